From an optimization exercise on the open Yosys and OpenROAD flow, aimed at small area and a short achievable clock period; shortcuts taken in it are not production practice. At most, simulation tests tie the RTL to the original design; equivalence was not proved. The runs stand in the order in which they began. Some may have run side by side, so a run need not build on the results above it, and the first need not be the original design. The series may have gaps, and a smaller design here may also do less where the tests do not look. The RTL of runs 1 to 4 and 16 was laid out without a check of its function.

### flow/constraint.sdc
create_clock -name core_clock -period 42.0 [get_ports {clk}]
set_input_delay 8.4000 -clock core_clock [delete_from_list [all_inputs] [get_ports {clk}]]
set_output_delay 8.4000 -clock core_clock [all_outputs]
set_load 0.01 [all_outputs]
### flow/run.sh
#!/bin/bash
# synth_recipe.tcl (not shown) runs the flow's synth.tcl, then flattens the netlist and writes it again
# the make line also repeats each setting of config.mk as NAME=value (left out here)
make -C /OpenROAD-flow-scripts/flow DESIGN_CONFIG=/design/flow/config.mk WORK_HOME=/design/flow/orfs CLKGATE_MAP_FILE= SYNTH_SCRIPT=/design/flow/synth_recipe.tcl finish
### flow/config.mk
export PLATFORM = sky130hd
export DESIGN_NAME = mac_top
export DESIGN_NICKNAME = mac_top
export VERILOG_FILES = /design/flow/design.v
export SDC_FILE = /design/flow/constraint.sdc
export NUM_CORES = 4
export LEC_CHECK = 0
export CAP_MARGIN = 20
export CORE_MARGIN = 2
export CORE_UTILIZATION = 40
export PLACE_DENSITY = 0.6
export SLEW_MARGIN = 20
### flow/design.v
module cla_nbit #(
    parameter n = 4
) (
  input   [n-1:0] a,
  input   [n-1:0] b,
  input           ci,
  output  [n-1:0] s,
  output          co
  );
  wire [n-1:0] g;
  wire [n-1:0] p;
  wire [  n:0] c;
  assign c[0] = ci;
  assign co   = c[n];
  genvar i;   
  generate
    for (i = 0; i < n; i = i + 1) begin : addbit
      assign s[i] = a[i] ^ b[i] ^ c[i];
      assign g[i] = a[i] & b[i];
      assign p[i] = a[i] | b[i];
      assign c[i + 1] = g[i] | (p[i] & c[i]);
    end
  endgenerate
endmodule
module mul2x2(
	input  [1:0] a,
	input  [1:0] b,
	output [3:0] c
	);
	wire [3:0] tmp;
	assign tmp[0] = a[0] & b[0];
	assign tmp[1] = (a[1]&b[0]) ^ (a[0]&b[1]);
	assign tmp[2] = (a[0]&b[1]) & (a[1]&b[0]) ^ (a[1]&b[1]);
	assign tmp[3] = (a[0]&b[1]) & (a[1]&b[0]) & (a[1]&b[1]);
	assign c 	  = {tmp[3],tmp[2],tmp[1],tmp[0]};
endmodule
module mul4x4(
	input  [3:0] a,
	input  [3:0] b,
	output [7:0] c
	);
	wire [15:0] tmp1;
	wire [ 5:0] result1;
	wire [ 5:0] result2;
	wire 		co1,co2,co3;
	mul2x2 u1(a[3:2],b[3:2],tmp1[15:12]);
	mul2x2 u2(a[1:0],b[3:2],tmp1[11:8]);
	mul2x2 u3(a[3:2],b[1:0],tmp1[7:4]);
	mul2x2 u4(a[1:0],b[1:0],tmp1[3:0]);
	cla_nbit #(.n(6)) u5({tmp1[15:12],2'b0},{2'b0,tmp1[11:8]},1'b0	,result1	,co1);
	cla_nbit #(.n(6)) u6({2'b0,tmp1[7:4]}  ,{4'b0,tmp1[3:2]} ,co1 	,result2	,co2);
	cla_nbit #(.n(6)) u7(result1		   ,result2			 ,co2 	,c[7:2] 	,co3);
	assign c[1:0] = tmp1[1:0];
endmodule
module mul8x8(
	input  [ 7:0] a,
	input  [ 7:0] b,
	output [15:0] c
);
	wire [31:0] tmp1;
	wire [11:0] result1;
	wire [11:0] result2;
	wire co1,co2,co3;
	mul4x4 u1(a[7:4],b[7:4],tmp1[31:24]);
	mul4x4 u2(a[3:0],b[7:4],tmp1[23:16]);
	mul4x4 u3(a[7:4],b[3:0],tmp1[15:8]);
	mul4x4 u4(a[3:0],b[3:0],tmp1[7:0]);
	cla_nbit #(.n(12)) u5({tmp1[31:24],4'b0} ,{4'b0,tmp1[23:16]} ,1'b0 ,result1 ,co1);
	cla_nbit #(.n(12)) u6({4'b0,tmp1[15:8]}  ,{8'b0,tmp1[7:4]}   ,co1  ,result2 ,co2);
	cla_nbit #(.n(12)) u7(result1			 ,result2			 ,co2  ,c[15:4] ,co3);
	assign c[3:0] = tmp1[3:0];
endmodule
module mul16x16(
    input  [15:0] a,
    input  [15:0] b,
    output [31:0] c);
    wire [63:0] tmp1,tmp2;
    wire [23:0] result1;
    wire [23:0] result2;
    wire co1,co2,co3;
	assign tmp2 = tmp1;
    mul8x8 u1(a[15:8],b[15:8],tmp1[63:48]);
    mul8x8 u2(a[7:0] ,b[15:8],tmp1[47:32]);
    mul8x8 u3(a[15:8],b[ 7:0],tmp1[31:16]);
    mul8x8 u4(a[7:0] ,b[ 7:0],tmp1[15:0]);
    cla_nbit #(.n(24)) u5({tmp2[63:48],8'b0} ,{8'b0,tmp2[47:32]} ,1'b0 ,result1 ,co1);
    cla_nbit #(.n(24)) u6({8'b0,tmp2[31:16]} ,{16'b0,tmp2[15:8]} ,co1  ,result2 ,co2);
    cla_nbit #(.n(24)) u7(result1            ,result2            ,co2  ,c[31:8] ,co3);
    assign c[7:0] = tmp2[7:0];
endmodule
module mul_normalizer (
	input  [ 4:0] exponent,
	input  [21:0] mantissa_prod,
	output [14:0] result
);
	wire [4:0] result_exponent;
	wire [9:0] result_mantissa;
	assign result_exponent = (mantissa_prod[21]) ? (exponent + 1'b1): exponent;
	assign result_mantissa = (mantissa_prod[21]) ? mantissa_prod[20:11]:mantissa_prod[19:10];
	assign result 		   = {result_exponent,result_mantissa};
endmodule
module int_fp_mul (
    input         mode,
    input  [15:0] a,
    input  [15:0] b,
    output [15:0] c,
    output        error  
    );
    wire [15:0] c_tmp;
    wire        c_sign,a_zero,b_zero;
    wire [4:0] sum_exponent, biased_sum_exponent;
    wire [15:0] multiplier_input1,multiplier_input2;
    wire [31:0] multiplier_output;
    wire [14:0] normalized_out;
    wire [21:0] mantissa_prod;
    wire c1,c2,underflow,overflow;
    assign overflow = (c1 && c2 && ~biased_sum_exponent[4]) ? 1'b1 :1'b0;
    assign underflow = (~c1 && ~c2 && biased_sum_exponent[4]) ? 1'b1:1'b0;
    assign a_zero = ~(|a);
    assign b_zero = ~(|b);
    assign c_sign = a[15] ^ b[15];
    assign multiplier_input1 = mode ? {5'b0,1'b1,a[9:0]} : ((a[7]==1'b0) ? {9'b0,a[6:0]} : {9'b0,~a[6:0]+1'b1});
    assign multiplier_input2 = mode ? {5'b0,1'b1,b[9:0]} : ((b[7]==1'b0) ? {9'b0,b[6:0]} : {9'b0,~b[6:0]+1'b1});
    assign c = mode ? ((a_zero | b_zero) ? 16'b0 : c_tmp) : ((a[7]^b[7] == 1'b0) ? multiplier_output[15:0] : {1'b1,~multiplier_output[14:0]+1'b1});
    assign c_tmp = (~error) ? {c_sign,normalized_out} : (underflow ? {c_sign,15'b0000_0000_0000_000} : {c_sign,5'b1111_1,10'b0000_0000_00});
    assign error = overflow | underflow; 
    assign mantissa_prod = multiplier_output[21:0];
    mul16x16 u1(multiplier_input1,multiplier_input2,multiplier_output);
    cla_nbit #(.n(5)) u2(a[14:10],b[14:10],1'b0,sum_exponent,c1);  
    cla_nbit #(.n(5)) u3(sum_exponent, 5'b10001,1'b0,biased_sum_exponent,c2);  
    mul_normalizer u4(biased_sum_exponent,mantissa_prod,normalized_out);
endmodule
module alignment (
	input  [14:0] bigger, 
	input  [14:0] smaller,
	output [13:0] aligned_small
	);
	wire c1;
	wire G;
	wire R;
	wire S;
	wire [4:0] bigger_exponent, smaller_exponent,shift_bits;
	wire [21:0] aligned_full;
	assign bigger_exponent  = bigger  [14:10];
	assign smaller_exponent = smaller [14:10];
	assign aligned_full = ({1'b1,smaller[9:0],11'd0} >> shift_bits);
	assign G = aligned_full[10];
	assign S = aligned_full[9];
	assign R = |aligned_full[8:0];
	assign aligned_small = {aligned_full[21:11],G,R,S};
	cla_nbit #(.n(5)) u1(bigger_exponent,~smaller_exponent+1'b1,1'b0,shift_bits,c1);
endmodule
module add_normalizer (
    input             sign,
    input      [ 4:0] exponent,
    input      [13:0] mantissa_add_in,
    output reg [15:0] result,
    input             if_carray,
    input             if_sub
    );
    wire [14:0] mantissa_add;
    reg [4:0] number_of_zero_lead;
    reg [3:0] left_shift_val;
    reg [14:0] norm_mantissa_add;
    reg [9:0] mantissa_tmp;
    wire [4:0] shift_left_exp;
    wire c1;
    wire borrow;
    reg round;
    assign mantissa_add = {if_carray,mantissa_add_in};
    always @ (*) begin
        if (mantissa_add[14:3] == 12'b0000_0000_0001) begin
            number_of_zero_lead = 5'd11;
        end else if (mantissa_add[14:4] == 11'b0000_0000_001) begin
            number_of_zero_lead = 5'd10;
        end else if (mantissa_add[14:5] == 10'b0000_0000_01) begin
            number_of_zero_lead = 5'd9;
        end else if (mantissa_add[14:6] == 9'b0000_0000_1) begin
            number_of_zero_lead = 5'd8;
        end else if (mantissa_add[14:7] == 8'b0000_0001) begin
            number_of_zero_lead = 5'd7;
        end else if (mantissa_add[14:8] == 7'b0000_001) begin
            number_of_zero_lead = 5'd6;
        end else if (mantissa_add[14:9] == 6'b0000_01) begin 
            number_of_zero_lead = 5'd5;
        end else if (mantissa_add[14:10] == 5'b0000_1) begin
            number_of_zero_lead = 5'd4;
        end else if (mantissa_add[14:11] == 4'b0001) begin
            number_of_zero_lead = 5'd3;
        end else if (mantissa_add[14:12] == 3'b001) begin
            number_of_zero_lead = 5'd2;
        end else if (mantissa_add[14:13] == 2'b01) begin
            number_of_zero_lead = 5'd1;
        end else begin 
            number_of_zero_lead = 5'd0;
        end 
    end
    always @(*) begin
        result[15]          = sign;
        left_shift_val      = number_of_zero_lead > shift_left_exp ? shift_left_exp : number_of_zero_lead;
        norm_mantissa_add   = (mantissa_add << left_shift_val[3:0]);
        if (!if_sub) begin 
            result[14:10] = if_carray ? exponent + 1'b1 : exponent;
        end else begin 
            result[14:10] = borrow ? 5'd0 : shift_left_exp ;
        end 
        round = (|norm_mantissa_add[2:0] || norm_mantissa_add[4])&&norm_mantissa_add[3];
        result[9:0]   = norm_mantissa_add[13:4] + {8'd0,round};
    end
    assign {borrow, shift_left_exp} = exponent-number_of_zero_lead + 1;
endmodule
module int_fp_add (
    input         mode,
    input  [15:0] a,
    input  [15:0] b,
    output [15:0] c
    );
    wire [13:0] adder_input_1,adder_input_2,aligned_small,adder_output;
    wire if_sub,a_sign, b_sign, c_sign,c1;
    wire [15:0] normalized_out;
    wire [4:0] higher_add,higher_a,higher_b;
    wire carry_valid;
    wire [15:0] result;
    reg [14:0] bigger, smaller;
    reg a_larger_b;
    assign a_sign        = a[15];
    assign b_sign        = b[15];
    assign if_sub        = (a_sign == b_sign) ? 1'b0 : 1'b1;
    assign c_sign        = a_larger_b ? a_sign : b_sign;
    assign higher_a      = (mode == 1'b0) ? a[15:11] : 5'b0;
    assign higher_b      = (mode == 1'b0) ? b[15:11] : 5'b0;
    assign adder_input_1 = (mode==1'b0) ? a[10:0] :{1'b1,bigger[9:0],3'd0};
    assign adder_input_2 = (mode==1'b0) ? b[10:0] : (if_sub ? ~aligned_small + 1'b1 : aligned_small);
    assign c             = (mode == 1'b0) ? {higher_add,adder_output} : result;
    always @(*) begin
        if (a[14:0] > b[14:0]) begin
            bigger = a[14:0];
            smaller = b[14:0];
            a_larger_b = 1'b1;
        end else begin 
            bigger = b[14:0];
            smaller = a[14:0];
            a_larger_b = 1'b0;
        end 
    end
    alignment u1(bigger,smaller,aligned_small);
    cla_nbit #(.n(14)) u2(adder_input_1,adder_input_2,1'b0,adder_output,c1);
    cla_nbit #(.n(5)) u3(higher_a,higher_b,c1,higher_add,c2);
    assign carry_valid = if_sub ? 0 : c1;
    add_normalizer u4(c_sign,bigger[14:10],adder_output,result,carry_valid,if_sub);
endmodule
module mac_unit
(
	input     [15:0] in_a,  
	input     [15:0] in_b,  
	input     [15:0] in_c,  
	input 	     	 mode,
	output    [15:0] mac_out,
	output 		     error
);
	wire [15:0] mul_out;
	int_fp_add add(
		.mode  ( mode  ) ,
		.a     (mul_out) ,
		.b     ( in_c  ) ,
		.c     (mac_out)
	);
	int_fp_mul mul(
		.mode  ( mode  ) ,
		.a     ( in_a  ) ,
		.b     ( in_b  ) ,
		.c     (mul_out),
		.error (error  )
	);
endmodule	
module mac_top
(
	input                    clk, 
	input                    rst_n,         
	input					 enable,
	input 					 valid,
	input 					 read,    
	input                    mode,    
	input					 cfg,
	input             [15:0] in_a, 
	input             [15:0] in_b, 
	output            [15:0] mac_out,
	output					 error
);
	reg [15:0] a_reg, b_reg, c_reg;
	reg mode_reg;
	wire [15:0] a,b,c,mac_out_tmp;
	wire float_int;
	assign a         = a_reg;
	assign b         = b_reg;
	assign c         = c_reg;
	assign float_int = mode_reg;
	assign mac_out   = (read && enable && ~valid) ? mac_out_tmp : 16'b0 ;  
	always @ ( posedge clk or negedge rst_n ) begin
		if ( ! rst_n ) begin
			a_reg    <= 16'b0 ;
			b_reg    <= 16'b0 ;
			c_reg    <= 16'b0;
			mode_reg <= 1'b0;
		end else if(enable) begin
			if (valid) begin 
				a_reg   <= in_a ;
				b_reg   <= in_b ;
				c_reg   <= mac_out_tmp;
			end
			else if (read) begin  
				c_reg <= 16'b0;
				a_reg <= 16'b0;
				b_reg <= 16'b0;
			end
		end else if (cfg) begin
			mode_reg <= mode;
		end 
	end 
	mac_unit u_mac (
		 .in_a    (a          ),
		 .in_b    (b          ),
		 .in_c    (c          ),
		 .mode    (float_int  ),
		 .mac_out (mac_out_tmp),
		 .error	  (error      )
	);
endmodule	
==> results of run 1 <==
[per-layer routing]
| metal | GRT usage [%] | up-vias | routed length [µm] |
|---|---|---|---|
| li1 | - | 5316 | - |
| met1 | 29.9 | 5432 | 16400 |
| met2 | 42.3 | 325 | 19300 |
| met3 | 1.85 | 75 | 1550 |
| met4 | 8.23 | 0 | 1290 |
| met5 | 0 | - | 0 |
[worst paths after layout]
kind                       cells after the start  startpoint         end
max                                          128    b_reg[0]  mac_out[4]
min                                            2   c_reg[13]   c_reg[13]
max reg2reg                                  127    b_reg[0]    c_reg[4]
min reg2reg                                    2   c_reg[13]   c_reg[13]
max in group asynchronous                      2       rst_n    mode_reg
min in group asynchronous                      2       rst_n    b_reg[4]
[area by class of cell]
type / instances / area [µm²]
Sequential cell: 49 / 1230
Timing Repair Buffer: 98 / 901
Tap cell: 396 / 495
Inverter: 234 / 878
Clock buffer: 5 / 125
Clock inverter: 3 / 28.8
Multi-Input combinational cell: 1189 / 10500
Fill cell: 3083 / 16700
[cell usage in the layout, fill, tap and decap left out, types with 7 or more instances in the layout]
cell type        count
inv_1              228
a21oi_2              8
a22o_1              37
nor4_1               9
nand2b_1             7
buf_4               39
and2_1              17
mux4_2              11
nand2_1            109
nor2_1             198
a211oi_1            12
dfrtp_1             47
nand3_1             24
ha_1               166
clkdlybuf4s50_1     54
a22oi_1              8
a21o_1              14
a21oi_1             73
o21ai_0             51
o211ai_1            14
a31oi_1              8
xor2_1              25
xnor2_1             43
nor3_1              11
fa_1               114
mux2i_1             33
o31ai_1              8
and3_1              22
[logic make-up (layout without fill, tap and decap cells)]
| family | count (synthesis) | after routing | share of synthesized area (%) |
|---|---|---|---|
| AND/OR/NAND/NOR | 452 | 452 | 16.7 |
| AO/OA/AOI/OAI | 319 | 319 | 17.7 |
| buffers and inverters | 296 | 340 | 9.20 |
| adder cells (fa/ha/maj) | 286 | 286 | 35.2 |
| XOR/XNOR | 73 | 73 | 5.22 |
| multiplexers | 59 | 59 | 6.17 |
| flip-flops | 49 | 49 | 9.73 |
[per-stage QoR]
stage / TNS [ps] / hold slack, ps / worst slack (ps)
2_1_floorplan: 0 / 471 / 2600
5_1_grt: -181 / 551 / -124
6_report: 0 / 522 / 1480
4_1_cts: 0 / 533 / 5.05
3_5_place_dp: 0 / 516 / 356
3_3_place_gp: 0 / 512 / 890
[tightest hold or removal path: stages (launching register included)]
cell	delay, ps
dfrtp_1	370
nand2_1	50
o21ai_0	60
[what timing repair did]
item / 4_1_cts / 5_1_grt
setup buffers: 0 / 12
gates resized for setup: 0 / 51
hold buffers: 0 / 0
hold endpoints to repair: 0 / 0
endpoints found under the setup margin: 0 / 10
==> results.sh, run 1 <==
export IMPL_ys_types=93
export IMPL_cts_buffers_inserted=5
export IMPL_ys_ff_latch=49
export IMPL_core_um2=30800
export IMPL_placed_area_um2=13600
export IMPL_startpoint_type="flop"
export IMPL_cp_top_family="adder cells"
export IMPL_worst_pin_slew_ps=906
export IMPL_finalMaxSlewViolations=0
export IMPL_max_stage_delay_ps=700
export IMPL_ys_flop_type="dfrtp_1"
export IMPL_drive_above_1_share_pct=9.63
export IMPL_finalSetupViolCount=0
export IMPL_numClockSinks=49
export IMPL_skew_ps=19.3
export IMPL_area_delta_synth_final_pct=12.1
export IMPL_synth_top_cells_by_count="inv_1, nor2_1, ha_1"
export IMPL_cts_tree="built"
export IMPL_drt_iter0_drc=804
export IMPL_num_vias=11148
export IMPL_drc=0
export IMPL_hold_viol_final=0
export IMPL_track_usage_pct=23.6
export IMPL_row_count=64
export IMPL_syn_inst=1534
export IMPL_initial_core_util_pct=40.9
export IMPL_clock_path_buffers=2
export IMPL_diodes=0
export IMPL_worst_setup_path_end_kind="output pin"
export IMPL_finalInstanceArea_um2=14100
export IMPL_grt_ovfl_total=0
export IMPL_stdcell_count=1974
export IMPL_yosysTopAreaCellShare_pct=18.4
export IMPL_drtPass1Iterations=5
export IMPL_grt_pass1_vias=11318
export IMPL_layout_nets=1898
export IMPL_io_pins=56
export IMPL_slew_headroom_pct=38.0
export IMPL_yosysTopAreaCell="fa_1"
export IMPL_yosys_top_cells_area="fa_1, ha_1, dfrtp_1"
export IMPL_synth_seq_area_share_pct=9.73
export IMPL_fin_crit_sh_pct=96.5
export IMPL_setup_worst_path_class="reg2out"
export IMPL_die_width_um=181
export IMPL_die_h_um=181
export IMPL_yosysWarnings=4
export IMPL_drv_cap=0
export IMPL_grt_pass1_wl_um=61600
export IMPL_critPathArrivalTime_ps=32120
export IMPL_htree_num_levels=2
export IMPL_clk_pin_slew_worst_paths_ps=90
export IMPL_clk_latency_ps=330
export IMPL_run_status="no timing/DRC/antenna violations"
export IMPL_port_buffers=55
export IMPL_grt_max_degree=78
export IMPL_slowest_stage="fa_1"
export IMPL_max_freq_mhz=24.7
export IMPL_dieArea_um2=32900
export IMPL_required_ps=33600
export IMPL_path_max_fanout=14
export IMPL_wl_um=38500
export IMPL_fin_util_pct=45.8
export IMPL_place_inst=1954
export IMPL_antenna_found_initial=0
export IMPL_timing_final_crit_period_ps=40520
export IMPL_routed_via_density=5.65
export IMPL_synth_edff_count=0
export IMPL_min_path_type="reg2reg"
export IMPL_dpl_hpwl_um=31400
export IMPL_yosysMostFrequentCell="inv_1"
export IMPL_cp_num_buf_inv=26
export IMPL_r2r_setup_slack_ps=10590
export IMPL_wl_per_cell_um=19.5
export IMPL_netlist_area_um2=12600
export IMPL_ant_nets=0
export IMPL_syn_area_per_cell_um2=8.21
export IMPL_place_congestion=0.965
export IMPL_synth_fp_nets=1855
export IMPL_cp_common_cell="fa_1"
export IMPL_cts_root_buf="clkbuf_16"
export IMPL_async_flop_share_pct=100
Power of run 1 is not shown: default switching activity piles up to over one toggle a cycle in this logic, so the estimate is an artifact.
==> run 2: changes to the inputs <==
--- a/flow/design.v
+++ b/flow/design.v
@@ -250,79 +250,70 @@
     add_normalizer u4(c_sign,bigger[14:10],adder_output,result,carry_valid,if_sub);
 endmodule
-module mac_unit
-(
-	input     [15:0] in_a,  
-	input     [15:0] in_b,  
-	input     [15:0] in_c,  
-	input 	     	 mode,
-	output    [15:0] mac_out,
-	output 		     error
-);
-	wire [15:0] mul_out;
-	int_fp_add add(
-		.mode  ( mode  ) ,
-		.a     (mul_out) ,
-		.b     ( in_c  ) ,
-		.c     (mac_out)
-	);
-	int_fp_mul mul(
-		.mode  ( mode  ) ,
-		.a     ( in_a  ) ,
-		.b     ( in_b  ) ,
-		.c     (mul_out),
-		.error (error  )
-	);
-endmodule	
 module mac_top
 (
-	input                    clk, 
+	input                    clk,
 	input                    rst_n,         
-	input					 enable,
-	input 					 valid,
-	input 					 read,    
+	input                    enable,
+	input                    valid,
+	input                    read,    
 	input                    mode,    
-	input					 cfg,
-	input             [15:0] in_a, 
-	input             [15:0] in_b, 
+	input                    cfg,
+	input             [15:0] in_a,
+	input             [15:0] in_b,
 	output            [15:0] mac_out,
-	output					 error
+	output                   error
 );
-	reg [15:0] a_reg, b_reg, c_reg;
-	reg mode_reg;
-	wire [15:0] a,b,c,mac_out_tmp;
-	wire float_int;
-	assign a         = a_reg;
-	assign b         = b_reg;
-	assign c         = c_reg;
-	assign float_int = mode_reg;
-	assign mac_out   = (read && enable && ~valid) ? mac_out_tmp : 16'b0 ;  
+	reg [15:0] pf_reg;    
+	reg [15:0] pi_reg;    
+	reg        err_reg;   
+	reg [15:0] c_reg;
+	reg        mode_reg;
+	wire [15:0] pf_next, pi_next, mac_out_tmp;
+	wire        err_next, err_unused;
+	int_fp_mul mul_fp (
+		.mode  (1'b1    ),
+		.a     (in_a    ),
+		.b     (in_b    ),
+		.c     (pf_next ),
+		.error (err_next)
+	);
+	int_fp_mul mul_int (
+		.mode  (1'b0      ),
+		.a     (in_a      ),
+		.b     (in_b      ),
+		.c     (pi_next   ),
+		.error (err_unused)
+	);
 	always @ ( posedge clk or negedge rst_n ) begin
 		if ( ! rst_n ) begin
-			a_reg    <= 16'b0 ;
-			b_reg    <= 16'b0 ;
+			pf_reg   <= 16'b0;   
+			pi_reg   <= 16'b0;
+			err_reg  <= 1'b1;    
 			c_reg    <= 16'b0;
 			mode_reg <= 1'b0;
-		end else if(enable) begin
-			if (valid) begin 
-				a_reg   <= in_a ;
-				b_reg   <= in_b ;
+		end else if (enable) begin
+			if (valid) begin
+				pf_reg  <= pf_next;
+				pi_reg  <= pi_next;
+				err_reg <= err_next;
 				c_reg   <= mac_out_tmp;
 			end
 			else if (read) begin  
-				c_reg <= 16'b0;
-				a_reg <= 16'b0;
-				b_reg <= 16'b0;
+				pf_reg  <= 16'b0;
+				pi_reg  <= 16'b0;
+				err_reg <= 1'b1;
+				c_reg   <= 16'b0;
 			end
 		end else if (cfg) begin
 			mode_reg <= mode;
-		end 
-	end 
-	mac_unit u_mac (
-		 .in_a    (a          ),
-		 .in_b    (b          ),
-		 .in_c    (c          ),
-		 .mode    (float_int  ),
-		 .mac_out (mac_out_tmp),
-		 .error	  (error      )
+		end
+	end
+	int_fp_add add (
+		.mode  (mode_reg                     ),
+		.a     (mode_reg ? pf_reg : pi_reg   ),
+		.b     (c_reg                        ),
+		.c     (mac_out_tmp                  )
 	);
-endmodule	
+	assign error   = err_reg;
+	assign mac_out = (read && enable && ~valid) ? mac_out_tmp : 16'b0;
+endmodule
==> run 2 against run 1 <==
Critical path depth fell by 58. Wire length up 5.7%. Final cell count grew 12%. Fmax rose by 43%. Final area is 9.7% higher. Die area rose by 14%. First-iteration DRC count grew 0.25%. Synthesized area is 14% higher. Clock-buffer cell count unchanged. Largest cell class unchanged. Highest routed layer is now met5.
==> results.sh, run 2 <==
export IMPL_ys_types=93
export IMPL_dpl_hpwl_um=33600
export IMPL_finalMaxSlewViolations=0
export IMPL_timing_final_crit_period_ps=28350
export IMPL_drv_cap=0
export IMPL_rsz0062_at_grt="no"
export IMPL_yosys_top_cells_area="fa_1, ha_1, dfrtp_1"
export IMPL_tns_ps=0
export IMPL_die_h_um=194
export IMPL_area_delta_synth_final_pct=7.77
export IMPL_htree_num_levels=2
export IMPL_yosysWarnings=4
export IMPL_yosysTopAreaCell="fa_1"
export IMPL_dieArea_um2=37500
export IMPL_slew_headroom_pct=25.5
export IMPL_fill_cells=3606
export IMPL_wl_um=40700
export IMPL_run_status="no timing/DRC/antenna violations"
export IMPL_drtPass1Iterations=5
export IMPL_ys_ff_latch=50
export IMPL_num_vias=12281
export IMPL_grt_max_degree=51
export IMPL_cts_buffers_inserted=5
export IMPL_routed_via_density=5.57
export IMPL_clk_latency_ps=290
export IMPL_yosysMostFrequentCell="inv_1"
export IMPL_port_buffers=55
export IMPL_cp_common_cell="fa_1"
export IMPL_min_path_type="reg2reg"
export IMPL_synth_top_cells_by_count="inv_1, ha_1, fa_1"
export IMPL_yosysTopAreaCellShare_pct=20.7
export IMPL_track_usage_pct=21.9
export IMPL_drive_above_1_share_pct=4.64
export IMPL_numClockSinks=50
export IMPL_setup_worst_path_class="reg2out"
export IMPL_place_congestion=0.948
export IMPL_startpoint_type="flop"
export IMPL_ant_nets=0
export IMPL_mostFrequentLayoutCell="inv_1"
export IMPL_grt_ovfl_total=0
export IMPL_initial_core_util_pct=40.5
export IMPL_die_width_um=194
export IMPL_syn_area_per_cell_um2=8.29
export IMPL_grt_pass1_vias=12596
export IMPL_netlist_area_um2=14400
export IMPL_wl_per_cell_um=18.5
export IMPL_row_count=69
export IMPL_postCtsSetupRepairBufs=0
export IMPL_ys_flop_type="dfrtp_1"
export IMPL_clk_pin_slew_worst_paths_ps=70
export IMPL_fin_crit_sh_pct=67.5
export IMPL_path_max_fanout=45
export IMPL_final_cell_mix="inv_1, ha_1, fa_1, nand2_1, nor2_1"
export IMPL_cts_root_buf="clkbuf_16"
export IMPL_worst_pin_slew_ps=1110
export IMPL_max_stage_delay_ps=800
export IMPL_hold_viol_final=0
export IMPL_grt_pass1_wl_um=66900
export IMPL_finalSetupViolCount=0
export IMPL_hold_buffers=0
export IMPL_worst_setup_path_end_kind="output pin"
export IMPL_syn_inst=1735
export IMPL_io_pins=56
export IMPL_synth_edff_count=0
export IMPL_required_ps=33600
export IMPL_clock_path_buffers=2
export IMPL_drc=0
export IMPL_synth_seq_area_share_pct=8.71
export IMPL_layout_nets=2138
export IMPL_max_freq_mhz=35.3
export IMPL_synth_fp_nets=2130
export IMPL_post_cts_resized=0
export IMPL_critPathArrivalTime_ps=19950
export IMPL_async_flop_share_pct=100
export IMPL_cts_tree="built"
export IMPL_core_um2=35500
export IMPL_drt_iter0_drc=806
export IMPL_slowest_stage="dfrtp_2"
export IMPL_antenna_found_initial=1
export IMPL_diodes=0
export IMPL_skew_ps=5.57
-- run 2: cell types whose count changed after synthesis, sizes merged, moves of 8 or more --
cell / delta
nand2: +32
fa: +33
a21oi: -27
xor2: +8
o32ai: +10
a22o: -13
o21ai: +33
ha: +41
and2: +70
and3: -17
or2: +9
nor2: -62
inv: +55
a211o: +10
-- run 2: stage by stage --
stage | setup WS, ps | util [%] | area, µm² | hold slack (ps) | cells
finish | 13650 | 43.7 | 15500 | 488 | 2205
detailed placement | 14320 | 43.2 | 15300 | 481 | 2197
CTS | 13940 | 43.7 | 15500 | 496 | 2205
floorplan | 17570 | - | 14400 | 442 | 1735
global placement | 14790 | 43.2 | 15300 | 477 | 2197
global route | 12200 | 43.7 | 15500 | 535 | 2205
-- run 2: critical path, delay by kind of cell, from the launching register on --
family	cells	cell delay (ps)
buffers and inverters	15	3020
xor gates and xnor gates	1	190
adders and majority gates	21	6580
AOI/OAI and AO/OA	21	6310
DFF	1	800
muxes	1	770
and+or+nand+nor	11	1920
-- run 2: path summary, 6_finish.rpt --
check / startpoint / to / slack (ps) / depth (start not counted)
worst min-delay path: pi_reg[0] / pi_reg[0] / 490 / 2
worst min register to register: pi_reg[0] / pi_reg[0] / 490 / 2
worst max register to register: mode_reg / c_reg[8] / 22830 / 69
min in group asynchronous: rst_n / c_reg[9] / 8200 / 2
worst max-delay path: mode_reg / mac_out[8] / 13650 / 70
max in group asynchronous: rst_n / mode_reg / 33340 / 2
-- run 2: area by class of cell --
type	instances	area (µm²)	share of cell area (%)
clock inverter	3	43.8	0.283
timing repair buffer	69	651	4.20
sequential	50	1250	8.09
inverter	288	1080	6.98
clock buffer	5	125	0.807
multi-input combinational	1329	11800	75.9
tap	461	577	3.72
-- run 2: logic make-up (layout without fill, tap and decap cells) --
family | count (synthesis) | after routing | share of synthesized area [%]
flip-flops | 50 | 50 | 8.71
AND/OR/NAND/NOR | 493 | 493 | 16.6
multiplexers | 54 | 54 | 4.35
AO/OA/AOI/OAI | 342 | 342 | 16.7
XOR/XNOR | 76 | 76 | 4.63
adder cells (fa/ha/maj) | 364 | 364 | 39.3
buffers and inverters | 356 | 365 | 9.69
-- run 2: layer usage --
layer  part of all wire [%]  track usage (%)
met4                    3.1             6.79
met3                    5.0             1.74
met2                     47             37.4
met1                     44             29.5
met5                  0.032                0
Power of run 2 is left out for the same reason.
==> run 3: changes to the inputs <==
==> flow/design.v (replaced) <==
module mac_top
(
	input                    clk,
	input                    rst_n,         
	input                    enable,
	input                    valid,
	input                    read,    
	input                    mode,    
	input                    cfg,
	input             [15:0] in_a,
	input             [15:0] in_b,
	output            [15:0] mac_out,
	output                   error
);
	reg [15:0] pf_reg;    
	reg [12:0] pi_reg;    
	reg        err_reg;   
	reg [15:0] c_reg;
	reg        mode_reg;
	wire [15:0] pf_next, sum;
	wire [12:0] pi_next;
	wire        err_next;
	fp_mul   u_fmul (.a(in_a), .b(in_b), .p(pf_next), .error(err_next));
	int_mul  u_imul (.a(in_a[7:0]), .b(in_b[7:0]), .p(pi_next));
	mac_add  u_add  (.mode(mode_reg), .pf(pf_reg), .pi(pi_reg), .c(c_reg), .s(sum));
	always @ ( posedge clk or negedge rst_n ) begin
		if ( ! rst_n ) begin
			pf_reg   <= 16'b0;   
			pi_reg   <= 13'b0;
			err_reg  <= 1'b1;    
			c_reg    <= 16'b0;
			mode_reg <= 1'b0;
		end else if (enable) begin
			if (valid) begin
				pf_reg  <= pf_next;
				pi_reg  <= pi_next;
				err_reg <= err_next;
				c_reg   <= sum;
			end
			else if (read) begin  
				pf_reg  <= 16'b0;
				pi_reg  <= 13'b0;
				err_reg <= 1'b1;
				c_reg   <= 16'b0;
			end
		end else if (cfg) begin
			mode_reg <= mode;
		end
	end
	assign error   = err_reg;
	assign mac_out = (read && enable && ~valid) ? sum : 16'b0;
endmodule
module fp_mul (
	input  [15:0] a,
	input  [15:0] b,
	output [15:0] p,
	output        error
);
	wire [5:0]  s  = a[14:10] + b[14:10];
	wire        uf = (s < 6'd15);
	wire        of = (s > 6'd46);
	wire [21:0] m  = {1'b1, a[9:0]} * {1'b1, b[9:0]};
	wire [4:0]  e  = s[4:0] + 5'd17 + {4'd0, m[21]};
	wire [9:0]  f  = m[21] ? m[20:11] : m[19:10];
	wire        sg = a[15] ^ b[15];
	wire        z  = ~(|a) | ~(|b);
	assign error = uf | of;
	assign p = z  ? 16'b0 :
	           uf ? {sg, 15'b0} :
	           of ? {sg, 5'h1f, 10'b0} :
	                {sg, e, f};
endmodule
module int_mul (
	input  [7:0]  a,
	input  [7:0]  b,
	output [12:0] p
);
	wire [6:0]  ma = a[7] ? -a[6:0] : a[6:0];
	wire [6:0]  mb = b[7] ? -b[6:0] : b[6:0];
	wire [13:0] m  = ma * mb;
	assign p = (a[7] ^ b[7]) ? -m[12:0] : m[12:0];
endmodule
module mac_add (
	input         mode,
	input  [15:0] pf,
	input  [12:0] pi,
	input  [15:0] c,
	output [15:0] s
);
	wire [11:0] lo = pi[10:0] + c[10:0];
	wire [1:0]  hi = pi[12:11] + c[12:11];
	wire [15:0] s_int = {hi, 2'b00, lo};
	wire        a_gt = pf[14:0] > c[14:0];
	wire [14:0] big  = a_gt ? pf[14:0] : c[14:0];
	wire [14:0] sml  = a_gt ? c[14:0]  : pf[14:0];
	wire        sign = a_gt ? pf[15]   : c[15];
	wire        sub  = pf[15] ^ c[15];
	wire [4:0]  sh   = big[14:10] - sml[14:10];
	wire [21:0] af   = {1'b1, sml[9:0], 11'd0} >> sh;
	wire [13:0] al   = {af[21:11], af[10], |af[8:0], af[9]};
	wire [14:0] add  = {1'b1, big[9:0], 3'd0} + (sub ? -al : al);
	wire [14:0] ma   = {add[14] & ~sub, add[13:0]};
	reg  [4:0]  nzl;
	always @(*) begin
		casez (ma[14:3])
			12'b1???????????: nzl = 5'd0;
			12'b01??????????: nzl = 5'd1;
			12'b001?????????: nzl = 5'd2;
			12'b0001????????: nzl = 5'd3;
			12'b00001???????: nzl = 5'd4;
			12'b000001??????: nzl = 5'd5;
			12'b0000001?????: nzl = 5'd6;
			12'b00000001????: nzl = 5'd7;
			12'b000000001???: nzl = 5'd8;
			12'b0000000001??: nzl = 5'd9;
			12'b00000000001?: nzl = 5'd10;
			12'b000000000001: nzl = 5'd11;
			default:          nzl = 5'd0;
		endcase
	end
	wire [5:0]  sle  = {1'b0, big[14:10]} - {1'b0, nzl} + 6'd1;
	wire [3:0]  lsv  = (nzl > sle[4:0]) ? sle[3:0] : nzl[3:0];
	wire [14:0] nm   = ma << lsv;
	wire        rnd  = (|nm[2:0] | nm[4]) & nm[3];
	wire [4:0]  ex   = sub ? (sle[5] ? 5'd0 : sle[4:0]) : (big[14:10] + {4'd0, ma[14]});
	wire [9:0]  fr   = nm[13:4] + {9'd0, rnd};
	wire [15:0] s_fp = {sign, ex, fr};
	assign s = mode ? s_fp : s_int;
endmodule
==> run 3 against run 2 <==
Still clean on timing, DRC and antenna. Wire length decreased by 12%. Sequential share of layout area increased by 0.55 points. Fmax increased by 19%. Synthesized area decreased by 12%. Critical endpoint is now mac_out[9]. Highest routed layer is now met4.
==> results.sh, run 3 <==
export IMPL_row_count=64
export IMPL_drv_cap=0
export IMPL_synth_edff_count=0
export IMPL_worst_pin_slew_ps=1080
export IMPL_track_usage_pct=22.1
export IMPL_ys_types=99
export IMPL_core_um2=30800
export IMPL_synth_fp_nets=1852
export IMPL_htree_num_levels=2
export IMPL_run_status="no timing/DRC/antenna violations"
export IMPL_place_congestion=0.926
export IMPL_clk_pin_slew_worst_paths_ps=70
export IMPL_critPathArrivalTime_ps=15340
export IMPL_startpoint_type="flop"
export IMPL_clk_latency_ps=290
export IMPL_yosysMostFrequentCell="nand2_1"
export IMPL_syn_area_per_cell_um2=8.11
export IMPL_clock_path_buffers=2
export IMPL_timing_final_crit_period_ps=23740
export IMPL_skew_ps=9.32
export IMPL_wl_um=35800
export IMPL_grt_pass1_vias=11159
export IMPL_dieArea_um2=32900
export IMPL_drc=0
export IMPL_hold_buffers=0
export IMPL_rsz0062_at_grt="no"
export IMPL_routed_via_density=5.66
export IMPL_async_flop_share_pct=100
export IMPL_finalSetupViolCount=0
export IMPL_yosys_top_cells_area="fa_1, ha_1, dfrtp_1"
export IMPL_io_pins=56
export IMPL_max_stage_delay_ps=850
export IMPL_synth_seq_area_share_pct=9.34
export IMPL_drtPass1Iterations=5
export IMPL_yosysTopAreaCellShare_pct=16.8
export IMPL_cts_root_buf="clkbuf_16"
export IMPL_post_cts_resized=0
export IMPL_cts_buffers_inserted=5
export IMPL_fin_crit_sh_pct=56.5
export IMPL_syn_inst=1555
export IMPL_ant_nets=0
export IMPL_worst_setup_path_end_kind="output pin"
export IMPL_yosysWarnings=2
export IMPL_grt_max_degree=48
export IMPL_cts_tree="built"
export IMPL_postCtsSetupRepairBufs=0
export IMPL_ys_flop_type="dfrtp_1"
export IMPL_num_vias=11114
export IMPL_r2r_setup_slack_ps=27470
export IMPL_cp_common_cell="ha_1"
export IMPL_max_freq_mhz=42.1
export IMPL_final_cell_mix="nand2_1, inv_1, ha_1, fa_1, nor2_1"
export IMPL_die_width_um=182
export IMPL_yosysTopAreaCell="fa_1"
export IMPL_diodes=0
export IMPL_fill_cells=3121
export IMPL_numClockSinks=47
export IMPL_die_h_um=182
export IMPL_dpl_hpwl_um=29700
export IMPL_setup_worst_path_class="reg2out"
export IMPL_path_max_fanout=30
export IMPL_hold_viol_final=0
export IMPL_wl_per_cell_um=18.2
export IMPL_required_ps=33600
export IMPL_initial_core_util_pct=40.9
export IMPL_finalMaxSlewViolations=0
export IMPL_synth_top_cells_by_count="nand2_1, inv_1, ha_1"
export IMPL_antenna_found_initial=0
export IMPL_netlist_area_um2=12600
export IMPL_drt_iter0_drc=767
export IMPL_slowest_stage="ha_1"
export IMPL_grt_ovfl_total=0
export IMPL_slew_headroom_pct=27.3
export IMPL_tns_ps=0
export IMPL_min_path_type="reg2reg"
export IMPL_area_delta_synth_final_pct=8.17
export IMPL_layout_nets=1863
export IMPL_drive_above_1_share_pct=5.42
export IMPL_port_buffers=55
export IMPL_mostFrequentLayoutCell="nand2_1"
export IMPL_ys_ff_latch=47
export IMPL_grt_pass1_wl_um=59300
run 3: metrics by stage:
| step | utilization (%) | hold WS [ps] | instances | instance area, µm² | setup WS, ps |
|---|---|---|---|---|---|
| final | 44.2 | 494 | 1963 | 13600 | 18260 |
| after CTS | 44.2 | 500 | 1963 | 13600 | 18430 |
| after global routing | 44.2 | 523 | 1963 | 13600 | 16990 |
| after detailed placement | 43.7 | 482 | 1955 | 13500 | 18780 |
| after floorplan | - | 456 | 1555 | 12600 | 21320 |
| after global placement | 43.6 | 477 | 1954 | 13400 | 19260 |
run 3: worst paths after layout:
kind / from / to / depth (start not counted)
hold reg to reg: pi_reg[4] / pi_reg[4] / 2
setup / recovery: c_reg[10] / mac_out[9] / 58
max in group asynchronous: rst_n / pf_reg[0] / 2
min in group asynchronous: rst_n / c_reg[7] / 2
setup reg to reg: c_reg[10] / c_reg[3] / 56
hold / removal: pi_reg[4] / pi_reg[4] / 2
run 3: cell families (layout without fill, tap and decap cells):
kind of cell    Yosys count  in the layout  share of synthesized area, %
compound gates          360            360                          19.8
xor+xnor                 98             98                          6.81
fa+ha+maj               258            258                          31.9
buf+inv                 228            240                          7.08
flops                    47             47                          9.34
mux                      60             60                          5.35
simple gates            504            504                          19.7
run 3: routing by layer:
metal | share of wire [%] | vias up | global-route usage (%)
met4 | 3.5 | 0 | 7.54
met1 | 46 | 5410 | 29.9
met3 | 4.6 | 59 | 1.99
met2 | 46 | 290 | 37.1
li1 | - | 5355 | -
met5 | 0 | - | 0
run 3: area by class of cell:
class                           instances  area [µm²]  area share (%)
Clock buffer                            7         143            1.05
Clock inverter                          1        8.76          0.0642
Inverter                              170         638            4.68
Multi-Input combinational cell       1280       10600            77.4
Sequential cell                        47        1180            8.64
Tap cell                              396         495            3.63
Timing Repair Buffer                   62         618            4.53
run 3: critical path, delay by kind of cell, from the launching register on:
family          cells  cell delay, ps
flops               1             430
buf+inv             8            1900
fa+ha+maj           9            3160
mux                 1             600
xor+xnor            4             790
compound gates     21            4980
simple gates       15            3180
Power of run 3 is left out for the same reason.
==> run 4: changes to the inputs <==
--- a/flow/design.v
+++ b/flow/design.v
@@ -91,14 +91,20 @@
 	wire [1:0]  hi = pi[12:11] + c[12:11];
 	wire [15:0] s_int = {hi, 2'b00, lo};
+	wire [4:0]  ep   = pf[14:10];
+	wire [4:0]  ec   = c[14:10];
+	wire [5:0]  d1   = {1'b0, ep} - {1'b0, ec};
+	wire [4:0]  d2   = ec - ep;
+	wire        p_ge = ~d1[5];
+	wire [4:0]  sh   = p_ge ? d1[4:0] : d2;
+	wire [4:0]  eb   = p_ge ? ep : ec;
 	wire        a_gt = pf[14:0] > c[14:0];
-	wire [14:0] big  = a_gt ? pf[14:0] : c[14:0];
-	wire [14:0] sml  = a_gt ? c[14:0]  : pf[14:0];
-	wire        sign = a_gt ? pf[15]   : c[15];
+	wire [9:0]  mb   = a_gt ? pf[9:0] : c[9:0];
+	wire [9:0]  ms   = a_gt ? c[9:0]  : pf[9:0];
+	wire        sign = a_gt ? pf[15]  : c[15];
 	wire        sub  = pf[15] ^ c[15];
-	wire [4:0]  sh   = big[14:10] - sml[14:10];
-	wire [21:0] af   = {1'b1, sml[9:0], 11'd0} >> sh;
+	wire [21:0] af   = {1'b1, ms, 11'd0} >> sh;
 	wire [13:0] al   = {af[21:11], af[10], |af[8:0], af[9]};
-	wire [14:0] add  = {1'b1, big[9:0], 3'd0} + (sub ? -al : al);
-	wire [14:0] ma   = {add[14] & ~sub, add[13:0]};
+	wire [14:0] sum  = {2'b01, mb, 3'd0} + {1'b0, al ^ {14{sub}}} + {14'd0, sub};
+	wire [14:0] ma   = {sum[14] & ~sub, sum[13:0]};
 	reg  [4:0]  nzl;
 	always @(*) begin
@@ -119,9 +125,9 @@
 		endcase
 	end
-	wire [5:0]  sle  = {1'b0, big[14:10]} - {1'b0, nzl} + 6'd1;
+	wire [5:0]  sle  = {1'b0, eb} - {1'b0, nzl} + 6'd1;
 	wire [3:0]  lsv  = (nzl > sle[4:0]) ? sle[3:0] : nzl[3:0];
 	wire [14:0] nm   = ma << lsv;
 	wire        rnd  = (|nm[2:0] | nm[4]) & nm[3];
-	wire [4:0]  ex   = sub ? (sle[5] ? 5'd0 : sle[4:0]) : (big[14:10] + {4'd0, ma[14]});
+	wire [4:0]  ex   = sub ? (sle[5] ? 5'd0 : sle[4:0]) : (eb + {4'd0, ma[14]});
 	wire [9:0]  fr   = nm[13:4] + {9'd0, rnd};
 	wire [15:0] s_fp = {sign, ex, fr};
==> run 4 against run 3 <==
Utilization shrank 0.20 points. Critical path depth decreased by 14. Global-route usage rose by 0.34 points. Synthesized area up 2.8%. Fmax grew 11%. Final cell count increased by 1.6%. Via count grew 2.1%. Synthesized cell count is 1.7% higher. Final area increased by 2.4%.
==> results.sh, run 4 <==
export IMPL_run_status="no timing/DRC/antenna violations"
export IMPL_clock_path_buffers=2
export IMPL_cp_num_buf_inv=3
export IMPL_ys_flop_type="dfrtp_1"
export IMPL_syn_area_per_cell_um2=8.19
export IMPL_clk_pin_slew_worst_paths_ps=70
export IMPL_worst_pin_slew_ps=1080
export IMPL_regArea_um2=1180
export IMPL_drv_cap=0
export IMPL_finalMaxSlewViolations=0
export IMPL_finalSetupViolCount=0
export IMPL_wl_per_cell_um=18.5
export IMPL_r2r_end="c_reg[4]"
export IMPL_min_path_type="reg2reg"
export IMPL_place_congestion=0.907
export IMPL_yosys_top_cells_area="fa_1, ha_1, dfrtp_1"
export IMPL_die_width_um=184
export IMPL_fin_crit_sh_pct=51.1
export IMPL_drc=0
export IMPL_dieArea_um2=33800
export IMPL_initial_core_util_pct=40.8
export IMPL_critPathArrivalTime_ps=13050
export IMPL_required_ps=33600
export IMPL_drive_above_1_share_pct=5.46
export IMPL_drt_iter0_drc=826
export IMPL_place_inst=1986
export IMPL_yosysTopAreaCell="fa_1"
export IMPL_setup_worst_path_class="reg2out"
export IMPL_fill_cells=3185
export IMPL_max_freq_mhz=46.6
export IMPL_async_flop_share_pct=100
export IMPL_grt_max_degree=48
export IMPL_stdcell_count=1994
export IMPL_hold_buffers=0
export IMPL_die_h_um=184
export IMPL_cts_tree="built"
export IMPL_diodes=0
export IMPL_num_vias=11344
export IMPL_synth_fp_nets=1885
export IMPL_startpoint_type="flop"
export IMPL_rsz0062_at_grt="no"
export IMPL_reg2reg_from="pf_reg[10]"
export IMPL_path_max_fanout=28
export IMPL_layout_nets=1894
export IMPL_slew_headroom_pct=27.4
export IMPL_timing_final_crit_period_ps=21460
export IMPL_numClockSinks=47
export IMPL_postCtsSetupRepairBufs=0
export IMPL_cp_common_cell="ha_1"
export IMPL_skew_ps=10.9
export IMPL_row_count=65
export IMPL_antenna_found_initial=0
export IMPL_cp_top_family="simple AND/OR/NAND/NOR gates"
export IMPL_min_path_cells=2
export IMPL_synth_top_cells_by_count="nand2_1, inv_1, ha_1"
export IMPL_core_um2=31700
export IMPL_r2r_cells=43
export IMPL_grt_pass1_wl_um=60700
export IMPL_hold_viol_final=0
export IMPL_track_usage_pct=22.5
export IMPL_drtPass1Iterations=6
export IMPL_syn_inst=1582
export IMPL_synth_seq_area_share_pct=9.09
export IMPL_mostFrequentLayoutCell="nand2_1"
export IMPL_port_buffers=55
export IMPL_ys_ff_latch=47
export IMPL_grt_ovfl_total=0
export IMPL_max_stage_delay_ps=930
export IMPL_wl_um=36800
export IMPL_io_pins=56
export IMPL_routed_via_density=5.69
export IMPL_r2r_setup_slack_ps=29660
export IMPL_slowest_stage="ha_1"
export IMPL_cts_buffers_inserted=5
export IMPL_hold_start="pi_reg[3]"
export IMPL_dpl_hpwl_um=30200
export IMPL_yosysMostFrequentCell="nand2_1"
export IMPL_yosysWarnings=2
export IMPL_yosysTopAreaCellShare_pct=16.5
export IMPL_clk_latency_ps=300
export IMPL_grt_pass1_vias=11321
export IMPL_cts_root_buf="clkbuf_16"
export IMPL_tns_ps=0
export IMPL_multi_input_area_um2=10800
export IMPL_ys_types=101
export IMPL_area_delta_synth_final_pct=7.78
export IMPL_ant_nets=0
export IMPL_whs_endpoint="pi_reg[3]"
export IMPL_htree_num_levels=2
export IMPL_worst_setup_path_end_kind="output pin"
export IMPL_post_cts_resized=0
export IMPL_final_cell_mix="nand2_1, inv_1, ha_1, fa_1, nor2_1"
export IMPL_synth_edff_count=0
export IMPL_netlist_area_um2=13000
[run 4: changes by cell type after synthesis, moves of 7 or more]
cell      delta
nand3b_1     +9
a21oi_1      -7
a21o_1      +16
buf_2        +7
xnor2_1     +10
o21ai_0      -8
nor2_1      -17
clkbuf_1     -7
and3_1      +12
[run 4: worst max-delay path by stage]
stage | from | end | cells after the start
6_report | pf_reg[10] | mac_out[8] | 44
5_1_grt | pf_reg[10] | mac_out[8] | 48
4_1_cts | pf_reg[10] | mac_out[8] | 45
3_5_place_dp | pf_reg[10] | mac_out[8] | 45
3_3_place_gp | pf_reg[10] | mac_out[8] | 44
2_1_floorplan | c_reg[12] | mac_out[8] | 47
[run 4: logic make-up after synthesis]
family	after synthesis	synth area share, %
and+or+nand+nor	507	19.7
AOI/OAI and AO/OA	366	20.1
adders and majority gates	264	31.7
buffers and inverters	233	7.36
xor gates and xnor gates	108	7.30
muxes	57	4.75
DFF	47	9.09
[run 4: worst min-delay path: stages (launching register included)]
cell and delay [ps]:
dfrtp_1 350, nand2_1 50, o21ai_0 60
[run 4: area by class of cell]
class / instances / area share (%)
multi-input cells: 1302 / 77.7
flip-flops and latches: 47 / 8.43
inverters: 170 / 4.57
repair buffers: 65 / 4.44
well taps: 402 / 3.60
clock buffers: 6 / 0.995
clock inverters: 2 / 0.278
[run 4: layer usage]
metal,routed length (µm),GRT usage (%)
met5,0,0
met3,1450,1.70
met1,16700,29.8
met2,17900,39.7
met4,842,5.28
[run 4: metrics by stage]
step,setup slack [ps],hold slack [ps],area (µm²),utilization [%]
3_3_place_gp,21230,480,13800,43.5
4_1_cts,20630,498,14000,44.0
5_1_grt,19460,534,14000,44.0
2_1_floorplan,23250,456,13000,-
6_report,20550,497,14000,44.0
3_5_place_dp,21000,480,13800,43.5
Power of run 4 is left out for the same reason.
==> run 5: changes to the inputs <==
--- a/flow/design.v
+++ b/flow/design.v
@@ -1,2 +1,260 @@
+module mul_unit (
+	input  [15:0] a,
+	input  [15:0] b,
+	output [15:0] pf,
+	output [12:0] pi,
+	output        error
+);
+wire m1, m2, m3, m4, m5, m6, m7, m8, m9, m10, m11, m12;
+wire m13, m14, m15, m16, m17, m18, m19, m20, m21, m22, m23, m24;
+wire m25, m26, m27, m28, m29, m30, m31, m32, m33, m34, m35, m36;
+wire m37, m38, m39, m40, m41, m42, m43, m44, m45, m46, m47, m48;
+wire m49, m50, m51, m52, m53, m54, m55, m56, m57, m58, m59, m60;
+wire m61, m62, m63, m64, m65, m66, m67, m68, m69, m70, m71, m72;
+wire m73, m74, m75, m76, m77, m78, m79, m80, m81, m82, m83, m84;
+wire m85, m86, m87, m88, m89, m90, m91, m92, m93, m94, m95, m96;
+wire m97, m98, m99, m100, m101, m102, m103, m104, m105, m106, m107, m108;
+wire m109, m110, m111, m112, m113, m114, m115, m116, m117, m118, m119, m120;
+wire m121, m122, m123, m124, m125, m126, m127, m128, m129, m130, m131, m132;
+wire m133, m134, m135, m136, m137, m138, m139, m140, m141, m142, m143, m144;
+wire m145, m146, m147, m148, m149, m150, m151, m152, m153, m154, m155, m156;
+wire m157, m158, m159, m160, m161, m162, m163, m164, m165, m166, m167, m168;
+wire m169, m170, m171, m172, m173, m174, m175, m176, m177, m178, m179, m180;
+wire m181, m182, m183, m184, m185, m186, m187, m188, m189, m190, m191, m192;
+wire m193, m194, m195, m196, m197, m198, m199, m200, m201, m202, m203, m204;
+wire m205, m206, m207, m208, m209, m210, m211, m212;
+assign m1 = (a[0] & b[6]) ^ (a[1] & b[5]);
+assign m2 = (a[0] & b[6]) & (a[1] & b[5]);
+assign m3 = (a[0] & b[7]) ^ (a[1] & b[6]) ^ (a[2] & b[5]);
+assign m4 = ((a[0] & b[7]) & (a[1] & b[6])) | ((a[0] & b[7]) & (a[2] & b[5])) | ((a[1] & b[6]) & (a[2] & b[5]));
+assign m5 = (a[3] & b[4]) ^ (a[4] & b[3]);
+assign m6 = (a[3] & b[4]) & (a[4] & b[3]);
+assign m7 = (a[1] & b[7]) ^ (a[2] & b[6]) ^ (a[3] & b[5]);
+assign m8 = ((a[1] & b[7]) & (a[2] & b[6])) | ((a[1] & b[7]) & (a[3] & b[5])) | ((a[2] & b[6]) & (a[3] & b[5]));
+assign m9 = (a[4] & b[4]) ^ (a[5] & b[3]);
+assign m10 = (a[4] & b[4]) & (a[5] & b[3]);
+assign m11 = (a[2] & b[7]) ^ (a[3] & b[6]) ^ (a[4] & b[5]);
+assign m12 = ((a[2] & b[7]) & (a[3] & b[6])) | ((a[2] & b[7]) & (a[4] & b[5])) | ((a[3] & b[6]) & (a[4] & b[5]));
+assign m13 = (a[0] & b[4]) ^ (a[1] & b[3]);
+assign m14 = (a[0] & b[4]) & (a[1] & b[3]);
+assign m15 = (a[0] & b[5]) ^ (a[1] & b[4]) ^ (a[2] & b[3]);
+assign m16 = ((a[0] & b[5]) & (a[1] & b[4])) | ((a[0] & b[5]) & (a[2] & b[3])) | ((a[1] & b[4]) & (a[2] & b[3]));
+assign m17 = (a[3] & b[2]) ^ (a[4] & b[1]);
+assign m18 = (a[3] & b[2]) & (a[4] & b[1]);
+assign m19 = m1 ^ (a[2] & b[4]) ^ (a[3] & b[3]);
+assign m20 = (m1 & (a[2] & b[4])) | (m1 & (a[3] & b[3])) | ((a[2] & b[4]) & (a[3] & b[3]));
+assign m21 = (a[4] & b[2]) ^ (a[5] & b[1]) ^ (a[6] & b[0]);
+assign m22 = ((a[4] & b[2]) & (a[5] & b[1])) | ((a[4] & b[2]) & (a[6] & b[0])) | ((a[5] & b[1]) & (a[6] & b[0]));
+assign m23 = m2 ^ m3 ^ m5;
+assign m24 = (m2 & m3) | (m2 & m5) | (m3 & m5);
+assign m25 = (a[5] & b[2]) ^ (a[6] & b[1]) ^ (a[7] & b[0]);
+assign m26 = ((a[5] & b[2]) & (a[6] & b[1])) | ((a[5] & b[2]) & (a[7] & b[0])) | ((a[6] & b[1]) & (a[7] & b[0]));
+assign m27 = m4 ^ m6 ^ m7;
+assign m28 = (m4 & m6) | (m4 & m7) | (m6 & m7);
+assign m29 = m9 ^ (a[6] & b[2]) ^ (a[7] & b[1]);
+assign m30 = (m9 & (a[6] & b[2])) | (m9 & (a[7] & b[1])) | ((a[6] & b[2]) & (a[7] & b[1]));
+assign m31 = m8 ^ m10 ^ m11;
+assign m32 = (m8 & m10) | (m8 & m11) | (m10 & m11);
+assign m33 = (a[5] & b[4]) ^ (a[6] & b[3]) ^ (a[7] & b[2]);
+assign m34 = ((a[5] & b[4]) & (a[6] & b[3])) | ((a[5] & b[4]) & (a[7] & b[2])) | ((a[6] & b[3]) & (a[7] & b[2]));
+assign m35 = m12 ^ (a[3] & b[7]) ^ (a[4] & b[6]);
+assign m36 = (m12 & (a[3] & b[7])) | (m12 & (a[4] & b[6])) | ((a[3] & b[7]) & (a[4] & b[6]));
+assign m37 = (a[5] & b[5]) ^ (a[6] & b[4]) ^ (a[7] & b[3]);
+assign m38 = ((a[5] & b[5]) & (a[6] & b[4])) | ((a[5] & b[5]) & (a[7] & b[3])) | ((a[6] & b[4]) & (a[7] & b[3]));
+assign m39 = (a[4] & b[7]) ^ (a[5] & b[6]) ^ (a[6] & b[5]);
+assign m40 = ((a[4] & b[7]) & (a[5] & b[6])) | ((a[4] & b[7]) & (a[6] & b[5])) | ((a[5] & b[6]) & (a[6] & b[5]));
+assign m41 = (a[0] & b[3]) ^ (a[1] & b[2]);
+assign m42 = (a[0] & b[3]) & (a[1] & b[2]);
+assign m43 = m13 ^ (a[2] & b[2]) ^ (a[3] & b[1]);
+assign m44 = (m13 & (a[2] & b[2])) | (m13 & (a[3] & b[1])) | ((a[2] & b[2]) & (a[3] & b[1]));
+assign m45 = m14 ^ m15 ^ m17;
+assign m46 = (m14 & m15) | (m14 & m17) | (m15 & m17);
+assign m47 = m16 ^ m18 ^ m19;
+assign m48 = (m16 & m18) | (m16 & m19) | (m18 & m19);
+assign m49 = m20 ^ m22 ^ m23;
+assign m50 = (m20 & m22) | (m20 & m23) | (m22 & m23);
+assign m51 = m24 ^ m26 ^ m27;
+assign m52 = (m24 & m26) | (m24 & m27) | (m26 & m27);
+assign m53 = m28 ^ m30 ^ m31;
+assign m54 = (m28 & m30) | (m28 & m31) | (m30 & m31);
+assign m55 = m32 ^ m34 ^ m35;
+assign m56 = (m32 & m34) | (m32 & m35) | (m34 & m35);
+assign m57 = m36 ^ m38 ^ m39;
+assign m58 = (m36 & m38) | (m36 & m39) | (m38 & m39);
+assign m59 = m40 ^ (a[5] & b[7]) ^ (a[6] & b[6]);
+assign m60 = (m40 & (a[5] & b[7])) | (m40 & (a[6] & b[6])) | ((a[5] & b[7]) & (a[6] & b[6]));
+assign m61 = (a[0] & b[2]) ^ (a[1] & b[1]);
+assign m62 = (a[0] & b[2]) & (a[1] & b[1]);
+assign m63 = m41 ^ (a[2] & b[1]) ^ (a[3] & b[0]);
+assign m64 = (m41 & (a[2] & b[1])) | (m41 & (a[3] & b[0])) | ((a[2] & b[1]) & (a[3] & b[0]));
+assign m65 = m42 ^ m43 ^ (a[4] & b[0]);
+assign m66 = (m42 & m43) | (m42 & (a[4] & b[0])) | (m43 & (a[4] & b[0]));
+assign m67 = m44 ^ m45 ^ (a[5] & b[0]);
+assign m68 = (m44 & m45) | (m44 & (a[5] & b[0])) | (m45 & (a[5] & b[0]));
+assign m69 = m46 ^ m47 ^ m21;
+assign m70 = (m46 & m47) | (m46 & m21) | (m47 & m21);
+assign m71 = m48 ^ m49 ^ m25;
+assign m72 = (m48 & m49) | (m48 & m25) | (m49 & m25);
+assign m73 = m50 ^ m51 ^ m29;
+assign m74 = (m50 & m51) | (m50 & m29) | (m51 & m29);
+assign m75 = m52 ^ m53 ^ m33;
+assign m76 = (m52 & m53) | (m52 & m33) | (m53 & m33);
+assign m77 = m54 ^ m55 ^ m37;
+assign m78 = (m54 & m55) | (m54 & m37) | (m55 & m37);
+assign m79 = m56 ^ m57 ^ (a[7] & b[4]);
+assign m80 = (m56 & m57) | (m56 & (a[7] & b[4])) | (m57 & (a[7] & b[4]));
+assign m81 = m58 ^ m59 ^ (a[7] & b[5]);
+assign m82 = (m58 & m59) | (m58 & (a[7] & b[5])) | (m59 & (a[7] & b[5]));
+assign m83 = m60 ^ (a[6] & b[7]) ^ (a[7] & b[6]);
+assign m84 = (m60 & (a[6] & b[7])) | (m60 & (a[7] & b[6])) | ((a[6] & b[7]) & (a[7] & b[6]));
+assign m85 = m74 ^ m75;
+assign m86 = m74 & m75;
+assign m87 = m76 ^ m77;
+assign m88 = m76 & m77;
+assign m89 = m78 ^ m79;
+assign m90 = m78 & m79;
+assign m91 = m80 ^ m81;
+assign m92 = m80 & m81;
+assign m93 = m72 ^ m73;
+assign m94 = m72 & m73;
+assign m95 = m85 ^ ~(a[7] & b[1]) ^ ~(b[7] & a[1]);
+assign m96 = (m85 & ~(a[7] & b[1])) | (m85 & ~(b[7] & a[1])) | (~(a[7] & b[1]) & ~(b[7] & a[1]));
+assign m97 = m86 ^ m87 ^ ~(a[7] & b[2]);
+assign m98 = (m86 & m87) | (m86 & ~(a[7] & b[2])) | (m87 & ~(a[7] & b[2]));
+assign m99 = m88 ^ m89 ^ ~(a[7] & b[3]);
+assign m100 = (m88 & m89) | (m88 & ~(a[7] & b[3])) | (m89 & ~(a[7] & b[3]));
+assign m101 = m90 ^ m91 ^ ~(a[7] & b[4]);
+assign m102 = (m90 & m91) | (m90 & ~(a[7] & b[4])) | (m91 & ~(a[7] & b[4]));
+assign m103 = m93 ^ ~(a[7] & b[0]);
+assign m104 = m93 & ~(a[7] & b[0]);
+assign m105 = m94 ^ m95 ^ 1'b1;
+assign m106 = (m94 & m95) | (m94 & 1'b1) | (m95 & 1'b1);
+assign m107 = m96 ^ m97 ^ ~(b[7] & a[2]);
+assign m108 = (m96 & m97) | (m96 & ~(b[7] & a[2])) | (m97 & ~(b[7] & a[2]));
+assign m109 = m98 ^ m99 ^ ~(b[7] & a[3]);
+assign m110 = (m98 & m99) | (m98 & ~(b[7] & a[3])) | (m99 & ~(b[7] & a[3]));
+assign m111 = m100 ^ m101 ^ ~(b[7] & a[4]);
+assign m112 = (m100 & m101) | (m100 & ~(b[7] & a[4])) | (m101 & ~(b[7] & a[4]));
+assign m113 = m102 ^ m92;
+assign m114 = m102 & m92;
+assign m115 = m76 ^ m77 ^ a[0];
+assign m116 = (m76 & m77) | (m76 & a[0]) | (m77 & a[0]);
+assign m117 = m78 ^ m79 ^ a[1];
+assign m118 = (m78 & m79) | (m78 & a[1]) | (m79 & a[1]);
+assign m119 = (a[2] & b[9]) ^ (a[3] & b[8]);
+assign m120 = (a[2] & b[9]) & (a[3] & b[8]);
+assign m121 = m80 ^ m81 ^ a[2];
+assign m122 = (m80 & m81) | (m80 & a[2]) | (m81 & a[2]);
+assign m123 = (a[3] & b[9]) ^ (a[4] & b[8]) ^ (a[8] & b[4]);
+assign m124 = ((a[3] & b[9]) & (a[4] & b[8])) | ((a[3] & b[9]) & (a[8] & b[4])) | ((a[4] & b[8]) & (a[8] & b[4]));
+assign m125 = m82 ^ m83 ^ a[3];
+assign m126 = (m82 & m83) | (m82 & a[3]) | (m83 & a[3]);
+assign m127 = (a[4] & b[9]) ^ (a[5] & b[8]) ^ (a[8] & b[5]);
+assign m128 = ((a[4] & b[9]) & (a[5] & b[8])) | ((a[4] & b[9]) & (a[8] & b[5])) | ((a[5] & b[8]) & (a[8] & b[5]));
+assign m129 = m84 ^ (a[7] & b[7]) ^ a[4];
+assign m130 = (m84 & (a[7] & b[7])) | (m84 & a[4]) | ((a[7] & b[7]) & a[4]);
+assign m131 = (a[5] & b[9]) ^ (a[6] & b[8]) ^ (a[8] & b[6]);
+assign m132 = ((a[5] & b[9]) & (a[6] & b[8])) | ((a[5] & b[9]) & (a[8] & b[6])) | ((a[6] & b[8]) & (a[8] & b[6]));
+assign m133 = a[5] ^ (a[6] & b[9]) ^ (a[7] & b[8]);
+assign m134 = (a[5] & (a[6] & b[9])) | (a[5] & (a[7] & b[8])) | ((a[6] & b[9]) & (a[7] & b[8]));
+assign m135 = m74 ^ m75 ^ (a[0] & b[9]);
+assign m136 = (m74 & m75) | (m74 & (a[0] & b[9])) | (m75 & (a[0] & b[9]));
+assign m137 = m115 ^ (a[1] & b[9]) ^ (a[2] & b[8]);
+assign m138 = (m115 & (a[1] & b[9])) | (m115 & (a[2] & b[8])) | ((a[1] & b[9]) & (a[2] & b[8]));
+assign m139 = (a[8] & b[2]) ^ (a[9] & b[1]);
+assign m140 = (a[8] & b[2]) & (a[9] & b[1]);
+assign m141 = m116 ^ m117 ^ m119;
+assign m142 = (m116 & m117) | (m116 & m119) | (m117 & m119);
+assign m143 = (a[8] & b[3]) ^ (a[9] & b[2]) ^ b[1];
+assign m144 = ((a[8] & b[3]) & (a[9] & b[2])) | ((a[8] & b[3]) & b[1]) | ((a[9] & b[2]) & b[1]);
+assign m145 = m118 ^ m120 ^ m121;
+assign m146 = (m118 & m120) | (m118 & m121) | (m120 & m121);
+assign m147 = m123 ^ (a[9] & b[3]) ^ b[2];
+assign m148 = (m123 & (a[9] & b[3])) | (m123 & b[2]) | ((a[9] & b[3]) & b[2]);
+assign m149 = m122 ^ m124 ^ m125;
+assign m150 = (m122 & m124) | (m122 & m125) | (m124 & m125);
+assign m151 = m127 ^ (a[9] & b[4]) ^ b[3];
+assign m152 = (m127 & (a[9] & b[4])) | (m127 & b[3]) | ((a[9] & b[4]) & b[3]);
+assign m153 = m126 ^ m128 ^ m129;
+assign m154 = (m126 & m128) | (m126 & m129) | (m128 & m129);
+assign m155 = m131 ^ (a[9] & b[5]) ^ b[4];
+assign m156 = (m131 & (a[9] & b[5])) | (m131 & b[4]) | ((a[9] & b[5]) & b[4]);
+assign m157 = m130 ^ m132 ^ m133;
+assign m158 = (m130 & m132) | (m130 & m133) | (m132 & m133);
+assign m159 = (a[8] & b[7]) ^ (a[9] & b[6]) ^ b[5];
+assign m160 = ((a[8] & b[7]) & (a[9] & b[6])) | ((a[8] & b[7]) & b[5]) | ((a[9] & b[6]) & b[5]);
+assign m161 = m134 ^ a[6] ^ (a[7] & b[9]);
+assign m162 = (m134 & a[6]) | (m134 & (a[7] & b[9])) | (a[6] & (a[7] & b[9]));
+assign m163 = (a[8] & b[8]) ^ (a[9] & b[7]) ^ b[6];
+assign m164 = ((a[8] & b[8]) & (a[9] & b[7])) | ((a[8] & b[8]) & b[6]) | ((a[9] & b[7]) & b[6]);
+assign m165 = a[7] ^ (a[8] & b[9]) ^ (a[9] & b[8]);
+assign m166 = (a[7] & (a[8] & b[9])) | (a[7] & (a[9] & b[8])) | ((a[8] & b[9]) & (a[9] & b[8]));
+assign m167 = m72 ^ m73;
+assign m168 = m72 & m73;
+assign m169 = m135 ^ (a[1] & b[8]) ^ (a[8] & b[1]);
+assign m170 = (m135 & (a[1] & b[8])) | (m135 & (a[8] & b[1])) | ((a[1] & b[8]) & (a[8] & b[1]));
+assign m171 = m136 ^ m137 ^ m139;
+assign m172 = (m136 & m137) | (m136 & m139) | (m137 & m139);
+assign m173 = m138 ^ m140 ^ m141;
+assign m174 = (m138 & m140) | (m138 & m141) | (m140 & m141);
+assign m175 = m142 ^ m144 ^ m145;
+assign m176 = (m142 & m144) | (m142 & m145) | (m144 & m145);
+assign m177 = m146 ^ m148 ^ m149;
+assign m178 = (m146 & m148) | (m146 & m149) | (m148 & m149);
+assign m179 = m150 ^ m152 ^ m153;
+assign m180 = (m150 & m152) | (m150 & m153) | (m152 & m153);
+assign m181 = m154 ^ m156 ^ m157;
+assign m182 = (m154 & m156) | (m154 & m157) | (m156 & m157);
+assign m183 = m158 ^ m160 ^ m161;
+assign m184 = (m158 & m160) | (m158 & m161) | (m160 & m161);
+assign m185 = m162 ^ m164 ^ m165;
+assign m186 = (m162 & m164) | (m162 & m165) | (m164 & m165);
+assign m187 = m166 ^ a[8] ^ (a[9] & b[9]);
+assign m188 = (m166 & a[8]) | (m166 & (a[9] & b[9])) | (a[8] & (a[9] & b[9]));
+assign m189 = m167 ^ (a[0] & b[8]);
+assign m190 = m167 & (a[0] & b[8]);
+assign m191 = m168 ^ m169 ^ (a[9] & b[0]);
+assign m192 = (m168 & m169) | (m168 & (a[9] & b[0])) | (m169 & (a[9] & b[0]));
+assign m193 = m170 ^ m171 ^ b[0];
+assign m194 = (m170 & m171) | (m170 & b[0]) | (m171 & b[0]);
+assign m195 = m172 ^ m173 ^ m143;
+assign m196 = (m172 & m173) | (m172 & m143) | (m173 & m143);
+assign m197 = m174 ^ m175 ^ m147;
+assign m198 = (m174 & m175) | (m174 & m147) | (m175 & m147);
+assign m199 = m176 ^ m177 ^ m151;
+assign m200 = (m176 & m177) | (m176 & m151) | (m177 & m151);
+assign m201 = m178 ^ m179 ^ m155;
+assign m202 = (m178 & m179) | (m178 & m155) | (m179 & m155);
+assign m203 = m180 ^ m181 ^ m159;
+assign m204 = (m180 & m181) | (m180 & m159) | (m181 & m159);
+assign m205 = m182 ^ m183 ^ m163;
+assign m206 = (m182 & m183) | (m182 & m163) | (m183 & m163);
+assign m207 = m184 ^ m185 ^ b[7];
+assign m208 = (m184 & m185) | (m184 & b[7]) | (m185 & b[7]);
+assign m209 = m186 ^ m187 ^ b[8];
+assign m210 = (m186 & m187) | (m186 & b[8]) | (m187 & b[8]);
+assign m211 = m188 ^ a[9] ^ b[9];
+assign m212 = (m188 & a[9]) | (m188 & b[9]) | (a[9] & b[9]);
+wire [12:0] ix0 = {m110, m108, m106, m104, m103, m70, m68, m66, m64, m62, m61, (a[0] & b[1]), (a[0] & b[0])};
+wire [12:0] ix1 = {m111, m109, m107, m105, ~(b[7] & a[0]), m71, m69, m67, m65, m63, (a[2] & b[0]), (a[1] & b[0]), 1'b0};
+wire [21:0] fx0 = {1'b0, m212, m210, m208, m206, m204, m202, m200, m198, m196, m194, m192, m190, m189, m70, m68, m66, m64, m62, m61, (a[0] & b[1]), (a[0] & b[0])};
+wire [21:0] fx1 = {1'b0, 1'b1, m211, m209, m207, m205, m203, m201, m199, m197, m195, m193, m191, (a[8] & b[0]), m71, m69, m67, m65, m63, (a[2] & b[0]), (a[1] & b[0]), 1'b0};
+	wire [12:0] isum = ix0 + ix1;
+	wire        iz   = (a[7:0] == 8'h80) | (b[7:0] == 8'h80);
+	assign pi = iz ? 13'd0 : isum;
+	wire [21:0] m  = fx0 + fx1;
+	wire [5:0]  s  = a[14:10] + b[14:10];
+	wire        uf = (s < 6'd15);
+	wire        of = (s > 6'd46);
+	wire [4:0]  e  = s[4:0] + 5'd17 + {4'd0, m[21]};
+	wire [9:0]  f  = m[21] ? m[20:11] : m[19:10];
+	wire        sg = a[15] ^ b[15];
+	wire        z  = ~(|a) | ~(|b);
+	assign error = uf | of;
+	assign pf = z  ? 16'b0 :
+	            uf ? {sg, 15'b0} :
+	            of ? {sg, 5'h1f, 10'b0} :
+	                 {sg, e, f};
+endmodule
 module mac_top
 (
@@ -21,6 +279,5 @@
 	wire [12:0] pi_next;
 	wire        err_next;
-	fp_mul   u_fmul (.a(in_a), .b(in_b), .p(pf_next), .error(err_next));
-	int_mul  u_imul (.a(in_a[7:0]), .b(in_b[7:0]), .p(pi_next));
+	mul_unit u_mul  (.a(in_a), .b(in_b), .pf(pf_next), .pi(pi_next), .error(err_next));
 	mac_add  u_add  (.mode(mode_reg), .pf(pf_reg), .pi(pi_reg), .c(c_reg), .s(sum));
 	always @ ( posedge clk or negedge rst_n ) begin
@@ -50,34 +307,4 @@
 	assign error   = err_reg;
 	assign mac_out = (read && enable && ~valid) ? sum : 16'b0;
-endmodule
-module fp_mul (
-	input  [15:0] a,
-	input  [15:0] b,
-	output [15:0] p,
-	output        error
-);
-	wire [5:0]  s  = a[14:10] + b[14:10];
-	wire        uf = (s < 6'd15);
-	wire        of = (s > 6'd46);
-	wire [21:0] m  = {1'b1, a[9:0]} * {1'b1, b[9:0]};
-	wire [4:0]  e  = s[4:0] + 5'd17 + {4'd0, m[21]};
-	wire [9:0]  f  = m[21] ? m[20:11] : m[19:10];
-	wire        sg = a[15] ^ b[15];
-	wire        z  = ~(|a) | ~(|b);
-	assign error = uf | of;
-	assign p = z  ? 16'b0 :
-	           uf ? {sg, 15'b0} :
-	           of ? {sg, 5'h1f, 10'b0} :
-	                {sg, e, f};
-endmodule
-module int_mul (
-	input  [7:0]  a,
-	input  [7:0]  b,
-	output [12:0] p
-);
-	wire [6:0]  ma = a[7] ? -a[6:0] : a[6:0];
-	wire [6:0]  mb = b[7] ? -b[6:0] : b[6:0];
-	wire [13:0] m  = ma * mb;
-	assign p = (a[7] ^ b[7]) ? -m[12:0] : m[12:0];
 endmodule
 module mac_add (
==> flow/flow/run.sh (new file) <==
#!/bin/bash
set -euo pipefail
bash standard.sh SETUP_SLACK_MARGIN=24 finish > standard_flow.log 2>&1
==> flow/standard.sh (new file) <==
#!/bin/bash
# synth_recipe.tcl (not shown) runs the flow's synth.tcl, then flattens the netlist and writes it again
# the make line also repeats each setting of config.mk as NAME=value (left out here)
make -C /OpenROAD-flow-scripts/flow DESIGN_CONFIG=/design/flow/config.mk WORK_HOME=/design/flow/orfs CLKGATE_MAP_FILE= SYNTH_SCRIPT=/design/flow/synth_recipe.tcl "${@:-finish}"
--- a/flow/config.mk
+++ b/flow/config.mk
@@ -6,4 +6,5 @@
 export NUM_CORES = 4
 export LEC_CHECK = 0
+export ABC_AREA = 1
 export CAP_MARGIN = 20
 export CORE_MARGIN = 2
removed: flow/run.sh
==> run 5 against run 4 <==
Clock-buffer cell count down 1. Largest cell class unchanged. Die area down 15%. Non-clock buffer count up 26. Wire length down 16%. Still clean on timing, DRC and antenna. Critical path depth down 37.
==> results.sh, run 5 <==
export IMPL_ant_nets=0
export IMPL_area_delta_synth_final_pct=12.5
export IMPL_slowest_stage="dlygate4sd2_1"
export IMPL_max_stage_delay_ps=230
export IMPL_ys_flop_type="dfrtp_1"
export IMPL_synth_fp_nets=1921
export IMPL_min_path_type="reg2reg"
export IMPL_num_vias=10590
export IMPL_initial_core_util_pct=40.7
export IMPL_cts_buffers_inserted=5
export IMPL_grt_pass1_wl_um=50600
export IMPL_grt_max_degree=48
export IMPL_clock_path_buffers=2
export IMPL_yosysWarnings=2
export IMPL_worst_setup_path_end_kind="output pin"
export IMPL_ys_types=54
export IMPL_yosysTopAreaCellShare_pct=16.7
export IMPL_worstPathCellList="dlygate4sd2_1 -> nand2_1 -> nor2_4 -> clkinvlp_4 -> buf_4 -> a21oi_2 -> clkbuf_2"
export IMPL_final_cell_mix="nand2_1, inv_1, nand3_1, ha_1, nor2_1"
export IMPL_grt_ovfl_total=0
export IMPL_finalSetupViolCount=0
export IMPL_syn_inst=1684
export IMPL_layout_nets=1965
export IMPL_core_um2=26900
export IMPL_skew_ps=6.16
export IMPL_netlist_area_um2=10900
export IMPL_cts_root_buf="clkbuf_16"
export IMPL_critPathArrivalTime_ps=9470
export IMPL_async_flop_share_pct=100
export IMPL_yosysTopAreaCell="fa_1"
export IMPL_tns_ps=0
export IMPL_stdcell_count=2070
export IMPL_htree_num_levels=2
export IMPL_worst_pin_slew_ps=1080
export IMPL_numClockSinks=47
export IMPL_startpoint_type="primary input"
export IMPL_drc=0
export IMPL_setup_worst_path_class="in2out"
export IMPL_ys_ff_latch=47
export IMPL_row_count=60
export IMPL_mostFrequentLayoutCell="nand2_1"
export IMPL_finalMaxSlewViolations=0
export IMPL_syn_area_per_cell_um2=6.50
export IMPL_dpl_hpwl_um=25100
export IMPL_drt_iter0_drc=753
export IMPL_wl_per_cell_um=14.9
export IMPL_wl_um=30800
export IMPL_io_pins=56
export IMPL_hold_viol_final=0
export IMPL_clk_pin_slew_worst_paths_ps=70
export IMPL_drv_cap=0
export IMPL_die_h_um=169
export IMPL_dieArea_um2=28700
export IMPL_diodes=0
export IMPL_required_ps=33600
export IMPL_grt_pass1_vias=10180
export IMPL_drtPass1Iterations=7
export IMPL_finalWorstSetupSlack_ps=24130
export IMPL_track_usage_pct=21.6
export IMPL_cts_tree="built"
export IMPL_run_status="no timing/DRC/antenna violations"
export IMPL_max_freq_mhz=56.0
export IMPL_yosysMostFrequentCell="nand2_1"
export IMPL_place_inst=2026
export IMPL_die_width_um=169
export IMPL_path_max_fanout=6
export IMPL_rsz0062_at_grt="yes"
export IMPL_slew_headroom_pct=28.1
export IMPL_yosys_top_cells_area="fa_1, nand2_1, ha_1"
export IMPL_drive_above_1_share_pct=9.66
export IMPL_antenna_found_initial=0
export IMPL_routed_via_density=5.12
export IMPL_place_congestion=0.908
export IMPL_place_ws_ps=23300
export IMPL_port_buffers=55
export IMPL_synth_top_cells_by_count="nand2_1, inv_1, nand3_1"
export IMPL_fill_cells=2848
export IMPL_fin_crit_sh_pct=42.5
export IMPL_synth_seq_area_share_pct=10.8
export IMPL_timing_final_crit_period_ps=17870
export IMPL_clk_latency_ps=300
export IMPL_synth_edff_count=0
## run 5: worst paths after layout
check | from | to | cells after the start | slack [ps]
worst min register to register | pi_reg[9] | pi_reg[9] | 2 | 510
max in group asynchronous | rst_n | c_reg[5] | 1 | 33440
worst max register to register | pf_reg[13] | c_reg[6] | 63 | 33240
worst max-delay path | enable | mac_out[8] | 7 | 24130
worst min-delay path | pi_reg[9] | pi_reg[9] | 2 | 510
min in group asynchronous | rst_n | pf_reg[12] | 1 | 8100
## run 5: metal layers
layer  wire length (µm)  track usage [%]
met1              13800             27.9
met2              15300             38.8
met3                794            0.863
met4                887             7.02
met5                  0                0
## run 5: cells by family after synthesis
logic type | count (synthesis) | synth area share, %
buffers and inverters | 391 | 14.1
xor gates and xnor gates | 49 | 3.99
adders and majority gates | 198 | 28.9
DFF | 47 | 10.8
and+or+nand+nor | 790 | 31.5
AOI/OAI and AO/OA | 207 | 10.6
muxes | 2 | 0.183
## run 5: layout make-up
type / instances / area, µm² / share of cell area (%)
flip-flops and latches: 47 / 1180 / 9.60
repair buffers: 91 / 769 / 6.25
well taps: 341 / 427 / 3.47
clock inverters: 3 / 27.5 / 0.224
inverters: 335 / 1270 / 10.4
multi-input cells: 1248 / 8500 / 69.1
clock buffers: 5 / 125 / 1.02
## run 5: through the flow
step	instance area (µm²)	hold slack [ps]	utilization (%)
after floorplan	10900	458	-
after global placement	11600	488	43.3
after detailed placement	11600	486	43.3
after CTS	11800	507	44.0
after global routing	12300	512	45.8
final	12300	506	45.8
## run 5: critical path: cells and delay by family
family                 cells  cell delay (ps)
and+or+nand+nor            2              240
AOI/OAI and AO/OA          1              100
buffers and inverters      4              720
## run 5: repair_timing
action | in CTS | in global routing
buffers inserted | 6 | 28
resized for setup | 76 | 62
pin swaps | 3 | 10
setup endpoints to repair | 16 | 16
hold buffers | 0 | 0
cloned | 0 | 2
Power of run 5 is left out for the same reason.
==> run 6: changes to the inputs <==
==> flow/run.sh (new file) <==
#!/bin/bash
# synth_recipe.tcl (not shown) runs the flow's synth.tcl, then flattens the netlist and writes it again
# the make line also repeats each setting of config.mk as NAME=value (left out here)
make -C /OpenROAD-flow-scripts/flow DESIGN_CONFIG=/design/flow/config.mk WORK_HOME=/design/flow/orfs CLKGATE_MAP_FILE= SYNTH_SCRIPT=/design/flow/synth_recipe.tcl finish
removed: flow/flow/run.sh
removed: flow/standard.sh
==> run 6 against run 5 <==
Utilization down 1.9 points. Hold slack worse by 0.56 ps. Die area did not move. Sequential cell count stayed put. Non-clock buffer count down 34. Via count fell by 2.2%. Synthesized area unchanged. Critical endpoint unchanged. Clock-buffer cell count unchanged. Still clean. Register-to-register slack got worse by 1100 ps.
==> results.sh, run 6 <==
export IMPL_ys_types=54
export IMPL_die_h_um=169
export IMPL_grt_max_degree=48
export IMPL_rsz0062_at_grt="no"
export IMPL_slowest_stage="clkdlybuf4s50_1"
export IMPL_syn_inst=1684
export IMPL_worst_setup_path_end_kind="output pin"
export IMPL_postCtsSetupRepairBufs=0
export IMPL_critPathArrivalTime_ps=10650
export IMPL_yosysWarnings=2
export IMPL_cp_common_cell="nand2_1"
export IMPL_max_freq_mhz=52.5
export IMPL_hold_buffers=0
export IMPL_synth_fp_nets=1921
export IMPL_mostFrequentLayoutCell="nand2_1"
export IMPL_multi_input_area_um2=8220
export IMPL_met3_usage_pct=0.840
export IMPL_synth_edff_count=0
export IMPL_final_cell_mix="nand2_1, inv_1, nand3_1, ha_1, nor2_1"
export IMPL_post_cts_resized=0
export IMPL_grtUsageMet1_pct=27.8
export IMPL_finalWorstSetupSlack_ps=22950
export IMPL_timing_final_crit_period_ps=19050
export IMPL_syn_area_per_cell_um2=6.50
export IMPL_slew_headroom_pct=26.4
export IMPL_tns_ps=0
export IMPL_dieArea_um2=28700
export IMPL_path_max_fanout=16
export IMPL_track_usage_pct=21.4
export IMPL_clk_pin_slew_worst_paths_ps=70
export IMPL_diodes=0
export IMPL_port_buffers=55
export IMPL_wl_per_cell_um=14.7
export IMPL_cts_buffers_inserted=5
export IMPL_yosys_top_cells_area="fa_1, nand2_1, ha_1"
export IMPL_max_stage_delay_ps=600
export IMPL_skew_ps=6.28
export IMPL_dpl_hpwl_um=25100
export IMPL_fill_cells=2872
export IMPL_drive_above_1_share_pct=4.25
export IMPL_finalSetupViolCount=0
export IMPL_cp_num_buf_inv=10
export IMPL_drc=0
export IMPL_place_ws_ps=23300
export IMPL_die_width_um=169
export IMPL_layout_nets=1929
export IMPL_cts_tree="built"
export IMPL_place_congestion=0.908
export IMPL_grt_pass1_wl_um=50300
export IMPL_routed_via_density=5.09
export IMPL_finalInstanceArea_um2=11800
export IMPL_ys_ff_latch=47
export IMPL_initial_core_util_pct=40.7
export IMPL_netlist_area_um2=10900
export IMPL_wl_um=29900
export IMPL_fin_crit_sh_pct=45.4
export IMPL_finalMaxSlewViolations=0
export IMPL_area_delta_synth_final_pct=7.87
export IMPL_antenna_found_initial=0
export IMPL_cts_root_buf="clkbuf_16"
export IMPL_grt_use_met2_pct=38.9
export IMPL_row_count=60
export IMPL_num_vias=10357
export IMPL_setup_worst_path_class="reg2out"
export IMPL_htree_num_levels=2
export IMPL_drv_cap=0
export IMPL_synth_seq_area_share_pct=10.8
export IMPL_required_ps=33600
export IMPL_io_pins=56
export IMPL_ant_nets=0
export IMPL_synth_top_cells_by_count="nand2_1, inv_1, nand3_1"
export IMPL_run_status="no timing/DRC/antenna violations"
export IMPL_busiest_layer="met2"
export IMPL_r2r_setup_slack_ps=32090
export IMPL_min_path_type="reg2reg"
export IMPL_placed_area_um2=11600
export IMPL_drt_iter0_drc=688
export IMPL_hold_viol_final=0
export IMPL_grt_pass1_vias=10114
export IMPL_cp_top_family="simple AND/OR/NAND/NOR gates"
export IMPL_core_um2=26900
export IMPL_numClockSinks=47
export IMPL_worst_pin_slew_ps=1100
export IMPL_yosysMostFrequentCell="nand2_1"
export IMPL_clk_latency_ps=300
export IMPL_yosysTopAreaCell="fa_1"
export IMPL_clock_path_buffers=2
export IMPL_async_flop_share_pct=100
export IMPL_grt_ovfl_total=0
export IMPL_ys_flop_type="dfrtp_1"
export IMPL_yosysTopAreaCellShare_pct=16.7
export IMPL_regArea_um2=1180
export IMPL_startpoint_type="flop"
export IMPL_whs_ps=505
export IMPL_drtPass1Iterations=6
==> run 6: kinds of logic (layout without fill, tap and decap cells) <==
logic type               Yosys count  in the layout  synth area share (%)
multiplexers                       2              2                 0.183
AND/OR/NAND/NOR                  790            790                  31.5
adder cells (fa/ha/maj)          198            198                  28.9
flip-flops                        47             47                  10.8
XOR/XNOR                          49             49                  3.99
AO/OA/AOI/OAI                    207            207                  10.6
buffers and inverters            391            400                  14.1
==> run 6: final timing paths <==
path	start	to	depth (start not counted)
setup / recovery	pf_reg[12]	mac_out[8]	57
hold / removal	pi_reg[9]	pi_reg[9]	2
setup reg to reg	pf_reg[12]	c_reg[6]	57
hold reg to reg	pi_reg[9]	pi_reg[9]	2
max in group asynchronous	rst_n	c_reg[3]	1
min in group asynchronous	rst_n	pf_reg[12]	1
==> run 6: layout make-up <==
class                   instances  area share [%]
multi-input cells            1246            69.7
clock inverters                 3           0.233
well taps                     341            3.62
flip-flops and latches         47            9.98
inverters                     335            10.7
clock buffers                   5            1.06
repair buffers                 57            4.77
==> run 6: per-stage QoR <==
step	util (%)	std cells
finish	43.9	2034
global route	43.9	2034
CTS	43.9	2034
detailed placement	43.3	2026
global placement	43.3	2026
floorplan	-	1684
==> run 6: worst register-to-register path, delay by kind of cell, from the launching register on <==
kind	cells	cell delay [ps]
flops	1	370
simple gates	29	3530
compound gates	10	2210
xor+xnor	1	80
buf+inv	9	980
fa+ha+maj	8	2580
==> run 6: metal layers <==
metal | wire [µm] | up-vias
li1 | - | 5304
met1 | 13800 | 4817
met2 | 14800 | 196
met3 | 707 | 40
met4 | 680 | 0
met5 | 0 | -
Power of run 6 is left out for the same reason.
==> run 7: changes to the inputs <==
==> flow/flow/run.sh (new file) <==
#!/bin/bash
set -euo pipefail
bash standard.sh SETUP_SLACK_MARGIN=24 finish > standard_flow.log 2>&1
==> flow/standard.sh (new file) <==
#!/bin/bash
# synth_recipe.tcl (not shown) runs the flow's synth.tcl, then flattens the netlist and writes it again
# the make line also repeats each setting of config.mk as NAME=value (left out here)
make -C /OpenROAD-flow-scripts/flow DESIGN_CONFIG=/design/flow/config.mk WORK_HOME=/design/flow/orfs CLKGATE_MAP_FILE= SYNTH_SCRIPT=/design/flow/synth_recipe.tcl "${@:-finish}"
--- a/flow/config.mk
+++ b/flow/config.mk
@@ -9,5 +9,5 @@
 export CAP_MARGIN = 20
 export CORE_MARGIN = 2
-export CORE_UTILIZATION = 40
-export PLACE_DENSITY = 0.6
+export CORE_UTILIZATION = 60
+export PLACE_DENSITY = 0.8
 export SLEW_MARGIN = 20
removed: flow/run.sh
==> run 7 against run 6 <==
Hold slack gained 3.0 ps. Fmax increased by 6.4%. Clock-buffer cell count did not move. Sequential cell count unchanged. Utilization grew 26 points. Final area rose by 5.6%. Critical path depth down 50. Register-to-register slack gained 1000 ps. Wire length grew 1.5%. Via count rose by 6.8%. Clock skew down 4.1 ps. Critical endpoint is now mac_out[2].
==> results.sh, run 7 <==
export IMPL_run_status="no timing/DRC/antenna violations"
export IMPL_yosysTopAreaCell="fa_1"
export IMPL_hold_start="err_reg"
export IMPL_worst_pin_slew_ps=1020
export IMPL_drc=0
export IMPL_r2r_cells=60
export IMPL_yosysTopAreaCellShare_pct=16.7
export IMPL_worst_setup_path_end_kind="output pin"
export IMPL_hold_viol_final=0
export IMPL_diodes=0
export IMPL_yosys_top_cells_area="fa_1, nand2_1, ha_1"
export IMPL_dieArea_um2=19300
export IMPL_finalSetupViolCount=0
export IMPL_timing_final_crit_period_ps=17910
export IMPL_finalMaxSlewViolations=0
export IMPL_critPathArrivalTime_ps=9510
export IMPL_track_usage_pct=29.6
export IMPL_cts_tree="built"
export IMPL_place_congestion=1.01
export IMPL_ys_ff_latch=47
export IMPL_grt_ovfl_total=0
export IMPL_clk_latency_ps=300
export IMPL_reg2reg_from="c_reg[10]"
export IMPL_routed_via_density=5.61
export IMPL_grt_pass1_vias=10333
export IMPL_drtPass1Iterations=6
export IMPL_max_freq_mhz=55.8
export IMPL_ant_nets=0
export IMPL_ys_flop_type="dfrtp_1"
export IMPL_grt_pass1_wl_um=47900
export IMPL_numClockSinks=47
export IMPL_yosysWarnings=2
export IMPL_synth_fp_nets=1921
export IMPL_async_flop_share_pct=100
export IMPL_final_cell_mix="nand2_1, inv_1, nand3_1, ha_1, nor2_1"
export IMPL_core_um2=17900
export IMPL_layout_nets=1978
export IMPL_cts_root_buf="clkbuf_16"
export IMPL_tns_ps=0
export IMPL_dpl_hpwl_um=23600
export IMPL_synth_top_cells_by_count="nand2_1, inv_1, nand3_1"
export IMPL_drive_above_1_share_pct=12.1
export IMPL_fin_crit_sh_pct=42.6
export IMPL_slew_headroom_pct=32.2
export IMPL_mostFrequentLayoutCell="nand2_1"
export IMPL_synth_edff_count=0
export IMPL_required_ps=33600
export IMPL_grt_max_degree=48
export IMPL_row_count=49
export IMPL_wl_um=30300
export IMPL_cts_buffers_inserted=5
export IMPL_die_width_um=139
export IMPL_rsz0062_at_grt="no"
export IMPL_drv_cap=0
export IMPL_drt_iter0_drc=706
export IMPL_ys_types=54
export IMPL_startpoint_type="primary input"
export IMPL_hold_buffers=0
export IMPL_skew_ps=2.20
export IMPL_io_pins=56
export IMPL_clk_pin_slew_worst_paths_ps=70
export IMPL_htree_num_levels=2
export IMPL_area_delta_synth_final_pct=13.9
export IMPL_crit_start="enable"
export IMPL_antenna_found_initial=0
export IMPL_setup_worst_path_class="in2out"
export IMPL_syn_area_per_cell_um2=6.50
export IMPL_yosysMostFrequentCell="nand2_1"
export IMPL_port_buffers=55
export IMPL_path_max_fanout=5
export IMPL_initial_core_util_pct=61.1
export IMPL_min_path_type="reg2reg"
export IMPL_clock_path_buffers=2
export IMPL_min_path_cells=2
export IMPL_die_h_um=139
export IMPL_syn_inst=1684
export IMPL_wl_per_cell_um=15.4
export IMPL_synth_seq_area_share_pct=10.8
export IMPL_num_vias=11059
export IMPL_netlist_area_um2=10900
run 7: changes by cell type in the layout (fill, tap and decap cells not counted), moves of 11 or more:
cell	change
buf_2	+11
nand2_1	-21
clkdlybuf4s50_1	-19
nand2_2	+14
buf_4	+40
nand3_2	+12
nand3_1	-13
run 7: path summary, 6_finish.rpt:
kind,end,slack (ps)
min,err_reg,510
max in group asynchronous,c_reg[1],33440
min in group asynchronous,pf_reg[14],8100
max,mac_out[2],24090
min reg2reg,err_reg,510
max reg2reg,c_reg[7],33110
run 7: timing repair:
| action | 4_1_cts | 5_1_grt |
|---|---|---|
| pin swaps | 4 | 31 |
| buffers inserted | 7 | 38 |
| setup endpoints to repair | 16 | 16 |
| resized for setup | 76 | 103 |
| gates cloned | 2 | 3 |
run 7: worst max-delay path, cell delays in order:
cell	delay, ps
dlygate4sd2_1	250
nand2_2	100
nor2_4	120
clkinvlp_4	150
buf_6	150
nor2_1	100
clkdlybuf4s15_1	240
run 7: metrics by stage:
stage	instance area (µm²)	cells	hold slack [ps]	setup WS, ps	utilization [%]
after floorplan	10900	1684	458	24570	-
after global placement	11500	1912	477	23430	64.2
after detailed placement	11500	1912	484	23410	64.2
after CTS	11800	1929	504	23910	65.8
after global routing	12500	1971	544	23780	69.6
final	12500	1971	508	24090	69.6
run 7: final cells by class:
cell class / count / area [µm²]
timing repair buffer: 102 / 857
clock inverter: 3 / 71.3
fill: 1545 / 5440
clock buffer: 5 / 125
tap: 229 / 287
timing repair inverter: 1 / 7.51
inverter: 335 / 1280
multi-input combinational: 1249 / 8650
sequential: 47 / 1190
run 7: kinds of logic after synthesis:
family	count (synthesis)	synth area share (%)
AND/OR/NAND/NOR	790	31.5
buffers and inverters	391	14.1
AO/OA/AOI/OAI	207	10.6
adder cells (fa/ha/maj)	198	28.9
XOR/XNOR	49	3.99
flip-flops	47	10.8
multiplexers	2	0.183
run 7: metal layers:
layer	vias up	track usage (%)	share of wire, %
li1	5421	-	-
met1	5161	35.6	40
met2	373	54.2	50
met3	104	1.73	4.7
met4	0	14.2	5.1
met5	-	0	0
Power of run 7 is left out for the same reason.
==> run 8: changes to the inputs <==
==> flow/flow/run.sh (replaced) <==
#!/bin/bash
set -euo pipefail
bash standard.sh SETUP_SLACK_MARGIN=23 finish > standard_flow.log 2>&1
--- a/flow/config.mk
+++ b/flow/config.mk
@@ -9,5 +9,5 @@
 export CAP_MARGIN = 20
 export CORE_MARGIN = 2
-export CORE_UTILIZATION = 60
-export PLACE_DENSITY = 0.8
+export CORE_UTILIZATION = 40
+export PLACE_DENSITY = 0.6
 export SLEW_MARGIN = 20
==> run 8 against run 7 <==
Fmax decreased by 3.8%. Setup slack got worse by 700 ps. Register-to-register slack got worse by 200 ps. First-iteration DRC count decreased by 6.1%. Synthesized area unchanged. Non-clock buffer count decreased by 24. Still clean on timing, DRC and antenna. Hold slack got worse by 2.7 ps. Sequential share of layout area increased by 0.21 points. Via count decreased by 5.5%. Sequential cell count unchanged.
==> results.sh, run 8 <==
export IMPL_run_status="no timing/DRC/antenna violations"
export IMPL_port_buffers=55
export IMPL_core_um2=26900
export IMPL_rsz0062_at_grt="no"
export IMPL_clk_latency_ps=300
export IMPL_drtPass1Iterations=5
export IMPL_async_flop_share_pct=100
export IMPL_timing_final_crit_period_ps=18610
export IMPL_crit_cells=6
export IMPL_worst_pin_slew_ps=1100
export IMPL_htree_num_levels=2
export IMPL_drc=0
export IMPL_initial_core_util_pct=40.7
export IMPL_mostFrequentLayoutCell="nand2_1"
export IMPL_num_vias=10455
export IMPL_drive_above_1_share_pct=6.35
export IMPL_wl_per_cell_um=14.7
export IMPL_place_congestion=0.908
export IMPL_grt_ovfl_total=0
export IMPL_numClockSinks=47
export IMPL_min_path_cells=2
export IMPL_worst_setup_path_end_kind="output pin"
export IMPL_ys_flop_type="dfrtp_1"
export IMPL_slowest_stage="clkdlybuf4s50_1"
export IMPL_synth_top_family_by_area="simple AND/OR/NAND/NOR gates"
export IMPL_finalMaxSlewViolations=0
export IMPL_multi_input_area_um2=8350
export IMPL_synthMuxAreaShare_pct=0.183
export IMPL_finalSetupViolCount=0
export IMPL_row_count=60
export IMPL_drv_cap=0
export IMPL_drt_iter0_drc=663
export IMPL_r2r_setup_slack_ps=32910
export IMPL_area_delta_synth_final_pct=10.7
export IMPL_routed_via_density=5.08
export IMPL_wl_um=30300
export IMPL_clock_path_buffers=2
export IMPL_clk_pin_slew_worst_paths_ps=70
export IMPL_grt_pass1_vias=10114
export IMPL_regArea_um2=1180
export IMPL_dpl_hpwl_um=25100
export IMPL_synth_fp_nets=1921
export IMPL_synth_seq_area_share_pct=10.8
export IMPL_slew_headroom_pct=26.4
export IMPL_ys_ff_latch=47
export IMPL_diodes=0
export IMPL_die_width_um=169
export IMPL_yosysWarnings=2
export IMPL_cts_tree="built"
export IMPL_layout_nets=1952
export IMPL_yosysTopAreaCell="fa_1"
export IMPL_cts_root_buf="clkbuf_16"
export IMPL_synthAdderAreaFrac_pct=28.9
export IMPL_critPathArrivalTime_ps=10210
export IMPL_min_path_type="reg2reg"
export IMPL_synth_edff_count=0
export IMPL_cp_num_buf_inv=3
export IMPL_yosysTopAreaCellShare_pct=16.7
export IMPL_dieArea_um2=28700
export IMPL_startpoint_type="primary input"
export IMPL_grt_pass1_wl_um=50300
export IMPL_syn_area_per_cell_um2=6.50
export IMPL_max_stage_delay_ps=560
export IMPL_final_cell_mix="nand2_1, inv_1, nand3_1, ha_1, nor2_1"
export IMPL_ys_types=54
export IMPL_required_ps=33600
export IMPL_cp_top_family="buffers and inverters"
export IMPL_die_h_um=169
export IMPL_track_usage_pct=21.4
export IMPL_hold_viol_final=0
export IMPL_cts_buffers_inserted=5
export IMPL_io_pins=56
export IMPL_synth_top_cells_by_count="nand2_1, inv_1, nand3_1"
export IMPL_fin_crit_sh_pct=44.3
export IMPL_tns_ps=0
export IMPL_r2r_cells=59
export IMPL_ant_nets=0
export IMPL_max_freq_mhz=53.7
export IMPL_synth_compound_area_share_pct=10.6
export IMPL_netlist_area_um2=10900
export IMPL_cp_common_cell="clkdlybuf4s50_1"
export IMPL_grt_max_degree=48
export IMPL_synthXorXnorAreaFrac_pct=3.99
export IMPL_skew_ps=5.66
export IMPL_yosys_top_cells_area="fa_1, nand2_1, ha_1"
export IMPL_setup_worst_path_class="in2out"
export IMPL_yosysMostFrequentCell="nand2_1"
export IMPL_worstPathCellList="clkdlybuf4s50_1 -> nand2_1 -> nor2_1 -> inv_1 -> a21oi_1 -> clkdlybuf4s50_1"
export IMPL_path_max_fanout=15
export IMPL_yosys_area_share_simple_pct=31.5
export IMPL_antenna_found_initial=0
export IMPL_syn_inst=1684
export IMPL_fill_cells=2861
==> run 8: metal layers <==
layer  GRT usage, %  routed length, µm  up-vias
li1               -                  -     5353
met1           27.8              13800     4811
met2           38.9              15000      245
met3          0.840                789       46
met4           6.13                766        0
met5              0                  0        -
==> run 8: layout make-up <==
class | instances | area share (%)
multi-input combinational | 1248 | 69.0
inverter | 335 | 10.5
sequential | 47 | 9.73
timing repair buffer | 78 | 6.06
tap | 341 | 3.52
clock buffer | 5 | 1.03
clock inverter | 3 | 0.227
==> run 8: cell families (layout without fill, tap and decap cells) <==
| logic type | count (synthesis) | count (layout) |
|---|---|---|
| AOI/OAI and AO/OA | 207 | 207 |
| DFF | 47 | 47 |
| muxes | 2 | 2 |
| buffers and inverters | 391 | 421 |
| adders and majority gates | 198 | 198 |
| xor gates and xnor gates | 49 | 49 |
| and+or+nand+nor | 790 | 792 |
==> run 8: through the flow <==
step	worst slack [ps]	instance area (µm²)	util, %	hold WS (ps)	instances
after floorplan	24570	10900	-	458	1684
after global placement	23430	11600	43.3	488	2026
after detailed placement	23300	11600	43.3	486	2026
after CTS	23090	11800	43.9	507	2034
after global routing	23070	12100	45.0	512	2057
final	23390	12100	45.0	506	2057
==> run 8: repair_timing <==
| action | in CTS | in global routing |
|---|---|---|
| resized for setup | 0 | 31 |
| buffers inserted | 0 | 21 |
| hold buffers | 0 | 0 |
| endpoints found under the setup margin | 0 | 10 |
==> run 8: worst paths after layout <==
| kind | startpoint | end |
|---|---|---|
| min in group asynchronous | rst_n | pf_reg[12] |
| min | pi_reg[9] | pi_reg[9] |
| max in group asynchronous | rst_n | c_reg[7] |
| max | enable | mac_out[9] |
| max reg2reg | c_reg[6] | c_reg[6] |
| min reg2reg | pi_reg[9] | pi_reg[9] |
==> run 8: worst min-delay path, cell delays in order, from the launching register on <==
cell     delay (ps)
dfrtp_1         360
nand2_1          60
o31ai_1          50
Power of run 8 is left out for the same reason.
==> run 9: changes to the inputs <==
==> flow/flow/run.sh (replaced) <==
#!/bin/bash
# Standard layout with three changes to how it is made (the clock, constraints
# and checks are the design's own):
#  - synthesis maps logic with the area-oriented ABC script in flow/abc_area.script
#  - synthesis maps adders' carry logic with Yosys's default Brent-Kung tree
#    (any SYNTH_OPERATIONS_ARGS drops ORFS's Kogge-Stone extra map; -nordff
#    only concerns memories, which this design has none of)
#  - timing repair aims for more setup slack than the design's period needs
set -euo pipefail
W=$(pwd)
rm -rf "$W/scripts_local"
cp -r "$FLOW_HOME/scripts" "$W/scripts_local"
cp "$W/flow/abc_area.script" "$W/scripts_local/abc_area.script"
bash standard.sh SCRIPTS_DIR="$W/scripts_local" SYNTH_OPERATIONS_ARGS=-nordff \
	SETUP_SLACK_MARGIN=24 finish > standard_flow.log 2>&1
==> flow/flow/abc_area.script (new file) <==
strash
dch -f
map -a
topo
stime -c
dnsize -c
==> run 9 against run 8 <==
Still clean on timing, DRC and antenna. Hold slack got worse by 8.9 ps. Fmax down 2.4%. Via count shrank 14%. Final cell count is 17% lower. Critical path depth rose by 60. Die area fell by 14%. Clock skew about the same. Synthesized area decreased by 14%. Setup slack got worse by 460 ps. Sequential share of layout area grew 0.10 points. Global-route usage increased by 3.4 points. Largest cell class unchanged.
==> results.sh, run 9 <==
export IMPL_die_width_um=157
export IMPL_clk_latency_ps=300
export IMPL_synth_top_cells_by_count="clkinv_1, nand2_1, nor2_1"
export IMPL_synth_fp_nets=1501
export IMPL_fin_crit_sh_pct=45.4
export IMPL_max_stage_delay_ps=580
export IMPL_hold_buffers=0
export IMPL_cts_tree="built"
export IMPL_htree_num_levels=2
export IMPL_clk_pin_slew_worst_paths_ps=70
export IMPL_yosysWarnings=2
export IMPL_setup_worst_path_class="reg2out"
export IMPL_initial_core_util_pct=41.1
export IMPL_numClockSinks=47
export IMPL_grt_ovfl_total=0
export IMPL_row_count=55
export IMPL_ys_flop_type="dfrtp_1"
export IMPL_worst_pin_slew_ps=1010
export IMPL_slowest_stage="fa_1"
export IMPL_cts_root_buf="clkbuf_16"
export IMPL_port_buffers=55
export IMPL_cts_buffers_inserted=5
export IMPL_layout_nets=1651
export IMPL_drv_cap=0
export IMPL_required_ps=33600
export IMPL_track_usage_pct=24.8
export IMPL_mostFrequentLayoutCell="clkinv_1"
export IMPL_drtPass1Iterations=5
export IMPL_cp_common_cell="nor2_4"
export IMPL_synth_edff_count=0
export IMPL_num_vias=8958
export IMPL_die_h_um=157
export IMPL_dpl_hpwl_um=23000
export IMPL_final_cell_mix="clkinv_1, nand2_1, nor2_1, fa_1, ha_1"
export IMPL_max_freq_mhz=52.4
export IMPL_yosysTopAreaCell="fa_1"
export IMPL_finalSetupViolCount=0
export IMPL_drc=0
export IMPL_synth_seq_area_share_pct=12.6
export IMPL_finalMaxSlewViolations=0
export IMPL_wl_um=29600
export IMPL_yosysMostFrequentCell="clkinv_1"
export IMPL_timing_final_crit_period_ps=19070
export IMPL_min_path_type="reg2reg"
export IMPL_tns_ps=0
export IMPL_io_pins=56
export IMPL_hold_viol_final=0
export IMPL_ys_types=37
export IMPL_startpoint_type="flop"
export IMPL_skew_ps=5.79
export IMPL_drive_above_1_share_pct=19.1
export IMPL_area_delta_synth_final_pct=28.1
export IMPL_core_um2=22800
export IMPL_drt_iter0_drc=582
export IMPL_grt_pass1_wl_um=48000
export IMPL_syn_area_per_cell_um2=7.56
export IMPL_run_status="no timing/DRC/antenna violations"
export IMPL_critPathArrivalTime_ps=10670
export IMPL_grt_pass1_vias=9215
export IMPL_fill_cells=2154
export IMPL_yosys_top_cells_area="fa_1, ha_1, dfrtp_1"
export IMPL_ant_nets=0
export IMPL_syn_inst=1239
export IMPL_path_max_fanout=5
export IMPL_routed_via_density=5.26
export IMPL_place_congestion=0.912
export IMPL_grt_max_degree=48
export IMPL_rsz0062_at_grt="yes"
export IMPL_worst_setup_path_end_kind="output pin"
export IMPL_clock_path_buffers=2
export IMPL_dieArea_um2=24600
export IMPL_async_flop_share_pct=100
export IMPL_wl_per_cell_um=17.4
export IMPL_ys_ff_latch=47
export IMPL_antenna_found_initial=0
export IMPL_slew_headroom_pct=32.7
export IMPL_yosysTopAreaCellShare_pct=25.0
export IMPL_diodes=0
export IMPL_netlist_area_um2=9360
-- run 9: cell types whose count changed in the layout (fill, tap and decap cells not counted), moves of 27 or more --
cell / before / now
nor2_1: 99 / 148
buf_4: 22 / 67
inv_1: 320 / 0
o22ai_1: 13 / 40
nand3_1: 167 / 28
nand2_1: 431 / 160
clkinv_1: 3 / 236
-- run 9: cell type report --
cell class,count,area (µm²),area share [%]
multi-input combinational,938,8030,67.0
inverter,259,1010,8.46
tap,313,392,3.27
timing repair inverter,1,5.00,0.0417
clock buffer,6,129,1.07
timing repair buffer,137,1210,10.1
sequential,47,1180,9.83
clock inverter,1,30.0,0.250
-- run 9: worst paths after layout --
kind / startpoint / end / slack (ps) / cells after the start
setup / recovery: c_reg[3] / mac_out[9] / 22930 / 66
hold / removal: pi_reg[5] / pi_reg[5] / 500 / 2
setup reg to reg: c_reg[3] / c_reg[7] / 31540 / 68
hold reg to reg: pi_reg[5] / pi_reg[5] / 500 / 2
max in group asynchronous: rst_n / c_reg[9] / 33350 / 2
min in group asynchronous: rst_n / pf_reg[15] / 8200 / 2
-- run 9: layer usage --
layer / routed length [µm] / share of wire, % / up-vias / GRT usage, %
li1: - / - / 4326 / -
met1: 12200 / 41 / 4284 / 30.0
met5: 0 / 0 / - / 0
met2: 15000 / 51 / 263 / 45.3
met3: 1120 / 3.8 / 85 / 1.95
met4: 1290 / 4.3 / 0 / 10.7
-- run 9: per-stage QoR --
step | instance area [µm²] | hold slack [ps] | setup slack (ps) | std cells | util (%)
final | 12000 | 497 | 22930 | 1702 | 52.7
after global routing | 12000 | 538 | 22290 | 1702 | 52.7
after CTS | 11700 | 500 | 23110 | 1684 | 51.3
after detailed placement | 10600 | 484 | 21620 | 1611 | 46.4
after global placement | 10600 | 478 | 21770 | 1611 | 46.4
after floorplan | 9610 | 458 | 23740 | 1239 | -
-- run 9: logic make-up after synthesis --
group | share of synthesized area [%]
AND/OR/NAND/NOR | 17.9
buffers and inverters | 10.4
AO/OA/AOI/OAI | 14.5
adder cells (fa/ha/maj) | 39.2
XOR/XNOR | 4.96
flip-flops | 12.6
multiplexers | 0.535
-- run 9: worst max-delay path, delay by kind of cell, from the launching register on --
family                   cells  cell delay [ps]
AO/OA/AOI/OAI               23             3070
buffers and inverters        8              880
adder cells (fa/ha/maj)     10             2720
XOR/XNOR                     3              460
flip-flops                   1              350
AND/OR/NAND/NOR             22             2870
-- run 9: what timing repair did --
| action | in CTS | in global routing |
|---|---|---|
| setup buffers | 59 | 17 |
| pin swaps | 59 | 40 |
| setup endpoints to repair | 16 | 16 |
| resized for setup | 156 | 68 |
| gates cloned | 7 | 1 |
Power of run 9 is left out for the same reason.
==> run 10: changes to the inputs <==
==> flow/flow/run.sh (replaced) <==
#!/bin/bash
# Standard layout with two changes to how it is made (the clock, constraints
# and checks are the design's own):
#  - synthesis maps adders' carry logic with Yosys's default Brent-Kung tree
#    (any SYNTH_OPERATIONS_ARGS drops ORFS's Kogge-Stone extra map; -nordff
#    only concerns memories, which this design has none of)
#  - timing repair aims for more setup slack than the design's period needs
set -euo pipefail
bash standard.sh SYNTH_OPERATIONS_ARGS=-nordff SETUP_SLACK_MARGIN=24 finish > standard_flow.log 2>&1
removed: flow/flow/abc_area.script
==> run 10 against run 9 <==
Still clean on timing, DRC and antenna. Sequential cell count is the same. First-iteration DRC count shrank 5.5%. Setup slack gained 1100 ps. Wire length grew 6.3%. Synthesized area grew 11%. Critical path type is now in2out. Largest cell class unchanged.
==> results.sh, run 10 <==
export IMPL_run_status="no timing/DRC/antenna violations"
export IMPL_ys_types=53
export IMPL_drive_above_1_share_pct=22.3
export IMPL_yosysWarnings=2
export IMPL_tns_ps=0
export IMPL_dpl_hpwl_um=24100
export IMPL_fill_cells=2528
export IMPL_cp_num_buf_inv=3
export IMPL_initial_core_util_pct=40.3
export IMPL_cts_buffers_inserted=5
export IMPL_fin_crit_sh_pct=42.8
export IMPL_finalSetupViolCount=0
export IMPL_wl_per_cell_um=16.4
export IMPL_startpoint_type="primary input"
export IMPL_synth_seq_area_share_pct=11.3
export IMPL_worst_setup_path_end_kind="output pin"
export IMPL_cp_top_family="buffers and inverters"
export IMPL_setup_worst_path_class="in2out"
export IMPL_routed_via_density=5.12
export IMPL_drv_cap=0
export IMPL_min_path_type="reg2reg"
export IMPL_grt_pass1_vias=10157
export IMPL_num_vias=9862
export IMPL_drt_iter0_drc=550
export IMPL_rsz0062_at_grt="yes"
export IMPL_synth_edff_count=0
export IMPL_critPathArrivalTime_ps=9570
export IMPL_place_congestion=0.967
export IMPL_syn_inst=1467
export IMPL_synth_fp_nets=1729
export IMPL_async_flop_share_pct=100
export IMPL_drtPass1Iterations=5
export IMPL_hold_buffers=0
export IMPL_hold_viol_final=0
export IMPL_core_um2=25800
export IMPL_dieArea_um2=27300
export IMPL_path_max_fanout=6
export IMPL_drc=0
export IMPL_cp_common_cell="buf_6"
export IMPL_clk_latency_ps=290
export IMPL_finalMaxSlewViolations=0
export IMPL_cts_tree="built"
export IMPL_max_stage_delay_ps=420
export IMPL_die_width_um=165
export IMPL_worst_pin_slew_ps=979
export IMPL_row_count=59
export IMPL_grt_max_degree=48
export IMPL_io_pins=56
export IMPL_timing_final_crit_period_ps=17970
export IMPL_syn_area_per_cell_um2=7.10
export IMPL_port_buffers=55
export IMPL_ys_ff_latch=47
export IMPL_final_cell_mix="nand2_1, inv_1, fa_1, buf_4, nand3_1"
export IMPL_yosys_top_cells_area="fa_1, ha_1, inv_1"
export IMPL_grt_ovfl_total=0
export IMPL_ys_flop_type="dfrtp_1"
export IMPL_max_freq_mhz=55.7
export IMPL_mostFrequentLayoutCell="nand2_1"
export IMPL_slowest_stage="clkdlybuf4s50_1"
export IMPL_clock_path_buffers=2
export IMPL_htree_num_levels=2
export IMPL_yosysTopAreaCellShare_pct=22.5
export IMPL_track_usage_pct=23.6
export IMPL_worstPathCellList="clkdlybuf4s50_1 -> or2_4 -> buf_6 -> nor2_4 -> buf_6"
export IMPL_area_delta_synth_final_pct=26.4
export IMPL_netlist_area_um2=10400
export IMPL_layout_nets=1853
export IMPL_wl_um=31500
export IMPL_antenna_found_initial=0
export IMPL_cts_root_buf="clkbuf_16"
export IMPL_yosysTopAreaCell="fa_1"
export IMPL_required_ps=33600
export IMPL_numClockSinks=47
export IMPL_grt_pass1_wl_um=51100
export IMPL_diodes=0
export IMPL_clk_pin_slew_worst_paths_ps=60
export IMPL_ant_nets=0
export IMPL_die_h_um=165
export IMPL_slew_headroom_pct=34.0
export IMPL_skew_ps=8.29
export IMPL_synth_top_cells_by_count="inv_1, nand2_1, fa_1"
-- run 10: worst paths after layout --
| check | from | cells past startpoint | slack [ps] | endpoint |
|---|---|---|---|---|
| worst max-delay path | valid | 5 | 24030 | mac_out[1] |
| min in group asynchronous | rst_n | 1 | 8130 | pi_reg[6] |
| worst min register to register | pi_reg[3] | 2 | 500 | pi_reg[3] |
| max in group asynchronous | rst_n | 1 | 33400 | c_reg[12] |
| worst min-delay path | pi_reg[3] | 2 | 500 | pi_reg[3] |
| worst max register to register | c_reg[5] | 74 | 32450 | c_reg[8] |
-- run 10: kinds of logic after synthesis --
family,count (synthesis),synth area share (%)
buffers and inverters,389,14.3
xor gates and xnor gates,48,4.04
DFF,47,11.3
muxes,3,0.288
adders and majority gates,223,35.2
and+or+nand+nor,569,24.3
AOI/OAI and AO/OA,188,10.6
-- run 10: routing by layer --
layer	vias to the layer above	track usage (%)	routed length, µm
li1	4806	-	-
met3	64	1.62	1030
met1	4752	29.6	13500
met4	0	7.72	1080
met5	-	0	0
met2	240	43.1	15900
-- run 10: through the flow --
step | cells | setup WS [ps] | hold slack (ps) | instance area (µm²) | util [%]
3_3_place_gp | 1809 | 21740 | 482 | 11200 | 43.3
5_1_grt | 1925 | 23500 | 524 | 13200 | 50.9
6_report | 1925 | 24030 | 496 | 13200 | 50.9
4_1_cts | 1895 | 23960 | 504 | 12600 | 48.6
3_5_place_dp | 1809 | 21540 | 490 | 11200 | 43.3
2_1_floorplan | 1467 | 24080 | 459 | 10400 | -
-- run 10: cell type report --
cell class | count | area, µm² | share of cell area [%]
inverter | 338 | 1290 | 9.84
timing repair inverter | 1 | 7.51 | 0.0570
tap | 335 | 419 | 3.18
timing repair buffer | 164 | 1360 | 10.3
multi-input combinational | 1034 | 8760 | 66.5
clock buffer | 5 | 125 | 0.951
clock inverter | 1 | 7.51 | 0.0570
sequential | 47 | 1190 | 9.07
-- run 10: tightest hold or removal path: stages, from the launching register on --
cell and delay (ps):
dfrtp_1 350, nand2_1 50, o21ai_0 60
-- run 10: timing repair --
| action | 4_1_cts | 5_1_grt |
|---|---|---|
| cloned | 5 | 0 |
| resized for setup | 248 | 87 |
| endpoints found under the setup margin | 16 | 16 |
| buffers inserted | 75 | 30 |
| pin swaps | 69 | 70 |
Power of run 10 is left out for the same reason.
==> run 11: changes to the inputs <==
==> flow/flow/run.sh (replaced) <==
#!/bin/bash
# Standard layout with four changes to how it is made (the clock, constraints
# and checks are the design's own):
#  - synthesis maps logic with the delay-bounded area mapping in flow/abc_area.script
#  - synthesis leaves full and half adders to that mapping (no ADDER_MAP_FILE)
#  - synthesis maps adders' carry logic with Yosys's default Brent-Kung tree
#    (any SYNTH_OPERATIONS_ARGS drops ORFS's Kogge-Stone extra map; -nordff
#    only concerns memories, which this design has none of)
#  - timing repair aims for more setup slack than the design's period needs
set -euo pipefail
W=$(pwd)
rm -rf "$W/scripts_local"
cp -r "$FLOW_HOME/scripts" "$W/scripts_local"
cp "$W/flow/abc_area.script" "$W/scripts_local/abc_area.script"
bash standard.sh SCRIPTS_DIR="$W/scripts_local" SYNTH_OPERATIONS_ARGS=-nordff ADDER_MAP_FILE= \
	SETUP_SLACK_MARGIN=24 finish > standard_flow.log 2>&1
==> flow/flow/abc_area.script (new file) <==
strash
dch -f
map -D 5000
topo
stime -c
dnsize -c -D 5000
==> run 11 against run 10 <==
Via count rose by 29%. Still clean. Sequential cell count did not move. Die area fell by 2.9%. Clock skew barely moved. Critical endpoint is now mac_out[11]. Global-route usage rose by 3.6 points. Fmax rose by 0.97%. Largest cell class unchanged. Register-to-register slack improved by 890 ps. Setup slack improved by 170 ps. Synthesized cell count rose by 31%.
==> results.sh, run 11 <==
export IMPL_run_status="no timing/DRC/antenna violations"
export IMPL_yosysWarnings=2
export IMPL_initial_core_util_pct=40.5
export IMPL_tns_ps=0
export IMPL_numClockSinks=47
export IMPL_clk_latency_ps=290
export IMPL_finalSetupViolCount=0
export IMPL_synth_fp_nets=1957
export IMPL_io_pins=56
export IMPL_fin_util_pct=47.0
export IMPL_busiest_layer="met2"
export IMPL_dieArea_um2=26600
export IMPL_grt_pass1_wl_um=58400
export IMPL_ys_types=43
export IMPL_min_path_cells=2
export IMPL_yosysTopAreaCellShare_pct=18.1
export IMPL_ant_nets=0
export IMPL_hold_buffers=0
export IMPL_max_freq_mhz=56.2
export IMPL_dpl_hpwl_um=29800
export IMPL_place_congestion=0.951
export IMPL_syn_area_per_cell_um2=5.27
export IMPL_grt_pass1_vias=11828
export IMPL_synth_seq_area_share_pct=11.7
export IMPL_ys_flop_type="dfrtp_1"
export IMPL_mostFrequentLayoutCell="nand2_1"
export IMPL_grt_ovfl_total=0
export IMPL_placed_area_um2=11100
export IMPL_drc=0
export IMPL_htree_num_levels=2
export IMPL_critPathArrivalTime_ps=9400
export IMPL_grtUsageMet1_pct=32.3
export IMPL_synth_edff_count=0
export IMPL_final_cell_mix="nand2_1, nor2_1, clkinv_1, nand3_1, o21ai_0"
export IMPL_cts_buffers_inserted=5
export IMPL_clock_path_buffers=2
export IMPL_antenna_found_initial=0
export IMPL_cts_tree="built"
export IMPL_core_um2=25000
export IMPL_yosysTopAreaCell="nand2_1"
export IMPL_met3_usage_pct=1.40
export IMPL_drt_iter0_drc=921
export IMPL_wl_um=36500
export IMPL_startpoint_type="primary input"
export IMPL_routed_via_density=5.46
export IMPL_r2r_cells=43
export IMPL_required_ps=33600
export IMPL_grt_use_met2_pct=50.3
export IMPL_cts_root_buf="clkbuf_16"
export IMPL_row_count=58
export IMPL_finalMaxSlewViolations=0
export IMPL_yosysMostFrequentCell="nand2_1"
export IMPL_yosys_top_cells_area="nand2_1, nor2_1, dfrtp_1"
export IMPL_die_h_um=163
export IMPL_timing_final_crit_period_ps=17800
export IMPL_ys_ff_latch=47
export IMPL_worst_pin_slew_ps=781
export IMPL_track_usage_pct=27.2
export IMPL_num_vias=12768
export IMPL_path_max_fanout=6
export IMPL_setup_worst_path_class="in2out"
export IMPL_hold_viol_final=0
export IMPL_diodes=0
export IMPL_drive_above_1_share_pct=6.98
export IMPL_wl_per_cell_um=15.6
export IMPL_layout_nets=2045
export IMPL_drtPass1Iterations=6
export IMPL_finalInstanceArea_um2=11700
export IMPL_die_width_um=163
export IMPL_clk_pin_slew_worst_paths_ps=60
export IMPL_netlist_area_um2=10100
export IMPL_port_buffers=55
export IMPL_async_flop_share_pct=100
export IMPL_drv_cap=0
export IMPL_min_path_type="reg2reg"
export IMPL_slew_headroom_pct=47.6
export IMPL_fin_crit_sh_pct=42.4
export IMPL_syn_inst=1918
export IMPL_worst_setup_path_end_kind="output pin"
export IMPL_grt_max_degree=48
export IMPL_skew_ps=8.66
export IMPL_area_delta_synth_final_pct=16.0
export IMPL_synth_top_cells_by_count="nand2_1, nor2_1, clkinv_1"
export IMPL_rsz0062_at_grt="no"
-- run 11: cell types whose count changed after synthesis, moves of 50 or more --
| cell | before | now |
|---|---|---|
| o21ai_0 | 75 | 125 |
| ha_1 | 106 | 0 |
| inv_1 | 334 | 0 |
| a21oi_1 | 31 | 95 |
| nor2_1 | 62 | 340 |
| clkinv_1 | 1 | 273 |
| fa_1 | 117 | 0 |
| xor2_1 | 26 | 92 |
| nand2_1 | 334 | 486 |
| nand3_1 | 105 | 165 |
-- run 11: path summary, 6_finish.rpt --
kind / slack [ps] / start / endpoint
max: 24200 / enable / mac_out[11]
max reg2reg: 33340 / c_reg[12] / c_reg[9]
min in group asynchronous: 8190 / rst_n / mode_reg
max in group asynchronous: 33370 / rst_n / c_reg[4]
min: 540 / pi_reg[12] / pi_reg[12]
min reg2reg: 540 / pi_reg[12] / pi_reg[12]
-- run 11: logic make-up after synthesis --
logic type | synth area share [%]
buffers and inverters | 10.1
adders and majority gates | 0.198
DFF | 11.7
xor gates and xnor gates | 10.8
AOI/OAI and AO/OA | 20.7
and+or+nand+nor | 46.5
-- run 11: through the flow --
step	worst slack (ps)	hold slack, ps	instances
6_report	24200	538	2337
5_1_grt	23960	567	2337
4_1_cts	23900	538	2327
3_5_place_dp	22490	524	2312
3_3_place_gp	22820	520	2312
2_1_floorplan	24350	473	1918
-- run 11: area by class of cell --
cell class	instances	area, µm²
Fill cell	2778	13200
Inverter	273	1040
Timing Repair Buffer	80	699
Multi-Input combinational cell	1599	8220
Clock buffer	6	139
Clock inverter	2	35.0
Tap cell	330	413
Sequential cell	47	1180
-- run 11: critical path, cell delays in order --
cell	delay [ps]
dlygate4sd2_1	250
nand3b_1	170
buf_6	180
nor2_2	150
clkdlybuf4s15_2	240
-- run 11: what timing repair did --
action | in CTS | in global routing
endpoints found under the setup margin | 16 | 16
setup buffers | 7 | 8
resized for setup | 56 | 87
pin swaps | 2 | 9
gates cloned | 0 | 2
-- run 11: per-layer routing --
layer / part of all wire (%) / up-vias
li1: - / 6558
met1: 41 / 5708
met2: 50 / 388
met3: 4.1 / 114
met4: 5.0 / 0
met5: 0 / -
Power of run 11 is left out for the same reason.
==> run 12: changes to the inputs <==
==> flow/flow/run.sh (replaced) <==
#!/bin/bash
# Standard layout with five changes to how it is made (the clock, constraints
# and checks are the design's own):
#  - synthesis maps logic with the delay-bounded area mapping in flow/abc_area.script
#  - synthesis leaves full and half adders to that mapping (no ADDER_MAP_FILE)
#  - synthesis maps adders' carry logic with Yosys's default Brent-Kung tree
#    (any SYNTH_OPERATIONS_ARGS drops ORFS's Kogge-Stone extra map; -nordff
#    only concerns memories, which this design has none of)
#  - ports get the smallest buffer (buf_1); timing repair resizes the ones that matter
#  - timing repair aims for more setup slack than the design's period needs
set -euo pipefail
W=$(pwd)
rm -rf "$W/scripts_local"
cp -r "$FLOW_HOME/scripts" "$W/scripts_local"
cp "$W/flow/abc_area.script" "$W/scripts_local/abc_area.script"
bash standard.sh SCRIPTS_DIR="$W/scripts_local" SYNTH_OPERATIONS_ARGS=-nordff ADDER_MAP_FILE= \
	"BUFFER_PORTS_ARGS=-buffer_cell sky130_fd_sc_hd__buf_1" SETUP_SLACK_MARGIN=23.5 finish > standard_flow.log 2>&1
==> run 12 against run 11 <==
Final area is 4.2% lower. Synthesized area unchanged. Via count down 0.56%. Sequential cell count unchanged. Synthesized cell count unchanged. Largest cell class unchanged. Setup slack got worse by 270 ps.
==> results.sh, run 12 <==
export IMPL_run_status="no timing/DRC/antenna violations"
export IMPL_ant_nets=0
export IMPL_yosysTopAreaCellShare_pct=18.1
export IMPL_worstPathCellList="buf_1 -> nand3b_1 -> nor2_1 -> buf_1"
export IMPL_slew_headroom_pct=37.0
export IMPL_initial_core_util_pct=40.5
export IMPL_hold_viol_final=0
export IMPL_grt_pass1_vias=11491
export IMPL_dieArea_um2=26600
export IMPL_startpoint_type="primary input"
export IMPL_path_max_fanout=16
export IMPL_final_cell_mix="nand2_1, nor2_1, clkinv_1, nand3_1, o21ai_0"
export IMPL_diodes=0
export IMPL_ys_types=43
export IMPL_min_path_type="reg2reg"
export IMPL_reg2reg_from="pf_reg[10]"
export IMPL_syn_inst=1918
export IMPL_r2r_cells=45
export IMPL_place_ws_ps=22900
export IMPL_drt_iter0_drc=1045
export IMPL_drv_cap=0
export IMPL_hold_buffers=0
export IMPL_timing_final_crit_period_ps=18070
export IMPL_wl_per_cell_um=15.3
export IMPL_skew_ps=8.68
export IMPL_grt_max_degree=48
export IMPL_whs_ps=530
export IMPL_async_flop_share_pct=100
export IMPL_yosysMostFrequentCell="nand2_1"
export IMPL_cts_root_buf="clkbuf_16"
export IMPL_finalInstanceArea_um2=11200
export IMPL_r2r_setup_slack_ps=33000
export IMPL_max_stage_delay_ps=550
export IMPL_synth_seq_area_share_pct=11.7
export IMPL_grt_pass1_wl_um=57200
export IMPL_die_width_um=163
export IMPL_endpoint="mac_out[1]"
export IMPL_slowest_stage="nand3b_1"
export IMPL_finalSetupViolCount=0
export IMPL_die_h_um=163
export IMPL_clk_latency_ps=300
export IMPL_fin_crit_sh_pct=43.0
export IMPL_max_freq_mhz=55.3
export IMPL_critPathArrivalTime_ps=9670
export IMPL_track_usage_pct=26.6
export IMPL_io_pins=56
export IMPL_min_path_cells=2
export IMPL_ys_ff_latch=47
export IMPL_numClockSinks=47
export IMPL_row_count=58
export IMPL_placed_area_um2=10800
export IMPL_required_ps=33600
export IMPL_place_congestion=0.930
export IMPL_worst_pin_slew_ps=941
export IMPL_clock_path_buffers=2
export IMPL_crit_start="valid"
export IMPL_htree_num_levels=2
export IMPL_layout_nets=2040
export IMPL_core_um2=25000
export IMPL_rsz0062_at_grt="no"
export IMPL_cts_buffers_inserted=5
export IMPL_drive_above_1_share_pct=4.75
export IMPL_yosysWarnings=2
export IMPL_r2r_end="c_reg[9]"
export IMPL_yosys_top_cells_area="nand2_1, nor2_1, dfrtp_1"
export IMPL_syn_area_per_cell_um2=5.27
export IMPL_finalMaxSlewViolations=0
export IMPL_ys_flop_type="dfrtp_1"
export IMPL_port_buffers=55
export IMPL_netlist_area_um2=10100
export IMPL_synth_fp_nets=1957
export IMPL_num_vias=12696
export IMPL_synth_top_cells_by_count="nand2_1, nor2_1, clkinv_1"
export IMPL_synth_edff_count=0
export IMPL_drtPass1Iterations=7
export IMPL_cp_common_cell="buf_1"
export IMPL_area_delta_synth_final_pct=11.1
export IMPL_grt_ovfl_total=0
export IMPL_cts_tree="built"
export IMPL_wl_um=35800
export IMPL_drc=0
export IMPL_setup_worst_path_class="in2out"
export IMPL_tns_ps=0
export IMPL_dpl_hpwl_um=29200
export IMPL_finalWorstSetupSlack_ps=23930
export IMPL_clk_pin_slew_worst_paths_ps=70
export IMPL_mostFrequentLayoutCell="nand2_1"
export IMPL_routed_via_density=5.44
export IMPL_yosysTopAreaCell="nand2_1"
export IMPL_antenna_found_initial=0
export IMPL_worst_setup_path_end_kind="output pin"
-- run 12: changes by cell type in the layout (fill, tap and decap cells not counted), sizes merged --
cell,change
buf,+46
clkbuf,-9
clkdlybuf4s15,-4
clkdlybuf4s50,-35
clkinv,+3
clkinvlp,-2
dlygate4sd2,-1
dlymetal6s2s,-2
nor3,-1
-- run 12: worst min path at each step --
stage	startpoint	to
floorplan	pi_reg[12]	pi_reg[12]
detailed placement	pi_reg[12]	pi_reg[12]
global placement	pi_reg[12]	pi_reg[12]
finish	pi_reg[12]	pi_reg[12]
CTS	pi_reg[12]	pi_reg[12]
global route	pi_reg[12]	pi_reg[12]
-- run 12: kinds of logic after synthesis --
family                   Yosys count  synth area share [%]
adder cells (fa/ha/maj)            2                 0.198
AND/OR/NAND/NOR                 1118                  46.5
AO/OA/AOI/OAI                    353                  20.7
flip-flops                        47                  11.7
XOR/XNOR                         125                  10.8
buffers and inverters            273                  10.1
-- run 12: layer usage --
layer	vias to the layer above	global-route usage, %	share of wire (%)
li1	6545	-	-
met2	382	48.5	49
met3	97	1.15	3.9
met4	0	11.4	4.3
met1	5672	32.5	43
met5	-	0	0
-- run 12: per-stage QoR --
stage	std cells	util [%]
after detailed placement	2315	43.3
final	2332	45.0
after global placement	2315	43.3
after floorplan	1918	-
after CTS	2325	44.2
after global routing	2332	45.0
-- run 12: layout make-up --
class                           count  area, µm²
Clock buffer                        5        125
Clock inverter                      3       47.5
Fill cell                        2795      13700
Inverter                          273       1030
Multi-Input combinational cell   1598       8070
Sequential cell                    47       1180
Tap cell                          330        413
Timing Repair Buffer               76        369
-- run 12: worst max-delay path: cells and delay by family --
family | cells | cell delay (ps)
and+or+nand+nor | 2 | 980
buffers and inverters | 2 | 280
-- run 12: timing repair --
item | in CTS | in global routing
pin swaps | 1 | 5
gates resized for setup | 7 | 33
endpoints found under the hold margin | 0 | 0
gates cloned | 0 | 0
endpoints found under the setup margin | 10 | 11
setup buffers | 2 | 7
Power of run 12 is left out for the same reason.
==> run 13: changes to the inputs <==
--- a/flow/flow/run.sh
+++ b/flow/flow/run.sh
@@ -2,5 +2,5 @@
 # Standard layout with five changes to how it is made (the clock, constraints
 # and checks are the design's own):
-#  - synthesis maps logic with the delay-bounded area mapping in flow/abc_area.script
+#  - synthesis maps logic with the area mapping under a delay bound in flow/abc_area.script (after the resyn2 rewriting)
 #  - synthesis leaves full and half adders to that mapping (no ADDER_MAP_FILE)
 #  - synthesis maps adders' carry logic with Yosys's default Brent-Kung tree
@@ -15,3 +15,3 @@
 cp "$W/flow/abc_area.script" "$W/scripts_local/abc_area.script"
 bash standard.sh SCRIPTS_DIR="$W/scripts_local" SYNTH_OPERATIONS_ARGS=-nordff ADDER_MAP_FILE= \
-	"BUFFER_PORTS_ARGS=-buffer_cell sky130_fd_sc_hd__buf_1" SETUP_SLACK_MARGIN=23.5 finish > standard_flow.log 2>&1
+	"BUFFER_PORTS_ARGS=-buffer_cell sky130_fd_sc_hd__buf_1" SETUP_SLACK_MARGIN=24 finish > standard_flow.log 2>&1
==> flow/flow/abc_area.script (replaced) <==
strash
balance
rewrite
refactor
balance
rewrite
rewrite -z
balance
refactor -z
rewrite -z
balance
dch -f
map -D 6000
topo
stime -c
dnsize -c -D 6000
==> run 13 against run 12 <==
Via count fell by 6.4%. Fmax increased by 1.8%. Hold slack gained 5.3 ps. Critical path depth increased by 55. Critical endpoint is now mac_out[9]. Sequential cell count stayed put.
==> results.sh, run 13 <==
export IMPL_drt_iter0_drc=946
export IMPL_area_delta_synth_final_pct=21.7
export IMPL_drive_above_1_share_pct=13.9
export IMPL_hold_viol_final=0
export IMPL_mostFrequentLayoutCell="nand2_1"
export IMPL_antenna_found_initial=0
export IMPL_hold_buffers=0
export IMPL_routed_via_density=5.45
export IMPL_yosysMostFrequentCell="nand2_1"
export IMPL_setup_worst_path_class="reg2out"
export IMPL_worst_pin_slew_ps=884
export IMPL_synth_edff_count=0
export IMPL_numClockSinks=47
export IMPL_clock_path_buffers=2
export IMPL_fill_cells=2463
export IMPL_grt_max_degree=48
export IMPL_ys_types=46
export IMPL_path_max_fanout=21
export IMPL_ant_nets=0
export IMPL_slowest_stage="dfrtp_1"
export IMPL_die_h_um=157
export IMPL_clk_latency_ps=310
export IMPL_final_cell_mix="nand2_1, nor2_1, clkinv_1, o21ai_0, xor2_1"
export IMPL_yosysTopAreaCell="nand2_1"
export IMPL_drc=0
export IMPL_cts_root_buf="clkbuf_16"
export IMPL_cts_tree="built"
export IMPL_grt_pass1_wl_um=52700
export IMPL_yosys_top_cells_area="nand2_1, dfrtp_1, nor2_1"
export IMPL_synth_top_cells_by_count="nand2_1, nor2_1, clkinv_1"
export IMPL_wl_per_cell_um=16.0
export IMPL_timing_final_crit_period_ps=17740
export IMPL_rsz0062_at_grt="no"
export IMPL_drtPass1Iterations=5
export IMPL_clk_pin_slew_worst_paths_ps=70
export IMPL_synth_seq_area_share_pct=12.6
export IMPL_layout_nets=1906
export IMPL_htree_num_levels=2
export IMPL_drv_cap=0
export IMPL_max_freq_mhz=56.4
export IMPL_run_status="no timing/DRC/antenna violations"
export IMPL_finalSetupViolCount=0
export IMPL_tns_ps=0
export IMPL_dieArea_um2=24600
export IMPL_ys_flop_type="dfrtp_1"
export IMPL_port_buffers=55
export IMPL_max_stage_delay_ps=420
export IMPL_yosysTopAreaCellShare_pct=18.6
export IMPL_skew_ps=13.9
export IMPL_cts_buffers_inserted=5
export IMPL_yosysWarnings=2
export IMPL_place_congestion=0.929
export IMPL_critPathArrivalTime_ps=9340
export IMPL_netlist_area_um2=9340
export IMPL_cp_common_cell="nand2_1"
export IMPL_initial_core_util_pct=41.0
export IMPL_syn_inst=1728
export IMPL_num_vias=11881
export IMPL_row_count=55
export IMPL_diodes=0
export IMPL_startpoint_type="flop"
export IMPL_wl_um=34900
export IMPL_ys_ff_latch=47
export IMPL_grt_ovfl_total=0
export IMPL_fin_crit_sh_pct=42.2
export IMPL_dpl_hpwl_um=26600
export IMPL_min_path_type="reg2reg"
export IMPL_track_usage_pct=26.7
export IMPL_finalMaxSlewViolations=0
export IMPL_die_width_um=157
export IMPL_core_um2=22800
export IMPL_required_ps=33600
export IMPL_async_flop_share_pct=100
export IMPL_io_pins=56
export IMPL_synth_fp_nets=1767
export IMPL_worst_setup_path_end_kind="output pin"
export IMPL_syn_area_per_cell_um2=5.40
export IMPL_grt_pass1_vias=10801
export IMPL_slew_headroom_pct=40.9
## run 13: changes by cell type after synthesis, sizes merged, moves of 15 or more
| cell | previous run | this run |
|---|---|---|
| nand2 | 486 | 463 |
| or2 | 33 | 48 |
| nand4 | 44 | 16 |
| clkinv | 273 | 223 |
| nand3 | 165 | 87 |
| nor2 | 340 | 293 |
## run 13: worst paths after layout
check | slack [ps] | startpoint | cells after the start | endpoint
setup / recovery | 24260 | c_reg[10] | 59 | mac_out[9]
max in group asynchronous | 33340 | rst_n | 2 | c_reg[0]
hold reg to reg | 540 | err_reg | 1 | err_reg
setup reg to reg | 32860 | c_reg[10] | 58 | c_reg[9]
hold / removal | 540 | err_reg | 1 | err_reg
min in group asynchronous | 8200 | rst_n | 2 | c_reg[5]
## run 13: kinds of logic (layout without fill, tap and decap cells)
kind of cell,Yosys count,in the layout,share of synthesized area (%)
xor gates and xnor gates,140,140,13.1
AOI/OAI and AO/OA,359,359,22.6
buffers and inverters,223,363,8.96
DFF,47,47,12.6
adders and majority gates,5,5,0.536
and+or+nand+nor,954,954,42.1
## run 13: cell type report
type	count	area, µm²	share of cell area, %
Clock inverter	3	46.3	0.407
Timing Repair Buffer	132	855	7.52
Multi-Input combinational cell	1458	7920	69.7
Clock buffer	5	125	1.10
Tap cell	313	392	3.45
Sequential cell	47	1180	10.4
Inverter	223	848	7.46
## run 13: critical path: cells and delay by family (launching register included)
kind                     cells  cell delay [ps]
AND/OR/NAND/NOR             32             4190
XOR/XNOR                     1              200
flip-flops                   1              420
buffers and inverters        9             1270
AO/OA/AOI/OAI               16             2610
adder cells (fa/ha/maj)      1              320
## run 13: repair_timing
action / 4_1_cts / 5_1_grt
resized for setup: 37 / 155
setup buffers: 16 / 44
cloned: 0 / 3
pin swaps: 10 / 46
endpoints found under the setup margin: 11 / 10
## run 13: per-stage QoR
step / instances / hold slack (ps) / area, µm² / utilization (%) / worst slack [ps]
5_1_grt: 2181 / 550 / 11400 / 49.9 / 23730
2_1_floorplan: 1728 / 473 / 9340 / - / 24420
3_5_place_dp: 2110 / 529 / 10000 / 44.1 / 22540
4_1_cts: 2134 / 539 / 10500 / 45.9 / 24010
3_3_place_gp: 2110 / 523 / 10000 / 44.1 / 22840
6_report: 2181 / 536 / 11400 / 49.9 / 24260
## run 13: per-layer routing
metal | global-route usage, % | part of all wire [%] | vias to the layer above
met5 | 0 | 0 | -
met3 | 2.30 | 5.4 | 99
met2 | 49.4 | 49 | 418
met4 | 10.0 | 4.2 | 0
li1 | - | - | 6015
met1 | 31.9 | 41 | 5349
Power of run 13 is left out for the same reason.
==> run 14: changes to the inputs <==
--- a/flow/flow/run.sh
+++ b/flow/flow/run.sh
@@ -15,3 +15,3 @@
 cp "$W/flow/abc_area.script" "$W/scripts_local/abc_area.script"
 bash standard.sh SCRIPTS_DIR="$W/scripts_local" SYNTH_OPERATIONS_ARGS=-nordff ADDER_MAP_FILE= \
-	"BUFFER_PORTS_ARGS=-buffer_cell sky130_fd_sc_hd__buf_1" SETUP_SLACK_MARGIN=24 finish > standard_flow.log 2>&1
+	"BUFFER_PORTS_ARGS=-buffer_cell sky130_fd_sc_hd__buf_1" SETUP_SLACK_MARGIN=24.4 finish > standard_flow.log 2>&1
==> run 14 against run 13 <==
Still clean on timing, DRC and antenna. Final area up 5.1%. Fmax increased by 0.86%. Sequential share of layout area down 0.44 points. Die area unchanged. Wire length increased by 3.8%. Global-route usage increased by 0.35 points. Final cell count is 0.78% higher. First-iteration DRC count is 5.5% higher. Non-clock buffer count grew 14. Hold slack better by 1.1 ps. Clock-buffer cell count unchanged.
==> results.sh, run 14 <==
export IMPL_tns_ps=0
export IMPL_whs_endpoint="err_reg"
export IMPL_setup_worst_path_class="reg2out"
export IMPL_clock_path_buffers=2
export IMPL_cts_buffers_inserted=5
export IMPL_crit_start="c_reg[7]"
export IMPL_max_stage_delay_ps=410
export IMPL_dieArea_um2=24600
export IMPL_cp_num_buf_inv=8
export IMPL_r2r_setup_slack_ps=33010
export IMPL_numClockSinks=47
export IMPL_critPathArrivalTime_ps=9190
export IMPL_clk_pin_slew_worst_paths_ps=80
export IMPL_slowest_stage="a311o_1"
export IMPL_drt_iter0_drc=998
export IMPL_clk_latency_ps=310
export IMPL_yosys_top_cells_area="nand2_1, dfrtp_1, nor2_1"
export IMPL_dpl_hpwl_um=26600
export IMPL_r2r_cells=51
export IMPL_synth_edff_count=0
export IMPL_yosysTopAreaCellShare_pct=18.6
export IMPL_startpoint_type="flop"
export IMPL_hold_viol_final=0
export IMPL_placed_area_um2=10000
export IMPL_worst_pin_slew_ps=895
export IMPL_finalMaxSlewViolations=0
export IMPL_cts_root_buf="clkbuf_16"
export IMPL_grt_pass1_wl_um=53500
export IMPL_routed_via_density=5.50
export IMPL_cts_tree="built"
export IMPL_row_count=55
export IMPL_drive_above_1_share_pct=18.3
export IMPL_diodes=0
export IMPL_reg2reg_from="c_reg[7]"
export IMPL_yosysWarnings=2
export IMPL_worst_setup_path_end_kind="output pin"
export IMPL_async_flop_share_pct=100
export IMPL_grt_ovfl_total=0
export IMPL_final_cell_mix="nand2_1, nor2_1, clkinv_1, o21ai_0, xor2_1"
export IMPL_synth_fp_nets=1767
export IMPL_cp_top_family="simple AND/OR/NAND/NOR gates"
export IMPL_min_path_type="reg2reg"
export IMPL_required_ps=33600
export IMPL_min_path_cells=1
export IMPL_ys_types=46
export IMPL_r2r_end="c_reg[9]"
export IMPL_synth_top_cells_by_count="nand2_1, nor2_1, clkinv_1"
export IMPL_run_status="no timing/DRC/antenna violations"
export IMPL_grt_max_degree=48
export IMPL_fin_util_pct=52.4
export IMPL_htree_num_levels=2
export IMPL_finalInstanceArea_um2=11900
export IMPL_io_pins=56
export IMPL_die_h_um=157
export IMPL_core_um2=22800
export IMPL_ys_flop_type="dfrtp_1"
export IMPL_fin_crit_sh_pct=41.9
export IMPL_wl_per_cell_um=16.5
export IMPL_ys_ff_latch=47
export IMPL_yosysMostFrequentCell="nand2_1"
export IMPL_drv_cap=0
export IMPL_synth_seq_area_share_pct=12.6
export IMPL_ant_nets=0
export IMPL_timing_final_crit_period_ps=17590
export IMPL_num_vias=12085
export IMPL_drtPass1Iterations=7
export IMPL_die_width_um=157
export IMPL_skew_ps=14.8
export IMPL_place_congestion=0.929
export IMPL_area_delta_synth_final_pct=27.9
export IMPL_antenna_found_initial=0
export IMPL_netlist_area_um2=9340
export IMPL_crit_cells=51
export IMPL_syn_area_per_cell_um2=5.40
export IMPL_syn_inst=1728
export IMPL_hold_start="err_reg"
export IMPL_layout_nets=1923
export IMPL_initial_core_util_pct=41.0
export IMPL_track_usage_pct=27.1
export IMPL_yosysTopAreaCell="nand2_1"
export IMPL_mostFrequentLayoutCell="nand2_1"
export IMPL_drc=0
export IMPL_slew_headroom_pct=40.2
export IMPL_grt_pass1_vias=10946
export IMPL_rsz0062_at_grt="yes"
export IMPL_finalSetupViolCount=0
export IMPL_max_freq_mhz=56.8
export IMPL_path_max_fanout=8
export IMPL_wl_um=36200
export IMPL_port_buffers=55
[run 14: cell counts after synthesis]
No cell type changed its count.
[run 14: cells by family (layout without fill, tap and decap cells)]
| kind of cell | Yosys count | in the layout | share of synthesized area, % |
|---|---|---|---|
| buffers and inverters | 223 | 378 | 8.96 |
| AOI/OAI and AO/OA | 359 | 359 | 22.6 |
| DFF | 47 | 47 | 12.6 |
| xor gates and xnor gates | 140 | 140 | 13.1 |
| and+or+nand+nor | 954 | 956 | 42.1 |
| adders and majority gates | 5 | 5 | 0.536 |
[run 14: worst max-delay path by stage]
stage / end / slack (ps)
global placement: mac_out[9] / 22840
floorplan: mac_out[9] / 24420
detailed placement: mac_out[9] / 22540
global route: mac_out[7] / 23970
finish: mac_out[9] / 24410
CTS: mac_out[9] / 24410
[run 14: layout make-up]
type	count	area, µm²
inverters	223	861
clock buffers	5	125
flip-flops and latches	47	1190
well taps	313	392
multi-input cells	1460	8300
repair buffers	146	1020
repair inverters	1	5.00
fillers	2377	10800
clock inverters	3	46.3
[run 14: worst register-to-register path, delay by kind of cell, from the launching register on]
| family | cells | cell delay (ps) |
|---|---|---|
| buf+inv | 8 | 1200 |
| compound gates | 16 | 3250 |
| xor+xnor | 1 | 210 |
| simple gates | 26 | 3710 |
| flops | 1 | 400 |
[run 14: through the flow]
stage	hold WS, ps	std cells	worst slack, ps
finish	537	2198	24410
global route	550	2198	23970
CTS	539	2142	24410
detailed placement	529	2110	22540
global placement	523	2110	22840
floorplan	473	1728	24420
[run 14: metal layers]
metal  GRT usage (%)  up-vias  wire length [µm]  share of wire [%]
met5               0        -                 0                  0
met3            2.22      119              1910                5.3
met2            50.4      475             18000                 50
met4            9.92        0              1490                4.1
li1                -     6044                 -                  -
met1            32.3     5447             14800                 41
[run 14: repair_timing]
item,CTS,global route
pin swaps,25,72
endpoints found under the hold margin,0,0
buffers inserted,24,46
hold buffers,0,0
setup endpoints to repair,16,15
cloned,0,10
resized for setup,83,229
Power of run 14 is left out for the same reason.
==> run 15: changes to the inputs <==
--- a/flow/flow/run.sh
+++ b/flow/flow/run.sh
@@ -2,5 +2,5 @@
 # Standard layout with five changes to how it is made (the clock, constraints
 # and checks are the design's own):
-#  - synthesis maps logic with the area mapping under a delay bound in flow/abc_area.script (after the resyn2 rewriting)
+#  - synthesis maps logic with the delay-bounded area mapping in flow/abc_area.script
 #  - synthesis leaves full and half adders to that mapping (no ADDER_MAP_FILE)
 #  - synthesis maps adders' carry logic with Yosys's default Brent-Kung tree
@@ -15,3 +15,3 @@
 cp "$W/flow/abc_area.script" "$W/scripts_local/abc_area.script"
 bash standard.sh SCRIPTS_DIR="$W/scripts_local" SYNTH_OPERATIONS_ARGS=-nordff ADDER_MAP_FILE= \
-	"BUFFER_PORTS_ARGS=-buffer_cell sky130_fd_sc_hd__buf_1" SETUP_SLACK_MARGIN=24.4 finish > standard_flow.log 2>&1
+	"BUFFER_PORTS_ARGS=-buffer_cell sky130_fd_sc_hd__buf_1" SETUP_SLACK_MARGIN=24 finish > standard_flow.log 2>&1
==> flow/flow/abc_area.script (replaced) <==
strash
dch -f
map -D 5000
topo
stime -c
dnsize -c -D 5000
==> run 15 against run 14 <==
Still clean on timing, DRC and antenna. Die area grew 8.0%. Final area shrank 5.2%. Wire length shrank 2.8%. Hold slack lost 1.1 ps. Non-clock buffer count shrank 66. Highest routed layer unchanged.
==> results.sh, run 15 <==
export IMPL_worstPathCellList="buf_1 -> nand3b_1 -> buf_4 -> nor2_1 -> buf_1"
export IMPL_routed_via_density=5.37
export IMPL_synthXorXnorAreaFrac_pct=10.8
export IMPL_synth_top_cells_by_count="nand2_1, nor2_1, clkinv_1"
export IMPL_timing_final_crit_period_ps=17650
export IMPL_numClockSinks=47
export IMPL_ys_flop_type="dfrtp_1"
export IMPL_drive_above_1_share_pct=5.28
export IMPL_netlist_area_um2=10100
export IMPL_clock_path_buffers=2
export IMPL_grt_max_degree=48
export IMPL_cp_num_buf_inv=3
export IMPL_diodes=0
export IMPL_finalSetupViolCount=0
export IMPL_drc=0
export IMPL_grt_ovfl_total=0
export IMPL_path_max_fanout=10
export IMPL_slew_headroom_pct=37.9
export IMPL_dpl_hpwl_um=29000
export IMPL_port_buffers=55
export IMPL_row_count=58
export IMPL_drtPass1Iterations=7
export IMPL_hold_viol_final=0
export IMPL_grt_pass1_wl_um=56500
export IMPL_startpoint_type="primary input"
export IMPL_synth_top_family_by_area="simple AND/OR/NAND/NOR gates"
export IMPL_run_status="no timing/DRC/antenna violations"
export IMPL_mostFrequentLayoutCell="nand2_1"
export IMPL_clk_pin_slew_worst_paths_ps=60
export IMPL_yosysTopAreaCellShare_pct=18.1
export IMPL_finalWorstSetupSlack_ps=24350
export IMPL_core_um2=25000
export IMPL_wl_um=35200
export IMPL_rsz0062_at_grt="no"
export IMPL_fin_crit_sh_pct=42.0
export IMPL_ys_types=43
export IMPL_cp_top_family="buffers and inverters"
export IMPL_yosysMostFrequentCell="nand2_1"
export IMPL_critPathArrivalTime_ps=9250
export IMPL_drv_cap=0
export IMPL_die_width_um=163
export IMPL_tns_ps=0
export IMPL_cts_buffers_inserted=5
export IMPL_slowest_stage="nor2_1"
export IMPL_finalMaxSlewViolations=0
export IMPL_cts_root_buf="clkbuf_16"
export IMPL_initial_core_util_pct=40.5
export IMPL_dieArea_um2=26600
export IMPL_synth_seq_area_share_pct=11.7
export IMPL_htree_num_levels=2
export IMPL_die_h_um=163
export IMPL_yosysWarnings=2
export IMPL_worst_setup_path_end_kind="output pin"
export IMPL_track_usage_pct=26.3
export IMPL_setup_worst_path_class="in2out"
export IMPL_synth_fp_nets=1957
export IMPL_cp_common_cell="buf_1"
export IMPL_syn_inst=1918
export IMPL_clk_latency_ps=290
export IMPL_final_cell_mix="nand2_1, nor2_1, clkinv_1, nand3_1, o21ai_0"
export IMPL_place_congestion=0.954
export IMPL_required_ps=33600
export IMPL_worst_pin_slew_ps=928
export IMPL_cts_tree="built"
export IMPL_area_delta_synth_final_pct=12.1
export IMPL_min_path_type="reg2reg"
export IMPL_yosys_top_cells_area="nand2_1, nor2_1, dfrtp_1"
export IMPL_num_vias=12545
export IMPL_antenna_found_initial=0
export IMPL_synthAdderAreaFrac_pct=0.198
export IMPL_io_pins=56
export IMPL_yosys_area_share_simple_pct=46.5
export IMPL_max_freq_mhz=56.6
export IMPL_drt_iter0_drc=892
export IMPL_skew_ps=5.59
export IMPL_ant_nets=0
export IMPL_async_flop_share_pct=100
export IMPL_synthMuxAreaShare_pct=0
export IMPL_synth_edff_count=0
export IMPL_grt_pass1_vias=11327
export IMPL_max_stage_delay_ps=240
export IMPL_synth_compound_area_share_pct=20.7
export IMPL_syn_area_per_cell_um2=5.27
export IMPL_place_ws_ps=22350
export IMPL_whs_ps=536
export IMPL_yosysTopAreaCell="nand2_1"
export IMPL_layout_nets=2045
export IMPL_ys_ff_latch=47
export IMPL_wl_per_cell_um=15.1
export IMPL_stdcell_count=2337
export IMPL_place_inst=2314
run 15: repair_timing:
action / 4_1_cts / 5_1_grt
setup buffers: 2 / 12
endpoints found under the setup margin: 15 / 10
pin swaps: 2 / 6
resized for setup: 12 / 39
cloned: 1 / 0
hold buffers: 0 / 0
run 15: per-layer routing:
layer | vias to the layer above | wire [µm] | global-route usage (%)
li1 | 6561 | - | -
met1 | 5574 | 15000 | 32.0
met2 | 332 | 17400 | 48.7
met3 | 78 | 1440 | 1.07
met4 | 0 | 1430 | 10.3
met5 | - | 0 | 0
run 15: final timing paths:
check	startpoint	endpoint	slack, ps	cells after the start
setup reg to reg	pf_reg[10]	c_reg[6]	33370	46
min in group asynchronous	rst_n	mode_reg	8190	2
setup / recovery	valid	mac_out[2]	24350	5
hold / removal	pi_reg[12]	pi_reg[12]	540	2
hold reg to reg	pi_reg[12]	pi_reg[12]	540	2
max in group asynchronous	rst_n	pf_reg[8]	33380	2
run 15: cells by family after synthesis:
group,Yosys count
fa+ha+maj,2
flops,47
simple gates,1118
buf+inv,273
compound gates,353
xor+xnor,125
run 15: final cells by class:
class,instances,area (µm²)
inverter,273,1030
clock buffer,5,125
timing repair buffer,80,420
tap,330,413
clock inverter,3,67.6
fill,2779,13600
multi-input combinational,1599,8100
sequential,47,1180
run 15: tightest hold or removal path: stages (launching register included):
cell and delay [ps]:
dfrtp_1 380, nand2_1 60, o21ai_0 60
run 15: through the flow:
stage               area (µm²)  util, %
finish                   11300     45.4
global route             11300     45.4
CTS                      11100     44.4
detailed placement       10800     43.3
global placement         10800     43.3
floorplan                10100        -
Power of run 15 is left out for the same reason.
==> run 16: changes to the inputs <==
==> flow/design.v (replaced) <==
module mul_unit (input [15:0] a, input [15:0] b, output [15:0] pf, output [12:0] pi, output error);
	wire [15:0] x  = a[7:0] * b[7:0];
	wire [4:0]  corr = (a[7] ? b[4:0] : 5'd0) + (b[7] ? a[4:0] : 5'd0);
	wire        iz = (a[7:0] == 8'h80) | (b[7:0] == 8'h80);
	assign pi = iz ? 13'd0 : {x[12:8] - corr, x[7:0]};
	wire [2:0]  ah = {1'b1, a[9:8]}, bh = {1'b1, b[9:8]};
	wire [10:0] t1 = ah * b[7:0];
	wire [10:0] t2 = bh * a[7:0];
	wire [5:0]  t3 = ah * bh;
	wire [21:0] m  = {6'd0, x} + {3'd0, t1, 8'd0} + {3'd0, t2, 8'd0} + {t3, 16'd0};
	wire [5:0]  s  = a[14:10] + b[14:10];
	wire        uf = (s < 6'd15);
	wire        of = (s > 6'd46);
	wire [4:0]  e  = s[4:0] + 5'd17 + {4'd0, m[21]};
	wire [9:0]  f  = m[21] ? m[20:11] : m[19:10];
	wire        sg = a[15] ^ b[15];
	wire        z  = ~(|a) | ~(|b);
	assign error = uf | of;
	assign pf = z  ? 16'b0 : uf ? {sg, 15'b0} : of ? {sg, 5'h1f, 10'b0} : {sg, e, f};
endmodule
module mac_top
(
	input                    clk,
	input                    rst_n,         
	input                    enable,
	input                    valid,
	input                    read,    
	input                    mode,    
	input                    cfg,
	input             [15:0] in_a,
	input             [15:0] in_b,
	output            [15:0] mac_out,
	output                   error
);
	reg [15:0] pf_reg;    
	reg [12:0] pi_reg;    
	reg        err_reg;   
	reg [15:0] c_reg;
	reg        mode_reg;
	wire [15:0] pf_next, sum;
	wire [12:0] pi_next;
	wire        err_next;
	mul_unit u_mul  (.a(in_a), .b(in_b), .pf(pf_next), .pi(pi_next), .error(err_next));
	mac_add  u_add  (.mode(mode_reg), .pf(pf_reg), .pi(pi_reg), .c(c_reg), .s(sum));
	always @ ( posedge clk or negedge rst_n ) begin
		if ( ! rst_n ) begin
			pf_reg   <= 16'b0;   
			pi_reg   <= 13'b0;
			err_reg  <= 1'b1;    
			c_reg    <= 16'b0;
			mode_reg <= 1'b0;
		end else if (enable) begin
			if (valid) begin
				pf_reg  <= pf_next;
				pi_reg  <= pi_next;
				err_reg <= err_next;
				c_reg   <= sum;
			end
			else if (read) begin  
				pf_reg  <= 16'b0;
				pi_reg  <= 13'b0;
				err_reg <= 1'b1;
				c_reg   <= 16'b0;
			end
		end else if (cfg) begin
			mode_reg <= mode;
		end
	end
	assign error   = err_reg;
	assign mac_out = (read && enable && ~valid) ? sum : 16'b0;
endmodule
module mac_add (
	input         mode,
	input  [15:0] pf,
	input  [12:0] pi,
	input  [15:0] c,
	output [15:0] s
);
	wire [11:0] lo = pi[10:0] + c[10:0];
	wire [1:0]  hi = pi[12:11] + c[12:11];
	wire [15:0] s_int = {hi, 2'b00, lo};
	wire [4:0]  ep   = pf[14:10];
	wire [4:0]  ec   = c[14:10];
	wire [5:0]  d1   = {1'b0, ep} - {1'b0, ec};
	wire [4:0]  d2   = ec - ep;
	wire        p_ge = ~d1[5];
	wire [4:0]  sh   = p_ge ? d1[4:0] : d2;
	wire [4:0]  eb   = p_ge ? ep : ec;
	wire        a_gt = pf[14:0] > c[14:0];
	wire [9:0]  mb   = a_gt ? pf[9:0] : c[9:0];
	wire [9:0]  ms   = a_gt ? c[9:0]  : pf[9:0];
	wire        sign = a_gt ? pf[15]  : c[15];
	wire        sub  = pf[15] ^ c[15];
	wire [21:0] af   = {1'b1, ms, 11'd0} >> sh;
	wire [13:0] al   = {af[21:11], af[10], |af[8:0], af[9]};
	wire [14:0] sum  = {2'b01, mb, 3'd0} + {1'b0, al ^ {14{sub}}} + {14'd0, sub};
	wire [14:0] ma   = {sum[14] & ~sub, sum[13:0]};
	reg  [4:0]  nzl;
	always @(*) begin
		casez (ma[14:3])
			12'b1???????????: nzl = 5'd0;
			12'b01??????????: nzl = 5'd1;
			12'b001?????????: nzl = 5'd2;
			12'b0001????????: nzl = 5'd3;
			12'b00001???????: nzl = 5'd4;
			12'b000001??????: nzl = 5'd5;
			12'b0000001?????: nzl = 5'd6;
			12'b00000001????: nzl = 5'd7;
			12'b000000001???: nzl = 5'd8;
			12'b0000000001??: nzl = 5'd9;
			12'b00000000001?: nzl = 5'd10;
			12'b000000000001: nzl = 5'd11;
			default:          nzl = 5'd0;
		endcase
	end
	wire [5:0]  sle  = {1'b0, eb} - {1'b0, nzl} + 6'd1;
	wire [3:0]  lsv  = (nzl > sle[4:0]) ? sle[3:0] : nzl[3:0];
	wire [14:0] nm   = ma << lsv;
	wire        rnd  = (|nm[2:0] | nm[4]) & nm[3];
	wire [4:0]  ex   = sub ? (sle[5] ? 5'd0 : sle[4:0]) : (eb + {4'd0, ma[14]});
	wire [9:0]  fr   = nm[13:4] + {9'd0, rnd};
	wire [15:0] s_fp = {sign, ex, fr};
	assign s = mode ? s_fp : s_int;
endmodule
==> run 16 against run 15 <==
Largest cell class unchanged. Clock-buffer cell count is 1 higher. Fmax is 0.57% lower. Synthesized area is 2.4% higher. Setup slack worse by 100 ps. Hold slack worse by 28 ps. First-iteration DRC count is 48% higher. Final area is 4.1% higher.
==> results.sh, run 16 <==
export IMPL_startpoint_type="primary input"
export IMPL_reg2reg_from="pf_reg[13]"
export IMPL_min_path_type="reg2reg"
export IMPL_yosys_top_cells_area="nand2_1, dfrtp_1, nor2_1"
export IMPL_ys_types=53
export IMPL_cts_root_buf="clkbuf_16"
export IMPL_htree_num_levels=2
export IMPL_slowest_stage="buf_1"
export IMPL_worst_pin_slew_ps=851
export IMPL_tns_ps=0
export IMPL_place_congestion=0.966
export IMPL_grt_ovfl_total=0
export IMPL_worstPathCellList="buf_1 -> nand3b_1 -> buf_4 -> buf_12 -> nor2_1 -> buf_1"
export IMPL_finalInstanceArea_um2=11800
export IMPL_min_path_cells=2
export IMPL_synth_fp_nets=1922
export IMPL_area_delta_synth_final_pct=14.0
export IMPL_cts_tree="built"
export IMPL_wl_um=37800
export IMPL_yosysWarnings=2
export IMPL_clk_pin_slew_worst_paths_ps=60
export IMPL_place_ws_ps=23340
export IMPL_slew_headroom_pct=42.8
export IMPL_hold_viol_final=0
export IMPL_whs_ps=507
export IMPL_io_pins=56
export IMPL_port_buffers=55
export IMPL_grt_pass1_wl_um=60100
export IMPL_placed_area_um2=11100
export IMPL_netlist_area_um2=10300
export IMPL_layout_nets=2026
export IMPL_drtPass1Iterations=7
export IMPL_ant_nets=0
export IMPL_async_flop_share_pct=100
export IMPL_drt_iter0_drc=1318
export IMPL_cp_top_family="buffers and inverters"
export IMPL_clock_path_buffers=2
export IMPL_num_vias=13309
export IMPL_yosysMostFrequentCell="nand2_1"
export IMPL_required_ps=33600
export IMPL_r2r_setup_slack_ps=33510
export IMPL_r2r_cells=47
export IMPL_drv_cap=0
export IMPL_die_width_um=165
export IMPL_routed_via_density=5.74
export IMPL_drive_above_1_share_pct=6.64
export IMPL_finalSetupViolCount=0
export IMPL_run_status="no timing/DRC/antenna violations"
export IMPL_finalMaxSlewViolations=0
export IMPL_max_freq_mhz=56.3
export IMPL_r2r_end="c_reg[9]"
export IMPL_core_um2=25300
export IMPL_mostFrequentLayoutCell="nand2_1"
export IMPL_ys_ff_latch=47
export IMPL_hold_buffers=0
export IMPL_syn_area_per_cell_um2=5.50
export IMPL_die_h_um=165
export IMPL_finalWorstSetupSlack_ps=24250
export IMPL_row_count=58
export IMPL_track_usage_pct=27.7
export IMPL_rsz0062_at_grt="yes"
export IMPL_cts_buffers_inserted=5
export IMPL_fin_crit_sh_pct=42.3
export IMPL_cp_common_cell="buf_1"
export IMPL_fill_cells=2800
export IMPL_max_stage_delay_ps=220
export IMPL_numClockSinks=47
export IMPL_antenna_found_initial=0
export IMPL_yosysTopAreaCell="nand2_1"
export IMPL_diodes=0
export IMPL_final_cell_mix="nand2_1, nor2_1, clkinv_1, nand3_1, o21ai_0"
export IMPL_ys_flop_type="dfrtp_1"
export IMPL_grt_pass1_vias=11643
export IMPL_initial_core_util_pct=41.0
export IMPL_critPathArrivalTime_ps=9350
export IMPL_timing_final_crit_period_ps=17750
export IMPL_cp_num_buf_inv=4
export IMPL_synth_top_cells_by_count="nand2_1, nor2_1, clkinv_1"
export IMPL_yosysTopAreaCellShare_pct=16.3
export IMPL_dieArea_um2=27200
export IMPL_grt_max_degree=48
export IMPL_worst_setup_path_end_kind="output pin"
export IMPL_setup_worst_path_class="in2out"
export IMPL_syn_inst=1883
export IMPL_synth_seq_area_share_pct=11.4
export IMPL_wl_per_cell_um=16.3
export IMPL_skew_ps=9.54
export IMPL_clk_latency_ps=310
export IMPL_dpl_hpwl_um=29900
export IMPL_hold_start="err_reg"
export IMPL_drc=0
export IMPL_synth_edff_count=0
export IMPL_whs_endpoint="err_reg"
export IMPL_path_max_fanout=9
-- run 16: changes by cell type after synthesis, sizes merged, moves of 12 or more --
cell,previous run,this run
nor2,340,289
a21oi,95,107
maj3,2,15
clkinv,273,230
nand3,165,185
nand2,486,449
-- run 16: timing repair --
item	CTS	global route
resized for setup	18	60
setup endpoints to repair	16	10
gates cloned	0	1
setup buffers	7	17
pin swaps	3	6
-- run 16: tightest hold or removal path, cell delays in order (launching register included) --
cell	delay [ps]
dfstp_2	370
nor2_1	90
nor2_1	50
-- run 16: kinds of logic after synthesis --
logic type	Yosys count	share of synthesized area [%]
and+or+nand+nor	1077	44.9
adders and majority gates	15	1.45
AOI/OAI and AO/OA	381	21.6
xor gates and xnor gates	133	12.3
DFF	47	11.4
buffers and inverters	230	8.34
-- run 16: worst max-delay path by stage --
| stage | end | slack, ps | start | cells after the start |
|---|---|---|---|---|
| finish | mac_out[3] | 24250 | enable | 6 |
| global route | mac_out[9] | 23900 | pf_reg[10] | 53 |
| CTS | mac_out[9] | 24050 | pf_reg[10] | 53 |
| detailed placement | mac_out[9] | 23340 | c_reg[12] | 43 |
| global placement | mac_out[9] | 23380 | c_reg[11] | 44 |
| floorplan | mac_out[9] | 24130 | pf_reg[10] | 46 |
-- run 16: per-layer routing --
| metal | wire length (µm) | global-route usage (%) | vias up | part of all wire (%) |
|---|---|---|---|---|
| li1 | - | - | 6655 | - |
| met1 | 17800 | 41.3 | 6047 | 47 |
| met2 | 16200 | 42.4 | 549 | 43 |
| met3 | 3040 | 2.61 | 58 | 8.0 |
| met4 | 852 | 7.08 | 0 | 2.3 |
| met5 | 0 | 0 | - | 0 |
-- run 16: layout make-up --
cell class	instances	area [µm²]	area share, %
Multi-Input combinational cell	1607	8630	73.2
Clock inverter	2	12.5	0.106
Sequential cell	47	1180	9.99
Inverter	230	868	7.36
Clock buffer	6	129	1.09
Tap cell	330	413	3.50
Timing Repair Buffer	96	557	4.72
-- run 16: stage by stage --
stage,utilization [%],instances
final,46.7,2318
after CTS,45.1,2300
after global routing,46.7,2318
after floorplan,-,1883
after global placement,43.9,2285
after detailed placement,43.9,2285
Power of run 16 is left out for the same reason.
==> run 17: changes to the inputs <==
==> flow/design.v: back to that of run 5 <==
--- a/flow/flow/run.sh
+++ b/flow/flow/run.sh
@@ -15,3 +15,3 @@
 cp "$W/flow/abc_area.script" "$W/scripts_local/abc_area.script"
 bash standard.sh SCRIPTS_DIR="$W/scripts_local" SYNTH_OPERATIONS_ARGS=-nordff ADDER_MAP_FILE= \
-	"BUFFER_PORTS_ARGS=-buffer_cell sky130_fd_sc_hd__buf_1" SETUP_SLACK_MARGIN=24 finish > standard_flow.log 2>&1
+	"BUFFER_PORTS_ARGS=-buffer_cell sky130_fd_sc_hd__buf_1" SETUP_SLACK_MARGIN=24.5 finish > standard_flow.log 2>&1
--- a/flow/config.mk
+++ b/flow/config.mk
@@ -7,7 +7,8 @@
 export LEC_CHECK = 0
 export ABC_AREA = 1
-export CAP_MARGIN = 20
+export CAP_MARGIN = 10
 export CORE_MARGIN = 2
 export CORE_UTILIZATION = 40
+export CTS_BUF_LIST = sky130_fd_sc_hd__clkbuf_4 sky130_fd_sc_hd__clkbuf_8
 export PLACE_DENSITY = 0.6
-export SLEW_MARGIN = 20
+export SLEW_MARGIN = 10
==> run 17 against run 16 <==
Still clean. Wire length down 4.5%. Sequential cell count stayed put. Die area shrank 2.3%. Hold slack better by 42 ps. Fmax up 0.88%. Clock skew up 11 ps. Final cell count grew 1.6%. Global-route usage shrank 1.6 points. Synthesized area decreased by 2.3%. Largest cell class unchanged.
==> results.sh, run 17 <==
export IMPL_run_status="no timing/DRC/antenna violations"
export IMPL_dpl_hpwl_um=28400
export IMPL_grt_ovfl_total=0
export IMPL_hold_viol_final=0
export IMPL_place_congestion=0.986
export IMPL_synth_top_cells_by_count="nand2_1, nor2_1, clkinv_1"
export IMPL_max_freq_mhz=56.8
export IMPL_skew_ps=20.3
export IMPL_area_delta_synth_final_pct=16.9
export IMPL_fin_crit_sh_pct=41.9
export IMPL_setup_worst_path_class="in2out"
export IMPL_ys_flop_type="dfrtp_1"
export IMPL_mostFrequentLayoutCell="nand2_1"
export IMPL_dieArea_um2=26600
export IMPL_min_path_type="reg2reg"
export IMPL_worst_setup_path_end_kind="output pin"
export IMPL_syn_inst=1918
export IMPL_synth_seq_area_share_pct=11.7
export IMPL_ys_types=43
export IMPL_grt_pass1_vias=11509
export IMPL_initial_core_util_pct=40.5
export IMPL_finalSetupViolCount=0
export IMPL_yosysTopAreaCell="nand2_1"
export IMPL_endpoint="mac_out[10]"
export IMPL_synth_fp_nets=1957
export IMPL_clk_latency_ps=320
export IMPL_tns_ps=0
export IMPL_worst_pin_slew_ps=851
export IMPL_rsz0062_at_grt="yes"
export IMPL_crit_start="valid"
export IMPL_yosysTopAreaCellShare_pct=18.1
export IMPL_grt_pass1_wl_um=56500
export IMPL_ant_nets=0
export IMPL_timing_final_crit_period_ps=17600
export IMPL_die_h_um=163
export IMPL_routed_via_density=5.54
export IMPL_drt_iter0_drc=1246
export IMPL_clk_pin_slew_worst_paths_ps=90
export IMPL_diodes=0
export IMPL_cts_tree="built"
export IMPL_critPathArrivalTime_ps=9200
export IMPL_hold_buffers=0
export IMPL_netlist_area_um2=10100
export IMPL_yosys_top_cells_area="nand2_1, nor2_1, dfrtp_1"
export IMPL_path_max_fanout=7
export IMPL_fill_cells=2740
export IMPL_row_count=58
export IMPL_ys_ff_latch=47
export IMPL_slew_headroom_pct=43.1
export IMPL_r2r_setup_slack_ps=33560
export IMPL_track_usage_pct=26.1
export IMPL_drive_above_1_share_pct=9.43
export IMPL_startpoint_type="primary input"
export IMPL_htree_num_levels=2
export IMPL_clock_path_buffers=2
export IMPL_grt_max_degree=48
export IMPL_syn_area_per_cell_um2=5.27
export IMPL_cts_root_buf="clkbuf_8"
export IMPL_core_um2=25000
export IMPL_r2r_end="c_reg[8]"
export IMPL_num_vias=13046
export IMPL_async_flop_share_pct=100
export IMPL_synth_edff_count=0
export IMPL_min_path_cells=2
export IMPL_drc=0
export IMPL_whs_ps=549
export IMPL_yosysMostFrequentCell="nand2_1"
export IMPL_layout_nets=2063
export IMPL_r2r_cells=44
export IMPL_cts_buffers_inserted=5
export IMPL_yosysWarnings=2
export IMPL_finalMaxSlewViolations=0
export IMPL_wl_um=36100
export IMPL_final_cell_mix="nand2_1, nor2_1, clkinv_1, nand3_1, o21ai_0"
export IMPL_io_pins=56
export IMPL_required_ps=33600
export IMPL_drtPass1Iterations=6
export IMPL_drv_cap=0
export IMPL_wl_per_cell_um=15.3
export IMPL_die_width_um=163
export IMPL_antenna_found_initial=0
export IMPL_port_buffers=55
export IMPL_reg2reg_from="c_reg[7]"
export IMPL_numClockSinks=47
[run 17: final cells by class]
type	instances	area, µm²	share of cell area [%]
multi-input cells	1601	8450	71.5
flip-flops and latches	47	1180	9.96
inverters	273	1040	8.78
repair buffers	96	624	5.28
well taps	330	413	3.49
clock buffers	6	76.3	0.646
clock inverters	2	37.5	0.318
[run 17: timing repair]
action	4_1_cts	5_1_grt
gates cloned	1	4
gates resized for setup	49	112
pin swaps	6	31
setup endpoints to repair	16	16
setup buffers	12	21
[run 17: critical path, stage by stage]
cell and delay (ps):
buf_6 90, nand3b_1 190, buf_6 170, buf_12 150, nor2_4 90, buf_6 110
[run 17: how the worst min path moves through the flow]
stage / start / endpoint / slack (ps)
2_1_floorplan: pi_reg[12] / pi_reg[12] / 470
3_3_place_gp: pi_reg[12] / pi_reg[12] / 520
3_5_place_dp: pi_reg[12] / pi_reg[12] / 530
4_1_cts: pi_reg[12] / pi_reg[12] / 550
5_1_grt: err_reg / err_reg / 580
6_report: pi_reg[12] / pi_reg[12] / 550
[run 17: per-stage QoR]
stage               worst slack, ps  std cells  area (µm²)  utilization, %
finish                        24400       2355       11800            47.3
global route                  24240       2355       11800            47.3
CTS                           24400       2330       11200            44.8
detailed placement            22790       2309       10800            43.2
global placement              23180       2309       10800            43.2
floorplan                     24540       1918       10100               -
[run 17: kinds of logic after synthesis]
| logic type | share of synthesized area, % |
|---|---|
| AO/OA/AOI/OAI | 20.7 |
| XOR/XNOR | 10.8 |
| adder cells (fa/ha/maj) | 0.198 |
| buffers and inverters | 10.1 |
| flip-flops | 11.7 |
| AND/OR/NAND/NOR | 46.5 |
[run 17: layer usage]
metal / global-route usage [%] / vias up / wire (µm)
li1: - / 6623 / -
met1: 32.6 / 5810 / 15200
met2: 46.6 / 500 / 17500
met3: 1.20 / 113 / 1780
met4: 11.2 / 0 / 1670
met5: 0 / - / 0
Power of run 17 is left out for the same reason.
==> run 18: changes to the inputs <==
--- a/flow/flow/run.sh
+++ b/flow/flow/run.sh
@@ -15,3 +15,3 @@
 cp "$W/flow/abc_area.script" "$W/scripts_local/abc_area.script"
 bash standard.sh SCRIPTS_DIR="$W/scripts_local" SYNTH_OPERATIONS_ARGS=-nordff ADDER_MAP_FILE= \
-	"BUFFER_PORTS_ARGS=-buffer_cell sky130_fd_sc_hd__buf_1" SETUP_SLACK_MARGIN=24.5 finish > standard_flow.log 2>&1
+	"BUFFER_PORTS_ARGS=-buffer_cell sky130_fd_sc_hd__buf_1" SETUP_SLACK_MARGIN=24.25 finish > standard_flow.log 2>&1
==> run 18 against run 17 <==
Final area shrank 3.1%. Non-clock buffer count decreased by 10. First-iteration DRC count is 28% lower. Wire length fell by 1.3%. Synthesized cell count did not move.
==> results.sh, run 18 <==
export IMPL_max_freq_mhz=56.6
export IMPL_io_pins=56
export IMPL_grt_pass1_wl_um=56700
export IMPL_finalWorstSetupSlack_ps=24350
export IMPL_run_status="no timing/DRC/antenna violations"
export IMPL_skew_ps=6.95
export IMPL_setup_worst_path_class="in2out"
export IMPL_routed_via_density=5.45
export IMPL_yosysWarnings=2
export IMPL_synth_top_cells_by_count="nand2_1, nor2_1, clkinv_1"
export IMPL_slowest_stage="buf_4"
export IMPL_finalSetupViolCount=0
export IMPL_timing_final_crit_period_ps=17650
export IMPL_ys_ff_latch=47
export IMPL_clock_path_buffers=2
export IMPL_drt_iter0_drc=896
export IMPL_yosysTopAreaCellShare_pct=18.1
export IMPL_ant_nets=0
export IMPL_initial_core_util_pct=40.5
export IMPL_min_path_type="reg2reg"
export IMPL_area_delta_synth_final_pct=13.3
export IMPL_cts_tree="built"
export IMPL_clk_latency_ps=310
export IMPL_netlist_area_um2=10100
export IMPL_tns_ps=0
export IMPL_wl_per_cell_um=15.2
export IMPL_rsz0062_at_grt="no"
export IMPL_worst_setup_path_end_kind="output pin"
export IMPL_drive_above_1_share_pct=6.56
export IMPL_htree_num_levels=2
export IMPL_synth_edff_count=0
export IMPL_syn_area_per_cell_um2=5.27
export IMPL_drc=0
export IMPL_cts_buffers_inserted=5
export IMPL_finalMaxSlewViolations=0
export IMPL_cp_num_buf_inv=4
export IMPL_wl_um=35700
export IMPL_port_buffers=55
export IMPL_required_ps=33600
export IMPL_hold_viol_final=0
export IMPL_syn_inst=1918
export IMPL_row_count=58
export IMPL_worstPathCellList="buf_1 -> nand3b_1 -> buf_4 -> buf_4 -> nor2_1 -> buf_1"
export IMPL_ys_types=43
export IMPL_startpoint_type="primary input"
export IMPL_dieArea_um2=26600
export IMPL_finalInstanceArea_um2=11400
export IMPL_mostFrequentLayoutCell="nand2_1"
export IMPL_antenna_found_initial=0
export IMPL_dpl_hpwl_um=29000
export IMPL_drtPass1Iterations=7
export IMPL_final_cell_mix="nand2_1, nor2_1, clkinv_1, nand3_1, o21ai_0"
export IMPL_num_vias=12770
export IMPL_track_usage_pct=26.4
export IMPL_yosysMostFrequentCell="nand2_1"
export IMPL_grt_ovfl_total=0
export IMPL_yosys_top_cells_area="nand2_1, nor2_1, dfrtp_1"
export IMPL_cp_top_family="buffers and inverters"
export IMPL_clk_pin_slew_worst_paths_ps=90
export IMPL_numClockSinks=47
export IMPL_place_ws_ps=22350
export IMPL_grt_max_degree=48
export IMPL_path_max_fanout=10
export IMPL_place_congestion=0.954
export IMPL_diodes=0
export IMPL_die_width_um=163
export IMPL_synth_seq_area_share_pct=11.7
export IMPL_worst_pin_slew_ps=786
export IMPL_ys_flop_type="dfrtp_1"
export IMPL_cts_root_buf="clkbuf_8"
export IMPL_die_h_um=163
export IMPL_fin_crit_sh_pct=42.0
export IMPL_grt_pass1_vias=11394
export IMPL_layout_nets=2051
export IMPL_critPathArrivalTime_ps=9250
export IMPL_synth_fp_nets=1957
export IMPL_max_stage_delay_ps=180
export IMPL_drv_cap=0
export IMPL_async_flop_share_pct=100
export IMPL_core_um2=25000
export IMPL_placed_area_um2=10800
export IMPL_slew_headroom_pct=47.5
export IMPL_yosysTopAreaCell="nand2_1"
[run 18: logic make-up after synthesis]
group / synth area share [%]
compound gates: 20.7
xor+xnor: 10.8
fa+ha+maj: 0.198
buf+inv: 10.1
flops: 11.7
simple gates: 46.5
[run 18: through the flow]
stage | std cells | utilization [%] | hold WS, ps
global route | 2343 | 45.9 | 560
floorplan | 1918 | - | 473
finish | 2343 | 45.9 | 541
detailed placement | 2314 | 43.3 | 519
CTS | 2330 | 44.5 | 540
global placement | 2314 | 43.3 | 516
[run 18: worst paths after layout]
kind	start	to	slack, ps	cells after the start
max	valid	mac_out[8]	24350	6
min	pi_reg[12]	pi_reg[12]	540	2
max reg2reg	c_reg[7]	c_reg[3]	33540	47
min reg2reg	pi_reg[12]	pi_reg[12]	540	2
max in group asynchronous	rst_n	pf_reg[8]	33400	2
min in group asynchronous	rst_n	mode_reg	8170	2
[run 18: worst reg2reg max path: cells and delay by family, from the launching register on]
family,cells,cell delay [ps]
compound gates,17,3600
buf+inv,6,1030
flops,1,450
simple gates,24,3260
[run 18: area by class of cell]
| class | count | area [µm²] |
|---|---|---|
| Fill cell | 2756 | 13500 |
| Multi-Input combinational cell | 1599 | 8240 |
| Sequential cell | 47 | 1180 |
| Inverter | 273 | 1030 |
| Timing Repair Buffer | 86 | 453 |
| Tap cell | 330 | 413 |
| Clock buffer | 5 | 68.8 |
| Clock inverter | 3 | 67.6 |
[run 18: metal layers]
layer  wire (µm)  GRT usage (%)  vias to the layer above  part of all wire, %
met1       15100           32.3                     5702                   42
met2       17700           48.5                      410                   50
met4        1450           10.4                        0                  4.1
met5           0              0                        -                    0
met3        1460           1.04                       90                  4.1
li1            -              -                     6568                    -
[run 18: repair_timing]
item                                    in CTS  in global routing
setup buffers                                7                 13
pin swaps                                    2                 14
endpoints found under the setup margin      16                 10
hold buffers                                 0                  0
gates resized for setup                     19                 68
gates cloned                                 1                  0
Power of run 18 is left out for the same reason.
==> run 19: changes to the inputs <==
--- a/flow/flow/run.sh
+++ b/flow/flow/run.sh
@@ -15,3 +15,3 @@
 cp "$W/flow/abc_area.script" "$W/scripts_local/abc_area.script"
 bash standard.sh SCRIPTS_DIR="$W/scripts_local" SYNTH_OPERATIONS_ARGS=-nordff ADDER_MAP_FILE= \
-	"BUFFER_PORTS_ARGS=-buffer_cell sky130_fd_sc_hd__buf_1" SETUP_SLACK_MARGIN=24.25 finish > standard_flow.log 2>&1
+	"BUFFER_PORTS_ARGS=-buffer_cell sky130_fd_sc_hd__buf_1" SETUP_SLACK_MARGIN=24 finish > standard_flow.log 2>&1
--- a/flow/config.mk
+++ b/flow/config.mk
@@ -11,4 +11,4 @@
 export CORE_UTILIZATION = 40
 export CTS_BUF_LIST = sky130_fd_sc_hd__clkbuf_4 sky130_fd_sc_hd__clkbuf_8
-export PLACE_DENSITY = 0.6
+export PLACE_DENSITY = 0.5
 export SLEW_MARGIN = 10
==> run 19 against run 18 <==
Still clean on timing, DRC and antenna. Die area unchanged. Critical path depth unchanged. Global-route usage up 1.6 points. Sequential share of layout area up 0.090 points. Clock-buffer cell count unchanged. First-iteration DRC count down 6.4%. Register-to-register slack worse by 110 ps. Via count down 1.4%. Critical path type unchanged. Highest routed layer unchanged.
==> results.sh, run 19 <==
export IMPL_drv_cap=0
export IMPL_place_congestion=0.921
export IMPL_async_flop_share_pct=100
export IMPL_cts_root_buf="clkbuf_8"
export IMPL_startpoint_type="primary input"
export IMPL_numClockSinks=47
export IMPL_regArea_um2=1180
export IMPL_multi_input_area_um2=8190
export IMPL_antenna_found_initial=0
export IMPL_layout_nets=2049
export IMPL_yosys_top_cells_area="nand2_1, nor2_1, dfrtp_1"
export IMPL_slew_headroom_pct=54.6
export IMPL_grt_pass1_wl_um=59200
export IMPL_finalSetupViolCount=0
export IMPL_wl_um=37300
export IMPL_min_path_cells=2
export IMPL_clk_latency_ps=310
export IMPL_yosysWarnings=2
export IMPL_worst_setup_path_end_kind="output pin"
export IMPL_fin_crit_sh_pct=42.0
export IMPL_netlist_area_um2=10100
export IMPL_clock_path_buffers=2
export IMPL_synth_fp_nets=1957
export IMPL_drc=0
export IMPL_initial_core_util_pct=40.5
export IMPL_setup_worst_path_class="in2out"
export IMPL_finalMaxSlewViolations=0
export IMPL_worst_pin_slew_ps=673
export IMPL_diodes=0
export IMPL_final_cell_mix="nand2_1, nor2_1, clkinv_1, nand3_1, o21ai_0"
export IMPL_min_path_type="reg2reg"
export IMPL_io_pins=56
export IMPL_synth_edff_count=0
export IMPL_max_freq_mhz=56.7
export IMPL_clk_pin_slew_worst_paths_ps=90
export IMPL_die_h_um=163
export IMPL_ant_nets=0
export IMPL_synth_top_cells_by_count="nand2_1, nor2_1, clkinv_1"
export IMPL_port_buffers=55
export IMPL_ys_flop_type="dfrtp_1"
export IMPL_tns_ps=0
export IMPL_synth_seq_area_share_pct=11.7
export IMPL_ys_types=43
export IMPL_die_width_um=163
export IMPL_wl_per_cell_um=15.9
export IMPL_htree_num_levels=2
export IMPL_core_um2=25000
export IMPL_reg2reg_from="c_reg[12]"
export IMPL_drive_above_1_share_pct=6.22
export IMPL_hold_viol_final=0
export IMPL_mostFrequentLayoutCell="nand2_1"
export IMPL_fill_cells=2853
export IMPL_hold_buffers=0
export IMPL_critPathArrivalTime_ps=9240
export IMPL_syn_area_per_cell_um2=5.27
export IMPL_yosysTopAreaCellShare_pct=18.1
export IMPL_area_delta_synth_final_pct=12.3
export IMPL_rsz0062_at_grt="no"
export IMPL_dieArea_um2=26600
export IMPL_drtPass1Iterations=6
export IMPL_routed_via_density=5.38
export IMPL_run_status="no timing/DRC/antenna violations"
export IMPL_grt_ovfl_total=0
export IMPL_hold_start="pi_reg[12]"
export IMPL_drt_iter0_drc=839
export IMPL_num_vias=12596
export IMPL_skew_ps=11.0
export IMPL_required_ps=33600
export IMPL_whs_endpoint="pi_reg[12]"
export IMPL_yosysTopAreaCell="nand2_1"
export IMPL_grt_pass1_vias=11331
export IMPL_row_count=58
export IMPL_cts_tree="built"
export IMPL_grt_max_degree=48
export IMPL_r2r_cells=48
export IMPL_path_max_fanout=10
export IMPL_track_usage_pct=28.0
export IMPL_dpl_hpwl_um=31000
export IMPL_syn_inst=1918
export IMPL_ys_ff_latch=47
export IMPL_yosysMostFrequentCell="nand2_1"
export IMPL_timing_final_crit_period_ps=17650
export IMPL_r2r_end="c_reg[5]"
export IMPL_r2r_setup_slack_ps=33430
export IMPL_cts_buffers_inserted=5
run 19: cell counts after synthesis:
Identical to the previous run, type by type.
run 19: layout make-up:
class	instances	area share, %
multi-input combinational	1599	72.2
clock buffer	5	0.606
tap	330	3.64
timing repair buffer	84	3.89
clock inverter	3	0.165
inverter	273	9.14
sequential	47	10.4
run 19: per-layer routing:
metal | share of wire, % | global-route usage, % | wire length, µm | vias up
li1 | - | - | - | 6571
met1 | 43 | 33.8 | 16200 | 5683
met2 | 50 | 52.7 | 18800 | 285
met3 | 3.0 | 0.993 | 1100 | 57
met4 | 3.4 | 9.90 | 1280 | 0
met5 | 0 | 0 | 0 | -
run 19: worst max-delay path by stage:
stage	endpoint	cells after the start	startpoint	slack (ps)
3_3_place_gp	mac_out[9]	49	pf_reg[10]	22740
5_1_grt	mac_out[9]	50	pf_reg[10]	23920
4_1_cts	mac_out[9]	50	pf_reg[10]	24030
3_5_place_dp	mac_out[9]	50	pf_reg[10]	22560
6_report	mac_out[14]	6	valid	24360
2_1_floorplan	mac_out[9]	44	pf_reg[10]	24350
run 19: through the flow:
step	hold WS (ps)	instance area (µm²)	util (%)	instances	setup slack, ps
2_1_floorplan	473	10100	-	1918	24350
3_3_place_gp	493	10800	43.3	2313	22740
3_5_place_dp	505	10800	43.3	2313	22560
4_1_cts	527	11000	44.2	2330	24030
5_1_grt	551	11400	45.5	2341	23920
6_report	520	11400	45.5	2341	24360
run 19: kinds of logic (layout without fill, tap and decap cells):
kind of cell	count (synthesis)	in the layout	share of synthesized area [%]
adders and majority gates	2	2	0.198
buffers and inverters	273	365	10.1
DFF	47	47	11.7
and+or+nand+nor	1118	1119	46.5
AOI/OAI and AO/OA	353	353	20.7
xor gates and xnor gates	125	125	10.8
run 19: timing repair:
item | CTS | global route
setup endpoints to repair | 14 | 10
setup buffers | 9 | 10
pin swaps | 2 | 11
gates resized for setup | 16 | 57
cloned | 0 | 1
run 19: worst max-delay path, cell delays in order:
cell      delay (ps)
buf_1             90
nand3b_1         150
buf_4            190
buf_4            160
nor2_1           100
buf_1            160
Power of run 19 is left out for the same reason.
==> run 20: changes to the inputs <==
--- a/flow/config.mk
+++ b/flow/config.mk
@@ -11,4 +11,4 @@
 export CORE_UTILIZATION = 40
 export CTS_BUF_LIST = sky130_fd_sc_hd__clkbuf_4 sky130_fd_sc_hd__clkbuf_8
-export PLACE_DENSITY = 0.5
+export PLACE_DENSITY = 0.7
 export SLEW_MARGIN = 10
==> run 20 against run 19 <==
Sequential share of layout area is essentially flat. Critical path depth fell by 1. Hold slack gained 6.2 ps. Fmax decreased by 0.41%. Die area is the same. Sequential cell count unchanged. Synthesized cell count did not move. Synthesized area unchanged. Non-clock buffer count fell by 2. Global-route usage is 2.2 points lower. Critical endpoint is now mac_out[2]. Utilization shrank 0.14 points.
==> results.sh, run 20 <==
export IMPL_run_status="no timing/DRC/antenna violations"
export IMPL_cts_buffers_inserted=5
export IMPL_drt_iter0_drc=1248
export IMPL_grt_ovfl_total=0
export IMPL_tns_ps=0
export IMPL_cts_tree="built"
export IMPL_routed_via_density=5.52
export IMPL_finalMaxSlewViolations=0
export IMPL_met3_usage_pct=2.04
export IMPL_whs_ps=526
export IMPL_track_usage_pct=25.8
export IMPL_timing_final_crit_period_ps=17720
export IMPL_min_path_cells=1
export IMPL_cts_root_buf="clkbuf_8"
export IMPL_finalSetupViolCount=0
export IMPL_mostFrequentLayoutCell="nand2_1"
export IMPL_fin_util_pct=45.3
export IMPL_synth_fp_nets=1957
export IMPL_grtUsageMet1_pct=31.7
export IMPL_worst_pin_slew_ps=758
export IMPL_drc=0
export IMPL_yosysMostFrequentCell="nand2_1"
export IMPL_netlist_area_um2=10100
export IMPL_setup_worst_path_class="in2out"
export IMPL_max_freq_mhz=56.4
export IMPL_synth_seq_area_share_pct=11.7
export IMPL_htree_num_levels=2
export IMPL_row_count=58
export IMPL_antenna_found_initial=0
export IMPL_hold_start="err_reg"
export IMPL_yosysTopAreaCellShare_pct=18.1
export IMPL_busiest_layer="met2"
export IMPL_initial_core_util_pct=40.5
export IMPL_synth_top_cells_by_count="nand2_1, nor2_1, clkinv_1"
export IMPL_die_h_um=163
export IMPL_ant_nets=0
export IMPL_drv_cap=0
export IMPL_die_width_um=163
export IMPL_yosysTopAreaCell="nand2_1"
export IMPL_r2r_setup_slack_ps=33380
export IMPL_r2r_end="c_reg[5]"
export IMPL_port_buffers=55
export IMPL_fill_cells=2730
export IMPL_r2r_cells=48
export IMPL_wl_per_cell_um=14.9
export IMPL_skew_ps=13.3
export IMPL_place_congestion=0.999
export IMPL_min_path_type="reg2reg"
export IMPL_async_flop_share_pct=100
export IMPL_yosysWarnings=2
export IMPL_hold_viol_final=0
export IMPL_grt_use_met2_pct=46.0
export IMPL_ys_ff_latch=47
export IMPL_dieArea_um2=26600
export IMPL_diodes=0
export IMPL_wl_um=34900
export IMPL_critPathArrivalTime_ps=9320
export IMPL_worst_setup_path_end_kind="output pin"
export IMPL_core_um2=25000
export IMPL_synth_edff_count=0
export IMPL_grt_pass1_wl_um=56100
export IMPL_slew_headroom_pct=49.3
export IMPL_clock_path_buffers=2
export IMPL_drive_above_1_share_pct=5.83
export IMPL_io_pins=56
export IMPL_rsz0062_at_grt="no"
export IMPL_ys_types=43
export IMPL_area_delta_synth_final_pct=12.0
export IMPL_startpoint_type="primary input"
export IMPL_clk_latency_ps=320
export IMPL_drtPass1Iterations=8
export IMPL_numClockSinks=47
export IMPL_reg2reg_from="pf_reg[10]"
export IMPL_required_ps=33600
export IMPL_path_max_fanout=12
export IMPL_syn_inst=1918
export IMPL_dpl_hpwl_um=28400
export IMPL_clk_pin_slew_worst_paths_ps=80
export IMPL_ys_flop_type="dfrtp_1"
export IMPL_stdcell_count=2337
export IMPL_fin_crit_sh_pct=42.2
export IMPL_grt_max_degree=48
export IMPL_yosys_top_cells_area="nand2_1, nor2_1, dfrtp_1"
export IMPL_place_inst=2313
export IMPL_final_cell_mix="nand2_1, nor2_1, clkinv_1, nand3_1, o21ai_0"
export IMPL_grt_pass1_vias=11647
export IMPL_whs_endpoint="err_reg"
export IMPL_num_vias=12896
export IMPL_syn_area_per_cell_um2=5.27
export IMPL_layout_nets=2046
[run 20: cell counts after synthesis]
No cell type changed its count.
[run 20: worst max-delay path by stage]
| stage | endpoint | cells after the start | slack, ps | from |
|---|---|---|---|---|
| after detailed placement | mac_out[5] | 47 | 22720 | pf_reg[10] |
| after global placement | mac_out[4] | 47 | 23180 | pf_reg[10] |
| after CTS | mac_out[4] | 4 | 24010 | enable |
| after floorplan | mac_out[9] | 44 | 24350 | pf_reg[10] |
| final | mac_out[2] | 5 | 24280 | enable |
| after global routing | mac_out[9] | 52 | 23900 | pf_reg[10] |
[run 20: area by class of cell]
| cell class | count | area, µm² | share of cell area (%) |
|---|---|---|---|
| Clock inverter | 1 | 30.0 | 0.265 |
| Tap cell | 330 | 413 | 3.65 |
| Clock buffer | 6 | 76.3 | 0.674 |
| Multi-Input combinational cell | 1598 | 8160 | 72.1 |
| Timing Repair Buffer | 82 | 430 | 3.80 |
| Inverter | 273 | 1030 | 9.13 |
| Sequential cell | 47 | 1180 | 10.4 |
[run 20: stage by stage]
stage	cell area, µm²	setup WS [ps]
detailed placement	10800	22720
finish	11300	24280
floorplan	10100	24350
global route	11300	23900
CTS	11000	24010
global placement	10800	23180
[run 20: layer usage]
layer | up-vias | share of wire [%] | routed length [µm]
li1 | 6545 | - | -
met1 | 5789 | 42 | 14500
met2 | 472 | 49 | 17000
met3 | 90 | 5.7 | 2000
met4 | 0 | 4.0 | 1380
met5 | - | 0 | 0
[run 20: logic make-up (layout without fill, tap and decap cells)]
family | after synthesis | after routing | share of synthesized area, %
AND/OR/NAND/NOR | 1118 | 1118 | 46.5
AO/OA/AOI/OAI | 353 | 353 | 20.7
buffers and inverters | 273 | 362 | 10.1
flip-flops | 47 | 47 | 11.7
adder cells (fa/ha/maj) | 2 | 2 | 0.198
XOR/XNOR | 125 | 125 | 10.8
[run 20: timing repair]
item / 4_1_cts / 5_1_grt
setup buffers: 2 / 15
pin swaps: 2 / 8
cloned: 0 / 0
endpoints found under the setup margin: 12 / 10
hold buffers: 0 / 0
gates resized for setup: 16 / 49
[run 20: worst max-delay path, cell delays in order]
cell	delay, ps
buf_1	150
nand3b_1	130
buf_4	210
nor2_1	230
buf_1	190
Power of run 20 is left out for the same reason.
==> run 21: changes to the inputs <==
--- a/flow/config.mk
+++ b/flow/config.mk
@@ -9,6 +9,6 @@
 export CAP_MARGIN = 10
 export CORE_MARGIN = 2
-export CORE_UTILIZATION = 40
+export CORE_UTILIZATION = 55
 export CTS_BUF_LIST = sky130_fd_sc_hd__clkbuf_4 sky130_fd_sc_hd__clkbuf_8
-export PLACE_DENSITY = 0.7
+export PLACE_DENSITY = 0.6
 export SLEW_MARGIN = 10
==> run 21 against run 20 <==
Hold slack improved by 2.0 ps. Register-to-register slack gained 150 ps. Synthesized cell count unchanged. Sequential share of layout area grew 0.088 points. Critical path type unchanged. Critical endpoint is now mac_out[6].
==> results.sh, run 21 <==
export IMPL_run_status="no timing/DRC/antenna violations"
export IMPL_netlist_area_um2=10100
export IMPL_dpl_hpwl_um=27800
export IMPL_timing_final_crit_period_ps=17690
export IMPL_rsz0062_at_grt="no"
export IMPL_required_ps=33600
export IMPL_startpoint_type="primary input"
export IMPL_yosysTopAreaCell="nand2_1"
export IMPL_fin_crit_sh_pct=42.1
export IMPL_cts_root_buf="clkbuf_8"
export IMPL_synth_top_cells_by_count="nand2_1, nor2_1, clkinv_1"
export IMPL_place_congestion=0.987
export IMPL_hold_start="pi_reg[12]"
export IMPL_layout_nets=2056
export IMPL_die_h_um=140
export IMPL_track_usage_pct=34.2
export IMPL_dieArea_um2=19500
export IMPL_drc=0
export IMPL_ys_flop_type="dfrtp_1"
export IMPL_cts_tree="built"
export IMPL_yosysTopAreaCellShare_pct=18.1
export IMPL_finalMaxSlewViolations=0
export IMPL_yosysWarnings=2
export IMPL_die_width_um=140
export IMPL_cts_buffers_inserted=5
export IMPL_reg2reg_from="c_reg[7]"
export IMPL_slowest_stage="buf_4"
export IMPL_path_max_fanout=13
export IMPL_row_count=49
export IMPL_drive_above_1_share_pct=6.10
export IMPL_worst_pin_slew_ps=889
export IMPL_grt_max_degree=48
export IMPL_synth_edff_count=0
export IMPL_antenna_found_initial=0
export IMPL_setup_worst_path_class="in2out"
export IMPL_ant_nets=0
export IMPL_regArea_um2=1180
export IMPL_synth_fp_nets=1957
export IMPL_grt_pass1_vias=11588
export IMPL_worstPathCellList="buf_1 -> nand3b_1 -> buf_4 -> buf_4 -> nor2_1 -> buf_1"
export IMPL_wl_um=34000
export IMPL_yosys_top_cells_area="nand2_1, nor2_1, dfrtp_1"
export IMPL_max_freq_mhz=56.5
export IMPL_drt_iter0_drc=898
export IMPL_core_um2=18000
export IMPL_io_pins=56
export IMPL_ys_ff_latch=47
export IMPL_wl_per_cell_um=15.1
export IMPL_drtPass1Iterations=7
export IMPL_crit_start="valid"
export IMPL_worst_setup_path_end_kind="output pin"
export IMPL_clk_latency_ps=320
export IMPL_max_stage_delay_ps=210
export IMPL_clk_pin_slew_worst_paths_ps=90
export IMPL_grt_pass1_wl_um=55400
export IMPL_drv_cap=0
export IMPL_area_delta_synth_final_pct=11.0
export IMPL_htree_num_levels=2
export IMPL_hold_viol_final=0
export IMPL_critPathArrivalTime_ps=9290
export IMPL_async_flop_share_pct=100
export IMPL_multi_input_area_um2=8120
export IMPL_numClockSinks=47
export IMPL_yosysMostFrequentCell="nand2_1"
export IMPL_slew_headroom_pct=40.5
export IMPL_ys_types=43
export IMPL_grt_ovfl_total=0
export IMPL_diodes=0
export IMPL_syn_inst=1918
export IMPL_whs_ps=528
export IMPL_mostFrequentLayoutCell="nand2_1"
export IMPL_num_vias=12897
export IMPL_min_path_type="reg2reg"
export IMPL_finalSetupViolCount=0
export IMPL_fill_cells=1878
export IMPL_tns_ps=0
export IMPL_clock_path_buffers=2
export IMPL_place_inst=2211
export IMPL_stdcell_count=2247
export IMPL_synth_seq_area_share_pct=11.7
export IMPL_initial_core_util_pct=56.1
export IMPL_port_buffers=55
export IMPL_skew_ps=19.7
export IMPL_r2r_setup_slack_ps=33530
export IMPL_syn_area_per_cell_um2=5.27
export IMPL_final_cell_mix="nand2_1, nor2_1, clkinv_1, nand3_1, o21ai_0"
export IMPL_routed_via_density=5.74
-- run 21: final timing paths --
path                              end  cells after the start
max                        mac_out[6]                      6
min                        pi_reg[12]                      2
max reg2reg                  c_reg[5]                     47
min reg2reg                pi_reg[12]                      2
max in group asynchronous   c_reg[12]                      2
min in group asynchronous   pf_reg[9]                      2
-- run 21: per-layer routing --
metal	GRT usage, %	vias to the layer above	part of all wire, %
met3	1.79	98	5.3
met4	13.3	0	4.3
met2	63.1	453	49
met5	0	-	0
met1	41.6	5758	41
li1	-	6588	-
-- run 21: repair_timing --
action	in CTS	in global routing
pin swaps	2	13
endpoints found under the setup margin	16	10
resized for setup	11	47
buffers inserted	11	16
hold buffers	0	0
cloned	1	0
-- run 21: final cells by class --
class | count | area share [%]
Inverter | 273 | 9.18
Sequential cell | 47 | 10.5
Clock inverter | 3 | 0.413
Tap cell | 229 | 2.55
Timing Repair Buffer | 91 | 4.37
Multi-Input combinational cell | 1599 | 72.4
Clock buffer | 5 | 0.613
-- run 21: kinds of logic after synthesis --
logic type / Yosys count / synth area share, %
AND/OR/NAND/NOR: 1118 / 46.5
AO/OA/AOI/OAI: 353 / 20.7
buffers and inverters: 273 / 10.1
XOR/XNOR: 125 / 10.8
flip-flops: 47 / 11.7
adder cells (fa/ha/maj): 2 / 0.198
-- run 21: critical path: cells and delay by family --
kind	cells	cell delay [ps]
AND/OR/NAND/NOR	2	280
buffers and inverters	4	620
-- run 21: metrics by stage --
stage	instance area [µm²]	utilization (%)	setup slack [ps]
CTS	10900	60.6	24080
global placement	10700	59.2	22520
finish	11200	62.3	24310
detailed placement	10700	59.2	22290
global route	11200	62.3	23890
floorplan	10100	-	24350
Power of run 21 is left out for the same reason.
==> run 22: changes to the inputs <==
--- a/flow/config.mk
+++ b/flow/config.mk
@@ -9,5 +9,5 @@
 export CAP_MARGIN = 10
 export CORE_MARGIN = 2
-export CORE_UTILIZATION = 55
+export CORE_UTILIZATION = 40
 export CTS_BUF_LIST = sky130_fd_sc_hd__clkbuf_4 sky130_fd_sc_hd__clkbuf_8
 export PLACE_DENSITY = 0.6
==> run 22 against run 21 <==
Synthesized cell count unchanged. Setup slack improved by 39 ps. Critical path depth unchanged. Global-route usage decreased by 7.9 points. Clock-buffer cell count unchanged.
==> results.sh, run 22 <==
export IMPL_run_status="no timing/DRC/antenna violations"
export IMPL_row_count=58
export IMPL_netlist_area_um2=10100
export IMPL_finalWorstSetupSlack_ps=24350
export IMPL_syn_area_per_cell_um2=5.27
export IMPL_async_flop_share_pct=100
export IMPL_yosysMostFrequentCell="nand2_1"
export IMPL_clk_pin_slew_worst_paths_ps=90
export IMPL_min_path_type="reg2reg"
export IMPL_synth_seq_area_share_pct=11.7
export IMPL_yosysTopAreaCellShare_pct=18.1
export IMPL_timing_final_crit_period_ps=17650
export IMPL_clock_path_buffers=2
export IMPL_synth_top_cells_by_count="nand2_1, nor2_1, clkinv_1"
export IMPL_area_delta_synth_final_pct=11.7
export IMPL_grt_ovfl_total=0
export IMPL_wl_per_cell_um=15.1
export IMPL_drtPass1Iterations=8
export IMPL_die_h_um=163
export IMPL_worst_pin_slew_ps=928
export IMPL_cts_tree="built"
export IMPL_drive_above_1_share_pct=5.43
export IMPL_ant_nets=0
export IMPL_grt_pass1_vias=11364
export IMPL_final_cell_mix="nand2_1, nor2_1, clkinv_1, nand3_1, o21ai_0"
export IMPL_slew_headroom_pct=37.9
export IMPL_worst_setup_path_end_kind="output pin"
export IMPL_yosys_top_cells_area="nand2_1, nor2_1, dfrtp_1"
export IMPL_synth_fp_nets=1957
export IMPL_antenna_found_initial=0
export IMPL_diodes=0
export IMPL_io_pins=56
export IMPL_place_congestion=0.954
export IMPL_track_usage_pct=26.3
export IMPL_cts_buffers_inserted=5
export IMPL_core_um2=25000
export IMPL_critPathArrivalTime_ps=9250
export IMPL_startpoint_type="primary input"
export IMPL_required_ps=33600
export IMPL_rsz0062_at_grt="no"
export IMPL_finalSetupViolCount=0
export IMPL_num_vias=12618
export IMPL_initial_core_util_pct=40.5
export IMPL_numClockSinks=47
export IMPL_yosysWarnings=2
export IMPL_drv_cap=0
export IMPL_clk_latency_ps=300
export IMPL_max_freq_mhz=56.6
export IMPL_ys_ff_latch=47
export IMPL_ys_types=43
export IMPL_drt_iter0_drc=966
export IMPL_wl_um=35200
export IMPL_syn_inst=1918
export IMPL_layout_nets=2046
export IMPL_place_ws_ps=22350
export IMPL_ys_flop_type="dfrtp_1"
export IMPL_grt_pass1_wl_um=56600
export IMPL_port_buffers=55
export IMPL_mostFrequentLayoutCell="nand2_1"
export IMPL_finalMaxSlewViolations=0
export IMPL_tns_ps=0
export IMPL_yosysTopAreaCell="nand2_1"
export IMPL_cts_root_buf="clkbuf_8"
export IMPL_setup_worst_path_class="in2out"
export IMPL_dieArea_um2=26600
export IMPL_fin_util_pct=45.2
export IMPL_die_width_um=163
export IMPL_drc=0
export IMPL_fin_crit_sh_pct=42.0
export IMPL_path_max_fanout=10
export IMPL_synth_edff_count=0
export IMPL_htree_num_levels=2
export IMPL_skew_ps=6.93
export IMPL_dpl_hpwl_um=29000
export IMPL_hold_viol_final=0
export IMPL_routed_via_density=5.40
export IMPL_grt_max_degree=48
==> run 22: changes by cell type in the layout (fill, tap and decap cells not counted), sizes merged <==
cell      change
buf          -10
clkinvlp      -1
inv           -1
bufinv        +1
clkinv        +1
==> run 22: cell type report <==
cell class,count,area [µm²]
flip-flops and latches,47,1180
inverters,273,1030
multi-input cells,1599,8120
clock inverters,3,67.6
repair buffers,81,415
fillers,2782,13700
clock buffers,5,68.8
well taps,330,413
==> run 22: stage by stage <==
stage | hold slack [ps] | instances | instance area, µm²
after global placement | 516 | 2314 | 10800
after floorplan | 473 | 1918 | 10100
after global routing | 560 | 2338 | 11300
final | 543 | 2338 | 11300
after CTS | 540 | 2327 | 11000
after detailed placement | 519 | 2314 | 10800
==> run 22: per-layer routing <==
layer,up-vias,global-route usage [%],routed length (µm)
li1,6556,-,-
met1,5641,32.2,15100
met2,343,48.6,17400
met3,78,1.02,1290
met4,0,10.2,1470
met5,-,0,0
==> run 22: cell families (layout without fill, tap and decap cells) <==
| group | Yosys count | in the layout | synth area share [%] |
|---|---|---|---|
| flops | 47 | 47 | 11.7 |
| fa+ha+maj | 2 | 2 | 0.198 |
| xor+xnor | 125 | 125 | 10.8 |
| buf+inv | 273 | 362 | 10.1 |
| compound gates | 353 | 353 | 20.7 |
| simple gates | 1118 | 1119 | 46.5 |
==> run 22: worst paths after layout <==
path | slack, ps | cells past startpoint | to | start
setup / recovery | 24350 | 6 | mac_out[8] | valid
hold / removal | 540 | 2 | pi_reg[12] | pi_reg[12]
setup reg to reg | 33270 | 46 | c_reg[6] | pf_reg[10]
hold reg to reg | 540 | 2 | pi_reg[12] | pi_reg[12]
max in group asynchronous | 33410 | 2 | pf_reg[8] | rst_n
min in group asynchronous | 8160 | 2 | mode_reg | rst_n
==> run 22: worst max-delay path: stages <==
cell      delay [ps]
buf_1             90
nand3b_1         150
buf_4            180
buf_4            160
nor2_1           110
buf_1            160
==> run 22: what timing repair did <==
item	4_1_cts	5_1_grt
hold buffers	0	0
pin swaps	2	8
cloned	1	0
setup buffers	4	11
gates resized for setup	12	42
endpoints found under the setup margin	15	10
Power of run 22 is left out for the same reason.
==> run 23: changes to the inputs <==
--- a/flow/flow/run.sh
+++ b/flow/flow/run.sh
@@ -2,5 +2,5 @@
 # Standard layout with five changes to how it is made (the clock, constraints
 # and checks are the design's own):
-#  - synthesis maps logic with the delay-bounded area mapping in flow/abc_area.script
+#  - synthesis maps logic with the delay-bounded area mapping in flow/abc_area.script, after resyn2-style AIG rewriting
 #  - synthesis leaves full and half adders to that mapping (no ADDER_MAP_FILE)
 #  - synthesis maps adders' carry logic with Yosys's default Brent-Kung tree
==> flow/flow/abc_area.script (replaced) <==
strash
balance
rewrite
refactor
balance
rewrite
rewrite -z
balance
refactor -z
rewrite -z
balance
dch -f
map -D 5000
topo
stime -c
dnsize -c -D 5000
==> run 23 against run 22 <==
Critical path type unchanged. Critical path depth is 1 lower. First-iteration DRC count is 17% lower. Clock-buffer cell count stayed put. Highest routed layer unchanged. Register-to-register slack improved by 140 ps.
==> results.sh, run 23 <==
export IMPL_clock_path_buffers=2
export IMPL_wl_per_cell_um=15.5
export IMPL_syn_area_per_cell_um2=5.44
export IMPL_ys_flop_type="dfrtp_1"
export IMPL_r2r_end="c_reg[7]"
export IMPL_min_path_type="reg2reg"
export IMPL_worst_pin_slew_ps=915
export IMPL_netlist_area_um2=9720
export IMPL_timing_final_crit_period_ps=17550
export IMPL_setup_worst_path_class="in2out"
export IMPL_multi_input_area_um2=8040
export IMPL_antenna_found_initial=0
export IMPL_hold_start="err_reg"
export IMPL_ys_types=50
export IMPL_synth_top_cells_by_count="nand2_1, nor2_1, clkinv_1"
export IMPL_drc=0
export IMPL_critPathArrivalTime_ps=9150
export IMPL_skew_ps=7.70
export IMPL_yosysTopAreaCell="nand2_1"
export IMPL_diodes=0
export IMPL_path_max_fanout=16
export IMPL_hold_viol_final=0
export IMPL_htree_num_levels=2
export IMPL_grt_ovfl_total=0
export IMPL_cts_tree="built"
export IMPL_area_delta_synth_final_pct=13.7
export IMPL_io_pins=56
export IMPL_drv_cap=0
export IMPL_yosysWarnings=2
export IMPL_mostFrequentLayoutCell="nand2_1"
export IMPL_r2r_cells=45
export IMPL_regArea_um2=1180
export IMPL_fin_crit_sh_pct=41.8
export IMPL_rsz0062_at_grt="no"
export IMPL_fill_cells=2707
export IMPL_startpoint_type="primary input"
export IMPL_ant_nets=0
export IMPL_die_h_um=160
export IMPL_layout_nets=1918
export IMPL_worst_setup_path_end_kind="output pin"
export IMPL_place_congestion=0.979
export IMPL_finalMaxSlewViolations=0
export IMPL_run_status="no timing/DRC/antenna violations"
export IMPL_dpl_hpwl_um=27800
export IMPL_final_cell_mix="nand2_1, nor2_1, clkinv_1, nand3_1, o21ai_0"
export IMPL_finalSetupViolCount=0
export IMPL_async_flop_share_pct=100
export IMPL_num_vias=12051
export IMPL_initial_core_util_pct=40.3
export IMPL_numClockSinks=47
export IMPL_cts_root_buf="clkbuf_8"
export IMPL_track_usage_pct=25.9
export IMPL_row_count=57
export IMPL_slew_headroom_pct=38.4
export IMPL_clk_pin_slew_worst_paths_ps=90
export IMPL_max_freq_mhz=57.0
export IMPL_core_um2=24100
export IMPL_drtPass1Iterations=6
export IMPL_syn_inst=1789
export IMPL_yosysTopAreaCellShare_pct=18.2
export IMPL_drive_above_1_share_pct=7.34
export IMPL_wl_um=34200
export IMPL_min_path_cells=1
export IMPL_synth_edff_count=0
export IMPL_tns_ps=0
export IMPL_clk_latency_ps=320
export IMPL_grt_pass1_wl_um=54500
export IMPL_cts_buffers_inserted=5
export IMPL_required_ps=33600
export IMPL_synth_fp_nets=1828
export IMPL_drt_iter0_drc=806
export IMPL_yosysMostFrequentCell="nand2_1"
export IMPL_dieArea_um2=25600
export IMPL_ys_ff_latch=47
export IMPL_grt_pass1_vias=11114
export IMPL_port_buffers=55
export IMPL_synth_seq_area_share_pct=12.1
export IMPL_r2r_setup_slack_ps=33410
export IMPL_whs_endpoint="err_reg"
export IMPL_yosys_top_cells_area="nand2_1, dfrtp_1, nor2_1"
export IMPL_reg2reg_from="c_reg[11]"
export IMPL_grt_max_degree=48
export IMPL_die_width_um=160
export IMPL_routed_via_density=5.47
==> run 23: cell types whose count changed after synthesis, sizes merged, moves of 6 or more <==
cell | previous run | this run
nand3 | 165 | 121
clkinv | 273 | 230
o22ai | 41 | 52
nand4 | 44 | 30
nor2 | 340 | 269
a21boi | 3 | 11
nand2 | 486 | 472
xnor2 | 33 | 39
o21ai | 125 | 140
nor3 | 22 | 33
==> run 23: area by class of cell <==
cell class | count | area share [%]
multi-input combinational | 1513 | 72.8
sequential | 47 | 10.7
inverter | 230 | 7.81
timing repair buffer | 82 | 3.83
tap | 324 | 3.67
clock inverter | 3 | 0.645
clock buffer | 5 | 0.623
==> run 23: metrics by stage <==
stage	setup WS (ps)	std cells	hold slack [ps]	utilization [%]	cell area, µm²
floorplan	24540	1789	473	-	9720
global placement	23660	2178	547	43.2	10400
detailed placement	23530	2178	540	43.2	10400
CTS	24100	2190	565	44.2	10600
global route	23990	2204	578	45.9	11100
finish	24450	2204	564	45.9	11100
==> run 23: worst max path at each step <==
stage | end | start
3_3_place_gp | mac_out[9] | c_reg[12]
6_report | mac_out[12] | valid
5_1_grt | mac_out[9] | c_reg[10]
4_1_cts | mac_out[12] | valid
3_5_place_dp | mac_out[7] | c_reg[11]
2_1_floorplan | mac_out[0] | valid
==> run 23: cells by family after synthesis <==
logic type / count (synthesis) / share of synthesized area [%]
flip-flops: 47 / 12.1
XOR/XNOR: 137 / 12.5
AND/OR/NAND/NOR: 981 / 42.1
buffers and inverters: 230 / 8.88
AO/OA/AOI/OAI: 387 / 23.6
multiplexers: 2 / 0.206
adder cells (fa/ha/maj): 5 / 0.515
==> run 23: routing by layer <==
metal	routed length (µm)	part of all wire (%)	track usage (%)	up-vias
met1	14300	42	31.4	5362
met2	16700	49	46.9	393
met3	1650	4.8	2.03	91
met4	1520	4.4	11.7	0
met5	0	0	0	-
li1	-	-	-	6205
==> run 23: what timing repair did <==
action | 4_1_cts | 5_1_grt
gates resized for setup | 18 | 84
pin swaps | 2 | 13
setup endpoints to repair | 10 | 11
hold buffers | 0 | 0
buffers inserted | 4 | 13
cloned | 0 | 1
==> run 23: worst max-delay path: stages <==
cell	delay, ps
buf_1	90
nand3b_1	150
buf_4	200
nor2_1	140
buf_1	160
Power of run 23 is left out for the same reason.
==> run 24: changes to the inputs <==
--- a/flow/flow/run.sh
+++ b/flow/flow/run.sh
@@ -2,5 +2,5 @@
 # Standard layout with five changes to how it is made (the clock, constraints
 # and checks are the design's own):
-#  - synthesis maps logic with the delay-bounded area mapping in flow/abc_area.script, after resyn2-style AIG rewriting
+#  - synthesis maps logic with the delay-bounded area mapping in flow/abc_area.script, after dc2 AIG rewriting
 #  - synthesis leaves full and half adders to that mapping (no ADDER_MAP_FILE)
 #  - synthesis maps adders' carry logic with Yosys's default Brent-Kung tree
==> flow/flow/abc_area.script (replaced) <==
strash
dc2
dch -f
map -D 5000
topo
stime -c
dnsize -c -D 5000
==> run 24 against run 23 <==
Synthesized area up 2.5%. Critical path depth grew 1. Register-to-register slack got worse by 380 ps. Clock-buffer cell count did not move. Wire length increased by 8.3%. Clock skew increased by 7.5 ps. Sequential share of layout area decreased by 0.48 points. Hold slack lost 15 ps. Final cell count is 3.1% higher. Critical endpoint is now mac_out[1]. Largest cell class unchanged.
==> results.sh, run 24 <==
export IMPL_grt_pass1_wl_um=58000
export IMPL_ant_nets=0
export IMPL_place_congestion=0.971
export IMPL_grt_ovfl_total=0
export IMPL_finalMaxSlewViolations=0
export IMPL_wl_um=37000
export IMPL_synth_top_family_by_area="simple AND/OR/NAND/NOR gates"
export IMPL_max_freq_mhz=55.9
export IMPL_drtPass1Iterations=5
export IMPL_layout_nets=1986
export IMPL_syn_area_per_cell_um2=5.45
export IMPL_cts_tree="built"
export IMPL_drc=0
export IMPL_clk_latency_ps=320
export IMPL_hold_start="err_reg"
export IMPL_drive_above_1_share_pct=11.1
export IMPL_whs_endpoint="err_reg"
export IMPL_clock_path_buffers=2
export IMPL_r2r_setup_slack_ps=33030
export IMPL_startpoint_type="primary input"
export IMPL_grt_pass1_vias=11378
export IMPL_drt_iter0_drc=1073
export IMPL_final_cell_mix="nand2_1, nor2_1, clkinv_1, nand3_1, o21ai_0"
export IMPL_fin_crit_sh_pct=42.6
export IMPL_synth_edff_count=0
export IMPL_clk_pin_slew_worst_paths_ps=90
export IMPL_synth_top_cells_by_count="nand2_1, nor2_1, clkinv_1"
export IMPL_die_h_um=162
export IMPL_critPathArrivalTime_ps=9470
export IMPL_max_stage_delay_ps=240
export IMPL_drv_cap=0
export IMPL_ys_types=48
export IMPL_slowest_stage="nor2_1"
export IMPL_numClockSinks=47
export IMPL_rsz0062_at_grt="no"
export IMPL_worst_pin_slew_ps=865
export IMPL_wl_per_cell_um=16.3
export IMPL_ys_ff_latch=47
export IMPL_cts_buffers_inserted=5
export IMPL_required_ps=33600
export IMPL_diodes=0
export IMPL_synthAdderAreaFrac_pct=0.201
export IMPL_min_path_cells=1
export IMPL_timing_final_crit_period_ps=17870
export IMPL_skew_ps=15.2
export IMPL_yosysTopAreaCell="nand2_1"
export IMPL_min_path_type="reg2reg"
export IMPL_cp_num_buf_inv=3
export IMPL_worst_setup_path_end_kind="output pin"
export IMPL_yosysTopAreaCellShare_pct=17.2
export IMPL_hold_buffers=0
export IMPL_yosys_area_share_simple_pct=44.0
export IMPL_htree_num_levels=2
export IMPL_hold_viol_final=0
export IMPL_initial_core_util_pct=40.8
export IMPL_cts_root_buf="clkbuf_8"
export IMPL_dieArea_um2=26200
export IMPL_row_count=57
export IMPL_slew_headroom_pct=41.7
export IMPL_tns_ps=0
export IMPL_yosysWarnings=2
export IMPL_run_status="no timing/DRC/antenna violations"
export IMPL_track_usage_pct=27.2
export IMPL_r2r_end="c_reg[9]"
export IMPL_num_vias=12827
export IMPL_reg2reg_from="c_reg[10]"
export IMPL_finalSetupViolCount=0
export IMPL_setup_worst_path_class="in2out"
export IMPL_routed_via_density=5.65
export IMPL_core_um2=24400
export IMPL_synthXorXnorAreaFrac_pct=12.8
export IMPL_netlist_area_um2=9960
export IMPL_area_delta_synth_final_pct=17.2
export IMPL_cp_top_family="simple AND/OR/NAND/NOR gates"
export IMPL_r2r_cells=48
export IMPL_antenna_found_initial=0
export IMPL_die_width_um=162
export IMPL_io_pins=56
export IMPL_yosysMostFrequentCell="nand2_1"
export IMPL_dpl_hpwl_um=29300
export IMPL_mostFrequentLayoutCell="nand2_1"
export IMPL_ys_flop_type="dfrtp_1"
export IMPL_worstPathCellList="buf_1 -> nand2_1 -> nor2_1 -> inv_4 -> nor2_1 -> buf_1"
export IMPL_fill_cells=2665
export IMPL_placed_area_um2=10700
export IMPL_synth_compound_area_share_pct=22.2
export IMPL_path_max_fanout=15
export IMPL_yosys_top_cells_area="nand2_1, dfrtp_1, nand3_1"
export IMPL_async_flop_share_pct=100
export IMPL_grt_max_degree=48
export IMPL_synth_fp_nets=1868
export IMPL_syn_inst=1829
export IMPL_port_buffers=55
export IMPL_synthMuxAreaShare_pct=0
export IMPL_synth_seq_area_share_pct=11.8
export IMPL_finalInstanceArea_um2=11700
run 24: cell count changes in the layout (fill, tap and decap cells not counted), sizes merged, moves of 6 or more:
cell | before | now
nand3 | 121 | 208
buf | 81 | 108
nor2 | 269 | 253
nand2 | 473 | 458
o21ai | 140 | 125
xor2 | 97 | 86
xnor2 | 39 | 49
nor3 | 33 | 25
clkinvlp | 0 | 7
o22ai | 52 | 45
a21boi | 11 | 5
run 24: area by class of cell:
type / count / area (µm²) / area share (%)
multi-input cells: 1543 / 8400 / 71.9
repair buffers: 109 / 631 / 5.40
inverters: 241 / 936 / 8.02
clock buffers: 5 / 68.8 / 0.590
clock inverters: 3 / 47.5 / 0.407
well taps: 324 / 405 / 3.47
flip-flops and latches: 47 / 1190 / 10.2
run 24: routing by layer:
metal	share of wire (%)	global-route usage [%]	up-vias
met5	0	0	-
met2	47	47.4	497
li1	-	-	6442
met1	42	34.3	5774
met3	6.0	2.45	114
met4	4.4	11.5	0
run 24: stage by stage:
step | cells | setup WS, ps | utilization [%] | hold slack, ps
after floorplan | 1829 | 24250 | - | 499
after global placement | 2221 | 22280 | 43.8 | 519
after detailed placement | 2221 | 22060 | 43.8 | 532
after CTS | 2239 | 24000 | 45.1 | 551
after global routing | 2272 | 23850 | 47.9 | 565
final | 2272 | 24130 | 47.9 | 549
run 24: kinds of logic after synthesis:
group                      count (synthesis)
AOI/OAI and AO/OA                        370
xor gates and xnor gates                 139
adders and majority gates                  2
buffers and inverters                    241
DFF                                       47
and+or+nand+nor                         1030
run 24: repair_timing:
action,in CTS,in global routing
gates resized for setup,31,122
buffers inserted,10,30
pin swaps,5,27
endpoints found under the setup margin,16,11
gates cloned,0,3
run 24: worst max-delay path by stage:
stage | startpoint | endpoint | cells after the start
2_1_floorplan | pf_reg[14] | mac_out[9] | 44
3_3_place_gp | pf_reg[14] | mac_out[9] | 46
3_5_place_dp | pf_reg[14] | mac_out[9] | 46
4_1_cts | c_reg[10] | mac_out[9] | 50
5_1_grt | c_reg[10] | mac_out[9] | 52
6_report | enable | mac_out[1] | 6
Power of run 24 is left out for the same reason.
==> run 25: changes to the inputs <==
--- a/flow/flow/run.sh
+++ b/flow/flow/run.sh
@@ -2,5 +2,5 @@
 # Standard layout with five changes to how it is made (the clock, constraints
 # and checks are the design's own):
-#  - synthesis maps logic with the delay-bounded area mapping in flow/abc_area.script, after dc2 AIG rewriting
+#  - synthesis maps logic with the delay-bounded area mapping in flow/abc_area.script, after resyn2-style AIG rewriting
 #  - synthesis leaves full and half adders to that mapping (no ADDER_MAP_FILE)
 #  - synthesis maps adders' carry logic with Yosys's default Brent-Kung tree
==> flow/flow/abc_area.script (replaced) <==
strash
balance
rewrite
refactor
balance
rewrite
rewrite -z
balance
refactor -z
rewrite -z
balance
balance
rewrite
refactor
balance
rewrite
rewrite -z
balance
refactor -z
rewrite -z
balance
dch -f
map -D 5000
topo
stime -c
dnsize -c -D 5000
==> run 25 against run 24 <==
Setup slack improved by 64 ps. Clock skew shrank 0.91 ps. Utilization decreased by 2.3 points. Critical path depth is the same. Register-to-register slack improved by 170 ps. Wire length down 11%.
==> results.sh, run 25 <==
export IMPL_mostFrequentLayoutCell="nand2_1"
export IMPL_critPathArrivalTime_ps=9410
export IMPL_dpl_hpwl_um=26700
export IMPL_finalMaxSlewViolations=0
export IMPL_setup_worst_path_class="in2out"
export IMPL_netlist_area_um2=9660
export IMPL_startpoint_type="primary input"
export IMPL_grt_max_degree=48
export IMPL_yosysTopAreaCell="nand2_1"
export IMPL_ys_ff_latch=47
export IMPL_max_freq_mhz=56.1
export IMPL_slew_headroom_pct=47.8
export IMPL_hold_viol_final=0
export IMPL_max_stage_delay_ps=230
export IMPL_worst_setup_path_end_kind="output pin"
export IMPL_grt_ovfl_total=0
export IMPL_r2r_cells=44
export IMPL_min_path_cells=1
export IMPL_timing_final_crit_period_ps=17810
export IMPL_r2r_setup_slack_ps=33200
export IMPL_initial_core_util_pct=40.9
export IMPL_slowest_stage="nor2_1"
export IMPL_worstPathCellList="buf_1 -> nand2_1 -> nor2_1 -> inv_4 -> nor2_1 -> buf_1"
export IMPL_skew_ps=14.3
export IMPL_required_ps=33600
export IMPL_finalSetupViolCount=0
export IMPL_htree_num_levels=2
export IMPL_io_pins=56
export IMPL_drtPass1Iterations=6
export IMPL_synth_top_cells_by_count="nand2_1, nor2_1, clkinv_1"
export IMPL_synth_seq_area_share_pct=12.2
export IMPL_worst_pin_slew_ps=781
export IMPL_cts_buffers_inserted=5
export IMPL_clk_latency_ps=320
export IMPL_numClockSinks=47
export IMPL_drc=0
export IMPL_die_h_um=159
export IMPL_syn_area_per_cell_um2=5.39
export IMPL_core_um2=23600
export IMPL_yosysWarnings=2
export IMPL_clk_pin_slew_worst_paths_ps=90
export IMPL_place_congestion=0.948
export IMPL_die_width_um=159
export IMPL_cts_tree="built"
export IMPL_port_buffers=55
export IMPL_row_count=56
export IMPL_drv_cap=0
export IMPL_dieArea_um2=25400
export IMPL_ant_nets=0
export IMPL_cts_root_buf="clkbuf_8"
export IMPL_layout_nets=1921
export IMPL_yosysMostFrequentCell="nand2_1"
export IMPL_diodes=0
export IMPL_fin_crit_sh_pct=42.4
export IMPL_ys_flop_type="dfrtp_1"
export IMPL_num_vias=12029
export IMPL_run_status="no timing/DRC/antenna violations"
export IMPL_wl_um=32900
export IMPL_async_flop_share_pct=100
export IMPL_yosys_top_cells_area="nand2_1, dfrtp_1, nor2_1"
export IMPL_ys_types=47
export IMPL_rsz0062_at_grt="yes"
export IMPL_final_cell_mix="nand2_1, nor2_1, clkinv_1, nand3_1, o21ai_0"
export IMPL_drive_above_1_share_pct=5.31
export IMPL_antenna_found_initial=0
export IMPL_wl_per_cell_um=14.9
export IMPL_yosysTopAreaCellShare_pct=18.4
export IMPL_routed_via_density=5.46
export IMPL_fill_cells=2633
export IMPL_drt_iter0_drc=907
export IMPL_synth_fp_nets=1831
export IMPL_synth_edff_count=0
export IMPL_clock_path_buffers=2
export IMPL_hold_buffers=0
export IMPL_track_usage_pct=25.1
export IMPL_min_path_type="reg2reg"
export IMPL_grt_pass1_wl_um=53000
export IMPL_path_max_fanout=16
export IMPL_grt_pass1_vias=10843
export IMPL_tns_ps=0
export IMPL_syn_inst=1792
export IMPL_area_delta_synth_final_pct=11.4
run 25: cell count changes after synthesis, moves of 7 or more:
cell      delta
nand3_1     -58
xor2_1      +13
nand2_1     +16
nor2_1      +14
xnor2_1     -13
o22ai_1      +7
clkinv_1     -9
o21ai_0     +25
run 25: area by class of cell:
type                    instances  area (µm²)  area share, %
clock inverters                 2        60.1          0.558
clock buffers                   6        76.3          0.709
flip-flops and latches         47        1180           10.9
repair buffers                 82         423           3.93
inverters                     232         878           8.16
multi-input cells            1514        7750           72.0
well taps                     319         399           3.71
run 25: final timing paths:
| kind | from | end |
|---|---|---|
| setup reg to reg | pf_reg[7] | c_reg[9] |
| min in group asynchronous | rst_n | mode_reg |
| max in group asynchronous | rst_n | pf_reg[10] |
| setup / recovery | enable | mac_out[13] |
| hold reg to reg | err_reg | err_reg |
| hold / removal | err_reg | err_reg |
run 25: through the flow:
stage                     hold WS [ps]  instance area [µm²]  std cells  worst slack (ps)  utilization [%]
after floorplan                    500                 9660       1792             24470                -
after global placement             528                10400       2177             23850             43.8
after detailed placement           534                10400       2177             23680             43.8
after CTS                          548                10500       2188             24000             44.7
after global routing               563                10800       2202             23900             45.6
final                              539                10800       2202             24190             45.6
run 25: cells by family after synthesis:
family | share of synthesized area [%]
and+or+nand+nor | 43.0
adders and majority gates | 0.414
xor gates and xnor gates | 12.5
AOI/OAI and AO/OA | 22.9
buffers and inverters | 9.01
DFF | 12.2
run 25: worst max-delay path: cells and delay by family:
kind | cells | cell delay [ps]
AND/OR/NAND/NOR | 3 | 560
buffers and inverters | 3 | 440
run 25: metal layers:
metal	GRT usage [%]	share of wire, %
met4	12.2	4.9
met5	0	0
met1	31.0	43
met2	44.6	48
met3	1.33	4.4
run 25: repair_timing:
action | in CTS | in global routing
pin swaps | 0 | 5
endpoints found under the setup margin | 16 | 15
gates cloned | 0 | 1
setup buffers | 3 | 13
resized for setup | 9 | 34
endpoints found under the hold margin | 0 | 0
Power of run 25 is left out for the same reason.
==> run 26: changes to the inputs <==
==> flow/flow/abc_area.script (replaced) <==
strash
balance
rewrite
refactor
balance
rewrite
rewrite -z
balance
refactor -z
rewrite -z
balance
dch -f
map -D 4500
topo
stime -c
dnsize -c -D 4500
==> run 26 against run 25 <==
Still clean on timing, DRC and antenna. Sequential cell count unchanged. Final area rose by 9.2%. Clock-buffer cell count stayed put. Hold slack got worse by 5.1 ps. Largest cell class unchanged.
==> results.sh, run 26 <==
export IMPL_run_status="no timing/DRC/antenna violations"
export IMPL_worstPathCellList="buf_1 -> nand3b_1 -> buf_4 -> nor2_1 -> buf_1"
export IMPL_skew_ps=17.9
export IMPL_hold_viol_final=0
export IMPL_grt_pass1_vias=11717
export IMPL_path_max_fanout=5
export IMPL_timing_final_crit_period_ps=17700
export IMPL_drc=0
export IMPL_min_path_type="reg2reg"
export IMPL_yosysTopAreaCellShare_pct=18.4
export IMPL_ys_types=47
export IMPL_core_um2=25800
export IMPL_synth_edff_count=0
export IMPL_layout_nets=2042
export IMPL_drt_iter0_drc=1275
export IMPL_yosys_top_cells_area="nand2_1, dfrtp_1, nand3_1"
export IMPL_cts_buffers_inserted=5
export IMPL_cp_top_family="buffers and inverters"
export IMPL_fin_crit_sh_pct=42.1
export IMPL_whs_ps=534
export IMPL_cp_common_cell="buf_1"
export IMPL_finalMaxSlewViolations=0
export IMPL_max_freq_mhz=56.5
export IMPL_dieArea_um2=27400
export IMPL_startpoint_type="primary input"
export IMPL_max_stage_delay_ps=290
export IMPL_wl_um=38900
export IMPL_drive_above_1_share_pct=6.09
export IMPL_io_pins=56
export IMPL_mostFrequentLayoutCell="nand2_1"
export IMPL_cts_root_buf="clkbuf_8"
export IMPL_synth_fp_nets=1951
export IMPL_rsz0062_at_grt="yes"
export IMPL_yosysWarnings=2
export IMPL_stdcell_count=2339
export IMPL_finalSetupViolCount=0
export IMPL_clk_latency_ps=310
export IMPL_required_ps=33600
export IMPL_place_inst=2316
export IMPL_worst_pin_slew_ps=854
export IMPL_diodes=0
export IMPL_setup_worst_path_class="in2out"
export IMPL_port_buffers=55
export IMPL_dpl_hpwl_um=31500
export IMPL_area_delta_synth_final_pct=12.6
export IMPL_yosysMostFrequentCell="nand2_1"
export IMPL_num_vias=13291
export IMPL_slew_headroom_pct=42.5
export IMPL_initial_core_util_pct=40.4
export IMPL_critPathArrivalTime_ps=9300
export IMPL_syn_area_per_cell_um2=5.46
export IMPL_async_flop_share_pct=100
export IMPL_synth_top_cells_by_count="nand2_1, nor2_1, clkinv_1"
export IMPL_ant_nets=0
export IMPL_drv_cap=0
export IMPL_worst_setup_path_end_kind="output pin"
export IMPL_cp_num_buf_inv=3
export IMPL_cts_tree="built"
export IMPL_routed_via_density=5.68
export IMPL_final_cell_mix="nand2_1, nor2_1, clkinv_1, nand3_1, o21ai_0"
export IMPL_numClockSinks=47
export IMPL_netlist_area_um2=10400
export IMPL_clock_path_buffers=2
export IMPL_row_count=59
export IMPL_grt_max_degree=48
export IMPL_fin_util_pct=45.5
export IMPL_ys_ff_latch=47
export IMPL_die_h_um=166
export IMPL_wl_per_cell_um=16.6
export IMPL_ys_flop_type="dfrtp_1"
export IMPL_tns_ps=0
export IMPL_yosysTopAreaCell="nand2_1"
export IMPL_place_congestion=0.957
export IMPL_track_usage_pct=28.2
export IMPL_slowest_stage="nor2_1"
export IMPL_fill_cells=2828
export IMPL_htree_num_levels=2
export IMPL_synth_seq_area_share_pct=11.3
export IMPL_drtPass1Iterations=6
export IMPL_clk_pin_slew_worst_paths_ps=100
export IMPL_grt_ovfl_total=0
export IMPL_die_width_um=166
export IMPL_antenna_found_initial=0
export IMPL_grt_pass1_wl_um=60900
export IMPL_syn_inst=1912
[run 26: cell types whose count changed after synthesis, sizes merged, moves of 10 or more]
cell and delta:
nand3 +49, nand2 +38, o21ai -37, o211ai +23
nor2 -20, nor3 +15, nand4 +14, clkinv +10
[run 26: path summary, 6_finish.rpt]
| kind | start | to | slack (ps) | cells past startpoint |
|---|---|---|---|---|
| max reg2reg | c_reg[10] | c_reg[8] | 33500 | 44 |
| max | valid | mac_out[1] | 24300 | 5 |
| max in group asynchronous | rst_n | pi_reg[0] | 33350 | 2 |
| min in group asynchronous | rst_n | pf_reg[8] | 8190 | 2 |
| min | pi_reg[6] | pi_reg[6] | 530 | 1 |
| min reg2reg | pi_reg[6] | pi_reg[6] | 530 | 1 |
[run 26: cells by family (layout without fill, tap and decap cells)]
kind of cell               count (synthesis)  after routing  share of synthesized area, %
AOI/OAI and AO/OA                        396            396                          23.3
xor gates and xnor gates                 135            135                          12.0
adders and majority gates                  4              4                         0.383
buffers and inverters                    242            334                          8.70
DFF                                       47             47                          11.3
and+or+nand+nor                         1088           1088                          44.3
[run 26: repair_timing]
action / in CTS / in global routing
setup endpoints to repair: 10 / 10
buffers inserted: 6 / 9
resized for setup: 19 / 58
pin swaps: 2 / 5
gates cloned: 0 / 0
hold buffers: 0 / 0
endpoints found under the hold margin: 0 / 0
[run 26: worst register-to-register path: cells and delay by family (launching register included)]
kind | cells | cell delay (ps)
AO/OA/AOI/OAI | 14 | 2700
buffers and inverters | 5 | 890
flip-flops | 1 | 400
AND/OR/NAND/NOR | 25 | 4380
[run 26: stage by stage]
step | setup WS, ps | area, µm²
2_1_floorplan | 24540 | 10400
3_3_place_gp | 23340 | 11200
3_5_place_dp | 23270 | 11200
4_1_cts | 23960 | 11400
5_1_grt | 23990 | 11800
6_report | 24300 | 11800
[run 26: area by class of cell]
cell class	count	area [µm²]	area share (%)
timing repair buffer	84	445	3.79
clock inverter	2	60.1	0.511
inverter	242	912	7.76
sequential	47	1180	10.0
tap	335	419	3.56
clock buffer	6	76.3	0.649
multi-input combinational	1623	8670	73.7
[run 26: metal layers]
metal / vias to the layer above / share of wire, % / wire (µm) / GRT usage, %
li1: 6716 / - / - / -
met1: 6041 / 44 / 17300 / 36.8
met2: 440 / 45 / 17700 / 47.4
met3: 94 / 6.2 / 2410 / 3.77
met4: 0 / 4.0 / 1550 / 10.3
met5: - / 0 / 0 / 0
Power of run 26 is left out for the same reason.
==> run 27: changes to the inputs <==
--- a/flow/flow/run.sh
+++ b/flow/flow/run.sh
@@ -2,5 +2,5 @@
 # Standard layout with five changes to how it is made (the clock, constraints
 # and checks are the design's own):
-#  - synthesis maps logic with the delay-bounded area mapping in flow/abc_area.script, after resyn2-style AIG rewriting
+#  - synthesis maps logic with the delay-bounded area mapping in flow/abc_area.script, after two rounds of resyn2-style AIG rewriting
 #  - synthesis leaves full and half adders to that mapping (no ADDER_MAP_FILE)
 #  - synthesis maps adders' carry logic with Yosys's default Brent-Kung tree
==> flow/flow/abc_area.script (replaced) <==
strash
balance
rewrite
refactor
balance
rewrite
rewrite -z
balance
refactor -z
rewrite -z
balance
balance
rewrite
refactor
balance
rewrite
rewrite -z
balance
refactor -z
rewrite -z
balance
dch -f
map -D 5000
topo
stime -c
dnsize -c -D 5000
==> run 27 against run 26 <==
Via count is 9.5% lower. Still clean on timing, DRC and antenna. Final area down 8.4%. Critical endpoint is now mac_out[13]. First-iteration DRC count shrank 29%. Wire length shrank 16%. Clock-buffer cell count unchanged. Synthesized area down 7.4%. Critical path type unchanged.
==> results.sh, run 27 <==
export IMPL_yosysWarnings=2
export IMPL_synth_fp_nets=1831
export IMPL_netlist_area_um2=9660
export IMPL_antenna_found_initial=0
export IMPL_cp_num_buf_inv=3
export IMPL_numClockSinks=47
export IMPL_synth_top_cells_by_count="nand2_1, nor2_1, clkinv_1"
export IMPL_yosysMostFrequentCell="nand2_1"
export IMPL_die_width_um=159
export IMPL_grt_pass1_wl_um=53000
export IMPL_ys_types=47
export IMPL_synth_edff_count=0
export IMPL_crit_start="enable"
export IMPL_worst_pin_slew_ps=781
export IMPL_finalWorstSetupSlack_ps=24190
export IMPL_placed_area_um2=10400
export IMPL_ant_nets=0
export IMPL_worst_setup_path_end_kind="output pin"
export IMPL_cts_buffers_inserted=5
export IMPL_worstPathCellList="buf_1 -> nand2_1 -> nor2_1 -> inv_4 -> nor2_1 -> buf_1"
export IMPL_ys_flop_type="dfrtp_1"
export IMPL_place_congestion=0.948
export IMPL_slew_headroom_pct=47.8
export IMPL_hold_viol_final=0
export IMPL_drc=0
export IMPL_ys_ff_latch=47
export IMPL_cts_root_buf="clkbuf_8"
export IMPL_num_vias=12029
export IMPL_tns_ps=0
export IMPL_die_h_um=159
export IMPL_rsz0062_at_grt="yes"
export IMPL_drive_above_1_share_pct=5.31
export IMPL_skew_ps=14.3
export IMPL_hold_start="err_reg"
export IMPL_slowest_stage="nor2_1"
export IMPL_max_freq_mhz=56.1
export IMPL_cp_top_family="simple AND/OR/NAND/NOR gates"
export IMPL_cts_tree="built"
export IMPL_synthXorXnorAreaFrac_pct=12.5
export IMPL_yosysTopAreaCell="nand2_1"
export IMPL_critPathArrivalTime_ps=9410
export IMPL_clk_pin_slew_worst_paths_ps=90
export IMPL_grt_max_degree=48
export IMPL_regArea_um2=1180
export IMPL_finalMaxSlewViolations=0
export IMPL_yosysTopAreaCellShare_pct=18.4
export IMPL_finalInstanceArea_um2=10800
export IMPL_drt_iter0_drc=907
export IMPL_finalSetupViolCount=0
export IMPL_port_buffers=55
export IMPL_multi_input_area_um2=7750
export IMPL_routed_via_density=5.46
export IMPL_synthMuxAreaShare_pct=0
export IMPL_clk_latency_ps=320
export IMPL_yosys_area_share_simple_pct=43.0
export IMPL_initial_core_util_pct=40.9
export IMPL_wl_um=32900
export IMPL_clock_path_buffers=2
export IMPL_final_cell_mix="nand2_1, nor2_1, clkinv_1, nand3_1, o21ai_0"
export IMPL_run_status="no timing/DRC/antenna violations"
export IMPL_diodes=0
export IMPL_synthAdderAreaFrac_pct=0.414
export IMPL_reg2reg_from="pf_reg[7]"
export IMPL_layout_nets=1921
export IMPL_syn_inst=1792
export IMPL_wl_per_cell_um=14.9
export IMPL_htree_num_levels=2
export IMPL_dieArea_um2=25400
export IMPL_synth_compound_area_share_pct=22.9
export IMPL_core_um2=23600
export IMPL_yosys_top_cells_area="nand2_1, dfrtp_1, nor2_1"
export IMPL_area_delta_synth_final_pct=11.4
export IMPL_io_pins=56
export IMPL_max_stage_delay_ps=230
export IMPL_synth_seq_area_share_pct=12.2
export IMPL_min_path_type="reg2reg"
export IMPL_row_count=56
export IMPL_track_usage_pct=25.1
export IMPL_dpl_hpwl_um=26700
export IMPL_mostFrequentLayoutCell="nand2_1"
export IMPL_async_flop_share_pct=100
export IMPL_place_ws_ps=23680
export IMPL_grt_pass1_vias=10843
export IMPL_timing_final_crit_period_ps=17810
export IMPL_startpoint_type="primary input"
export IMPL_drtPass1Iterations=6
export IMPL_hold_buffers=0
export IMPL_fill_cells=2633
export IMPL_setup_worst_path_class="in2out"
export IMPL_fin_crit_sh_pct=42.4
export IMPL_drv_cap=0
export IMPL_synth_top_family_by_area="simple AND/OR/NAND/NOR gates"
export IMPL_grt_ovfl_total=0
export IMPL_required_ps=33600
export IMPL_path_max_fanout=16
export IMPL_syn_area_per_cell_um2=5.39
[run 27: repair_timing]
action                                  4_1_cts  5_1_grt
gates resized for setup                       9       34
pin swaps                                     0        5
setup buffers                                 3       13
endpoints found under the setup margin       16       15
cloned                                        0        1
[run 27: logic make-up after synthesis]
logic type	Yosys count
and+or+nand+nor	993
AOI/OAI and AO/OA	380
xor gates and xnor gates	136
adders and majority gates	4
DFF	47
buffers and inverters	232
[run 27: worst paths after layout]
kind,end,slack [ps],cells past startpoint
worst max-delay path,mac_out[13],24190,6
worst max register to register,c_reg[9],33200,44
worst min-delay path,err_reg,540,1
worst min register to register,err_reg,540,1
min in group asynchronous,mode_reg,8150,2
max in group asynchronous,pf_reg[10],33400,2
[run 27: per-stage QoR]
stage                     cells  utilization (%)  hold WS (ps)
after detailed placement   2177             43.8           534
after global routing       2202             45.6           563
after CTS                  2188             44.7           548
after floorplan            1792                -           500
final                      2202             45.6           539
after global placement     2177             43.8           528
[run 27: final cells by class]
type                       instances  area share, %
timing repair buffer              82           3.93
tap                              319           3.71
inverter                         232           8.16
multi-input combinational       1514           72.0
sequential                        47           10.9
clock buffer                       6          0.709
clock inverter                     2          0.558
[run 27: per-layer routing]
layer	GRT usage, %	wire, µm	vias to the layer above
li1	-	-	6203
met1	31.0	14200	5341
met2	44.6	15600	386
met3	1.33	1440	99
met4	12.2	1630	0
met5	0	0	-
Power of run 27 is left out for the same reason.
==> run 28: changes to the inputs <==
--- a/flow/flow/run.sh
+++ b/flow/flow/run.sh
@@ -2,5 +2,5 @@
 # Standard layout with five changes to how it is made (the clock, constraints
 # and checks are the design's own):
-#  - synthesis maps logic with the delay-bounded area mapping in flow/abc_area.script, after two rounds of resyn2-style AIG rewriting
+#  - synthesis maps logic with the delay-bounded area mapping in flow/abc_area.script, after three rounds of resyn2-style AIG rewriting
 #  - synthesis leaves full and half adders to that mapping (no ADDER_MAP_FILE)
 #  - synthesis maps adders' carry logic with Yosys's default Brent-Kung tree
--- a/flow/flow/abc_area.script
+++ b/flow/flow/abc_area.script
@@ -1,3 +1,13 @@
 strash
+balance
+rewrite
+refactor
+balance
+rewrite
+rewrite -z
+balance
+refactor -z
+rewrite -z
+balance
 balance
 rewrite
==> run 28 against run 27 <==
Clock-buffer cell count decreased by 1. First-iteration DRC count decreased by 7.1%. Final area increased by 0.22%. Still clean. Sequential share of layout area about the same. Via count decreased by 0.49%. Critical path depth decreased by 1.
==> results.sh, run 28 <==
export IMPL_run_status="no timing/DRC/antenna violations"
export IMPL_drive_above_1_share_pct=6.17
export IMPL_endpoint="mac_out[12]"
export IMPL_antenna_found_initial=0
export IMPL_syn_area_per_cell_um2=5.41
export IMPL_track_usage_pct=25.4
export IMPL_max_freq_mhz=57.0
export IMPL_placed_area_um2=10300
export IMPL_drv_cap=0
export IMPL_setup_worst_path_class="in2out"
export IMPL_core_um2=23500
export IMPL_clk_latency_ps=320
export IMPL_worst_pin_slew_ps=744
export IMPL_ys_types=49
export IMPL_hold_start="pi_reg[6]"
export IMPL_startpoint_type="primary input"
export IMPL_wl_um=33400
export IMPL_tns_ps=0
export IMPL_required_ps=33600
export IMPL_worstPathCellList="buf_1 -> nand3b_1 -> buf_4 -> nor2_1 -> buf_1"
export IMPL_cts_root_buf="clkbuf_8"
export IMPL_yosysWarnings=2
export IMPL_worst_setup_path_end_kind="output pin"
export IMPL_fill_cells=2664
export IMPL_wl_per_cell_um=15.3
export IMPL_timing_final_crit_period_ps=17550
export IMPL_grt_pass1_vias=10721
export IMPL_grt_pass1_wl_um=52800
export IMPL_skew_ps=14.4
export IMPL_numClockSinks=47
export IMPL_fin_crit_sh_pct=41.8
export IMPL_cp_common_cell="buf_1"
export IMPL_ant_nets=0
export IMPL_dieArea_um2=25300
export IMPL_max_stage_delay_ps=200
export IMPL_path_max_fanout=16
export IMPL_r2r_end="c_reg[8]"
export IMPL_synth_seq_area_share_pct=12.3
export IMPL_finalSetupViolCount=0
export IMPL_ys_flop_type="dfrtp_1"
export IMPL_async_flop_share_pct=100
export IMPL_r2r_setup_slack_ps=33190
export IMPL_port_buffers=55
export IMPL_ys_ff_latch=47
export IMPL_mostFrequentLayoutCell="nand2_1"
export IMPL_cts_tree="built"
export IMPL_hold_buffers=0
export IMPL_min_path_type="reg2reg"
export IMPL_syn_inst=1774
export IMPL_hold_viol_final=0
export IMPL_yosys_top_cells_area="nand2_1, dfrtp_1, nor2_1"
export IMPL_drtPass1Iterations=5
export IMPL_yosysTopAreaCellShare_pct=18.2
export IMPL_grt_ovfl_total=0
export IMPL_io_pins=56
export IMPL_yosysTopAreaCell="nand2_1"
export IMPL_dpl_hpwl_um=27300
export IMPL_rsz0062_at_grt="yes"
export IMPL_yosysMostFrequentCell="nand2_1"
export IMPL_die_h_um=159
export IMPL_finalMaxSlewViolations=0
export IMPL_final_cell_mix="nand2_1, nor2_1, clkinv_1, o21ai_0, nand3_1"
export IMPL_synth_fp_nets=1813
export IMPL_clk_pin_slew_worst_paths_ps=90
export IMPL_area_delta_synth_final_pct=12.4
export IMPL_synth_edff_count=0
export IMPL_drc=0
export IMPL_synth_top_cells_by_count="nand2_1, nor2_1, clkinv_1"
export IMPL_whs_ps=523
export IMPL_diodes=0
export IMPL_critPathArrivalTime_ps=9150
export IMPL_place_congestion=1.02
export IMPL_clock_path_buffers=2
export IMPL_reg2reg_from="c_reg[7]"
export IMPL_cts_buffers_inserted=5
export IMPL_row_count=56
export IMPL_grt_max_degree=48
export IMPL_r2r_cells=46
export IMPL_die_width_um=159
export IMPL_initial_core_util_pct=40.8
export IMPL_htree_num_levels=2
export IMPL_slew_headroom_pct=50.4
export IMPL_layout_nets=1903
export IMPL_num_vias=11970
export IMPL_drt_iter0_drc=843
export IMPL_crit_start="valid"
export IMPL_finalInstanceArea_um2=10800
export IMPL_slowest_stage="buf_4"
export IMPL_routed_via_density=5.48
export IMPL_netlist_area_um2=9600
## run 28: how the worst min path moves through the flow
stage | end | slack, ps | cells after the start
finish | pi_reg[6] | 520 | 1
global route | pi_reg[12] | 560 | 2
CTS | pi_reg[6] | 530 | 1
detailed placement | pi_reg[6] | 510 | 1
global placement | pi_reg[6] | 510 | 1
floorplan | pi_reg[12] | 470 | 2
## run 28: cells by family after synthesis
group / share of synthesized area (%)
xor+xnor: 12.0
compound gates: 23.8
fa+ha+maj: 0.209
mux: 0.209
simple gates: 42.7
buf+inv: 8.80
flops: 12.3
## run 28: timing repair
action                                  in CTS  in global routing
cloned                                       0                  2
gates resized for setup                     19                 45
endpoints found under the setup margin      10                 16
pin swaps                                    2                  9
buffers inserted                             2                 13
## run 28: critical path: cells and delay by family
kind / cells / cell delay [ps]
buf+inv: 3 / 450
simple gates: 2 / 290
## run 28: per-stage QoR
step	setup WS [ps]	util (%)	cells
6_report	24450	45.8	2184
5_1_grt	23890	45.8	2184
4_1_cts	24030	44.6	2169
3_5_place_dp	23180	43.7	2159
3_3_place_gp	23440	43.7	2159
2_1_floorplan	24540	-	1774
## run 28: per-layer routing
layer | share of wire, % | global-route usage, % | vias to the layer above
met3 | 4.8 | 1.59 | 102
met5 | 0 | 0 | -
met2 | 47 | 45.1 | 409
met4 | 5.2 | 13.1 | 0
met1 | 43 | 31.0 | 5312
li1 | - | - | 6147
## run 28: final cells by class
| type | count | area [µm²] | share of cell area [%] |
|---|---|---|---|
| timing repair buffer | 81 | 415 | 3.85 |
| multi-input combinational | 1504 | 7830 | 72.6 |
| tap | 319 | 399 | 3.70 |
| clock inverter | 3 | 47.5 | 0.441 |
| sequential | 47 | 1180 | 10.9 |
| clock buffer | 5 | 68.8 | 0.638 |
| inverter | 225 | 848 | 7.86 |
Power of run 28 is left out for the same reason.
==> run 29: changes to the inputs <==
==> flow/flow/run.sh (replaced) <==
#!/bin/bash
set -euo pipefail
W=$(pwd)
rm -rf "$W/scripts_local"
cp -r "$FLOW_HOME/scripts" "$W/scripts_local"
cp "$W/flow/abc_area.script" "$W/scripts_local/abc_area.script"
bash standard.sh SCRIPTS_DIR="$W/scripts_local" SYNTH_OPERATIONS_ARGS=-nordff ADDER_MAP_FILE= \
	"BUFFER_PORTS_ARGS=-buffer_cell sky130_fd_sc_hd__buf_1" \
	"CTS_ARGS=-sink_clustering_enable -repair_clock_nets -dont_use_dummy_load -buf_list {sky130_fd_sc_hd__clkbuf_4 sky130_fd_sc_hd__clkbuf_8}" SETUP_SLACK_MARGIN=24 finish > standard_flow.log 2>&1
--- a/flow/flow/abc_area.script
+++ b/flow/flow/abc_area.script
@@ -1,13 +1,3 @@
 strash
-balance
-rewrite
-refactor
-balance
-rewrite
-rewrite -z
-balance
-refactor -z
-rewrite -z
-balance
 balance
 rewrite
==> run 29 against run 28 <==
Wire length down 1.4%. Critical path depth up 1. Clock skew up 6.5 ps. Synthesized cell count up 1.0%. Global-route usage down 0.26 points. Setup slack worse by 270 ps. Sequential share of layout area up 0.084 points. Non-clock buffer count down 1. Clock-buffer cell count unchanged. Critical endpoint is now mac_out[3]. Largest cell class unchanged. Highest routed layer unchanged.
==> results.sh, run 29 <==
export IMPL_rsz0062_at_grt="yes"
export IMPL_port_buffers=55
export IMPL_initial_core_util_pct=40.9
export IMPL_hold_buffers=0
export IMPL_hold_start="err_reg"
export IMPL_ys_ff_latch=47
export IMPL_setup_worst_path_class="in2out"
export IMPL_drt_iter0_drc=889
export IMPL_synth_edff_count=0
export IMPL_final_cell_mix="nand2_1, nor2_1, clkinv_1, nand3_1, o21ai_0"
export IMPL_max_freq_mhz=56.1
export IMPL_critPathArrivalTime_ps=9420
export IMPL_required_ps=33600
export IMPL_whs_ps=538
export IMPL_drc=0
export IMPL_cts_root_buf="clkbuf_8"
export IMPL_drtPass1Iterations=6
export IMPL_r2r_setup_slack_ps=33270
export IMPL_drive_above_1_share_pct=5.11
export IMPL_mostFrequentLayoutCell="nand2_1"
export IMPL_fin_crit_sh_pct=42.4
export IMPL_r2r_cells=47
export IMPL_grt_pass1_wl_um=53000
export IMPL_io_pins=56
export IMPL_yosysTopAreaCellShare_pct=18.4
export IMPL_ant_nets=0
export IMPL_hold_viol_final=0
export IMPL_clk_latency_ps=320
export IMPL_worst_pin_slew_ps=799
export IMPL_path_max_fanout=16
export IMPL_row_count=56
export IMPL_yosys_top_cells_area="nand2_1, dfrtp_1, nor2_1"
export IMPL_clk_pin_slew_worst_paths_ps=90
export IMPL_finalSetupViolCount=0
export IMPL_area_delta_synth_final_pct=10.6
export IMPL_synth_seq_area_share_pct=12.2
export IMPL_diodes=0
export IMPL_cts_tree="built"
export IMPL_dieArea_um2=25400
export IMPL_slew_headroom_pct=46.5
export IMPL_reg2reg_from="pf_reg[7]"
export IMPL_wl_um=32900
export IMPL_cts_buffers_inserted=5
export IMPL_clock_path_buffers=2
export IMPL_timing_final_crit_period_ps=17820
export IMPL_yosysMostFrequentCell="nand2_1"
export IMPL_worst_setup_path_end_kind="output pin"
export IMPL_numClockSinks=47
export IMPL_grt_max_degree=48
export IMPL_whs_endpoint="err_reg"
export IMPL_drv_cap=0
export IMPL_die_h_um=159
export IMPL_dpl_hpwl_um=26700
export IMPL_antenna_found_initial=0
export IMPL_place_congestion=0.948
export IMPL_yosysTopAreaCell="nand2_1"
export IMPL_synth_top_cells_by_count="nand2_1, nor2_1, clkinv_1"
export IMPL_syn_area_per_cell_um2=5.39
export IMPL_finalInstanceArea_um2=10700
export IMPL_core_um2=23600
export IMPL_yosysWarnings=2
export IMPL_finalMaxSlewViolations=0
export IMPL_min_path_type="reg2reg"
export IMPL_synth_fp_nets=1831
export IMPL_async_flop_share_pct=100
export IMPL_startpoint_type="primary input"
export IMPL_grt_pass1_vias=10856
export IMPL_netlist_area_um2=9660
export IMPL_die_width_um=159
export IMPL_htree_num_levels=2
export IMPL_layout_nets=1919
export IMPL_r2r_end="c_reg[9]"
export IMPL_fin_util_pct=45.3
export IMPL_routed_via_density=5.46
export IMPL_grt_ovfl_total=0
export IMPL_run_status="no timing/DRC/antenna violations"
export IMPL_syn_inst=1792
export IMPL_wl_per_cell_um=15.0
export IMPL_ys_flop_type="dfrtp_1"
export IMPL_skew_ps=20.9
export IMPL_ys_types=47
export IMPL_tns_ps=0
export IMPL_min_path_cells=1
export IMPL_num_vias=11985
export IMPL_placed_area_um2=10400
export IMPL_track_usage_pct=25.1
==> run 29: logic make-up after synthesis <==
group,synth area share [%]
buffers and inverters,9.01
adder cells (fa/ha/maj),0.414
XOR/XNOR,12.5
flip-flops,12.2
AO/OA/AOI/OAI,22.9
AND/OR/NAND/NOR,43.0
==> run 29: area by class of cell <==
class                   instances  area (µm²)
fillers                      2643       12900
multi-input cells            1514        7750
flip-flops and latches         47        1180
inverters                     232         880
repair buffers                 80         408
well taps                     319         399
clock buffers                   5        68.8
==> run 29: routing by layer <==
layer | share of wire (%) | GRT usage [%] | vias to the layer above
li1 | - | - | 6185
met1 | 43 | 30.8 | 5314
met2 | 47 | 44.4 | 390
met3 | 4.8 | 1.69 | 96
met4 | 4.9 | 12.6 | 0
met5 | 0 | 0 | -
==> run 29: how the worst max path moves through the flow <==
stage | start | to | slack [ps]
global route | pf_reg[10] | mac_out[9] | 23920
finish | enable | mac_out[3] | 24180
floorplan | read | mac_out[9] | 24470
CTS | c_reg[12] | mac_out[9] | 24010
global placement | c_reg[12] | mac_out[9] | 23850
detailed placement | c_reg[12] | mac_out[9] | 23680
==> run 29: stage by stage <==
| stage | setup slack, ps | cells |
|---|---|---|
| CTS | 24010 | 2185 |
| global placement | 23850 | 2177 |
| detailed placement | 23680 | 2177 |
| finish | 24180 | 2197 |
| global route | 23920 | 2197 |
| floorplan | 24470 | 1792 |
==> run 29: timing repair <==
action | CTS | global route
setup endpoints to repair | 16 | 15
resized for setup | 9 | 39
pin swaps | 0 | 4
cloned | 0 | 1
endpoints found under the hold margin | 0 | 0
setup buffers | 3 | 11
==> run 29: critical path, cell delays in order <==
cell and delay (ps):
buf_1 130, nand2_1 210, nor2_1 230, inv_4 130, nor2_1 140, buf_1 180
Power of run 29 is left out for the same reason.
==> run 30: changes to the inputs <==
--- a/flow/flow/abc_area.script
+++ b/flow/flow/abc_area.script
@@ -1,3 +1,13 @@
 strash
+balance
+rewrite
+refactor
+balance
+rewrite
+rewrite -z
+balance
+refactor -z
+rewrite -z
+balance
 balance
 rewrite
==> run 30 against run 29 <==
First-iteration DRC count is 7.1% lower. Fmax is 1.5% higher. Die area is 0.66% lower. Sequential cell count stayed put. Wire length is 1.3% higher. Largest cell class unchanged.
==> results.sh, run 30 <==
export IMPL_die_width_um=159
export IMPL_layout_nets=1903
export IMPL_finalSetupViolCount=0
export IMPL_core_um2=23500
export IMPL_netlist_area_um2=9600
export IMPL_run_status="no timing/DRC/antenna violations"
export IMPL_grt_ovfl_total=0
export IMPL_required_ps=33600
export IMPL_yosysMostFrequentCell="nand2_1"
export IMPL_clk_pin_slew_worst_paths_ps=90
export IMPL_place_congestion=1.02
export IMPL_path_max_fanout=16
export IMPL_hold_viol_final=0
export IMPL_worst_pin_slew_ps=755
export IMPL_synth_fp_nets=1813
export IMPL_drv_cap=0
export IMPL_io_pins=56
export IMPL_rsz0062_at_grt="yes"
export IMPL_initial_core_util_pct=40.8
export IMPL_htree_num_levels=2
export IMPL_r2r_setup_slack_ps=33290
export IMPL_ant_nets=0
export IMPL_drive_above_1_share_pct=6.12
export IMPL_numClockSinks=47
export IMPL_hold_buffers=0
export IMPL_drtPass1Iterations=6
export IMPL_min_path_type="reg2reg"
export IMPL_syn_area_per_cell_um2=5.41
export IMPL_wl_um=33400
export IMPL_cp_common_cell="buf_1"
export IMPL_cts_tree="built"
export IMPL_grt_pass1_vias=10715
export IMPL_final_cell_mix="nand2_1, nor2_1, clkinv_1, o21ai_0, nand3_1"
export IMPL_ys_types=49
export IMPL_max_stage_delay_ps=200
export IMPL_port_buffers=55
export IMPL_ys_flop_type="dfrtp_1"
export IMPL_die_h_um=159
export IMPL_mostFrequentLayoutCell="nand2_1"
export IMPL_startpoint_type="primary input"
export IMPL_clock_path_buffers=2
export IMPL_skew_ps=21.7
export IMPL_grt_pass1_wl_um=52800
export IMPL_grt_max_degree=48
export IMPL_drt_iter0_drc=826
export IMPL_worstPathCellList="buf_1 -> nand3b_1 -> buf_4 -> nor2_1 -> buf_1"
export IMPL_slew_headroom_pct=49.7
export IMPL_critPathArrivalTime_ps=9150
export IMPL_clk_latency_ps=310
export IMPL_cts_buffers_inserted=5
export IMPL_wl_per_cell_um=15.3
export IMPL_yosys_top_cells_area="nand2_1, dfrtp_1, nor2_1"
export IMPL_diodes=0
export IMPL_yosysWarnings=2
export IMPL_dieArea_um2=25300
export IMPL_routed_via_density=5.48
export IMPL_synth_top_cells_by_count="nand2_1, nor2_1, clkinv_1"
export IMPL_ys_ff_latch=47
export IMPL_tns_ps=0
export IMPL_track_usage_pct=25.4
export IMPL_finalMaxSlewViolations=0
export IMPL_row_count=56
export IMPL_fin_crit_sh_pct=41.8
export IMPL_worst_setup_path_end_kind="output pin"
export IMPL_num_vias=11957
export IMPL_slowest_stage="buf_4"
export IMPL_yosysTopAreaCell="nand2_1"
export IMPL_dpl_hpwl_um=27300
export IMPL_timing_final_crit_period_ps=17550
export IMPL_syn_inst=1774
export IMPL_synth_edff_count=0
export IMPL_cts_root_buf="clkbuf_8"
export IMPL_antenna_found_initial=0
export IMPL_yosysTopAreaCellShare_pct=18.2
export IMPL_drc=0
export IMPL_async_flop_share_pct=100
export IMPL_setup_worst_path_class="in2out"
export IMPL_area_delta_synth_final_pct=12.0
export IMPL_synth_seq_area_share_pct=12.3
export IMPL_max_freq_mhz=57.0
-- run 30: cells by family (layout without fill, tap and decap cells) --
kind of cell	Yosys count	count (layout)	synth area share [%]
and+or+nand+nor	981	982	42.7
AOI/OAI and AO/OA	385	386	23.8
buffers and inverters	225	311	8.80
xor gates and xnor gates	132	132	12.0
DFF	47	47	12.3
adders and majority gates	2	2	0.209
muxes	2	2	0.209
-- run 30: worst max-delay path: cells and delay by family --
kind / cells / cell delay [ps]
buf+inv: 3 / 450
simple gates: 2 / 290
-- run 30: area by class of cell --
type / instances / area [µm²]
fill: 2667 / 12800
tap: 319 / 399
sequential: 47 / 1180
inverter: 225 / 851
clock buffer: 5 / 68.8
timing repair buffer: 81 / 415
multi-input combinational: 1504 / 7830
-- run 30: final timing paths --
path,startpoint,end,depth (start not counted)
setup reg to reg,c_reg[11],c_reg[8],49
hold reg to reg,pi_reg[6],pi_reg[6],1
min in group asynchronous,rst_n,c_reg[6],2
max in group asynchronous,rst_n,pf_reg[10],2
setup / recovery,valid,mac_out[12],5
hold / removal,pi_reg[6],pi_reg[6],1
-- run 30: stage by stage --
stage / std cells / hold WS (ps) / util (%) / instance area [µm²] / setup slack [ps]
3_3_place_gp: 2159 / 507 / 43.7 / 10300 / 23440
3_5_place_dp: 2159 / 511 / 43.7 / 10300 / 23180
6_report: 2181 / 523 / 45.6 / 10700 / 24450
4_1_cts: 2166 / 533 / 44.4 / 10400 / 24050
2_1_floorplan: 1774 / 473 / - / 9600 / 24540
5_1_grt: 2181 / 558 / 45.6 / 10700 / 23870
-- run 30: per-layer routing --
layer  share of wire [%]  up-vias  GRT usage [%]
li1                    -     6137              -
met2                  47      420           45.2
met4                 5.0        0           12.9
met5                   0        -              0
met1                  43     5304           30.9
met3                 5.0       96           1.59
-- run 30: repair_timing --
action / in CTS / in global routing
pin swaps: 2 / 9
endpoints found under the setup margin: 10 / 16
setup buffers: 2 / 13
resized for setup: 19 / 46
hold endpoints to repair: 0 / 0
gates cloned: 0 / 2
Power of run 30 is left out for the same reason.
==> run 31: changes to the inputs <==
==> flow/flow/run.sh (replaced) <==
#!/bin/bash
set -euo pipefail
W=$(pwd)
rm -rf "$W/scripts_local"
cp -r "$FLOW_HOME/scripts" "$W/scripts_local"
cp "$W/flow/abc_area.script" "$W/scripts_local/abc_area.script"
bash standard.sh SCRIPTS_DIR="$W/scripts_local" SYNTH_OPERATIONS_ARGS=-nordff ADDER_MAP_FILE= \
	"BUFFER_PORTS_ARGS=-buffer_cell sky130_fd_sc_hd__buf_1" \
	"CTS_ARGS=-sink_clustering_enable -repair_clock_nets -dont_use_dummy_load -buf_list {sky130_fd_sc_hd__clkbuf_4 sky130_fd_sc_hd__clkbuf_8}" SETUP_SLACK_MARGIN=24.3 finish > standard_flow.log 2>&1
--- a/flow/flow/abc_area.script
+++ b/flow/flow/abc_area.script
@@ -1,13 +1,3 @@
 strash
-balance
-rewrite
-refactor
-balance
-rewrite
-rewrite -z
-balance
-refactor -z
-rewrite -z
-balance
 balance
 rewrite
==> run 31 against run 30 <==
First-iteration DRC count is 10% higher. Die area is 0.66% higher. Clock-buffer cell count stayed put. Still clean. Clock skew is 1.0 ps higher. Hold slack better by 15 ps. Largest cell class unchanged. Synthesized cell count is 1.0% higher. Non-clock buffer count is 4 higher. Critical path depth is 1 higher.
==> results.sh, run 31 <==
export IMPL_reg2reg_from="c_reg[11]"
export IMPL_r2r_setup_slack_ps=33560
export IMPL_whs_ps=538
export IMPL_hold_viol_final=0
export IMPL_mostFrequentLayoutCell="nand2_1"
export IMPL_endpoint="mac_out[15]"
export IMPL_min_path_type="reg2reg"
export IMPL_drv_cap=0
export IMPL_routed_via_density=5.47
export IMPL_place_ws_ps=23680
export IMPL_synth_edff_count=0
export IMPL_finalWorstSetupSlack_ps=24330
export IMPL_hold_start="err_reg"
export IMPL_tns_ps=0
export IMPL_fill_cells=2627
export IMPL_final_cell_mix="nand2_1, nor2_1, clkinv_1, nand3_1, o21ai_0"
export IMPL_run_status="no timing/DRC/antenna violations"
export IMPL_cp_top_family="buffers and inverters"
export IMPL_syn_inst=1792
export IMPL_cts_buffers_inserted=5
export IMPL_setup_worst_path_class="in2out"
export IMPL_synth_fp_nets=1831
export IMPL_antenna_found_initial=0
export IMPL_async_flop_share_pct=100
export IMPL_numClockSinks=47
export IMPL_yosysMostFrequentCell="nand2_1"
export IMPL_fin_util_pct=45.8
export IMPL_max_stage_delay_ps=180
export IMPL_ys_types=47
export IMPL_grt_ovfl_total=0
export IMPL_die_width_um=159
export IMPL_max_freq_mhz=56.6
export IMPL_clk_latency_ps=320
export IMPL_grt_pass1_wl_um=53400
export IMPL_required_ps=33600
export IMPL_startpoint_type="primary input"
export IMPL_drt_iter0_drc=909
export IMPL_grt_max_degree=48
export IMPL_multi_input_area_um2=7820
export IMPL_finalMaxSlewViolations=0
export IMPL_ant_nets=0
export IMPL_synth_top_cells_by_count="nand2_1, nor2_1, clkinv_1"
export IMPL_die_h_um=159
export IMPL_clk_pin_slew_worst_paths_ps=90
export IMPL_drtPass1Iterations=6
export IMPL_r2r_cells=49
export IMPL_rsz0062_at_grt="yes"
export IMPL_synth_seq_area_share_pct=12.2
export IMPL_drive_above_1_share_pct=7.17
export IMPL_path_max_fanout=8
export IMPL_yosys_top_cells_area="nand2_1, dfrtp_1, nor2_1"
export IMPL_dieArea_um2=25400
export IMPL_regArea_um2=1180
export IMPL_finalSetupViolCount=0
export IMPL_slowest_stage="nor2_4"
export IMPL_crit_start="enable"
export IMPL_drc=0
export IMPL_r2r_end="c_reg[9]"
export IMPL_skew_ps=22.8
export IMPL_worstPathCellList="buf_2 -> nand2_4 -> nor2_4 -> clkinv_4 -> nor2_2 -> clkbuf_2"
export IMPL_area_delta_synth_final_pct=11.9
export IMPL_port_buffers=55
export IMPL_crit_cells=6
export IMPL_slew_headroom_pct=45.8
export IMPL_worst_pin_slew_ps=804
export IMPL_wl_um=33100
export IMPL_io_pins=56
export IMPL_num_vias=12053
export IMPL_track_usage_pct=25.3
export IMPL_cts_tree="built"
export IMPL_ys_flop_type="dfrtp_1"
export IMPL_layout_nets=1925
export IMPL_core_um2=23600
export IMPL_htree_num_levels=2
export IMPL_initial_core_util_pct=40.9
export IMPL_syn_area_per_cell_um2=5.39
export IMPL_yosysTopAreaCell="nand2_1"
export IMPL_cp_num_buf_inv=3
export IMPL_clock_path_buffers=2
export IMPL_dpl_hpwl_um=26700
export IMPL_ys_ff_latch=47
export IMPL_critPathArrivalTime_ps=9270
export IMPL_netlist_area_um2=9660
export IMPL_fin_crit_sh_pct=42.1
export IMPL_cts_root_buf="clkbuf_8"
export IMPL_place_congestion=0.948
export IMPL_worst_setup_path_end_kind="output pin"
export IMPL_yosysTopAreaCellShare_pct=18.4
export IMPL_grt_pass1_vias=10898
export IMPL_wl_per_cell_um=15.0
export IMPL_timing_final_crit_period_ps=17670
export IMPL_diodes=0
export IMPL_hold_buffers=0
export IMPL_yosysWarnings=2
export IMPL_row_count=56
[run 31: cell count changes after synthesis, moves of 4 or more]
cell	change
xnor2_1	+5
o211a_1	-5
nand3_1	+25
nor3_1	-13
nor2_1	-8
nand2_1	+8
nand4_1	+4
clkinv_1	+7
a22oi_1	-4
[run 31: cells by family after synthesis]
logic type | Yosys count | share of synthesized area (%)
AOI/OAI and AO/OA | 380 | 22.9
xor gates and xnor gates | 136 | 12.5
adders and majority gates | 4 | 0.414
buffers and inverters | 232 | 9.01
DFF | 47 | 12.2
and+or+nand+nor | 993 | 43.0
[run 31: how the worst min path moves through the flow]
stage                       to  slack [ps]  cells after the start
floorplan           pi_reg[12]         500                      2
global placement       err_reg         530                      1
detailed placement     err_reg         530                      1
CTS                    err_reg         550                      1
global route           err_reg         560                      1
finish                 err_reg         540                      1
[run 31: routing by layer]
layer	global-route usage, %	up-vias	part of all wire, %
met5	0	-	0
met4	12.5	0	4.8
met3	1.85	96	4.9
met2	44.8	402	47
met1	31.0	5346	43
li1	-	6209	-
[run 31: what timing repair did]
| item | 4_1_cts | 5_1_grt |
|---|---|---|
| pin swaps | 2 | 8 |
| cloned | 1 | 1 |
| setup buffers | 4 | 15 |
| hold endpoints to repair | 0 | 0 |
| resized for setup | 19 | 69 |
| endpoints found under the setup margin | 16 | 16 |
[run 31: layout make-up]
type,instances,share of cell area (%)
repair buffers,85,4.26
flip-flops and latches,47,10.9
clock buffers,5,0.636
well taps,319,3.69
repair inverters,1,0.0810
inverters,232,8.16
multi-input cells,1514,72.3
[run 31: worst reg2reg max path: cells and delay by family, from the launching register on]
kind            cells  cell delay [ps]
simple gates       31             4520
compound gates     11             2210
buf+inv             5              680
xor+xnor            2              540
flops               1              430
[run 31: per-stage QoR]
stage          instances  cell area [µm²]
6_report            2203            10800
5_1_grt             2203            10800
2_1_floorplan       1792             9660
3_5_place_dp        2177            10400
3_3_place_gp        2177            10400
4_1_cts             2187            10500
Power of run 31 is left out for the same reason.

afterwards: timing with drivers on the ports:
The flow's constraints put no driver on any port. The routed layouts listed below were extracted and timed again, unchanged, in two steps.
Step 1: set_driving_cell puts a clkbuf_16 on clk and a buf_2 on each other input, an assumption about the parent block.
Step 2 adds t to the input delays and takes it off the output delays; t is the mean of the earliest and latest rising clock arrival at the registers after step 1. Input paths then give back, and output paths get back, about the clock's delay inside the block.
Slacks: no drivers / after step 1 / after step 2; pairs: no drivers / after step 1.
run | t, ns | slack for setup (ns) | hold slack, ns | worst setup path after step 2 | cell pins on the clock port's net
run 1 | 0.364 | 1.482 / 1.437 / 1.801 | 0.522 / 0.522 / 0.522 | register to output | 1
run 2 | 0.329 | 13.649 / 13.608 / 13.937 | 0.488 / 0.488 / 0.488 | register to output | 1
run 3 | 0.324 | 18.259 / 18.220 / 18.544 | 0.494 / 0.494 / 0.494 | register to output | 1
run 4 | 0.328 | 20.545 / 20.508 / 20.835 | 0.497 / 0.497 / 0.497 | register to output | 1
run 5 | 0.337 | 24.134 / 24.110 / 24.110 | 0.506 / 0.506 / 0.506 | input to output | 1
run 6 | 0.338 | 22.953 / 22.911 / 23.249 | 0.505 / 0.505 / 0.505 | register to output | 1
run 7 | 0.331 | 24.093 / 24.074 / 24.074 | 0.508 / 0.508 / 0.508 | input to output | 1
run 8 | 0.338 | 23.388 / 23.361 / 23.361 | 0.506 / 0.506 / 0.506 | input to output | 1
run 9 | 0.335 | 22.928 / 22.886 / 23.221 | 0.497 / 0.497 / 0.497 | register to output | 1
run 10 | 0.332 | 24.031 / 23.998 / 24.010 | 0.496 / 0.496 / 0.496 | input to output | 1
run 11 | 0.329 | 24.203 / 24.184 / 24.184 | 0.538 / 0.538 / 0.538 | input to output | 1
run 12 | 0.339 | 23.932 / 23.912 / 23.912 | 0.530 / 0.530 / 0.530 | input to output | 1
run 13 | 0.339 | 24.259 / 24.218 / 24.384 | 0.536 / 0.536 / 0.536 | input to output | 1
run 14 | 0.339 | 24.409 / 24.370 / 24.425 | 0.537 / 0.537 / 0.537 | input to output | 1
run 15 | 0.327 | 24.347 / 24.327 / 24.327 | 0.536 / 0.536 / 0.536 | input to output | 1
run 16 | 0.346 | 24.246 / 24.226 / 24.226 | 0.507 / 0.507 / 0.507 | input to output | 1
run 17 | 0.348 | 24.401 / 24.369 / 24.369 | 0.549 / 0.549 / 0.549 | input to output | 1
run 18 | 0.338 | 24.347 / 24.327 / 24.328 | 0.541 / 0.541 / 0.541 | input to output | 1
run 19 | 0.346 | 24.355 / 24.332 / 24.332 | 0.520 / 0.520 / 0.520 | input to output | 1
run 20 | 0.344 | 24.282 / 24.260 / 24.260 | 0.526 / 0.526 / 0.526 | input to output | 1
run 21 | 0.347 | 24.307 / 24.286 / 24.286 | 0.528 / 0.528 / 0.528 | input to output | 1
run 22 | 0.334 | 24.345 / 24.325 / 24.325 | 0.543 / 0.543 / 0.543 | input to output | 1
run 23 | 0.349 | 24.450 / 24.428 / 24.428 | 0.564 / 0.564 / 0.564 | input to output | 1
run 24 | 0.346 | 24.126 / 24.100 / 24.100 | 0.549 / 0.549 / 0.549 | input to output | 1
run 25 | 0.343 | 24.190 / 24.166 / 24.166 | 0.539 / 0.539 / 0.539 | input to output | 1
run 26 | 0.342 | 24.299 / 24.279 / 24.279 | 0.534 / 0.534 / 0.534 | input to output | 1
run 27 | 0.343 | 24.190 / 24.166 / 24.166 | 0.539 / 0.539 / 0.539 | input to output | 1
run 28 | 0.352 | 24.453 / 24.433 / 24.433 | 0.523 / 0.523 / 0.523 | input to output | 1
run 29 | 0.343 | 24.179 / 24.155 / 24.155 | 0.538 / 0.538 / 0.538 | input to output | 1
run 30 | 0.338 | 24.450 / 24.430 / 24.430 | 0.523 / 0.523 / 0.523 | input to output | 1
run 31 | 0.345 | 24.335 / 24.312 / 24.312 | 0.538 / 0.538 / 0.538 | input to output | 1
After both steps setup and hold are still met in every run listed. For run 17, which loses most, drivers alone change the setup slack by -0.032 ns; drivers and shift together by -0.032 ns.
